This is an optimization exercise on Yosys and OpenROAD, whose aim is small area, not a production implementation. At most, simulation tests tie the RTL to the original design; equivalence was not proved. Runs are listed by start time; runs that overlapped did not see each other's results, and the first one shown may already differ from the original design. Some runs may be left out. An edit can pass the tests and still lose a function that they never use. Function not checked in runs 1 to 4 and 6: the RTL went through the layout flow alone.

File: config.mk
export PLATFORM = sky130hd
export DESIGN_NAME = top
export DESIGN_NICKNAME = top
export VERILOG_FILES = /design/flow/design.v
export SDC_FILE = /design/flow/constraint.sdc
export NUM_CORES = 4
export LEC_CHECK = 0
export CAP_MARGIN = 20
export CORE_MARGIN = 2
export CORE_UTILIZATION = 50
export SLEW_MARGIN = 20
File: constraint.sdc
create_clock -name core_clock -period 12.0 [get_ports {clk}]
set_input_delay 2.4000 -clock core_clock [delete_from_list [all_inputs] [get_ports {clk}]]
set_output_delay 2.4000 -clock core_clock [all_outputs]
set_load 0.01 [all_outputs]
File: design.v
`timescale 1ns/10ps
module top(
			clk, rst, data_in, data1, data2,
			lut_q_R0, lut_q_R1, lut_q_R2, lut_q_R3,
			lut_q_L0, lut_q_L1, lut_q_L2, lut_q_L3,
			lut_q_U0, lut_q_U1, lut_q_U2, lut_q_U3,
			lut_q_D0, lut_q_D1, lut_q_D2, lut_q_D3,
			out_valid,  
			en, 
			addr,
			out1, out2, out3, out4,
			addr1, addr2,
			lut_wen, lut_da, lut_db,
			lut_a_R0, lut_a_R1, lut_a_R2, lut_a_R3,
			lut_a_L0, lut_a_L1, lut_a_L2, lut_a_L3,
			lut_a_U0, lut_a_U1, lut_a_U2, lut_a_U3,
			lut_a_D0, lut_a_D1, lut_a_D2, lut_a_D3
			);
parameter width = 114; 
parameter width_minus_1 = width - 1; 
parameter height = 172; 
input clk, rst;
input [7:0] data_in;
input [31:0] data1, data2;
output reg out_valid;
output reg en;
output reg [$clog2(width*height)-1:0] addr;
output reg signed [7:0] out1, out2, out3, out4;
output [11 :0] addr1, addr2;
input  [31:0] lut_q_R0, lut_q_R1, lut_q_R2, lut_q_R3;
input  [31:0] lut_q_L0, lut_q_L1, lut_q_L2, lut_q_L3;
input  [31:0] lut_q_U0, lut_q_U1, lut_q_U2, lut_q_U3;
input  [31:0] lut_q_D0, lut_q_D1, lut_q_D2, lut_q_D3;
output lut_wen;
output [31:0] lut_da, lut_db;
output [11:0] lut_a_R0, lut_a_R1, lut_a_R2, lut_a_R3;
output [11:0] lut_a_L0, lut_a_L1, lut_a_L2, lut_a_L3;
output [11:0] lut_a_U0, lut_a_U1, lut_a_U2, lut_a_U3;
output [11:0] lut_a_D0, lut_a_D1, lut_a_D2, lut_a_D3;
wire  [31:0] O0_R = lut_q_R0, O1_R = lut_q_R1, O2_R = lut_q_R2, O3_R = lut_q_R3;
wire  [31:0] O0_L = lut_q_L0, O1_L = lut_q_L1, O2_L = lut_q_L2, O3_L = lut_q_L3; 
wire  [31:0] O0_U = lut_q_U0, O1_U = lut_q_U1, O2_U = lut_q_U2, O3_U = lut_q_U3; 
wire  [31:0] O0_D = lut_q_D0, O1_D = lut_q_D1, O2_D = lut_q_D2, O3_D = lut_q_D3; 
reg SR_start, LUT_WE;
wire [11:0] O0_addr_R, O1_addr_R, O2_addr_R, O3_addr_R, O0_addr_L, O1_addr_L, O2_addr_L, O3_addr_L, O0_addr_U, O1_addr_U, O2_addr_U, O3_addr_U, O0_addr_D, O1_addr_D, O2_addr_D, O3_addr_D;
parameter IDLE = 0;
parameter STATE1 = 1;
parameter STATE2 = 2; 
reg [1:0] cur_state, next_state;
reg [7:0] wdata; 
reg [7:0] col_1 [0:4];
reg [7:0] col_2 [0:4];
reg [7:0] col_3 [0:4];
reg [7:0] col_4 [0:4];
wire [7:0] SRAM_0, SRAM_1, SRAM_2, SRAM_3;
wire signed [10:0] out1_R, out2_R, out3_R, out4_R;
wire signed [10:0] out1_L, out2_L, out3_L, out4_L;
wire signed [10:0] out1_U, out2_U, out3_U, out4_U;
wire signed [10:0] out1_D, out2_D, out3_D, out4_D;
wire signed [8:0] out1_buffer, out2_buffer, out3_buffer, out4_buffer; 
Rotational_Ensemble_calculator_Y_8_C my_REC_8(
			.out1_R(out1_R), .out2_R(out2_R), .out3_R(out3_R), .out4_R(out4_R), 
			.out1_L(out1_L), .out2_L(out2_L), .out3_L(out3_L), .out4_L(out4_L), 
			.out1_U(out1_U), .out2_U(out2_U), .out3_U(out3_U), .out4_U(out4_U), 
			.out1_D(out1_D), .out2_D(out2_D), .out3_D(out3_D), .out4_D(out4_D), 
			.out1_buffer(out1_buffer), .out2_buffer(out2_buffer), .out3_buffer(out3_buffer), .out4_buffer(out4_buffer)
			);
Direction_Calculator_Y_8 Right(
			.clk(clk), .rst(rst), .center(col_3[2]), .data1(col_4[2]), .data2(SRAM_2), .O0(O0_R), .O1(O1_R), .O2(O2_R), .O3(O3_R), 
			.O0_addr(O0_addr_R), .O1_addr(O1_addr_R), .O2_addr(O2_addr_R), .O3_addr(O3_addr_R),
			.out1(out1_R), .out2(out2_R), .out3(out3_R), .out4(out4_R)
			);
Direction_Calculator_Y_8 Left(
			.clk(clk), .rst(rst), .center(col_3[2]), .data1(col_2[2]), .data2(col_1[2]), .O0(O0_L), .O1(O1_L), .O2(O2_L), .O3(O3_L), 
			.O0_addr(O0_addr_L), .O1_addr(O1_addr_L), .O2_addr(O2_addr_L), .O3_addr(O3_addr_L),
			.out1(out1_L), .out2(out2_L), .out3(out3_L), .out4(out4_L)
			);
Direction_Calculator_Y_8 Up(
			.clk(clk), .rst(rst), .center(col_3[2]), .data1(col_3[1]), .data2(col_3[0]), .O0(O0_U), .O1(O1_U), .O2(O2_U), .O3(O3_U), 
			.O0_addr(O0_addr_U), .O1_addr(O1_addr_U), .O2_addr(O2_addr_U), .O3_addr(O3_addr_U),
			.out1(out1_U), .out2(out2_U), .out3(out3_U), .out4(out4_U)
			);
Direction_Calculator_Y_8 Down(
			.clk(clk), .rst(rst), .center(col_3[2]), .data1(col_3[3]), .data2(col_3[4]), .O0(O0_D), .O1(O1_D), .O2(O2_D), .O3(O3_D), 
			.O0_addr(O0_addr_D), .O1_addr(O1_addr_D), .O2_addr(O2_addr_D), .O3_addr(O3_addr_D),
			.out1(out1_D), .out2(out2_D), .out3(out3_D), .out4(out4_D)
			);
Line_Buf my_Line_Buf
(
	.clk(clk),
	.rst(rst),
	.en(en),
	.wdata(wdata),
	.out1(SRAM_0),
	.out2(SRAM_1),
	.out3(SRAM_2),
	.out4(SRAM_3)
);
assign lut_wen = LUT_WE;
LUT myLUT
(
    .clk(clk),
	.rst(rst),
    .data1(data1), .data2(data2),
    .O0_addr_R(O0_addr_R), .O1_addr_R(O1_addr_R), .O2_addr_R(O2_addr_R), .O3_addr_R(O3_addr_R), 
	.O0_addr_L(O0_addr_L), .O1_addr_L(O1_addr_L), .O2_addr_L(O2_addr_L), .O3_addr_L(O3_addr_L), 
	.O0_addr_U(O0_addr_U), .O1_addr_U(O1_addr_U), .O2_addr_U(O2_addr_U), .O3_addr_U(O3_addr_U), 
	.O0_addr_D(O0_addr_D), .O1_addr_D(O1_addr_D), .O2_addr_D(O2_addr_D), .O3_addr_D(O3_addr_D), 	
    .addr1(addr1), .addr2(addr2), .SR_start(SR_start),
    .data1_(lut_da), .data2_(lut_db),
    .addr1_R(lut_a_R0), .addr2_R(lut_a_R1), .addr3_R(lut_a_R2), .addr4_R(lut_a_R3),
    .addr1_L(lut_a_L0), .addr2_L(lut_a_L1), .addr3_L(lut_a_L2), .addr4_L(lut_a_L3),
    .addr1_U(lut_a_U0), .addr2_U(lut_a_U1), .addr3_U(lut_a_U2), .addr4_U(lut_a_U3),
    .addr1_D(lut_a_D0), .addr2_D(lut_a_D1), .addr3_D(lut_a_D2), .addr4_D(lut_a_D3)
);
integer i;
always@(posedge clk) begin
		if(rst) begin
			for(i=0 ; i<=4 ; i=i+1)	begin
				col_1[i] <= 0;
				col_2[i] <= 0;
				col_3[i] <= 0;
				col_4[i] <= 0;
			end
			wdata <= 0;
			out1 <= 0;
			out2 <= 0;
			out3 <= 0;
			out4 <= 0;
		end
		else begin
			wdata <= data_in;
			col_4[0] <= SRAM_0;
			col_4[1] <= SRAM_1;
			col_4[2] <= SRAM_2;
			col_4[3] <= SRAM_3;
			col_4[4] <= wdata;
			for(i=0 ; i<=4 ; i=i+1)	begin
				col_1[i] <= col_2[i];
				col_2[i] <= col_3[i];
				col_3[i] <= col_4[i];
			end
			out1 <= $signed(out1_buffer[7:0]);
			out2 <= $signed(out2_buffer[7:0]);
			out3 <= $signed(out3_buffer[7:0]);
			out4 <= $signed(out4_buffer[7:0]);
		end
	end
reg [10:0] addr_base;
assign addr1 = {addr_base, 1'b0};
assign addr2 = {addr_base, 1'b1};
always@(posedge clk) begin
	if(rst) begin
		LUT_WE <= 0;
		SR_start <= 0;
		addr_base <= 0;
	end
	else begin
		if(addr_base >= 1689) begin
			LUT_WE <= 1;
			SR_start <= 1;
		end	
		else begin
			addr_base <= addr_base + 1;
		end	
	end
end
if (((width & (width - 1)) == 0)) begin 
	always@(posedge clk) begin
		if(rst) addr <= {$clog2(width*height){1'b1}};
		else begin
			if(SR_start) addr <= addr + 1;
		end
	end
	wire [$clog2(width)-1:0] X = addr[$clog2(width)-1:0];
	wire [$clog2(height)-1:0] Y = addr[$clog2(width*height)-1:$clog2(width)];
	always@(*) begin
		case(cur_state)
		IDLE: next_state = STATE1;
		STATE1: begin
			if(X == 7 && Y == 4) next_state = STATE2;
			else next_state = STATE1;
		end
		STATE2: next_state = STATE2;
		default: next_state = IDLE;
		endcase
	end
	always@(posedge clk) begin
		if(rst) cur_state <= IDLE;
		else cur_state <= next_state;
	end
	always@(posedge clk) begin
		if(rst) begin	
			out_valid <= 0;
			en <= 0;
		end
		else begin		
			case(cur_state) 
			IDLE: out_valid <= 0;
			STATE1: begin
				out_valid <= 0;				
				if(X && !Y) en <= 1;
			end
			STATE2:	begin				
				if(X > 3 && X < 8) out_valid <= 0; 			
				else out_valid <= 1;
			end
			endcase
		end
	end
end 	
else begin
	reg [$clog2(width)-1:0] pixel_x;
	reg [$clog2(height)-1:0] pixel_y;
	wire [$clog2(width*height)-1:0] addr_buffer = (pixel_y*width) + pixel_x;
	always@(*) begin
		case(cur_state)
		IDLE: next_state = STATE1;
		STATE1: begin
			if(pixel_x == 8 && pixel_y == 4) next_state = STATE2;			
			else next_state = STATE1;
		end
		STATE2: next_state = STATE2;
		default: next_state = IDLE;
		endcase
	end
	always@(posedge clk) begin
		if(rst) cur_state <= IDLE;
		else cur_state <= next_state;
	end
	always@(posedge clk) begin
		if(rst) begin
			pixel_x <= 0;
			pixel_y <= 0;
			addr <= 0;
		end
		else begin
			if(SR_start) begin
				if(pixel_x >= width_minus_1) begin
					pixel_x <= 0;
					pixel_y <= pixel_y + 1;
				end
				else pixel_x <= pixel_x + 1;
			end			
			addr <= addr_buffer;
		end
	end
	always@(posedge clk) begin
		if(rst) begin	
			out_valid <= 0;
			en <= 0;
		end
		else begin		
			case(cur_state) 
			IDLE: out_valid <= 0;
			STATE1: begin
				out_valid <= 0;			
				if(pixel_x > 1) en <= 1;
			end
			STATE2:	begin		
				if(pixel_x > 4 && pixel_x < 9) out_valid <= 0;
			else out_valid <= 1;
			end
			endcase
		end
	end
end
endmodule
module LUT
(    
    clk,
    rst,
    data1, data2,
    O0_addr_R, O1_addr_R, O2_addr_R, O3_addr_R, 
    O0_addr_L, O1_addr_L, O2_addr_L, O3_addr_L, 
    O0_addr_U, O1_addr_U, O2_addr_U, O3_addr_U, 
    O0_addr_D, O1_addr_D, O2_addr_D, O3_addr_D,
    addr1, addr2, SR_start,
    data1_, data2_,
    addr1_R, addr2_R, addr3_R, addr4_R,
    addr1_L, addr2_L, addr3_L, addr4_L,
    addr1_U, addr2_U, addr3_U, addr4_U,
    addr1_D, addr2_D, addr3_D, addr4_D
);
input clk, rst;
input [31:0] data1, data2;
input [11:0] O0_addr_R, O1_addr_R, O2_addr_R, O3_addr_R, O0_addr_L, O1_addr_L, O2_addr_L, O3_addr_L, O0_addr_U, O1_addr_U, O2_addr_U, O3_addr_U, O0_addr_D, O1_addr_D, O2_addr_D, O3_addr_D;
input [11:0] addr1, addr2;
input SR_start;
output reg [31:0] data1_, data2_;
output [11:0] addr1_R, addr2_R, addr3_R, addr4_R;
output [11:0] addr1_L, addr2_L, addr3_L, addr4_L;
output [11:0] addr1_U, addr2_U, addr3_U, addr4_U;
output [11:0] addr1_D, addr2_D, addr3_D, addr4_D;
assign addr1_R = (SR_start)? O0_addr_R : (addr1-4);
assign addr2_R = (SR_start)? O1_addr_R : (addr2-4);
assign addr3_R = (SR_start)? O2_addr_R : (addr1-4);
assign addr4_R = (SR_start)? O3_addr_R : (addr2-4);
always@(posedge clk) begin
	if(rst) begin
        data1_ <= 0;
        data2_ <= 0;
	end
	else begin
        data1_ <= data1;
        data2_ <= data2;
	end
end
assign addr1_L = (SR_start)? O0_addr_L : addr1-4;
assign addr2_L = (SR_start)? O1_addr_L : addr2-4;
assign addr3_L = (SR_start)? O2_addr_L : addr1-4;
assign addr4_L = (SR_start)? O3_addr_L : addr2-4;
assign addr1_U = (SR_start)? O0_addr_U : addr1-4;
assign addr2_U = (SR_start)? O1_addr_U : addr2-4;
assign addr3_U = (SR_start)? O2_addr_U : addr1-4;
assign addr4_U = (SR_start)? O3_addr_U : addr2-4;
assign addr1_D = (SR_start)? O0_addr_D : addr1-4;
assign addr2_D = (SR_start)? O1_addr_D : addr2-4;
assign addr3_D = (SR_start)? O2_addr_D : addr1-4;
assign addr4_D = (SR_start)? O3_addr_D : addr2-4;
endmodule
module Line_Buf
(
    clk,
    rst,
    en,
    wdata,
    out1,
    out2,
    out3,
    out4
);
parameter input_size = 8;
parameter line_width = 114;
input clk;
input rst;
input en;
input [input_size-1:0] wdata;
output [input_size-1:0] out1;
output [input_size-1:0] out2;
output [input_size-1:0] out3;
output [input_size-1:0] out4;
reg [8:0] cur_waddr, cur_raddr;
wire [input_size*4-1:0] full_wdata;
wire [input_size*4-1:0] full_rdata;
assign out1 = full_rdata[input_size*4-1 : input_size*3];
assign out2 = full_rdata[input_size*3-1 : input_size*2];
assign out3 = full_rdata[input_size*2-1 : input_size*1];
assign out4 = full_rdata[input_size*1-1 : 0];
assign full_wdata = (en)?{out2, out3, out4, wdata}:32'b0;
reg [8:0] rst_addr;
wire [8:0] waddr = (en)?cur_waddr:rst_addr;
always@(posedge clk) begin
    if(rst) begin
        cur_waddr <= $unsigned(2'b00);
        cur_raddr <= $unsigned(2'b01);
        rst_addr <= 0;
    end        
    else begin
        if(en) begin
            cur_waddr <= (cur_waddr == line_width-$unsigned(2'b01))? 0 : cur_waddr+$unsigned(2'b01);
            cur_raddr <= (cur_raddr == line_width-$unsigned(2'b01))? 0 : cur_raddr+$unsigned(2'b01);            
        end
        else begin
            rst_addr <= rst_addr + 1;
        end
    end
end
reg [31:0] out_reg;
reg [31:0] line_mem [0:line_width-1];
assign full_rdata = out_reg;
always@(posedge clk) begin
    if(waddr < line_width) line_mem[waddr] <= full_wdata;     
    out_reg <= line_mem[cur_raddr];
end
endmodule
module Direction_Calculator_Y_8(
			clk, rst, center, data1, data2, O0, O1, O2, O3, 
			O0_addr, O1_addr, O2_addr, O3_addr,
			out1, out2, out3, out4
			);
input clk, rst;
input [7:0] center, data1, data2;  
input [31:0] O0, O1, O2, O3;  
output reg [11:0] O0_addr, O1_addr, O2_addr, O3_addr;
output reg signed [10:0] out1, out2, out3, out4; 
wire [7:0] center_Normal = center-16;
wire [7:0] data1_Normal = data1-16;
wire [7:0] data2_Normal = data2-16;
wire [3:0] img_a1 = center_Normal[7:4];  
wire [3:0] img_b1 = data1_Normal[7:4];
wire [3:0] img_c1 = data2_Normal[7:4];
wire [4:0] img_a2 = img_a1 + 1;  
wire [4:0] img_b2 = img_b1 + 1;
wire [4:0] img_c2 = img_c1 + 1;
wire [2:0] Lx = center[3:1];
wire [2:0] Ly = data1[3:1];
wire [2:0] Lz = data2[3:1];
wire [11:0] addr_P000 = img_a1*225 + img_b1*15 + img_c1;  
wire [11:0] addr_P001 = addr_P000 + 1;
wire [11:0] addr_P010 = addr_P000 + 15;
wire [11:0] addr_P011 = addr_P000 + 16;
wire [11:0] addr_P100 = addr_P000 + 225;
wire [11:0] addr_P101 = addr_P000 + 226;
wire [11:0] addr_P110 = addr_P000 + 240;
wire [11:0] addr_P111 = addr_P000 + 241;
reg signed [4:0] W0;  
reg signed [3:0] W1, W2, W3;  
reg [3:0] W0_;  
reg [2:0] W1_, W2_, W3_;  
always@(posedge clk) begin
	if(rst) begin
		W0 <= 0;
		W1 <= 0;
		W2 <= 0;
		W3 <= 0;
	end
	else begin
		W0 <= {1'b0, W0_};
		W1 <= {1'b0, W1_};
		W2 <= {1'b0, W2_};
		W3 <= {1'b0, W3_};
		out1  <= ($signed(O0[31:24])*W0 + $signed(O1[31:24])*W1) + ($signed(O2[31:24])*W2 + $signed(O3[31:24])*W3);
		out2  <= ($signed(O0[23:16])*W0 + $signed(O1[23:16])*W1) + ($signed(O2[23:16])*W2 + $signed(O3[23:16])*W3);
		out3  <= ($signed(O0[15:8])*W0 + $signed(O1[15:8])*W1) + ($signed(O2[15:8])*W2 + $signed(O3[15:8])*W3);
		out4  <= ($signed(O0[7:0])*W0 + $signed(O1[7:0])*W1) + ($signed(O2[7:0])*W2 + $signed(O3[7:0])*W3);		 
	end
end
always@(*) begin
	if(Lx > Ly) begin
		if(Ly > Lz) begin
			W0_ = 8 - Lx;
			W1_ = Lx - Ly;
			W2_ = Ly - Lz;
			W3_ = Lz;
			O0_addr = addr_P000;			
			O1_addr = addr_P100;
			O2_addr = addr_P110;
			O3_addr = addr_P111;			
		end
		else if(Lx > Lz) begin
			W0_ = 8 - Lx;
			W1_ = Lx - Lz;
			W2_ = Lz - Ly;
			W3_ = Ly;
			O0_addr = addr_P000;
			O1_addr = addr_P100;
			O2_addr = addr_P101;
			O3_addr = addr_P111;			                           
		end
		else begin
			W0_ = 8 - Lz;
			W1_ = Lz - Lx;
			W2_ = Lx - Ly;
			W3_ = Ly;
			O0_addr = addr_P000;
			O1_addr = addr_P001;
			O2_addr = addr_P101;
			O3_addr = addr_P111;			                          
		end
	end
	else begin
		if(Lz > Ly) begin
			W0_ = 8 - Lz;
			W1_ = Lz - Ly;
			W2_ = Ly - Lx;
			W3_ = Lx;
			O0_addr = addr_P000;
			O1_addr = addr_P001;
			O2_addr = addr_P011;
			O3_addr = addr_P111;			
		end
		else if(Lz > Lx) begin
			W0_ = 8 - Ly;
			W1_ = Ly - Lz;
			W2_ = Lz - Lx;
			W3_ = Lx;
			O0_addr = addr_P000;
			O1_addr = addr_P010;
			O2_addr = addr_P011;
			O3_addr = addr_P111;                         
		end
		else begin
			W0_ = 8 - Ly;
			W1_ = Ly - Lx;
			W2_ = Lx - Lz;
			W3_ = Lz;
			O0_addr = addr_P000;
			O1_addr = addr_P010;
			O2_addr = addr_P110;
			O3_addr = addr_P111;			
		end
	end
end
endmodule
module Rotational_Ensemble_calculator_Y_8_C(
			out1_R, out2_R, out3_R, out4_R,
            out1_L, out2_L, out3_L, out4_L,
            out1_U, out2_U, out3_U, out4_U,
            out1_D, out2_D, out3_D, out4_D,
			out1_buffer,out2_buffer, out3_buffer, out4_buffer
			);
input signed [10:0] out1_R, out2_R, out3_R, out4_R;
input signed [10:0] out1_L, out2_L, out3_L, out4_L;
input signed [10:0] out1_U, out2_U, out3_U, out4_U;
input signed [10:0] out1_D, out2_D, out3_D, out4_D;
output signed [8:0] out1_buffer,out2_buffer, out3_buffer, out4_buffer;
wire signed [12:0] out1_1 = (out1_R + out4_L) + (out2_U + out3_D);
wire signed [8:0] out1_1_ = $signed({1'b0,out1_1[10:3]}) + $signed({7'b0,out1_1[2]});  
wire signed [8:0] out1_buffer = (out1_1[12])? 16 : (out1_1 >= 1752)? 235 : (out1_1_+16) ;  
wire signed [12:0] out2_1 = (out2_R + out3_L) + (out4_U + out1_D);
wire signed [8:0] out2_1_ = $signed({1'b0,out2_1[10:3]}) + $signed({7'b0,out2_1[2]}); 
wire signed [8:0] out2_buffer = (out2_1[12])? 16 : (out2_1 >= 1752)? 235 : (out2_1_+16) ;
wire signed [12:0] out3_1 = (out3_R + out2_L) + (out1_U + out4_D);
wire signed [8:0] out3_1_ = $signed({1'b0,out3_1[10:3]}) + $signed({7'b0,out3_1[2]}); 
wire signed [8:0] out3_buffer = (out3_1[12])? 16 : (out3_1 >= 1752)? 235 : (out3_1_+16) ;
wire signed [12:0] out4_1 = (out4_R + out1_L) + (out3_U + out2_D);
wire signed [8:0] out4_1_ = $signed({1'b0,out4_1[10:3]}) + $signed({7'b0,out4_1[2]}); 
wire signed [8:0] out4_buffer = (out4_1[12])? 16 : (out4_1 >= 1752)? 235 : (out4_1_+16) ;
endmodule
File: run.sh
#!/bin/bash
# synth_recipe.tcl (not shown) runs the flow's synth.tcl, then flattens the netlist and writes it again
# the make line also repeats each setting of config.mk as NAME=value (left out here)
make -C /OpenROAD-flow-scripts/flow DESIGN_CONFIG=/design/flow/config.mk WORK_HOME=/design/flow/orfs CLKGATE_MAP_FILE= SYNTH_SCRIPT=/design/flow/synth_recipe.tcl finish
==> flow_metrics.py, run 1 <==
metrics = {
    "floorplanning": {
        "die-area_mm2": 0.441,
        "floorplan.rows": 242,
        "initial_core_util_pct": 50.2,
        "core_area_mm2": 0.434,
        "io_pins": 916,
        "die_h_um": 664,
        "die_w_um": 664,
    },
    "route": {
        "drc": 0,
        "wl_met3_um": 42400,
        "drt-initial-drc-count": 11800,
        "maxUsedRoutingLayer": "met5",
        "routed_wl_um": 639000,
        "drtPass1Iterations": 6,
        "drt-met1-wl_um": 254000,
        "wl_met2_um": 317000,
        "ant_nets": 0,
        "post_drt_wl_per_cell_um": 28.4,
        "via_per_inst": 5.69,
        "vias": 128000,
    },
    "final_layout": {
        "layout_commonest_cell": "edfxtp_1",
        "areaGrowthSynthToFinish_pct": 13.7,
        "top_regs": "my_Line_Buf.line_mem x3192, col_3 x35, col_4 x35",
        "nets": 19600,
        "final_cell_mix": "3368 x edfxtp_1, 2169 x inv_1, 1403 x fa_1",
        "top_register": "my_Line_Buf.line_mem",
        "largest_reg_flops": 3192,
        "drive_gt1_share_pct": 12.9,
    },
    "global_route": {
        "overflow": 0,
        "grt_pass1_wl_um": 923000,
        "grt_pass1_vias": 131000,
        "grt_max_degree": 148,
        "antenna_found_initial": 143,
        "grt_usage_pct": 28.9,
    },
    "synthesis": {
        "synth_top_area_share_pct": 46.4,
        "yosys.area.top_type": "edfxtp_1",
        "ys_types": 88,
        "ys_warn_count": 12,
        "synthTopCellsByArea": "edfxtp_1 46%, fa_1 13%, mux4_2 11%",
        "seq_area_frac_synth_pct": 49.5,
        "synth_ff_type": "edfxtp_1",
        "avgSynthCellArea_um2": 14.2,
        "syn-instance-count": 15300,
        "async_flop_share_pct": 0,
        "syn-cell-area_mm2": 0.218,
        "synth-seq-cells": 3708,
        "synth_edf_count": 3368,
    },
    "setup_path": {
        "endpoint_kind": "output port",
        "arrival_ps": 8420,
        "path_class": "reg2out",
        "cp_data_required_time_ps": 9600,
        "cp-start-kind": "register",
        "crit_fanout": 10,
    },
    "sta": {
        "skew_ps": 68.4,
        "slew_headroom_pct": 12.9,
        "hold_ws_ps": 430,
        "max_freq_mhz": 92.5,
        "fin_tns_setup_ps": 0,
        "grt_setup_unrepaired": "false",
        "period_minus_slack_ps": 10820,
        "finalSetupViolCount": 0,
        "setup_ws_ps": 1180,
        "finalHoldViolCount": 0,
        "worst_pin_slew_ps": 1310,
        "timing.final.max_slew_violations": 0,
        "fin_crit_sh_pct": 90.1,
    },
    "clock_network": {
        "clockBufferDepth": 4,
        "root_buffer": "clkbuf_16",
        "cts_tree": "built",
        "cts_buffers": 386,
        "clk_latency_ps": 970,
        "postCtsSetupRepairBufs": 0,
        "ctsResizeCount": 0,
        "htreeDepth": 5,
        "cts.clk_slew.worst_paths_ps": 70,
        "numClockSinks": 3708,
        "hold_buffers": 0,
    },
    "place": {
        "dp_slack_ps": 2210,
        "place_congestion": 0.969,
        "io_buffers": 912,
        "hpwl_um": 445000,
    },
    "run_status": {
        "status": "no timing/DRC/antenna violations",
    },
    "job": {
        "cap_violations": 0,
    },
    "worst_hold_path": {
        "hold_path.class": "reg2reg",
    },
}
==> layer usage <==
metal / GRT usage (%) / up-vias
met2: 48.7 / 4192
met4: 10.2 / 44
met5: 0 / -
li1: - / 56100
met1: 38.5 / 66700
met3: 4.34 / 962
==> path summary, 6_finish.rpt <==
| check | from | to | slack [ps] | depth (start not counted) |
|---|---|---|---|---|
| setup / recovery | col_3[3][4]$_SDFF_PP0_ | lut_a_D1[9] | 1180 | 21 |
| hold / removal | col_4[0][1]$_SDFF_PP0_ | col_3[0][1]$_SDFF_PP0_ | 430 | 1 |
| setup reg to reg | Right.W2[0]$_SDFF_PP0_ | Right.out4[9]$_DFFE_PN_ | 5770 | 19 |
| hold reg to reg | col_4[0][1]$_SDFF_PP0_ | col_3[0][1]$_SDFF_PP0_ | 430 | 1 |
==> stage by stage <==
| stage | area (um^2) | std cells | util [%] |
|---|---|---|---|
| 2_1_floorplan | 218000 | 15300 | - |
| 3_3_place_gp | 235000 | 21700 | 54.2 |
| 3_5_place_dp | 235000 | 21700 | 54.2 |
| 4_1_cts | 248000 | 22400 | 57.0 |
| 5_1_grt | 248000 | 22400 | 57.1 |
| 6_report | 248000 | 22500 | 57.1 |
==> cells in the mapped netlist (all sizes together), types with 16 or more instances <==
cell type / n
edfxtp: 3368
inv: 2171
fa: 1403
ha: 1275
and2: 1253
mux4: 1032
nand2: 738
xnor2: 683
nor2: 459
clkbuf: 428
a21oi: 370
dfxtp: 340
nor2b: 182
o21ai: 179
xor2: 151
a21o: 145
buf: 142
o21bai: 117
nor3: 88
nand3: 83
mux2: 58
o21a: 57
a31oi: 56
mux2i: 52
a211oi: 45
nor4: 37
o211ai: 36
and3: 28
nand4: 26
o221ai: 26
or2: 26
o22ai: 25
o31ai: 21
or3: 17
a21boi: 16
a31o: 16
==> layout make-up <==
| class | count | area (um^2) |
|---|---|---|
| Antenna cell | 74 | 185 |
| Inverter | 2181 | 8200 |
| Clock inverter | 186 | 1740 |
| Sequential cell | 3708 | 108000 |
| Fill cell | 35000 | 186000 |
| Timing Repair Buffer | 1198 | 11500 |
| Tap cell | 5734 | 7170 |
| Clock buffer | 516 | 10500 |
| Multi-Input combinational cell | 8887 | 101000 |
==> logic make-up after synthesis <==
| group | after synthesis | share of synthesized area, % |
|---|---|---|
| multiplexers | 1142 | 11.2 |
| AO/OA/AOI/OAI | 1251 | 3.76 |
| adder cells (fa/ha/maj) | 2678 | 20.2 |
| AND/OR/NAND/NOR | 2980 | 7.11 |
| other | 2 | 0.00345 |
| buffers and inverters | 2751 | 4.82 |
| XOR/XNOR | 834 | 3.36 |
| flip-flops | 3708 | 49.5 |
==> critical path, cell delays in order, from the launching register on <==
cell and delay, ps:
dfxtp_1 440, inv_1 70, ha_1 220, xnor2_1 250, inv_1 150, ha_1 300
ha_1 360, xnor2_1 230, inv_1 90, fa_1 540, inv_1 50, fa_1 450
ha_1 510, xor2_1 710, nand3_1 470, nor3_1 610, o211ai_1 280, nor2_1 200
xnor2_1 90, o211a_1 210, o21ai_0 220, clkdlybuf4s50_1 1030
Power of run 1 is not shown: the default activity estimate is doubtful for this run.
--- run 2: outline of the changes from run 1 ---
design.v: 520 -> 4972 lines; modules unchanged: 0
  top: edited, 267 -> 126 lines
  srl_addr: new, 193 lines
  fa: new, 4 lines
  ha: new, 4 lines
  srl_weights: new, 13 lines
  srl_sum: new, 4631 lines, shown in part
  removed: LUT, Line_Buf, Direction_Calculator_Y_8, Rotational_Ensemble_calculator_Y_8_C
==> module top as of run 2 <==
module top(
			clk, rst, data_in, data1, data2,
			lut_q_R0, lut_q_R1, lut_q_R2, lut_q_R3,
			lut_q_L0, lut_q_L1, lut_q_L2, lut_q_L3,
			lut_q_U0, lut_q_U1, lut_q_U2, lut_q_U3,
			lut_q_D0, lut_q_D1, lut_q_D2, lut_q_D3,
			out_valid,
			en,
			addr,
			out1, out2, out3, out4,
			addr1, addr2,
			lut_wen, lut_da, lut_db,
			lut_a_R0, lut_a_R1, lut_a_R2, lut_a_R3,
			lut_a_L0, lut_a_L1, lut_a_L2, lut_a_L3,
			lut_a_U0, lut_a_U1, lut_a_U2, lut_a_U3,
			lut_a_D0, lut_a_D1, lut_a_D2, lut_a_D3
			);
input clk, rst;
input [7:0] data_in;
input [31:0] data1, data2;
output out_valid;
output en;
output [14:0] addr;
output reg signed [7:0] out1, out2, out3, out4;
output [11 :0] addr1, addr2;
input  [31:0] lut_q_R0, lut_q_R1, lut_q_R2, lut_q_R3;
input  [31:0] lut_q_L0, lut_q_L1, lut_q_L2, lut_q_L3;
input  [31:0] lut_q_U0, lut_q_U1, lut_q_U2, lut_q_U3;
input  [31:0] lut_q_D0, lut_q_D1, lut_q_D2, lut_q_D3;
output lut_wen;
output reg [31:0] lut_da, lut_db;
output [11:0] lut_a_R0, lut_a_R1, lut_a_R2, lut_a_R3;
output [11:0] lut_a_L0, lut_a_L1, lut_a_L2, lut_a_L3;
output [11:0] lut_a_U0, lut_a_U1, lut_a_U2, lut_a_U3;
output [11:0] lut_a_D0, lut_a_D1, lut_a_D2, lut_a_D3;
reg sr, sr_d;
reg [14:0] cnt;
reg [6:0] cmod;
wire load_end = (cnt[10:0] == 11'd1689);
always @(posedge clk) begin
	if (rst) begin
		sr <= 1'b0;
		sr_d <= 1'b0;
		cnt <= 15'd0;
		cmod <= 7'd0;
	end
	else begin
		sr <= sr | load_end;
		sr_d <= sr;
		if (sr_d) cnt <= cnt + 15'd1;
		else if (!sr) cnt <= load_end ? 15'd0 : cnt + 15'd1;
		if (sr_d) cmod <= (cmod == 7'd113) ? 7'd0 : cmod + 7'd1;
	end
end
assign lut_wen = sr;
assign addr = sr ? cnt : 15'd0;
assign addr1 = {(sr ? 11'd1689 : cnt[10:0]), 1'b0};
assign addr2 = {(sr ? 11'd1689 : cnt[10:0]), 1'b1};
assign en = sr & (|cnt[14:1]);
assign out_valid = sr & (cnt >= 15'd465) & ~((cmod >= 7'd5) & (cmod <= 7'd8));
always @(posedge clk) begin
	if (rst) begin
		lut_da <= 32'd0;
		lut_db <= 32'd0;
	end
	else begin
		lut_da <= data1;
		lut_db <= data2;
	end
end
reg [6:0] wdata;
reg [6:0] x1, x2;
reg [2:0] x3;
always @(posedge clk) begin
	wdata <= {data_in[7:4] - 4'd1, data_in[3:1]};
	x1 <= wdata;
	x2 <= x1;
	x3 <= x2[2:0];
end
reg [7*458-1:0] chain;
reg [2:0] chain_last;
always @(posedge clk) begin
	chain <= {chain[7*457-1:0], (en ? wdata : 7'b1111000)};
	chain_last <= chain[7*457 +: 3];
end
wire [7*459-1:0] taps = {4'b0, chain_last, chain};
wire [6:0] ctr = taps[7*(230)-1 -: 7];
wire [2:0] pctr = taps[7*(231)-5 -: 3];
reg [11:0] a225;
always @(*) begin
	case (ctr[6:3])
	4'd0: a225 = 12'd0;     4'd1: a225 = 12'd225;   4'd2: a225 = 12'd450;   4'd3: a225 = 12'd675;
	4'd4: a225 = 12'd900;   4'd5: a225 = 12'd1125;  4'd6: a225 = 12'd1350;  4'd7: a225 = 12'd1575;
	4'd8: a225 = 12'd1800;  4'd9: a225 = 12'd2025;  4'd10: a225 = 12'd2250; 4'd11: a225 = 12'd2475;
	4'd12: a225 = 12'd2700; 4'd13: a225 = 12'd2925; 4'd14: a225 = 12'd3150; default: a225 = 12'd3375;
	endcase
end
wire [10:0] lbase = cnt[10:0] - 11'd2;
wire [11:0] A = sr ? a225 : {lbase, 1'b0};
srl_addr ad_R(.sr(sr), .A(A), .pb(taps[7*(229)-1 -: 7]), .pc(taps[7*(228)-1 -: 7]), .fx(ctr[2:0]),
	.o0(lut_a_R0), .o1(lut_a_R1), .o2(lut_a_R2), .o3(lut_a_R3));
srl_addr ad_L(.sr(sr), .A(A), .pb(taps[7*(231)-1 -: 7]), .pc(taps[7*(232)-1 -: 7]), .fx(ctr[2:0]),
	.o0(lut_a_L0), .o1(lut_a_L1), .o2(lut_a_L2), .o3(lut_a_L3));
srl_addr ad_U(.sr(sr), .A(A), .pb(taps[7*(344)-1 -: 7]), .pc(taps[7*(458)-1 -: 7]), .fx(ctr[2:0]),
	.o0(lut_a_U0), .o1(lut_a_U1), .o2(lut_a_U2), .o3(lut_a_U3));
srl_addr ad_D(.sr(sr), .A(A), .pb(taps[7*(116)-1 -: 7]), .pc(x2), .fx(ctr[2:0]),
	.o0(lut_a_D0), .o1(lut_a_D1), .o2(lut_a_D2), .o3(lut_a_D3));
wire [12:0] wR, wL, wU, wD;
srl_weights we_R(.fx(pctr), .fy(taps[7*(230)-5 -: 3]), .fz(taps[7*(229)-5 -: 3]), .w(wR));
srl_weights we_L(.fx(pctr), .fy(taps[7*(232)-5 -: 3]), .fz(taps[7*(233)-5 -: 3]), .w(wL));
srl_weights we_U(.fx(pctr), .fy(taps[7*(345)-5 -: 3]), .fz(taps[7*(459)-5 -: 3]), .w(wU));
srl_weights we_D(.fx(pctr), .fy(taps[7*(117)-5 -: 3]), .fz(x3), .w(wD));
wire [7:0] r1, r2, r3, r4;
srl_sum sum_i(
	.qR0(lut_q_R0), .qR1(lut_q_R1), .qR2(lut_q_R2), .qR3(lut_q_R3),
	.qL0(lut_q_L0), .qL1(lut_q_L1), .qL2(lut_q_L2), .qL3(lut_q_L3),
	.qU0(lut_q_U0), .qU1(lut_q_U1), .qU2(lut_q_U2), .qU3(lut_q_U3),
	.qD0(lut_q_D0), .qD1(lut_q_D1), .qD2(lut_q_D2), .qD3(lut_q_D3),
	.wR(wR), .wL(wL), .wU(wU), .wD(wD),
	.r1(r1), .r2(r2), .r3(r3), .r4(r4));
reg [7:0] p1, p2, p3, p4;
always @(posedge clk) begin
	p1 <= r1; p2 <= r2; p3 <= r3; p4 <= r4;
	out1 <= p1; out2 <= p2; out3 <= p3; out4 <= p4;
end
endmodule
==> module srl_addr as of run 2 <==
module srl_addr(
  input sr,
  input [11:0] A,
  input [6:0] pb, input [6:0] pc, input [2:0] fx,
  output [11:0] o0, output [11:0] o1, output [11:0] o2, output [11:0] o3
);
  wire [3:0] b = pb[6:3] & {4{sr}};
  wire [3:0] c = pc[6:3] & {4{sr}};
  wire [2:0] fy = pb[2:0], fz = pc[2:0];
  wire pa_1;
  wire pa_2;
  fa upa_1 (.a(A[0]), .b(1'b1), .c(c[0]), .s(pa_1), .co(pa_2));
  wire pa_3;
  wire pa_4;
  ha upa_3 (.a(~b[0]), .b(pa_1), .s(pa_3), .co(pa_4));
  wire pa_5;
  wire pa_6;
  fa upa_5 (.a(A[1]), .b(c[1]), .c(~b[1]), .s(pa_5), .co(pa_6));
  wire pa_7;
  wire pa_8;
  fa upa_7 (.a(pa_2), .b(pa_5), .c(pa_4), .s(pa_7), .co(pa_8));
  wire pa_9;
  wire pa_10;
  fa upa_9 (.a(A[2]), .b(c[2]), .c(~b[2]), .s(pa_9), .co(pa_10));
  wire pa_11;
  wire pa_12;
  fa upa_11 (.a(pa_6), .b(pa_9), .c(pa_8), .s(pa_11), .co(pa_12));
  wire pa_13;
  wire pa_14;
  fa upa_13 (.a(A[3]), .b(c[3]), .c(~b[3]), .s(pa_13), .co(pa_14));
  wire pa_15;
  wire pa_16;
  fa upa_15 (.a(pa_10), .b(pa_13), .c(pa_12), .s(pa_15), .co(pa_16));
  wire pa_17;
  wire pa_18;
  fa upa_17 (.a(A[4]), .b(1'b1), .c(b[0]), .s(pa_17), .co(pa_18));
  wire pa_19;
  wire pa_20;
  fa upa_19 (.a(pa_14), .b(pa_17), .c(pa_16), .s(pa_19), .co(pa_20));
  wire pa_21;
  wire pa_22;
  fa upa_21 (.a(A[5]), .b(1'b1), .c(b[1]), .s(pa_21), .co(pa_22));
  wire pa_23;
  wire pa_24;
  fa upa_23 (.a(pa_18), .b(pa_21), .c(pa_20), .s(pa_23), .co(pa_24));
  wire pa_25;
  wire pa_26;
  fa upa_25 (.a(A[6]), .b(1'b1), .c(b[2]), .s(pa_25), .co(pa_26));
  wire pa_27;
  wire pa_28;
  fa upa_27 (.a(pa_22), .b(pa_25), .c(pa_24), .s(pa_27), .co(pa_28));
  wire pa_29;
  wire pa_30;
  fa upa_29 (.a(A[7]), .b(1'b1), .c(b[3]), .s(pa_29), .co(pa_30));
  wire pa_31;
  wire pa_32;
  fa upa_31 (.a(pa_26), .b(pa_29), .c(pa_28), .s(pa_31), .co(pa_32));
  wire pa_33;
  wire pa_34;
  fa upa_33 (.a(A[8]), .b(1'b1), .c(pa_30), .s(pa_33), .co(pa_34));
  wire pa_35;
  wire pa_36;
  ha upa_35 (.a(pa_33), .b(pa_32), .s(pa_35), .co(pa_36));
  wire pa_37;
  wire pa_38;
  fa upa_37 (.a(A[9]), .b(1'b1), .c(pa_34), .s(pa_37), .co(pa_38));
  wire pa_39;
  wire pa_40;
  ha upa_39 (.a(pa_37), .b(pa_36), .s(pa_39), .co(pa_40));
  wire pa_41;
  wire pa_42;
  fa upa_41 (.a(A[10]), .b(1'b1), .c(pa_38), .s(pa_41), .co(pa_42));
  wire pa_43;
  wire pa_44;
  ha upa_43 (.a(pa_41), .b(pa_40), .s(pa_43), .co(pa_44));
  wire pa_45;
  assign pa_45 = A[11] ^ 1'b1 ^ pa_42;
  wire pa_46;
  assign pa_46 = pa_45 ^ pa_44;
  assign o0 = {pa_46, pa_43, pa_39, pa_35, pa_31, pa_27, pa_23, pa_19, pa_15, pa_11, pa_7, pa_3};
  wire c1 = fx > fy, c2 = fy > fz, c3 = fx > fz, c4 = fz > fy, c5 = fz > fx;
  wire sa = sr & c1 & (c2 | c3);
  wire sb = sr & ~c1 & ~c4;
  wire t240 = sr & ((c1 & c2) | (~c1 & ~c4 & ~c5));
  wire t226 = sr & c1 & ~c2;
  wire t16 = sr & ~c1 & (c4 | c5);
  wire o1_1;
  wire o1_2;
  ha uo1_1 (.a(o0[0]), .b(1'b1), .s(o1_1), .co(o1_2));
  wire o1_3;
  wire o1_4;
  fa uo1_3 (.a(o0[1]), .b(sb), .c(o1_2), .s(o1_3), .co(o1_4));
  wire o1_5;
  wire o1_6;
  fa uo1_5 (.a(o0[2]), .b(sb), .c(o1_4), .s(o1_5), .co(o1_6));
  wire o1_7;
  wire o1_8;
  fa uo1_7 (.a(o0[3]), .b(sb), .c(o1_6), .s(o1_7), .co(o1_8));
  wire o1_9;
  wire o1_10;
  ha uo1_9 (.a(o0[4]), .b(o1_8), .s(o1_9), .co(o1_10));
  wire o1_11;
  wire o1_12;
  fa uo1_11 (.a(o0[5]), .b(sa), .c(o1_10), .s(o1_11), .co(o1_12));
  wire o1_13;
  wire o1_14;
  fa uo1_13 (.a(o0[6]), .b(sa), .c(o1_12), .s(o1_13), .co(o1_14));
  wire o1_15;
  wire o1_16;
  fa uo1_15 (.a(o0[7]), .b(sa), .c(o1_14), .s(o1_15), .co(o1_16));
  wire o1_17;
  wire o1_18;
  ha uo1_17 (.a(o0[8]), .b(o1_16), .s(o1_17), .co(o1_18));
  wire o1_19;
  wire o1_20;
  ha uo1_19 (.a(o0[9]), .b(o1_18), .s(o1_19), .co(o1_20));
  wire o1_21;
  wire o1_22;
  ha uo1_21 (.a(o0[10]), .b(o1_20), .s(o1_21), .co(o1_22));
  wire o1_23;
  assign o1_23 = o0[11] ^ o1_22;
  assign o1 = {o1_23, o1_21, o1_19, o1_17, o1_15, o1_13, o1_11, o1_9, o1_7, o1_5, o1_3, o1_1};
  wire t4 = t16 | t240, t5 = t226 | t240;
  wire o2_1;
  wire o2_2;
  ha uo2_1 (.a(o0[1]), .b(t226), .s(o2_1), .co(o2_2));
  wire o2_3;
  wire o2_4;
  ha uo2_3 (.a(o0[2]), .b(o2_2), .s(o2_3), .co(o2_4));
  wire o2_5;
  wire o2_6;
  ha uo2_5 (.a(o0[3]), .b(o2_4), .s(o2_5), .co(o2_6));
  wire o2_7;
  wire o2_8;
  fa uo2_7 (.a(o0[4]), .b(t4), .c(o2_6), .s(o2_7), .co(o2_8));
  wire o2_9;
  wire o2_10;
  fa uo2_9 (.a(o0[5]), .b(t5), .c(o2_8), .s(o2_9), .co(o2_10));
  wire o2_11;
  wire o2_12;
  fa uo2_11 (.a(o0[6]), .b(t5), .c(o2_10), .s(o2_11), .co(o2_12));
  wire o2_13;
  wire o2_14;
  fa uo2_13 (.a(o0[7]), .b(t5), .c(o2_12), .s(o2_13), .co(o2_14));
  wire o2_15;
  wire o2_16;
  ha uo2_15 (.a(o0[8]), .b(o2_14), .s(o2_15), .co(o2_16));
  wire o2_17;
  wire o2_18;
  ha uo2_17 (.a(o0[9]), .b(o2_16), .s(o2_17), .co(o2_18));
  wire o2_19;
  wire o2_20;
  ha uo2_19 (.a(o0[10]), .b(o2_18), .s(o2_19), .co(o2_20));
  wire o2_21;
  assign o2_21 = o0[11] ^ o2_20;
  assign o2 = {o2_21, o2_19, o2_17, o2_15, o2_13, o2_11, o2_9, o2_7, o2_5, o2_3, o2_1, o0[0]};
  wire o3_1;
  wire o3_2;
  ha uo3_1 (.a(o0[0]), .b(1'b1), .s(o3_1), .co(o3_2));
  wire o3_3;
  wire o3_4;
  ha uo3_3 (.a(o0[1]), .b(o3_2), .s(o3_3), .co(o3_4));
  wire o3_5;
  wire o3_6;
  ha uo3_5 (.a(o0[2]), .b(o3_4), .s(o3_5), .co(o3_6));
  wire o3_7;
  wire o3_8;
  ha uo3_7 (.a(o0[3]), .b(o3_6), .s(o3_7), .co(o3_8));
  wire o3_9;
  wire o3_10;
  fa uo3_9 (.a(o0[4]), .b(sr), .c(o3_8), .s(o3_9), .co(o3_10));
  wire o3_11;
  wire o3_12;
  fa uo3_11 (.a(o0[5]), .b(sr), .c(o3_10), .s(o3_11), .co(o3_12));
  wire o3_13;
  wire o3_14;
  fa uo3_13 (.a(o0[6]), .b(sr), .c(o3_12), .s(o3_13), .co(o3_14));
  wire o3_15;
  wire o3_16;
  fa uo3_15 (.a(o0[7]), .b(sr), .c(o3_14), .s(o3_15), .co(o3_16));
  wire o3_17;
  wire o3_18;
  ha uo3_17 (.a(o0[8]), .b(o3_16), .s(o3_17), .co(o3_18));
  wire o3_19;
  wire o3_20;
  ha uo3_19 (.a(o0[9]), .b(o3_18), .s(o3_19), .co(o3_20));
  wire o3_21;
  wire o3_22;
  ha uo3_21 (.a(o0[10]), .b(o3_20), .s(o3_21), .co(o3_22));
  wire o3_23;
  assign o3_23 = o0[11] ^ o3_22;
  assign o3 = {o3_23, o3_21, o3_19, o3_17, o3_15, o3_13, o3_11, o3_9, o3_7, o3_5, o3_3, o3_1};
endmodule
==> module fa as of run 2 <==
module fa(input a, input b, input c, output s, output co);
  assign s = a ^ b ^ c;
  assign co = (a & b) | (c & (a ^ b));
endmodule
==> module ha as of run 2 <==
module ha(input a, input b, output s, output co);
  assign s = a ^ b;
  assign co = a & b;
endmodule
==> module srl_weights as of run 2 <==
module srl_weights(input [2:0] fx, input [2:0] fy, input [2:0] fz, output [12:0] w);
  wire [2:0] mx1 = (fx > fy) ? fx : fy;
  wire [2:0] mn1 = (fx > fy) ? fy : fx;
  wire [2:0] mx = (mx1 > fz) ? mx1 : fz;
  wire [2:0] r = (mx1 > fz) ? fz : mx1;
  wire [2:0] md = (mn1 > r) ? mn1 : r;
  wire [2:0] mn = (mn1 > r) ? r : mn1;
  wire [2:0] a0 = ~mx;
  wire [2:0] w1 = mx - md;
  wire [2:0] w2 = md - mn;
  wire [2:0] w3 = mn;
  assign w = {1'b0, w3[2], w2[2], w1[2], a0[2], w3[1], w2[1], w1[1], a0[1], w3[0], w2[0], w1[0], a0[0]};
endmodule
==> module srl_sum as of run 2, first 56 of 4631 lines <==
module srl_sum(
  input [31:0] qR0,
  input [31:0] qR1,
  input [31:0] qR2,
  input [31:0] qR3,
  input [31:0] qL0,
  input [31:0] qL1,
  input [31:0] qL2,
  input [31:0] qL3,
  input [31:0] qU0,
  input [31:0] qU1,
  input [31:0] qU2,
  input [31:0] qU3,
  input [31:0] qD0,
  input [31:0] qD1,
  input [31:0] qD2,
  input [31:0] qD3,
  input [12:0] wR,
  input [12:0] wL,
  input [12:0] wU,
  input [12:0] wD,
  output [7:0] r1,
  output [7:0] r2,
  output [7:0] r3,
  output [7:0] r4
);
  wire p1_R1_m0 = ~(wR[0] ? 1'b0 : qR0[24]);
  wire p1_R1_m1 = ~(wR[0] ? qR0[24] : qR0[25]);
  wire p1_R1_m2 = ~(wR[0] ? qR0[25] : qR0[26]);
  wire p1_R1_m3 = ~(wR[0] ? qR0[26] : qR0[27]);
  wire p1_R1_m4 = ~(wR[0] ? qR0[27] : qR0[28]);
  wire p1_R1_m5 = ~(wR[0] ? qR0[28] : qR0[29]);
  wire p1_R1_m6 = ~(wR[0] ? qR0[29] : qR0[30]);
  wire p1_R1_m7 = ~(wR[0] ? qR0[30] : ~qR0[31]);
  wire p1_R1_m8 = ~(wR[0] ? ~qR0[31] : 1'b0);
  wire p1_R1_a1_0 = ~(wR[1] & qR1[24]);
  wire p1_R1_a1_1 = ~(wR[1] & qR1[25]);
  wire p1_R1_a1_2 = ~(wR[1] & qR1[26]);
  wire p1_R1_a1_3 = ~(wR[1] & qR1[27]);
  wire p1_R1_a1_4 = ~(wR[1] & qR1[28]);
  wire p1_R1_a1_5 = ~(wR[1] & qR1[29]);
  wire p1_R1_a1_6 = ~(wR[1] & qR1[30]);
  wire p1_R1_a1_7 = ~(wR[1] & ~qR1[31]);
  wire p1_R1_a2_0 = ~(wR[2] & qR2[24]);
  wire p1_R1_a2_1 = ~(wR[2] & qR2[25]);
  wire p1_R1_a2_2 = ~(wR[2] & qR2[26]);
  wire p1_R1_a2_3 = ~(wR[2] & qR2[27]);
  wire p1_R1_a2_4 = ~(wR[2] & qR2[28]);
  wire p1_R1_a2_5 = ~(wR[2] & qR2[29]);
  wire p1_R1_a2_6 = ~(wR[2] & qR2[30]);
  wire p1_R1_a2_7 = ~(wR[2] & ~qR2[31]);
  wire p1_R1_a3_0 = ~(wR[3] & qR3[24]);
  wire p1_R1_a3_1 = ~(wR[3] & qR3[25]);
  wire p1_R1_a3_2 = ~(wR[3] & qR3[26]);
  wire p1_R1_a3_3 = ~(wR[3] & qR3[27]);
  wire p1_R1_a3_4 = ~(wR[3] & qR3[28]);
--- a/config.mk
+++ b/config.mk
@@ -9,3 +9,5 @@
 export CORE_MARGIN = 2
 export CORE_UTILIZATION = 50
 export SLEW_MARGIN = 20
+export SYNTH_HIERARCHICAL = 1
+export SYNTH_MINIMUM_KEEP_SIZE = 0
==> flow_metrics.py, run 2 <==
metrics = {
    "floorplanning": {
        "die-area_mm2": 0.225,
        "core_area_mm2": 0.220,
        "initial_core_util_pct": 50.3,
        "floorplan.rows": 172,
        "io_pins": 916,
        "die_w_um": 474,
        "die_h_um": 474,
    },
    "sta": {
        "max_freq_mhz": 85.7,
        "skew_ps": 118,
        "worst_pin_slew_ps": 1240,
        "timing.final.max_slew_violations": 0,
        "slew_headroom_pct": 15.8,
        "period_minus_slack_ps": 11660,
        "finalHoldViolCount": 0,
        "fin_crit_sh_pct": 97.2,
        "finalSetupViolCount": 0,
        "hold_ws_ps": 212,
    },
    "final_layout": {
        "top_regs": "chain x3206, lut_da x32, lut_db x32",
        "final_util_pct": 62.1,
        "nets": 10800,
        "areaGrowthSynthToFinish_pct": 23.4,
        "drive_gt1_share_pct": 12.5,
        "fill_cells": 16600,
        "final_cell_mix": "3386 x dfxtp_1, 1217 x fa_1, 968 x nand2_1",
        "stdcell_area_mm2": 0.136,
        "largest_reg_flops": 3206,
        "layout_commonest_cell": "dfxtp_1",
        "top_register": "chain",
    },
    "place": {
        "placed_cell_area_mm2": 0.125,
        "place_congestion": 0.989,
        "io_buffers": 912,
        "hpwl_um": 241000,
    },
    "route": {
        "drtPass1Iterations": 7,
        "ant_nets": 0,
        "drc": 0,
        "drt-initial-drc-count": 4066,
        "via_per_inst": 5.03,
        "post_drt_wl_per_cell_um": 26.1,
        "vias": 60300,
        "routed_wl_um": 314000,
    },
    "clock_network": {
        "cts.clk_slew.worst_paths_ps": 60,
        "cts_buffers": 311,
        "htreeDepth": 5,
        "root_buffer": "clkbuf_16",
        "hold_buffers": 0,
        "clockBufferDepth": 4,
        "clk_latency_ps": 930,
        "cts_tree": "built",
        "numClockSinks": 3391,
    },
    "global_route": {
        "overflow": 0,
        "antenna_found_initial": 100,
        "grt_max_degree": 86,
        "grt_pass1_vias": 64300,
        "grt_usage_pct": 28.1,
        "grt_pass1_wl_um": 448000,
    },
    "setup_path": {
        "arrival_ps": 12450,
        "crit_path_frequent_cell": "fa_1",
        "path_class": "reg2reg",
        "cp_slowest_cell": "fa_1",
        "cp_data_required_time_ps": 12790,
        "endpoint_kind": "register",
        "max_stage_delay_ps": 580,
        "cp-start-kind": "register",
        "crit_fanout": 7,
    },
    "synthesis": {
        "avgSynthCellArea_um2": 14.8,
        "syn-instance-count": 7480,
        "ys_warn_count": 7,
        "syn-cell-area_mm2": 0.111,
    },
    "job": {
        "cap_violations": 0,
    },
    "worst_hold_path": {
        "hold_path.class": "reg2reg",
    },
    "run_status": {
        "status": "no timing/DRC/antenna violations",
    },
}
==> run 2: layer usage <==
metal,global-route usage (%),vias up,wire length [um]
li1,-,26300,-
met1,36.5,30500,128000
met2,42.7,2734,141000
met3,7.73,804,26000
met4,15.0,60,18500
met5,0,-,332
==> run 2: critical path, delay by kind of cell, from the launching register on <==
| family | cells | cell delay (ps) |
|---|---|---|
| fa+ha+maj | 20 | 7890 |
| compound gates | 6 | 1040 |
| mux | 3 | 910 |
| buf+inv | 6 | 890 |
| flops | 1 | 470 |
| xor+xnor | 2 | 340 |
| simple gates | 1 | 70 |
==> run 2: final cells by class <==
class	instances	area, um^2	area share, %
antenna	52	130	0.0954
timing repair buffer	1290	12500	9.18
clock buffer	428	8880	6.51
tap	2958	3700	2.71
clock inverter	113	1520	1.11
multi-input combinational	3574	41000	30.1
sequential	3391	67900	49.8
inverter	190	718	0.527
==> run 2: what timing repair did <==
action,4_1_cts,5_1_grt
setup buffers,4,11
resized for setup,45,119
endpoints found under the setup margin,32,32
pin swaps,4,61
==> run 2: per-stage QoR <==
stage | worst slack [ps] | setup TNS (ps) | cells
floorplan | 4.52 | 0 | 7543
detailed placement | -323 | -7340 | 11400
global route | -26.0 | -108 | 12000
finish | 338 | 0 | 12000
global placement | -166 | -3540 | 11400
CTS | 5.54 | 0 | 11900
==> run 2: final timing paths <==
| path | start | to | slack [ps] | depth (start not counted) |
|---|---|---|---|---|
| max | chain[1612]$_DFF_P_ | p1[4]$_DFF_P_ | 340 | 38 |
| min | chain[2463]$_DFF_P_ | chain[2470]$_DFF_P_ | 210 | 0 |
| max reg2reg | chain[1612]$_DFF_P_ | p1[4]$_DFF_P_ | 340 | 38 |
| min reg2reg | chain[2463]$_DFF_P_ | chain[2470]$_DFF_P_ | 210 | 0 |
Power of run 2 is not shown: the default activity estimate is doubtful for this run.
==> run 3: changes to the inputs <==
--- a/design.v
+++ b/design.v
@@ -327,15 +327,19 @@
   assign co = a & b;
 endmodule
 module srl_weights(input [2:0] fx, input [2:0] fy, input [2:0] fz, output [12:0] w);
-  wire [2:0] mx1 = (fx > fy) ? fx : fy;
-  wire [2:0] mn1 = (fx > fy) ? fy : fx;
-  wire [2:0] mx = (mx1 > fz) ? mx1 : fz;
-  wire [2:0] r = (mx1 > fz) ? fz : mx1;
-  wire [2:0] md = (mn1 > r) ? mn1 : r;
-  wire [2:0] mn = (mn1 > r) ? r : mn1;
+  wire gxy = (fx[2] & ~fy[2]) | (~(fx[2] ^ fy[2]) & ((fx[1] & ~fy[1]) | (~(fx[1] ^ fy[1]) & fx[0] & ~fy[0])));
+  wire gyz = (fy[2] & ~fz[2]) | (~(fy[2] ^ fz[2]) & ((fy[1] & ~fz[1]) | (~(fy[1] ^ fz[1]) & fy[0] & ~fz[0])));
+  wire gxz = (fx[2] & ~fz[2]) | (~(fx[2] ^ fz[2]) & ((fx[1] & ~fz[1]) | (~(fx[1] ^ fz[1]) & fx[0] & ~fz[0])));
+  wire [2:0] mx = gxy ? (gxz ? fx : fz) : (gyz ? fy : fz);
+  wire [2:0] mn = gxy ? (gyz ? fz : fy) : (gxz ? fz : fx);
+  wire [2:0] md = gxy ? (gyz ? fy : (gxz ? fz : fx)) : (gxz ? fx : (gyz ? fz : fy));
+  wire b11 = ~mx[0] & md[0];
+  wire b12 = (~mx[1] & md[1]) | (~(mx[1] ^ md[1]) & b11);
+  wire [2:0] w1 = {mx[2] ^ md[2] ^ b12, mx[1] ^ md[1] ^ b11, mx[0] ^ md[0]};
+  wire b21 = ~md[0] & mn[0];
+  wire b22 = (~md[1] & mn[1]) | (~(md[1] ^ mn[1]) & b21);
+  wire [2:0] w2 = {md[2] ^ mn[2] ^ b22, md[1] ^ mn[1] ^ b21, md[0] ^ mn[0]};
   wire [2:0] a0 = ~mx;
-  wire [2:0] w1 = mx - md;
-  wire [2:0] w2 = md - mn;
   wire [2:0] w3 = mn;
   assign w = {1'b0, w3[2], w2[2], w1[2], a0[2], w3[1], w2[1], w1[1], a0[1], w3[0], w2[0], w1[0], a0[0]};
 endmodule
==> flow/run.sh (new file) <==
#!/bin/bash
# Standard layout, with the ports buffered by the smallest buffer and a
# clock tree built without dummy loads from mid-size clock buffers.
set -euo pipefail
export BUFFER_PORTS_ARGS="-buffer_cell sky130_fd_sc_hd__buf_1"
export CTS_ARGS="-sink_clustering_enable -repair_clock_nets -dont_use_dummy_load -buf_list {sky130_fd_sc_hd__clkbuf_8}"
bash standard.sh > flow.log 2>&1
==> standard.sh (new file) <==
#!/bin/bash
# synth_recipe.tcl (not shown) runs the flow's synth.tcl, then flattens the netlist and writes it again
# the make line also repeats each setting of config.mk as NAME=value (left out here)
make -C /OpenROAD-flow-scripts/flow DESIGN_CONFIG=/design/flow/config.mk WORK_HOME=/design/flow/orfs CLKGATE_MAP_FILE= SYNTH_SCRIPT=/design/flow/synth_recipe.tcl "${@:-finish}"
removed: run.sh
==> flow_metrics.py, run 3 <==
metrics = {
    "sta": {
        "slew_headroom_pct": 32.2,
        "finalHoldViolCount": 0,
        "period_minus_slack_ps": 11520,
        "timing.final.max_slew_violations": 0,
        "skew_ps": 125,
        "finalSetupViolCount": 0,
        "fin_tns_setup_ps": 0,
        "fin_crit_sh_pct": 96.0,
        "grt_setup_unrepaired": "false",
        "worst_pin_slew_ps": 1020,
        "max_freq_mhz": 86.8,
    },
    "route": {
        "via_per_inst": 5.16,
        "vias": 59400,
        "ant_nets": 0,
        "routed_wl_um": 304000,
        "drc": 0,
        "post_drt_wl_per_cell_um": 26.4,
        "drt-initial-drc-count": 4502,
        "drtPass1Iterations": 6,
    },
    "setup_path": {
        "cp-start-kind": "register",
        "endpoint_kind": "register",
        "cp_slowest_cell": "xnor3_2",
        "cp_data_required_time_ps": 12840,
        "crit_fanout": 22,
        "arrival_ps": 12360,
        "max_stage_delay_ps": 740,
        "crit_path_frequent_cell": "fa_1",
        "path_class": "reg2reg",
    },
    "final_layout": {
        "drive_gt1_share_pct": 8.43,
        "fill_cells": 18100,
        "nets": 10700,
        "areaGrowthSynthToFinish_pct": 11.9,
        "top_regs": "chain x3206, lut_da x32, lut_db x32",
        "top_register": "chain",
        "largest_reg_flops": 3206,
        "final_cell_mix": "3389 x dfxtp_1, 1260 x fa_1, 961 x nand2_1",
        "layout_commonest_cell": "dfxtp_1",
    },
    "run_status": {
        "status": "no timing/DRC/antenna violations",
    },
    "place": {
        "place_congestion": 0.971,
        "io_buffers": 912,
        "hpwl_um": 230000,
    },
    "clock_network": {
        "clk_latency_ps": 990,
        "clockBufferDepth": 4,
        "cts_buffers": 477,
        "cts.clk_slew.worst_paths_ps": 60,
        "hold_buffers": 0,
        "cts_tree": "built",
        "numClockSinks": 3391,
        "htreeDepth": 5,
        "root_buffer": "clkbuf_8",
    },
    "global_route": {
        "grt_pass1_wl_um": 438000,
        "grt_max_degree": 86,
        "grt_usage_pct": 27.3,
        "grt_pass1_vias": 63400,
        "overflow": 0,
        "antenna_found_initial": 91,
    },
    "floorplanning": {
        "io_pins": 916,
        "die-area_mm2": 0.224,
        "die_h_um": 474,
        "initial_core_util_pct": 50.3,
        "floorplan.rows": 172,
        "die_w_um": 474,
        "core_area_mm2": 0.220,
    },
    "synthesis": {
        "syn-cell-area_mm2": 0.110,
        "ys_warn_count": 7,
        "syn-instance-count": 7404,
        "avgSynthCellArea_um2": 14.9,
    },
    "worst_hold_path": {
        "hold_path.class": "reg2reg",
    },
    "job": {
        "cap_violations": 0,
    },
}
-- run 3: what timing repair did --
item | in CTS | in global routing
setup buffers | 0 | 0
resized for setup | 0 | 2
setup endpoints to repair | 0 | 17
-- run 3: worst max-delay path, delay by kind of cell, from the launching register on --
| kind | cells | cell delay (ps) |
|---|---|---|
| DFF | 1 | 300 |
| and+or+nand+nor | 4 | 1060 |
| buffers and inverters | 5 | 960 |
| adders and majority gates | 17 | 6830 |
| AOI/OAI and AO/OA | 4 | 1140 |
| xor gates and xnor gates | 3 | 1010 |
-- run 3: path summary, 6_finish.rpt --
path / from / to / slack [ps] / cells past startpoint
setup / recovery: chain[1612]$_DFF_P_ / p2[2]$_DFF_P_ / 480 / 33
setup reg to reg: chain[1612]$_DFF_P_ / p2[2]$_DFF_P_ / 480 / 33
hold / removal: chain[2411]$_DFF_P_ / chain[2418]$_DFF_P_ / 200 / 0
hold reg to reg: chain[2411]$_DFF_P_ / chain[2418]$_DFF_P_ / 200 / 0
-- run 3: stage by stage --
stage | util [%] | hold WS [ps] | cell area [um^2] | worst slack (ps) | cells
floorplan | - | 310 | 111000 | 1400 | 7467
finish | 56.3 | 197 | 123000 | 475 | 11500
global route | 56.2 | 182 | 123000 | 46.6 | 11500
global placement | 53.2 | 310 | 117000 | 434 | 11000
CTS | 56.2 | 177 | 123000 | 330 | 11500
detailed placement | 53.2 | 312 | 117000 | 289 | 11000
-- run 3: metal layers --
layer	track usage [%]	wire, um	vias to the layer above	share of wire (%)
li1	-	-	25500	-
met1	35.7	125000	30100	41
met2	41.7	137000	2865	45
met3	7.85	26500	858	8.7
met4	13.8	16300	54	5.4
met5	0	327	-	0.11
-- run 3: layout make-up --
| class | count | area (um^2) | area share [%] |
|---|---|---|---|
| Timing Repair Buffer | 1046 | 4710 | 3.81 |
| Inverter | 178 | 668 | 0.541 |
| Antenna cell | 41 | 103 | 0.0831 |
| Multi-Input combinational cell | 3510 | 40000 | 32.4 |
| Tap cell | 2871 | 3590 | 2.91 |
| Sequential cell | 3391 | 67900 | 55.0 |
| Clock buffer | 477 | 6570 | 5.32 |
Power of run 3 is not shown: the default activity estimate is doubtful for this run.
==> run 4: changes to the inputs <==
--- a/design.v
+++ b/design.v
@@ -90,10 +90,10 @@
 reg [11:0] a225;
 always @(*) begin
 	case (ctr[6:3])
-	4'd0: a225 = 12'd0;     4'd1: a225 = 12'd225;   4'd2: a225 = 12'd450;   4'd3: a225 = 12'd675;
-	4'd4: a225 = 12'd900;   4'd5: a225 = 12'd1125;  4'd6: a225 = 12'd1350;  4'd7: a225 = 12'd1575;
-	4'd8: a225 = 12'd1800;  4'd9: a225 = 12'd2025;  4'd10: a225 = 12'd2250; 4'd11: a225 = 12'd2475;
-	4'd12: a225 = 12'd2700; 4'd13: a225 = 12'd2925; 4'd14: a225 = 12'd3150; default: a225 = 12'd3375;
+	4'd0: a225 = 12'd4081;     4'd1: a225 = 12'd210;   4'd2: a225 = 12'd435;   4'd3: a225 = 12'd660;
+	4'd4: a225 = 12'd885;   4'd5: a225 = 12'd1110;  4'd6: a225 = 12'd1335;  4'd7: a225 = 12'd1560;
+	4'd8: a225 = 12'd1785;  4'd9: a225 = 12'd2010;  4'd10: a225 = 12'd2235; 4'd11: a225 = 12'd2460;
+	4'd12: a225 = 12'd2685; 4'd13: a225 = 12'd2910; 4'd14: a225 = 12'd3135; default: a225 = 12'd3360;
 	endcase
 end
 wire [10:0] lbase = cnt[10:0] - 11'd2;
@@ -132,79 +132,66 @@
   output [11:0] o0, output [11:0] o1, output [11:0] o2, output [11:0] o3
 );
   wire [3:0] b = pb[6:3] & {4{sr}};
+  wire [3:0] nb = ~pb[6:3] & {4{sr}};
   wire [3:0] c = pc[6:3] & {4{sr}};
   wire [2:0] fy = pb[2:0], fz = pc[2:0];
   wire pa_1;
   wire pa_2;
-  fa upa_1 (.a(A[0]), .b(1'b1), .c(c[0]), .s(pa_1), .co(pa_2));
+  fa upa_1 (.a(A[0]), .b(c[0]), .c(nb[0]), .s(pa_1), .co(pa_2));
   wire pa_3;
   wire pa_4;
-  ha upa_3 (.a(~b[0]), .b(pa_1), .s(pa_3), .co(pa_4));
+  fa upa_3 (.a(A[1]), .b(c[1]), .c(nb[1]), .s(pa_3), .co(pa_4));
   wire pa_5;
   wire pa_6;
-  fa upa_5 (.a(A[1]), .b(c[1]), .c(~b[1]), .s(pa_5), .co(pa_6));
+  ha upa_5 (.a(pa_2), .b(pa_3), .s(pa_5), .co(pa_6));
   wire pa_7;
   wire pa_8;
-  fa upa_7 (.a(pa_2), .b(pa_5), .c(pa_4), .s(pa_7), .co(pa_8));
+  fa upa_7 (.a(A[2]), .b(c[2]), .c(nb[2]), .s(pa_7), .co(pa_8));
   wire pa_9;
   wire pa_10;
-  fa upa_9 (.a(A[2]), .b(c[2]), .c(~b[2]), .s(pa_9), .co(pa_10));
+  fa upa_9 (.a(pa_4), .b(pa_7), .c(pa_6), .s(pa_9), .co(pa_10));
   wire pa_11;
   wire pa_12;
-  fa upa_11 (.a(pa_6), .b(pa_9), .c(pa_8), .s(pa_11), .co(pa_12));
+  fa upa_11 (.a(A[3]), .b(c[3]), .c(nb[3]), .s(pa_11), .co(pa_12));
   wire pa_13;
   wire pa_14;
-  fa upa_13 (.a(A[3]), .b(c[3]), .c(~b[3]), .s(pa_13), .co(pa_14));
+  fa upa_13 (.a(pa_8), .b(pa_11), .c(pa_10), .s(pa_13), .co(pa_14));
   wire pa_15;
   wire pa_16;
-  fa upa_15 (.a(pa_10), .b(pa_13), .c(pa_12), .s(pa_15), .co(pa_16));
+  fa upa_15 (.a(A[4]), .b(b[0]), .c(pa_12), .s(pa_15), .co(pa_16));
   wire pa_17;
   wire pa_18;
-  fa upa_17 (.a(A[4]), .b(1'b1), .c(b[0]), .s(pa_17), .co(pa_18));
+  ha upa_17 (.a(pa_15), .b(pa_14), .s(pa_17), .co(pa_18));
   wire pa_19;
   wire pa_20;
-  fa upa_19 (.a(pa_14), .b(pa_17), .c(pa_16), .s(pa_19), .co(pa_20));
+  fa upa_19 (.a(A[5]), .b(b[1]), .c(pa_16), .s(pa_19), .co(pa_20));
   wire pa_21;
   wire pa_22;
-  fa upa_21 (.a(A[5]), .b(1'b1), .c(b[1]), .s(pa_21), .co(pa_22));
+  ha upa_21 (.a(pa_19), .b(pa_18), .s(pa_21), .co(pa_22));
   wire pa_23;
   wire pa_24;
-  fa upa_23 (.a(pa_18), .b(pa_21), .c(pa_20), .s(pa_23), .co(pa_24));
+  fa upa_23 (.a(A[6]), .b(b[2]), .c(pa_20), .s(pa_23), .co(pa_24));
   wire pa_25;
   wire pa_26;
-  fa upa_25 (.a(A[6]), .b(1'b1), .c(b[2]), .s(pa_25), .co(pa_26));
+  ha upa_25 (.a(pa_23), .b(pa_22), .s(pa_25), .co(pa_26));
   wire pa_27;
   wire pa_28;
-  fa upa_27 (.a(pa_22), .b(pa_25), .c(pa_24), .s(pa_27), .co(pa_28));
+  fa upa_27 (.a(A[7]), .b(b[3]), .c(pa_24), .s(pa_27), .co(pa_28));
   wire pa_29;
   wire pa_30;
-  fa upa_29 (.a(A[7]), .b(1'b1), .c(b[3]), .s(pa_29), .co(pa_30));
+  ha upa_29 (.a(pa_27), .b(pa_26), .s(pa_29), .co(pa_30));
   wire pa_31;
   wire pa_32;
-  fa upa_31 (.a(pa_26), .b(pa_29), .c(pa_28), .s(pa_31), .co(pa_32));
+  fa upa_31 (.a(A[8]), .b(pa_28), .c(pa_30), .s(pa_31), .co(pa_32));
   wire pa_33;
   wire pa_34;
-  fa upa_33 (.a(A[8]), .b(1'b1), .c(pa_30), .s(pa_33), .co(pa_34));
+  ha upa_33 (.a(A[9]), .b(pa_32), .s(pa_33), .co(pa_34));
   wire pa_35;
   wire pa_36;
-  ha upa_35 (.a(pa_33), .b(pa_32), .s(pa_35), .co(pa_36));
+  ha upa_35 (.a(A[10]), .b(pa_34), .s(pa_35), .co(pa_36));
   wire pa_37;
-  wire pa_38;
-  fa upa_37 (.a(A[9]), .b(1'b1), .c(pa_34), .s(pa_37), .co(pa_38));
-  wire pa_39;
-  wire pa_40;
-  ha upa_39 (.a(pa_37), .b(pa_36), .s(pa_39), .co(pa_40));
-  wire pa_41;
-  wire pa_42;
-  fa upa_41 (.a(A[10]), .b(1'b1), .c(pa_38), .s(pa_41), .co(pa_42));
-  wire pa_43;
-  wire pa_44;
-  ha upa_43 (.a(pa_41), .b(pa_40), .s(pa_43), .co(pa_44));
-  wire pa_45;
-  assign pa_45 = A[11] ^ 1'b1 ^ pa_42;
-  wire pa_46;
-  assign pa_46 = pa_45 ^ pa_44;
-  assign o0 = {pa_46, pa_43, pa_39, pa_35, pa_31, pa_27, pa_23, pa_19, pa_15, pa_11, pa_7, pa_3};
+  assign pa_37 = A[11] ^ pa_36;
+  assign o0 = {pa_37, pa_35, pa_33, pa_31, pa_29, pa_25, pa_21, pa_17, pa_13, pa_9, pa_5, pa_1};
   wire c1 = fx > fy, c2 = fy > fz, c3 = fx > fz, c4 = fz > fy, c5 = fz > fx;
   wire sa = sr & c1 & (c2 | c3);
   wire sb = sr & ~c1 & ~c4;
@@ -212,41 +199,40 @@
   wire t226 = sr & c1 & ~c2;
   wire t16 = sr & ~c1 & (c4 | c5);
   wire o1_1;
+  assign o1_1 = ~o0[0];
   wire o1_2;
-  ha uo1_1 (.a(o0[0]), .b(1'b1), .s(o1_1), .co(o1_2));
   wire o1_3;
+  fa uo1_2 (.a(o0[1]), .b(sb), .c(o0[0]), .s(o1_2), .co(o1_3));
   wire o1_4;
-  fa uo1_3 (.a(o0[1]), .b(sb), .c(o1_2), .s(o1_3), .co(o1_4));
   wire o1_5;
+  fa uo1_4 (.a(o0[2]), .b(sb), .c(o1_3), .s(o1_4), .co(o1_5));
   wire o1_6;
-  fa uo1_5 (.a(o0[2]), .b(sb), .c(o1_4), .s(o1_5), .co(o1_6));
   wire o1_7;
+  fa uo1_6 (.a(o0[3]), .b(sb), .c(o1_5), .s(o1_6), .co(o1_7));
   wire o1_8;
-  fa uo1_7 (.a(o0[3]), .b(sb), .c(o1_6), .s(o1_7), .co(o1_8));
   wire o1_9;
+  ha uo1_8 (.a(o0[4]), .b(o1_7), .s(o1_8), .co(o1_9));
   wire o1_10;
-  ha uo1_9 (.a(o0[4]), .b(o1_8), .s(o1_9), .co(o1_10));
   wire o1_11;
+  fa uo1_10 (.a(o0[5]), .b(sa), .c(o1_9), .s(o1_10), .co(o1_11));
   wire o1_12;
-  fa uo1_11 (.a(o0[5]), .b(sa), .c(o1_10), .s(o1_11), .co(o1_12));
   wire o1_13;
+  fa uo1_12 (.a(o0[6]), .b(sa), .c(o1_11), .s(o1_12), .co(o1_13));
   wire o1_14;
-  fa uo1_13 (.a(o0[6]), .b(sa), .c(o1_12), .s(o1_13), .co(o1_14));
   wire o1_15;
+  fa uo1_14 (.a(o0[7]), .b(sa), .c(o1_13), .s(o1_14), .co(o1_15));
   wire o1_16;
-  fa uo1_15 (.a(o0[7]), .b(sa), .c(o1_14), .s(o1_15), .co(o1_16));
   wire o1_17;
+  ha uo1_16 (.a(o0[8]), .b(o1_15), .s(o1_16), .co(o1_17));
   wire o1_18;
-  ha uo1_17 (.a(o0[8]), .b(o1_16), .s(o1_17), .co(o1_18));
   wire o1_19;
+  ha uo1_18 (.a(o0[9]), .b(o1_17), .s(o1_18), .co(o1_19));
   wire o1_20;
-  ha uo1_19 (.a(o0[9]), .b(o1_18), .s(o1_19), .co(o1_20));
   wire o1_21;
+  ha uo1_20 (.a(o0[10]), .b(o1_19), .s(o1_20), .co(o1_21));
   wire o1_22;
-  ha uo1_21 (.a(o0[10]), .b(o1_20), .s(o1_21), .co(o1_22));
-  wire o1_23;
-  assign o1_23 = o0[11] ^ o1_22;
-  assign o1 = {o1_23, o1_21, o1_19, o1_17, o1_15, o1_13, o1_11, o1_9, o1_7, o1_5, o1_3, o1_1};
+  assign o1_22 = o0[11] ^ o1_21;
+  assign o1 = {o1_22, o1_20, o1_18, o1_16, o1_14, o1_12, o1_10, o1_8, o1_6, o1_4, o1_2, o1_1};
   wire t4 = t16 | t240, t5 = t226 | t240;
   wire o2_1;
   wire o2_2;
@@ -282,41 +268,40 @@
   assign o2_21 = o0[11] ^ o2_20;
   assign o2 = {o2_21, o2_19, o2_17, o2_15, o2_13, o2_11, o2_9, o2_7, o2_5, o2_3, o2_1, o0[0]};
   wire o3_1;
+  assign o3_1 = ~o0[0];
   wire o3_2;
-  ha uo3_1 (.a(o0[0]), .b(1'b1), .s(o3_1), .co(o3_2));
   wire o3_3;
+  ha uo3_2 (.a(o0[1]), .b(o0[0]), .s(o3_2), .co(o3_3));
   wire o3_4;
-  ha uo3_3 (.a(o0[1]), .b(o3_2), .s(o3_3), .co(o3_4));
   wire o3_5;
+  ha uo3_4 (.a(o0[2]), .b(o3_3), .s(o3_4), .co(o3_5));
   wire o3_6;
-  ha uo3_5 (.a(o0[2]), .b(o3_4), .s(o3_5), .co(o3_6));
   wire o3_7;
+  ha uo3_6 (.a(o0[3]), .b(o3_5), .s(o3_6), .co(o3_7));
   wire o3_8;
-  ha uo3_7 (.a(o0[3]), .b(o3_6), .s(o3_7), .co(o3_8));
   wire o3_9;
+  fa uo3_8 (.a(o0[4]), .b(sr), .c(o3_7), .s(o3_8), .co(o3_9));
   wire o3_10;
-  fa uo3_9 (.a(o0[4]), .b(sr), .c(o3_8), .s(o3_9), .co(o3_10));
   wire o3_11;
+  fa uo3_10 (.a(o0[5]), .b(sr), .c(o3_9), .s(o3_10), .co(o3_11));
   wire o3_12;
-  fa uo3_11 (.a(o0[5]), .b(sr), .c(o3_10), .s(o3_11), .co(o3_12));
   wire o3_13;
+  fa uo3_12 (.a(o0[6]), .b(sr), .c(o3_11), .s(o3_12), .co(o3_13));
   wire o3_14;
-  fa uo3_13 (.a(o0[6]), .b(sr), .c(o3_12), .s(o3_13), .co(o3_14));
   wire o3_15;
+  fa uo3_14 (.a(o0[7]), .b(sr), .c(o3_13), .s(o3_14), .co(o3_15));
   wire o3_16;
-  fa uo3_15 (.a(o0[7]), .b(sr), .c(o3_14), .s(o3_15), .co(o3_16));
   wire o3_17;
+  ha uo3_16 (.a(o0[8]), .b(o3_15), .s(o3_16), .co(o3_17));
   wire o3_18;
-  ha uo3_17 (.a(o0[8]), .b(o3_16), .s(o3_17), .co(o3_18));
   wire o3_19;
+  ha uo3_18 (.a(o0[9]), .b(o3_17), .s(o3_18), .co(o3_19));
   wire o3_20;
-  ha uo3_19 (.a(o0[9]), .b(o3_18), .s(o3_19), .co(o3_20));
   wire o3_21;
+  ha uo3_20 (.a(o0[10]), .b(o3_19), .s(o3_20), .co(o3_21));
   wire o3_22;
-  ha uo3_21 (.a(o0[10]), .b(o3_20), .s(o3_21), .co(o3_22));
-  wire o3_23;
-  assign o3_23 = o0[11] ^ o3_22;
-  assign o3 = {o3_23, o3_21, o3_19, o3_17, o3_15, o3_13, o3_11, o3_9, o3_7, o3_5, o3_3, o3_1};
+  assign o3_22 = o0[11] ^ o3_21;
+  assign o3 = {o3_22, o3_20, o3_18, o3_16, o3_14, o3_12, o3_10, o3_8, o3_6, o3_4, o3_2, o3_1};
 endmodule
 module fa(input a, input b, input c, output s, output co);
   assign s = a ^ b ^ c;
==> flow/run.sh (replaced) <==
#!/bin/bash
# Standard layout, with the ports buffered by the smallest buffer and a
# clock tree built without dummy loads from mid-size clock buffers.
set -euo pipefail
export BUFFER_PORTS_ARGS="-buffer_cell sky130_fd_sc_hd__buf_1"
export CTS_ARGS="-sink_clustering_enable -repair_clock_nets -dont_use_dummy_load -buf_list {sky130_fd_sc_hd__clkbuf_8} -sink_clustering_size 20 -sink_clustering_max_diameter 60"
bash standard.sh > flow.log 2>&1
==> flow_metrics.py, run 4 <==
metrics = {
    "clock_network": {
        "clockBufferDepth": 3,
        "clk_latency_ps": 970,
        "cts.clk_slew.worst_paths_ps": 110,
        "cts_buffers": 207,
        "hold_buffers": 0,
        "numClockSinks": 3397,
        "root_buffer": "clkbuf_8",
        "postCtsSetupRepairBufs": 0,
        "cts_tree": "built",
        "ctsResizeCount": 0,
        "htreeDepth": 4,
    },
    "final_layout": {
        "areaGrowthSynthToFinish_pct": 8.46,
        "top_regs": "chain x3206, lut_da x32, lut_db x32",
        "drive_gt1_share_pct": 5.55,
        "nets": 10300,
        "largest_reg_flops": 3206,
        "layout_commonest_cell": "dfxtp_1",
        "top_register": "chain",
        "fill_cells": 18400,
        "final_cell_mix": "3394 x dfxtp_1, 1232 x fa_1, 947 x nand2_1",
    },
    "sta": {
        "setup_ws_ps": 469,
        "grt_setup_unrepaired": "false",
        "period_minus_slack_ps": 11530,
        "max_freq_mhz": 86.7,
        "fin_tns_setup_ps": 0,
        "fin_crit_sh_pct": 96.1,
        "finalHoldViolCount": 0,
        "timing.final.max_slew_violations": 0,
        "skew_ps": 136,
        "slew_headroom_pct": 28.0,
        "worst_pin_slew_ps": 1080,
        "finalSetupViolCount": 0,
    },
    "synthesis": {
        "syn-instance-count": 7391,
        "syn-cell-area_mm2": 0.110,
        "avgSynthCellArea_um2": 14.9,
        "ys_warn_count": 7,
    },
    "setup_path": {
        "max_stage_delay_ps": 660,
        "cp-start-kind": "register",
        "path_class": "reg2reg",
        "cp_data_required_time_ps": 12720,
        "r2r_slack_ps": 470,
        "crit_family": "adder cells",
        "crit_path_frequent_cell": "fa_1",
        "arrival_ps": 12250,
        "crit_fanout": 18,
        "cp_slowest_cell": "dfxtp_2",
        "endpoint_kind": "register",
        "cp_num_buf_inv": 3,
    },
    "job": {
        "cap_violations": 0,
    },
    "place": {
        "place_congestion": 0.978,
        "dp_slack_ps": 156,
        "io_buffers": 912,
        "hpwl_um": 241000,
    },
    "route": {
        "post_drt_wl_per_cell_um": 28.1,
        "vias": 58300,
        "ant_nets": 0,
        "drt-initial-drc-count": 4508,
        "routed_wl_um": 315000,
        "drtPass1Iterations": 6,
        "via_per_inst": 5.20,
        "drc": 0,
    },
    "global_route": {
        "grt_pass1_vias": 60800,
        "overflow": 0,
        "grt_max_degree": 86,
        "antenna_found_initial": 90,
        "grt_usage_pct": 28.2,
        "grt_pass1_wl_um": 445000,
    },
    "floorplanning": {
        "initial_core_util_pct": 50.2,
        "io_pins": 916,
        "die_h_um": 473,
        "die-area_mm2": 0.224,
        "floorplan.rows": 172,
        "core_area_mm2": 0.219,
        "die_w_um": 473,
    },
    "worst_hold_path": {
        "hold_path.class": "reg2reg",
    },
    "run_status": {
        "status": "no timing/DRC/antenna violations",
    },
}
==> run 4: worst paths after layout <==
kind	start	end	cells past startpoint
max	chain[1612]$_DFF_P_	p4[5]$_DFF_P_	31
min	chain[667]$_DFF_P_	chain[674]$_DFF_P_	0
max reg2reg	chain[1612]$_DFF_P_	p4[5]$_DFF_P_	31
min reg2reg	chain[667]$_DFF_P_	chain[674]$_DFF_P_	0
==> run 4: stage by stage <==
step	hold WS (ps)	instance area (um^2)	util, %	cells
global placement	310	116000	53.1	11000
floorplan	310	110000	-	7418
global route	187	119000	54.4	11200
detailed placement	312	116000	53.1	11000
CTS	184	119000	54.4	11200
finish	205	119000	54.4	11200
==> run 4: final cells by class <==
cell class | count | area, um^2 | area share [%]
Sequential cell | 3397 | 68000 | 57.0
Multi-Input combinational cell | 3459 | 39300 | 33.0
Timing Repair Buffer | 1055 | 4710 | 3.95
Tap cell | 2871 | 3590 | 3.01
Clock buffer | 207 | 2850 | 2.39
Inverter | 174 | 653 | 0.548
Antenna cell | 41 | 103 | 0.0860
==> run 4: layer usage <==
layer  vias to the layer above  wire length, um  share of wire, %  GRT usage (%)
met5                         -              316              0.10              0
li1                      24900                -                 -              -
met2                      2687           142000                45           43.3
met1                     29900           133000                42           38.1
met3                       751            25000               7.9           7.00
met4                        54            14300               4.5           12.5
Power of run 4 is not shown: the default activity estimate is doubtful for this run.
==> run 5: too many edits to list; what changed since run 4 <==
design.v: 4961 -> 3992 lines; modules unchanged: 3
  top: edited, 126 -> 126 lines
  srl_weights: edited, 17 -> 20 lines
  srl_sum: edited, 4631 -> 3659 lines, shown in part
==> module top, changes in run 5 <==
@@ -105,7 +105,7 @@
 	.o0(lut_a_U0), .o1(lut_a_U1), .o2(lut_a_U2), .o3(lut_a_U3));
 srl_addr ad_D(.sr(sr), .A(A), .pb(taps[7*(116)-1 -: 7]), .pc(x2), .fx(ctr[2:0]),
 	.o0(lut_a_D0), .o1(lut_a_D1), .o2(lut_a_D2), .o3(lut_a_D3));
-wire [12:0] wR, wL, wU, wD;
+wire [13:0] wR, wL, wU, wD;
 srl_weights we_R(.fx(pctr), .fy(taps[7*(230)-5 -: 3]), .fz(taps[7*(229)-5 -: 3]), .w(wR));
 srl_weights we_L(.fx(pctr), .fy(taps[7*(232)-5 -: 3]), .fz(taps[7*(233)-5 -: 3]), .w(wL));
 srl_weights we_U(.fx(pctr), .fy(taps[7*(345)-5 -: 3]), .fz(taps[7*(459)-5 -: 3]), .w(wU));
==> module srl_weights as of run 5 <==
module srl_weights(input [2:0] fx, input [2:0] fy, input [2:0] fz, output [13:0] w);
  wire gxy = (fx[2] & ~fy[2]) | (~(fx[2] ^ fy[2]) & ((fx[1] & ~fy[1]) | (~(fx[1] ^ fy[1]) & fx[0] & ~fy[0])));
  wire gyz = (fy[2] & ~fz[2]) | (~(fy[2] ^ fz[2]) & ((fy[1] & ~fz[1]) | (~(fy[1] ^ fz[1]) & fy[0] & ~fz[0])));
  wire gxz = (fx[2] & ~fz[2]) | (~(fx[2] ^ fz[2]) & ((fx[1] & ~fz[1]) | (~(fx[1] ^ fz[1]) & fx[0] & ~fz[0])));
  wire [2:0] mx = gxy ? (gxz ? fx : fz) : (gyz ? fy : fz);
  wire [2:0] mn = gxy ? (gyz ? fz : fy) : (gxz ? fz : fx);
  wire [2:0] md = gxy ? (gyz ? fy : (gxz ? fz : fx)) : (gxz ? fx : (gyz ? fz : fy));
  wire b11 = ~mx[0] & md[0];
  wire b12 = (~mx[1] & md[1]) | (~(mx[1] ^ md[1]) & b11);
  wire [2:0] w1 = {mx[2] ^ md[2] ^ b12, mx[1] ^ md[1] ^ b11, mx[0] ^ md[0]};
  wire b21 = ~md[0] & mn[0];
  wire b22 = (~md[1] & mn[1]) | (~(md[1] ^ mn[1]) & b21);
  wire [2:0] w2 = {md[2] ^ mn[2] ^ b22, md[1] ^ mn[1] ^ b21, md[0] ^ mn[0]};
  wire [2:0] a0 = ~mx;
  wire [2:0] w3 = mn;
  wire r1a = a0[1], r1b = ~a0[1] & w1[1];
  wire r2b = w3[1], r2a = ~w3[1] & w2[1];
  wire x12 = a0[1] & w1[1], x22 = w2[1] & w3[1];
  assign w = {w3[2], w2[2], w1[2], a0[2], x22, x12, r2b, r2a, r1b, r1a, w3[0], w2[0], w1[0], a0[0]};
endmodule
==> module srl_sum, changes in run 5, first 51 of 5375 lines <==
@@ -15,10 +15,10 @@
   input [31:0] qD1,
   input [31:0] qD2,
   input [31:0] qD3,
-  input [12:0] wR,
-  input [12:0] wL,
-  input [12:0] wU,
-  input [12:0] wD,
+  input [13:0] wR,
+  input [13:0] wL,
+  input [13:0] wU,
+  input [13:0] wD,
   output [7:0] r1,
   output [7:0] r2,
   output [7:0] r3,
@@ -57,46 +57,31 @@
   wire p1_R1_a3_5 = ~(wR[3] & qR3[29]);
   wire p1_R1_a3_6 = ~(wR[3] & qR3[30]);
   wire p1_R1_a3_7 = ~(wR[3] & ~qR3[31]);
-  wire p1_R1_b0_0 = ~(wR[4] & qR0[24]);
-  wire p1_R1_b0_1 = ~(wR[4] & qR0[25]);
-  wire p1_R1_b0_2 = ~(wR[4] & qR0[26]);
-  wire p1_R1_b0_3 = ~(wR[4] & qR0[27]);
-  wire p1_R1_b0_4 = ~(wR[4] & qR0[28]);
-  wire p1_R1_b0_5 = ~(wR[4] & qR0[29]);
-  wire p1_R1_b0_6 = ~(wR[4] & qR0[30]);
-  wire p1_R1_b0_7 = ~(wR[4] & ~qR0[31]);
-  wire p1_R1_b1_0 = ~(wR[5] & qR1[24]);
-  wire p1_R1_b1_1 = ~(wR[5] & qR1[25]);
-  wire p1_R1_b1_2 = ~(wR[5] & qR1[26]);
-  wire p1_R1_b1_3 = ~(wR[5] & qR1[27]);
-  wire p1_R1_b1_4 = ~(wR[5] & qR1[28]);
-  wire p1_R1_b1_5 = ~(wR[5] & qR1[29]);
-  wire p1_R1_b1_6 = ~(wR[5] & qR1[30]);
-  wire p1_R1_b1_7 = ~(wR[5] & ~qR1[31]);
-  wire p1_R1_b2_0 = ~(wR[6] & qR2[24]);
-  wire p1_R1_b2_1 = ~(wR[6] & qR2[25]);
-  wire p1_R1_b2_2 = ~(wR[6] & qR2[26]);
-  wire p1_R1_b2_3 = ~(wR[6] & qR2[27]);
-  wire p1_R1_b2_4 = ~(wR[6] & qR2[28]);
-  wire p1_R1_b2_5 = ~(wR[6] & qR2[29]);
-  wire p1_R1_b2_6 = ~(wR[6] & qR2[30]);
-  wire p1_R1_b2_7 = ~(wR[6] & ~qR2[31]);
-  wire p1_R1_b3_0 = ~(wR[7] & qR3[24]);
-  wire p1_R1_b3_1 = ~(wR[7] & qR3[25]);
-  wire p1_R1_b3_2 = ~(wR[7] & qR3[26]);
-  wire p1_R1_b3_3 = ~(wR[7] & qR3[27]);
-  wire p1_R1_b3_4 = ~(wR[7] & qR3[28]);
-  wire p1_R1_b3_5 = ~(wR[7] & qR3[29]);
-  wire p1_R1_b3_6 = ~(wR[7] & qR3[30]);
-  wire p1_R1_b3_7 = ~(wR[7] & ~qR3[31]);
==> flow_metrics.py, run 5 <==
metrics = {
    "clock_network": {
        "hold_buffers": 0,
        "numClockSinks": 3397,
        "htreeDepth": 4,
        "ctsResizeCount": 0,
        "clk_latency_ps": 990,
        "clockBufferDepth": 3,
        "root_buffer": "clkbuf_8",
        "cts.clk_slew.worst_paths_ps": 110,
        "cts_tree": "built",
        "cts_buffers": 200,
        "postCtsSetupRepairBufs": 0,
    },
    "setup_path": {
        "endpoint_kind": "register",
        "r2r_slack_ps": 460,
        "r2r_start": "chain[1618]$_DFF_P_",
        "r2r_end": "p3[2]$_DFF_P_",
        "crit_path_frequent_cell": "fa_1",
        "cp_data_required_time_ps": 12710,
        "path_class": "reg2reg",
        "cp_slowest_cell": "xnor3_2",
        "arrival_ps": 12250,
        "max_stage_delay_ps": 650,
        "reg2reg_depth": 31,
        "crit_fanout": 10,
        "cp-start-kind": "register",
    },
    "final_layout": {
        "fill_cells": 17600,
        "final_util_pct": 54.6,
        "largest_reg_flops": 3206,
        "areaGrowthSynthToFinish_pct": 8.58,
        "drive_gt1_share_pct": 5.99,
        "instances_no_fill": 10900,
        "layout_commonest_cell": "dfxtp_1",
        "nets": 9839,
        "top_register": "chain",
        "final_cell_mix": "3393 x dfxtp_1, 996 x fa_1, 911 x buf_1",
        "top_regs": "chain x3206, lut_da x32, lut_db x32",
    },
    "route": {
        "routed_wl_um": 302000,
        "drt-initial-drc-count": 5488,
        "vias": 58300,
        "via_per_inst": 5.34,
        "ant_nets": 0,
        "post_drt_wl_per_cell_um": 27.6,
        "drtPass1Iterations": 9,
        "drc": 0,
    },
    "synthesis": {
        "ys_types": 72,
        "synthTopCellsByArea": "dfxtp_1 64%, fa_1 19%, a22oi_1 3.7%",
        "synthTopCellsByCount": "3397 x dfxtp_1, 996 x fa_1, 567 x nand2_1",
        "yosysMostFrequentCell": "dfxtp_1",
        "synth_ff_type": "dfxtp_1",
        "synth_top_area_share_pct": 63.7,
        "syn-instance-count": 7188,
        "ys_warn_count": 7,
        "async_flop_share_pct": 0,
        "synth_edf_count": 0,
        "syn-cell-area_mm2": 0.107,
        "yosys.area.top_type": "dfxtp_1",
        "synth-seq-cells": 3397,
        "seq_area_frac_synth_pct": 63.7,
        "avgSynthCellArea_um2": 14.8,
    },
    "worst_hold_path": {
        "hold_path.class": "reg2reg",
        "worstHoldEndpoint": "chain[1343]$_DFF_P_",
        "hold-path-cell-count": 0,
        "min_from": "chain[1336]$_DFF_P_",
    },
    "floorplanning": {
        "floorplan.rows": 169,
        "die_h_um": 466,
        "initial_core_util_pct": 50.3,
        "die_w_um": 466,
        "core_area_mm2": 0.212,
        "die-area_mm2": 0.217,
        "io_pins": 916,
    },
    "sta": {
        "slew_headroom_pct": 27.8,
        "finalHoldViolCount": 0,
        "skew_ps": 155,
        "hold_ws_ps": 218,
        "grt_setup_unrepaired": "false",
        "fin_tns_setup_ps": 0,
        "max_freq_mhz": 86.7,
        "finalSetupViolCount": 0,
        "worst_pin_slew_ps": 1080,
        "fin_crit_sh_pct": 96.1,
        "period_minus_slack_ps": 11540,
        "timing.final.max_slew_violations": 0,
    },
    "place": {
        "hpwl_um": 230000,
        "post-place-cells": 10700,
        "place_congestion": 1.00,
        "io_buffers": 912,
    },
    "global_route": {
        "overflow": 0,
        "grt_pass1_wl_um": 428000,
        "grt_pass1_vias": 59100,
        "grt_usage_pct": 27.7,
        "grt_max_degree": 80,
        "antenna_found_initial": 120,
    },
    "job": {
        "cap_violations": 0,
    },
    "run_status": {
        "status": "no timing/DRC/antenna violations",
    },
}
[run 5: cell families (layout without fill, tap and decap cells)]
kind of cell | Yosys count | after routing | share of synthesized area [%]
other | 3 | 79 | 0.0106
xor gates and xnor gates | 54 | 54 | 0.608
adders and majority gates | 1201 | 1201 | 21.1
muxes | 136 | 136 | 1.28
and+or+nand+nor | 956 | 956 | 4.32
DFF | 3397 | 3397 | 63.7
AOI/OAI and AO/OA | 824 | 824 | 5.91
buffers and inverters | 617 | 1460 | 3.02
[run 5: per-module statistics from Yosys, one instance, submodules excluded]
module	flops+latches	area [um^2]
srl_weights	0	679
top	3397	70200
srl_sum	0	9880
fa	0	20.0
ha	0	12.5
srl_addr	0	726
[run 5: per-layer routing]
layer / vias up / part of all wire (%) / GRT usage (%)
met2: 3105 / 42 / 39.8
met1: 29400 / 43 / 38.7
li1: 25000 / - / -
met3: 815 / 9.6 / 8.27
met5: - / 0.098 / 0
met4: 46 / 5.1 / 12.5
[run 5: how the worst max path moves through the flow]
stage	start	endpoint	slack [ps]
5_1_grt	chain[1618]$_DFF_P_	p2[1]$_DFF_P_	6
6_report	chain[1618]$_DFF_P_	p3[2]$_DFF_P_	460
2_1_floorplan	chain[1612]$_DFF_P_	p3[2]$_DFF_P_	1560
3_5_place_dp	chain[1611]$_DFF_P_	p3[2]$_DFF_P_	190
4_1_cts	chain[1611]$_DFF_P_	p3[2]$_DFF_P_	210
3_3_place_gp	chain[1611]$_DFF_P_	p3[2]$_DFF_P_	340
[run 5: worst max-delay path: cells and delay by family (launching register included)]
kind                     cells  cell delay [ps]
adder cells (fa/ha/maj)     17             7120
AO/OA/AOI/OAI                5             1690
XOR/XNOR                     3             1290
flip-flops                   1              600
AND/OR/NAND/NOR              4              490
buffers and inverters        2              230
[run 5: final cells by class]
cell class / count / area (um^2) / share of cell area, %
diodes: 57 / 143 / 0.123
clock buffers: 200 / 2750 / 2.38
inverters: 189 / 709 / 0.612
multi-input cells: 3193 / 35800 / 30.9
flip-flops and latches: 3397 / 68000 / 58.7
well taps: 2821 / 3530 / 3.05
repair buffers: 1071 / 4930 / 4.26
[run 5: per-stage QoR]
step	cell area [um^2]	setup slack, ps
after detailed placement	113000	187
after floorplan	107000	1560
after global placement	113000	335
after CTS	116000	208
final	116000	463
after global routing	116000	5.99
Power of run 5 is not shown: the default activity estimate is doubtful for this run.
==> run 6: changes to the inputs <==
--- a/design.v
+++ b/design.v
@@ -87,15 +87,19 @@
 wire [7*459-1:0] taps = {4'b0, chain_last, chain};
 wire [6:0] ctr = taps[7*(230)-1 -: 7];
 wire [2:0] pctr = taps[7*(231)-5 -: 3];
-reg [11:0] a225;
-always @(*) begin
-	case (ctr[6:3])
-	4'd0: a225 = 12'd4081;     4'd1: a225 = 12'd210;   4'd2: a225 = 12'd435;   4'd3: a225 = 12'd660;
-	4'd4: a225 = 12'd885;   4'd5: a225 = 12'd1110;  4'd6: a225 = 12'd1335;  4'd7: a225 = 12'd1560;
-	4'd8: a225 = 12'd1785;  4'd9: a225 = 12'd2010;  4'd10: a225 = 12'd2235; 4'd11: a225 = 12'd2460;
-	4'd12: a225 = 12'd2685; 4'd13: a225 = 12'd2910; 4'd14: a225 = 12'd3135; default: a225 = 12'd3360;
-	endcase
-end
+wire [11:0] a225;   
+assign a225[0] = (ctr[6:3] == 4'd0) | (ctr[6:3] == 4'd2) | (ctr[6:3] == 4'd4) | (ctr[6:3] == 4'd6) | (ctr[6:3] == 4'd8) | (ctr[6:3] == 4'd10) | (ctr[6:3] == 4'd12) | (ctr[6:3] == 4'd14);
+assign a225[1] = (ctr[6:3] == 4'd1) | (ctr[6:3] == 4'd2) | (ctr[6:3] == 4'd5) | (ctr[6:3] == 4'd6) | (ctr[6:3] == 4'd9) | (ctr[6:3] == 4'd10) | (ctr[6:3] == 4'd13) | (ctr[6:3] == 4'd14);
+assign a225[2] = (ctr[6:3] == 4'd3) | (ctr[6:3] == 4'd4) | (ctr[6:3] == 4'd5) | (ctr[6:3] == 4'd6) | (ctr[6:3] == 4'd11) | (ctr[6:3] == 4'd12) | (ctr[6:3] == 4'd13) | (ctr[6:3] == 4'd14);
+assign a225[3] = (ctr[6:3] == 4'd7) | (ctr[6:3] == 4'd8) | (ctr[6:3] == 4'd9) | (ctr[6:3] == 4'd10) | (ctr[6:3] == 4'd11) | (ctr[6:3] == 4'd12) | (ctr[6:3] == 4'd13) | (ctr[6:3] == 4'd14);
+assign a225[4] = (ctr[6:3] == 4'd0) | (ctr[6:3] == 4'd1) | (ctr[6:3] == 4'd2) | (ctr[6:3] == 4'd3) | (ctr[6:3] == 4'd4) | (ctr[6:3] == 4'd5) | (ctr[6:3] == 4'd6) | (ctr[6:3] == 4'd7) | (ctr[6:3] == 4'd8) | (ctr[6:3] == 4'd9) | (ctr[6:3] == 4'd10) | (ctr[6:3] == 4'd11) | (ctr[6:3] == 4'd12) | (ctr[6:3] == 4'd13) | (ctr[6:3] == 4'd14);
+assign a225[5] = (ctr[6:3] == 4'd0) | (ctr[6:3] == 4'd2) | (ctr[6:3] == 4'd4) | (ctr[6:3] == 4'd6) | (ctr[6:3] == 4'd8) | (ctr[6:3] == 4'd10) | (ctr[6:3] == 4'd12) | (ctr[6:3] == 4'd14) | (ctr[6:3] == 4'd15);
+assign a225[6] = (ctr[6:3] == 4'd0) | (ctr[6:3] == 4'd1) | (ctr[6:3] == 4'd4) | (ctr[6:3] == 4'd5) | (ctr[6:3] == 4'd8) | (ctr[6:3] == 4'd9) | (ctr[6:3] == 4'd12) | (ctr[6:3] == 4'd13);
+assign a225[7] = (ctr[6:3] == 4'd0) | (ctr[6:3] == 4'd1) | (ctr[6:3] == 4'd2) | (ctr[6:3] == 4'd3) | (ctr[6:3] == 4'd8) | (ctr[6:3] == 4'd9) | (ctr[6:3] == 4'd10) | (ctr[6:3] == 4'd11);
+assign a225[8] = (ctr[6:3] == 4'd0) | (ctr[6:3] == 4'd2) | (ctr[6:3] == 4'd4) | (ctr[6:3] == 4'd6) | (ctr[6:3] == 4'd9) | (ctr[6:3] == 4'd11) | (ctr[6:3] == 4'd13) | (ctr[6:3] == 4'd15);
+assign a225[9] = (ctr[6:3] == 4'd0) | (ctr[6:3] == 4'd3) | (ctr[6:3] == 4'd4) | (ctr[6:3] == 4'd7) | (ctr[6:3] == 4'd8) | (ctr[6:3] == 4'd9) | (ctr[6:3] == 4'd12) | (ctr[6:3] == 4'd13);
+assign a225[10] = (ctr[6:3] == 4'd0) | (ctr[6:3] == 4'd5) | (ctr[6:3] == 4'd6) | (ctr[6:3] == 4'd7) | (ctr[6:3] == 4'd8) | (ctr[6:3] == 4'd9) | (ctr[6:3] == 4'd14) | (ctr[6:3] == 4'd15);
+assign a225[11] = (ctr[6:3] == 4'd0) | (ctr[6:3] == 4'd10) | (ctr[6:3] == 4'd11) | (ctr[6:3] == 4'd12) | (ctr[6:3] == 4'd13) | (ctr[6:3] == 4'd14) | (ctr[6:3] == 4'd15);
 wire [10:0] lbase = cnt[10:0] - 11'd2;
 wire [11:0] A = sr ? a225 : {lbase, 1'b0};
 srl_addr ad_R(.sr(sr), .A(A), .pb(taps[7*(229)-1 -: 7]), .pc(taps[7*(228)-1 -: 7]), .fx(ctr[2:0]),
==> flow_metrics.py, run 6 <==
metrics = {
    "synthesis": {
        "synth_ff_type": "dfxtp_1",
        "syn-instance-count": 7174,
        "synthTopCellsByArea": "dfxtp_1 64%, fa_1 19%, a22oi_1 3.7%",
        "ys_warn_count": 7,
        "yosys.area.top_type": "dfxtp_1",
        "syn-cell-area_mm2": 0.106,
        "async_flop_share_pct": 0,
        "ys_types": 70,
        "avgSynthCellArea_um2": 14.8,
        "synth-seq-cells": 3385,
        "synth_edf_count": 0,
        "seq_area_frac_synth_pct": 63.7,
        "synth_top_area_share_pct": 63.7,
        "synthTopCellsByCount": "3385 x dfxtp_1, 996 x fa_1, 565 x nand2_1",
        "yosysMostFrequentCell": "dfxtp_1",
    },
    "final_layout": {
        "nets": 9832,
        "drive_gt1_share_pct": 6.12,
        "layout_commonest_cell": "dfxtp_1",
        "stdcell_area_mm2": 0.116,
        "final_cell_mix": "3383 x dfxtp_1, 996 x fa_1, 911 x buf_1",
        "top_regs": "chain x3206, lut_da x32, lut_db x32",
        "areaGrowthSynthToFinish_pct": 8.79,
        "top_register": "chain",
        "largest_reg_flops": 3206,
        "final_util_pct": 54.7,
    },
    "sta": {
        "max_freq_mhz": 87.2,
        "timing.final.max_slew_violations": 0,
        "finalSetupViolCount": 0,
        "grt_setup_unrepaired": "false",
        "finalHoldViolCount": 0,
        "slew_headroom_pct": 26.9,
        "period_minus_slack_ps": 11460,
        "fin_crit_sh_pct": 95.5,
        "skew_ps": 211,
        "fin_tns_setup_ps": 0,
        "worst_pin_slew_ps": 1090,
    },
    "setup_path": {
        "arrival_ps": 12270,
        "crit_fanout": 23,
        "cp_data_required_time_ps": 12800,
        "max_stage_delay_ps": 1060,
        "crit_path_end": "p4[2]$_DFF_P_",
        "r2r_slack_ps": 540,
        "cp_slowest_cell": "dfxtp_1",
        "path_class": "reg2reg",
        "crit_path_start": "chain[1610]$_DFF_P_",
        "reg2reg_depth": 30,
        "cp-start-kind": "register",
        "crit_cells": 30,
        "crit_family": "adder cells",
        "r2r_start": "chain[1610]$_DFF_P_",
        "r2r_end": "p4[2]$_DFF_P_",
        "crit_path_frequent_cell": "fa_1",
        "cp_num_buf_inv": 2,
        "endpoint_kind": "register",
    },
    "run_status": {
        "status": "no timing/DRC/antenna violations",
    },
    "route": {
        "drt-initial-drc-count": 5904,
        "routed_wl_um": 305000,
        "drc": 0,
        "ant_nets": 0,
        "via_per_inst": 5.33,
        "vias": 58200,
        "post_drt_wl_per_cell_um": 27.9,
        "drtPass1Iterations": 7,
    },
    "job": {
        "cap_violations": 0,
    },
    "clock_network": {
        "cts_buffers": 200,
        "cts_tree": "built",
        "hold_buffers": 0,
        "htreeDepth": 4,
        "clockBufferDepth": 3,
        "clk_latency_ps": 1000,
        "numClockSinks": 3385,
        "cts.clk_slew.worst_paths_ps": 110,
        "root_buffer": "clkbuf_8",
    },
    "place": {
        "hpwl_um": 233000,
        "placed_cell_area_mm2": 0.113,
        "place_congestion": 1.00,
        "io_buffers": 912,
    },
    "global_route": {
        "grt_pass1_wl_um": 434000,
        "grt_usage_pct": 28.2,
        "top_usage_layer": "met2",
        "grt_max_degree": 83,
        "met1_usage_pct": 40.0,
        "antenna_found_initial": 102,
        "use_met2_pct": 41.1,
        "grt_pass1_vias": 59600,
        "use_met3_pct": 7.35,
        "overflow": 0,
    },
    "floorplanning": {
        "core_area_mm2": 0.212,
        "die_w_um": 465,
        "floorplan.rows": 169,
        "die_h_um": 465,
        "initial_core_util_pct": 50.2,
        "io_pins": 916,
        "die-area_mm2": 0.216,
    },
    "worst_hold_path": {
        "hold_path.class": "reg2reg",
    },
}
==> run 6: cell count changes in the layout (fill, tap and decap cells not counted), moves of 5 or more <==
| cell | previous run | this run |
|---|---|---|
| mux2i_1 | 131 | 136 |
| ha_1 | 205 | 197 |
| or2b_1 | 9 | 4 |
| o21ai_1 | 11 | 4 |
| and2_1 | 61 | 56 |
| buf_4 | 134 | 145 |
| dfxtp_1 | 3393 | 3383 |
==> run 6: area by class of cell <==
cell class,count,area (um^2)
antenna,60,150
clock buffer,200,2750
fill,17700,96000
inverter,190,713
multi-input combinational,3188,35700
sequential,3385,67800
tap,2821,3530
timing repair buffer,1088,5110
==> run 6: worst min path at each step <==
stage / cells past startpoint / slack, ps / startpoint / to
final: 0 / 140 / chain[3131]$_DFF_P_ / chain[3138]$_DFF_P_
after floorplan: 0 / 310 / chain[993]$_DFF_P_ / chain[1000]$_DFF_P_
after global routing: 0 / 100 / chain[3131]$_DFF_P_ / chain[3138]$_DFF_P_
after detailed placement: 0 / 310 / chain[1079]$_DFF_P_ / chain[1086]$_DFF_P_
after global placement: 0 / 310 / chain[2235]$_DFF_P_ / chain[2242]$_DFF_P_
after CTS: 0 / 120 / chain[3131]$_DFF_P_ / chain[3138]$_DFF_P_
==> run 6: modules after synthesis, one instance, submodules excluded <==
module / times used / flip-flops and latches
fa: 988 / 0
ha: 96 / 0
srl_addr: 4 / 0
srl_sum: 1 / 0
srl_weights: 4 / 0
top: 1 / 3385
==> run 6: logic make-up after synthesis <==
family          count (synthesis)  synth area share, %
buf+inv                       620                 3.04
xor+xnor                       52                0.593
compound gates                827                 5.97
flops                        3385                 63.7
fa+ha+maj                    1193                 21.1
mux                           140                 1.32
simple gates                  954                 4.27
other cells                     3               0.0106
==> run 6: what timing repair did <==
action,CTS,global route
buffers inserted,0,0
gates resized for setup,0,1
setup endpoints to repair,0,4
endpoints found under the hold margin,0,0
==> run 6: metrics by stage <==
step                cells  hold WS [ps]  setup WS (ps)
finish              10900           140            538
global route        10900           101            181
CTS                 10900           117            381
detailed placement  10700           312            292
global placement    10700           310            492
floorplan            7193           310           1560
==> run 6: layer usage <==
layer	routed length, um	vias to the layer above
met5	223	-
met2	131000	3014
met1	134000	29400
met4	13500	38
li1	-	25000
met3	27000	786
Power of run 6 is not shown: the default activity estimate is doubtful for this run.
==> run 7: changes to the inputs <==
--- a/design.v
+++ b/design.v
@@ -70,18 +70,13 @@
 	end
 end
 reg [6:0] wdata;
-reg [6:0] x1, x2;
-reg [2:0] x3;
-always @(posedge clk) begin
+always @(posedge clk)
 	wdata <= {data_in[7:4] - 4'd1, data_in[3:1]};
-	x1 <= wdata;
-	x2 <= x1;
-	x3 <= x2[2:0];
-end
 reg [7*458-1:0] chain;
 reg [2:0] chain_last;
+wire en_2 = sr & (|cnt[14:2]);   
 always @(posedge clk) begin
-	chain <= {chain[7*457-1:0], (en ? wdata : 7'b1111000)};
+	chain <= {chain[7*457-1:14], (en_2 ? chain[13:7] : 7'b1111000), chain[6:0], wdata};
 	chain_last <= chain[7*457 +: 3];
 end
 wire [7*459-1:0] taps = {4'b0, chain_last, chain};
@@ -108,13 +103,13 @@
 	.o0(lut_a_L0), .o1(lut_a_L1), .o2(lut_a_L2), .o3(lut_a_L3));
 srl_addr ad_U(.sr(sr), .A(A), .pb(taps[7*(344)-1 -: 7]), .pc(taps[7*(458)-1 -: 7]), .fx(ctr[2:0]),
 	.o0(lut_a_U0), .o1(lut_a_U1), .o2(lut_a_U2), .o3(lut_a_U3));
-srl_addr ad_D(.sr(sr), .A(A), .pb(taps[7*(116)-1 -: 7]), .pc(x2), .fx(ctr[2:0]),
+srl_addr ad_D(.sr(sr), .A(A), .pb(taps[7*(116)-1 -: 7]), .pc(taps[7*(2)-1 -: 7]), .fx(ctr[2:0]),
 	.o0(lut_a_D0), .o1(lut_a_D1), .o2(lut_a_D2), .o3(lut_a_D3));
 wire [13:0] wR, wL, wU, wD;
 srl_weights we_R(.fx(pctr), .fy(taps[7*(230)-5 -: 3]), .fz(taps[7*(229)-5 -: 3]), .w(wR));
 srl_weights we_L(.fx(pctr), .fy(taps[7*(232)-5 -: 3]), .fz(taps[7*(233)-5 -: 3]), .w(wL));
 srl_weights we_U(.fx(pctr), .fy(taps[7*(345)-5 -: 3]), .fz(taps[7*(459)-5 -: 3]), .w(wU));
-srl_weights we_D(.fx(pctr), .fy(taps[7*(117)-5 -: 3]), .fz(x3), .w(wD));
+srl_weights we_D(.fx(pctr), .fy(taps[7*(117)-5 -: 3]), .fz(taps[7*(3)-5 -: 3]), .w(wD));
 wire [7:0] r1, r2, r3, r4;
 srl_sum sum_i(
 	.qR0(lut_q_R0), .qR1(lut_q_R1), .qR2(lut_q_R2), .qR3(lut_q_R3),
==> flow_metrics.py, run 7 <==
metrics = {
    "run_status": {
        "status": "no timing/DRC/antenna violations",
    },
    "synthesis": {
        "synthTopCellsByCount": "3368 x dfxtp_1, 996 x fa_1, 565 x nand2_1",
        "synthTopCellsByArea": "dfxtp_1 64%, fa_1 19%, a22oi_1 3.7%",
        "syn-cell-area_mm2": 0.106,
        "synth-seq-cells": 3368,
        "ys_warn_count": 7,
        "synth_edf_count": 0,
        "yosys.area.top_type": "dfxtp_1",
        "avgSynthCellArea_um2": 14.8,
        "ys_types": 67,
        "async_flop_share_pct": 0,
        "seq_area_frac_synth_pct": 63.6,
        "synth_ff_type": "dfxtp_1",
        "synth_top_area_share_pct": 63.6,
        "syn-instance-count": 7152,
        "yosysMostFrequentCell": "dfxtp_1",
    },
    "floorplanning": {
        "io_pins": 916,
        "floorplan.rows": 168,
        "die-area_mm2": 0.216,
        "die_w_um": 464,
        "die_h_um": 464,
        "core_area_mm2": 0.210,
        "initial_core_util_pct": 50.4,
    },
    "clock_network": {
        "postCtsSetupRepairBufs": 0,
        "clk_latency_ps": 1000,
        "clockBufferDepth": 3,
        "cts.clk_slew.worst_paths_ps": 110,
        "htreeDepth": 4,
        "cts_tree": "built",
        "numClockSinks": 3368,
        "cts_buffers": 201,
        "root_buffer": "clkbuf_8",
    },
    "final_layout": {
        "final_cell_mix": "3367 x dfxtp_1, 996 x fa_1, 911 x buf_1",
        "largest_reg_flops": 3206,
        "top_register": "chain",
        "drive_gt1_share_pct": 5.84,
        "nets": 9784,
        "areaGrowthSynthToFinish_pct": 8.54,
        "layout_commonest_cell": "dfxtp_1",
        "fill_cells": 17700,
        "top_regs": "chain x3206, lut_da x32, lut_db x32",
    },
    "setup_path": {
        "crit_fanout": 15,
        "r2r_end": "p2[2]$_DFF_P_",
        "cp_slowest_cell": "xnor3_2",
        "crit_path_frequent_cell": "fa_1",
        "reg2reg_depth": 32,
        "arrival_ps": 12460,
        "r2r_start": "chain[1625]$_DFF_P_",
        "r2r_slack_ps": 360,
        "path_class": "reg2reg",
        "cp-start-kind": "register",
        "endpoint_kind": "register",
        "max_stage_delay_ps": 700,
        "cp_data_required_time_ps": 12820,
    },
    "worst_hold_path": {
        "hold-path-cell-count": 0,
        "hold_path.class": "reg2reg",
        "min_from": "chain[2085]$_DFF_P_",
        "worstHoldEndpoint": "chain[2092]$_DFF_P_",
    },
    "route": {
        "ant_nets": 0,
        "via_per_inst": 5.28,
        "drc": 0,
        "post_drt_wl_per_cell_um": 27.8,
        "drt-initial-drc-count": 5640,
        "routed_wl_um": 304000,
        "vias": 57700,
        "drtPass1Iterations": 6,
    },
    "place": {
        "hpwl_um": 238000,
        "io_buffers": 912,
        "place_congestion": 0.976,
    },
    "sta": {
        "finalSetupViolCount": 0,
        "timing.final.max_slew_violations": 0,
        "slew_headroom_pct": 28.1,
        "worst_pin_slew_ps": 1080,
        "skew_ps": 105,
        "grt_setup_unrepaired": "false",
        "fin_tns_setup_ps": 0,
        "max_freq_mhz": 85.9,
        "fin_crit_sh_pct": 97.0,
        "finalHoldViolCount": 0,
        "period_minus_slack_ps": 11640,
    },
    "global_route": {
        "grt_usage_pct": 28.0,
        "grt_pass1_wl_um": 428000,
        "grt_pass1_vias": 58400,
        "antenna_found_initial": 193,
        "grt_max_degree": 82,
        "overflow": 0,
    },
    "job": {
        "cap_violations": 0,
    },
}
-- run 7: cell count changes in the layout (fill, tap and decap cells not counted), moves of 4 or more --
cell and delta:
nand2b_1 -6, dfxtp_1 -16, xnor2_1 +4, or4_1 +4, a31oi_1 -4, buf_4 -12, or2_2 +4, nor2_1 +8
and2_1 -6, buf_12 -15, or3_1 +4, a211oi_1 -4, diode_2 +48
-- run 7: modules after synthesis (local to each module, per instance) --
module       cells  cell area (um^2)  flip-flops and latches  times used
fa               1              20.0                       0         988
ha               1              12.5                       0          96
srl_addr       102               726                       0           4
srl_sum       1625              9880                       0           1
srl_weights     81               679                       0           4
top           3711             69500                    3368           1
-- run 7: worst max-delay path by stage --
| stage | start | end | cells past startpoint |
|---|---|---|---|
| after floorplan | chain[1612]$_DFF_P_ | p3[2]$_DFF_P_ | 33 |
| after global placement | chain[1625]$_DFF_P_ | p2[2]$_DFF_P_ | 32 |
| after detailed placement | chain[1625]$_DFF_P_ | p2[2]$_DFF_P_ | 32 |
| after CTS | chain[1625]$_DFF_P_ | p2[2]$_DFF_P_ | 32 |
| after global routing | chain[1625]$_DFF_P_ | p2[2]$_DFF_P_ | 32 |
| final | chain[1625]$_DFF_P_ | p2[2]$_DFF_P_ | 32 |
-- run 7: final cells by class --
type	instances	area, um^2	area share [%]
tap	2805	3510	3.05
timing repair buffer	1059	4700	4.09
inverter	193	724	0.630
sequential	3368	67400	58.6
multi-input combinational	3182	35600	31.0
clock buffer	201	2770	2.41
antenna	108	270	0.235
-- run 7: stage by stage --
| step | std cells | utilization, % | worst slack (ps) | area [um^2] | hold slack (ps) |
|---|---|---|---|---|---|
| 2_1_floorplan | 7171 | - | 1560 | 106000 | 310 |
| 3_3_place_gp | 10600 | 53.3 | 210 | 112000 | 310 |
| 3_5_place_dp | 10600 | 53.3 | 327 | 112000 | 312 |
| 4_1_cts | 10800 | 54.6 | 333 | 115000 | 231 |
| 5_1_grt | 10900 | 54.7 | 107 | 115000 | 236 |
| 6_report | 10900 | 54.7 | 361 | 115000 | 246 |
-- run 7: critical path: cells and delay by family (launching register included) --
kind | cells | cell delay [ps]
simple gates | 5 | 1200
buf+inv | 3 | 510
xor+xnor | 3 | 1080
flops | 1 | 430
fa+ha+maj | 17 | 7100
compound gates | 4 | 1220
-- run 7: timing repair --
action                                  4_1_cts  5_1_grt
gates resized for setup                       0        2
endpoints found under the setup margin        0       17
hold buffers                                  0        0
-- run 7: per-layer routing --
layer	share of wire, %	global-route usage, %	vias to the layer above
li1	-	-	24900
met1	43	38.8	29100
met2	43	40.5	2848
met3	9.9	9.44	720
met4	4.0	11.1	74
met5	0.20	0.290	-
-- run 7: logic make-up after synthesis --
family,count (synthesis),share of synthesized area (%)
compound gates,816,5.92
xor+xnor,55,0.620
fa+ha+maj,1193,21.1
buf+inv,621,3.05
flops,3368,63.6
mux,141,1.34
other cells,3,0.0106
simple gates,955,4.28
Power of run 7 is not shown: the default activity estimate is doubtful for this run.
==> run 8: changes to the inputs <==
--- a/config.mk
+++ b/config.mk
@@ -5,6 +5,7 @@
 export SDC_FILE = /design/flow/constraint.sdc
 export NUM_CORES = 4
 export LEC_CHECK = 0
+export ABC_AREA = 1
 export CAP_MARGIN = 20
 export CORE_MARGIN = 2
 export CORE_UTILIZATION = 50
==> flow_metrics.py, run 8 <==
metrics = {
    "job": {
        "cap_violations": 0,
    },
    "synthesis": {
        "async_flop_share_pct": 0,
        "syn-instance-count": 8903,
        "syn-cell-area_mm2": 0.110,
        "seq_area_frac_synth_pct": 61.1,
        "synth_edf_count": 0,
        "yosys.area.top_type": "dfxtp_1",
        "synth-seq-cells": 3368,
        "ys_types": 47,
        "yosysMostFrequentCell": "dfxtp_1",
        "synth_ff_type": "dfxtp_1",
        "avgSynthCellArea_um2": 12.4,
        "synth_top_area_share_pct": 61.1,
        "ys_warn_count": 7,
        "synthTopCellsByArea": "dfxtp_1 61%, fa_1 18%, nand2_1 4.5%",
        "synthTopCellsByCount": "3368 x dfxtp_1, 1316 x nand2_1, 1015 x inv_1",
    },
    "sta": {
        "fin_tns_setup_ps": 0,
        "worst_pin_slew_ps": 1130,
        "timing.final.max_slew_violations": 0,
        "skew_ps": 147,
        "grt_setup_unrepaired": "false",
        "hold_ws_ps": 224,
        "max_freq_mhz": 87.5,
        "slew_headroom_pct": 24.5,
        "finalHoldViolCount": 0,
        "finalSetupViolCount": 0,
        "fin_crit_sh_pct": 95.3,
        "period_minus_slack_ps": 11430,
    },
    "clock_network": {
        "numClockSinks": 3368,
        "postCtsSetupRepairBufs": 0,
        "clk_latency_ps": 990,
        "cts.clk_slew.worst_paths_ps": 110,
        "cts_tree": "built",
        "ctsResizeCount": 0,
        "htreeDepth": 4,
        "hold_buffers": 0,
        "root_buffer": "clkbuf_8",
        "clockBufferDepth": 3,
        "cts_buffers": 195,
    },
    "global_route": {
        "grt_pass1_wl_um": 469000,
        "grt_max_degree": 83,
        "grt_pass1_vias": 64500,
        "overflow": 0,
        "grt_usage_pct": 29.8,
        "antenna_found_initial": 160,
    },
    "setup_path": {
        "cp_data_required_time_ps": 12720,
        "path_class": "reg2reg",
        "r2r_end": "p1[4]$_DFF_P_",
        "r2r_start": "chain[1611]$_DFF_P_",
        "endpoint_kind": "register",
        "crit_path_frequent_cell": "fa_1",
        "max_stage_delay_ps": 630,
        "crit_family": "adder cells",
        "arrival_ps": 12150,
        "crit_fanout": 20,
        "r2r_slack_ps": 570,
        "cp-start-kind": "register",
        "reg2reg_depth": 35,
        "cp_num_buf_inv": 3,
        "cp_slowest_cell": "nand2_2",
    },
    "worst_hold_path": {
        "min_from": "chain[1244]$_DFF_P_",
        "hold_path.class": "reg2reg",
        "hold-path-cell-count": 0,
        "worstHoldEndpoint": "chain[1251]$_DFF_P_",
    },
    "floorplanning": {
        "die_h_um": 474,
        "initial_core_util_pct": 50.3,
        "die_w_um": 474,
        "io_pins": 916,
        "die-area_mm2": 0.224,
        "core_area_mm2": 0.220,
        "floorplan.rows": 172,
    },
    "final_layout": {
        "areaGrowthSynthToFinish_pct": 7.81,
        "layout_commonest_cell": "dfxtp_1",
        "stdcell_area_mm2": 0.119,
        "drive_gt1_share_pct": 6.15,
        "fill_cells": 19000,
        "multiInputGateArea_mm2": 0.0363,
        "top_register": "chain",
        "instances_no_fill": 12700,
        "ff_latch_area_mm2": 0.0674,
        "nets": 11500,
        "final_cell_mix": "3367 x dfxtp_1, 1305 x nand2_1, 1004 x inv_1",
        "top_regs": "chain x3206, lut_da x32, lut_db x32",
        "largest_reg_flops": 3206,
    },
    "route": {
        "drt-met1-wl_um": 145000,
        "wl_met2_um": 136000,
        "maxUsedRoutingLayer": "met5",
        "drtPass1Iterations": 8,
        "routed_wl_um": 335000,
        "drc": 0,
        "vias": 64700,
        "via_per_inst": 5.10,
        "wl_met3_um": 37800,
        "ant_nets": 0,
        "drt-initial-drc-count": 6279,
        "post_drt_wl_per_cell_um": 26.4,
    },
    "place": {
        "hpwl_um": 261000,
        "placed_cell_area_mm2": 0.116,
        "post-place-cells": 12400,
        "io_buffers": 912,
        "place_congestion": 1.02,
    },
    "run_status": {
        "status": "no timing/DRC/antenna violations",
    },
}
run 8: per-stage QoR:
stage,utilization (%),worst slack (ps)
floorplan,-,2100
global route,54.2,256
finish,54.2,568
detailed placement,52.9,667
CTS,54.1,682
global placement,52.9,763
run 8: area by class of cell:
| type | count | area share (%) |
|---|---|---|
| tap | 2871 | 3.02 |
| sequential | 3368 | 56.7 |
| multi-input combinational | 4052 | 30.5 |
| antenna | 73 | 0.154 |
| timing repair buffer | 1059 | 3.93 |
| inverter | 1077 | 3.43 |
| clock buffer | 195 | 2.26 |
run 8: worst max-delay path by stage:
| stage | startpoint | endpoint | slack [ps] | cells after the start |
|---|---|---|---|---|
| 2_1_floorplan | chain[1612]$_DFF_P_ | p3[4]$_DFF_P_ | 2100 | 37 |
| 3_3_place_gp | chain[1612]$_DFF_P_ | p2[4]$_DFF_P_ | 760 | 36 |
| 3_5_place_dp | chain[1612]$_DFF_P_ | p2[4]$_DFF_P_ | 670 | 36 |
| 4_1_cts | chain[1611]$_DFF_P_ | p1[4]$_DFF_P_ | 680 | 35 |
| 5_1_grt | chain[1611]$_DFF_P_ | p1[4]$_DFF_P_ | 260 | 35 |
| 6_report | chain[1611]$_DFF_P_ | p1[4]$_DFF_P_ | 570 | 35 |
run 8: kinds of logic (layout without fill, tap and decap cells):
logic type | after synthesis | count (layout) | share of synthesized area (%)
simple gates | 1990 | 1990 | 7.91
other cells | 3 | 95 | 0.0102
fa+ha+maj | 1193 | 1193 | 20.3
buf+inv | 1502 | 2331 | 6.10
xor+xnor | 36 | 36 | 0.367
compound gates | 811 | 811 | 4.18
flops | 3368 | 3368 | 61.1
run 8: per-layer routing:
layer  vias to the layer above  GRT usage, %
li1                      28700             -
met2                      3233          41.5
met4                        78          12.7
met3                       797          11.3
met1                     31900          41.4
met5                         -             0
run 8: per-module statistics from Yosys (local to each module, per instance):
module       area, um^2  cells  flip-flops and latches
srl_sum           12700   2871                       0
srl_addr            756    120                       0
ha                 12.5      1                       0
srl_weights         961    152                       0
fa                 20.0      1                       0
top               69800   3860                    3368
Power of run 8 is not shown: the default activity estimate is doubtful for this run.
==> run 9: changes to the inputs <==
--- a/design.v
+++ b/design.v
@@ -191,7 +191,11 @@
   wire pa_37;
   assign pa_37 = A[11] ^ pa_36;
   assign o0 = {pa_37, pa_35, pa_33, pa_31, pa_29, pa_25, pa_21, pa_17, pa_13, pa_9, pa_5, pa_1};
-  wire c1 = fx > fy, c2 = fy > fz, c3 = fx > fz, c4 = fz > fy, c5 = fz > fx;
+  wire c1 = (fx[2] & ~fy[2]) | ((fx[2] | ~fy[2]) & ((fx[1] & ~fy[1]) | ((fx[1] | ~fy[1]) & fx[0] & ~fy[0])));
+  wire c2 = (fy[2] & ~fz[2]) | ((fy[2] | ~fz[2]) & ((fy[1] & ~fz[1]) | ((fy[1] | ~fz[1]) & fy[0] & ~fz[0])));
+  wire c3 = (fx[2] & ~fz[2]) | ((fx[2] | ~fz[2]) & ((fx[1] & ~fz[1]) | ((fx[1] | ~fz[1]) & fx[0] & ~fz[0])));
+  wire c4 = (fz[2] & ~fy[2]) | ((fz[2] | ~fy[2]) & ((fz[1] & ~fy[1]) | ((fz[1] | ~fy[1]) & fz[0] & ~fy[0])));
+  wire c5 = (fz[2] & ~fx[2]) | ((fz[2] | ~fx[2]) & ((fz[1] & ~fx[1]) | ((fz[1] | ~fx[1]) & fz[0] & ~fx[0])));
   wire sa = sr & c1 & (c2 | c3);
   wire sb = sr & ~c1 & ~c4;
   wire t240 = sr & ((c1 & c2) | (~c1 & ~c4 & ~c5));
@@ -311,9 +315,9 @@
   assign co = a & b;
 endmodule
 module srl_weights(input [2:0] fx, input [2:0] fy, input [2:0] fz, output [13:0] w);
-  wire gxy = (fx[2] & ~fy[2]) | (~(fx[2] ^ fy[2]) & ((fx[1] & ~fy[1]) | (~(fx[1] ^ fy[1]) & fx[0] & ~fy[0])));
-  wire gyz = (fy[2] & ~fz[2]) | (~(fy[2] ^ fz[2]) & ((fy[1] & ~fz[1]) | (~(fy[1] ^ fz[1]) & fy[0] & ~fz[0])));
-  wire gxz = (fx[2] & ~fz[2]) | (~(fx[2] ^ fz[2]) & ((fx[1] & ~fz[1]) | (~(fx[1] ^ fz[1]) & fx[0] & ~fz[0])));
+  wire gxy = (fx[2] & ~fy[2]) | ((fx[2] | ~fy[2]) & ((fx[1] & ~fy[1]) | ((fx[1] | ~fy[1]) & fx[0] & ~fy[0])));
+  wire gyz = (fy[2] & ~fz[2]) | ((fy[2] | ~fz[2]) & ((fy[1] & ~fz[1]) | ((fy[1] | ~fz[1]) & fy[0] & ~fz[0])));
+  wire gxz = (fx[2] & ~fz[2]) | ((fx[2] | ~fz[2]) & ((fx[1] & ~fz[1]) | ((fx[1] | ~fz[1]) & fx[0] & ~fz[0])));
   wire [2:0] mx = gxy ? (gxz ? fx : fz) : (gyz ? fy : fz);
   wire [2:0] mn = gxy ? (gyz ? fz : fy) : (gxz ? fz : fx);
   wire [2:0] md = gxy ? (gyz ? fy : (gxz ? fz : fx)) : (gxz ? fx : (gyz ? fz : fy));
@@ -1263,7 +1267,10 @@
   assign s1_448 = s1_447 ^ s1_446;
   wire [12:0] t1 = {s1_448, s1_445, s1_439, s1_427, s1_403, s1_361, s1_307, s1_253, s1_199, s1_147, s1_97, s1_51, s1_15};
   wire [12:0] R1 = ~t1;
-  assign r1 = R1[12] ? 8'd16 : ((R1[11] || R1[10:3] >= 8'd219) ? 8'd235 : R1[10:3] + 8'd16);
+  wire [7:0] v1 = R1[10:3];
+  wire ge1 = v1[7] & v1[6] & (v1[5] | (v1[4] & v1[3] & (v1[2] | (v1[1] & v1[0]))));
+  wire [3:0] hi1 = {v1[7] ^ (v1[6] & v1[5] & v1[4]), v1[6] ^ (v1[5] & v1[4]), v1[5] ^ v1[4], ~v1[4]};
+  assign r1 = R1[12] ? 8'd16 : ((R1[11] | ge1) ? 8'd235 : {hi1, v1[3:0]});
   wire p2_R2_m0 = ~(wR[0] ? 1'b0 : qR0[16]);
   wire p2_R2_m1 = ~(wR[0] ? qR0[16] : qR0[17]);
   wire p2_R2_m2 = ~(wR[0] ? qR0[17] : qR0[18]);
@@ -2171,7 +2178,10 @@
   assign s2_448 = s2_447 ^ s2_446;
   wire [12:0] t2 = {s2_448, s2_445, s2_439, s2_427, s2_403, s2_361, s2_307, s2_253, s2_199, s2_147, s2_97, s2_51, s2_15};
   wire [12:0] R2 = ~t2;
-  assign r2 = R2[12] ? 8'd16 : ((R2[11] || R2[10:3] >= 8'd219) ? 8'd235 : R2[10:3] + 8'd16);
+  wire [7:0] v2 = R2[10:3];
+  wire ge2 = v2[7] & v2[6] & (v2[5] | (v2[4] & v2[3] & (v2[2] | (v2[1] & v2[0]))));
+  wire [3:0] hi2 = {v2[7] ^ (v2[6] & v2[5] & v2[4]), v2[6] ^ (v2[5] & v2[4]), v2[5] ^ v2[4], ~v2[4]};
+  assign r2 = R2[12] ? 8'd16 : ((R2[11] | ge2) ? 8'd235 : {hi2, v2[3:0]});
   wire p3_R3_m0 = ~(wR[0] ? 1'b0 : qR0[8]);
   wire p3_R3_m1 = ~(wR[0] ? qR0[8] : qR0[9]);
   wire p3_R3_m2 = ~(wR[0] ? qR0[9] : qR0[10]);
@@ -3079,7 +3089,10 @@
   assign s3_448 = s3_447 ^ s3_446;
   wire [12:0] t3 = {s3_448, s3_445, s3_439, s3_427, s3_403, s3_361, s3_307, s3_253, s3_199, s3_147, s3_97, s3_51, s3_15};
   wire [12:0] R3 = ~t3;
-  assign r3 = R3[12] ? 8'd16 : ((R3[11] || R3[10:3] >= 8'd219) ? 8'd235 : R3[10:3] + 8'd16);
+  wire [7:0] v3 = R3[10:3];
+  wire ge3 = v3[7] & v3[6] & (v3[5] | (v3[4] & v3[3] & (v3[2] | (v3[1] & v3[0]))));
+  wire [3:0] hi3 = {v3[7] ^ (v3[6] & v3[5] & v3[4]), v3[6] ^ (v3[5] & v3[4]), v3[5] ^ v3[4], ~v3[4]};
+  assign r3 = R3[12] ? 8'd16 : ((R3[11] | ge3) ? 8'd235 : {hi3, v3[3:0]});
   wire p4_R4_m0 = ~(wR[0] ? 1'b0 : qR0[0]);
   wire p4_R4_m1 = ~(wR[0] ? qR0[0] : qR0[1]);
   wire p4_R4_m2 = ~(wR[0] ? qR0[1] : qR0[2]);
@@ -3987,5 +4000,8 @@
   assign s4_448 = s4_447 ^ s4_446;
   wire [12:0] t4 = {s4_448, s4_445, s4_439, s4_427, s4_403, s4_361, s4_307, s4_253, s4_199, s4_147, s4_97, s4_51, s4_15};
   wire [12:0] R4 = ~t4;
-  assign r4 = R4[12] ? 8'd16 : ((R4[11] || R4[10:3] >= 8'd219) ? 8'd235 : R4[10:3] + 8'd16);
+  wire [7:0] v4 = R4[10:3];
+  wire ge4 = v4[7] & v4[6] & (v4[5] | (v4[4] & v4[3] & (v4[2] | (v4[1] & v4[0]))));
+  wire [3:0] hi4 = {v4[7] ^ (v4[6] & v4[5] & v4[4]), v4[6] ^ (v4[5] & v4[4]), v4[5] ^ v4[4], ~v4[4]};
+  assign r4 = R4[12] ? 8'd16 : ((R4[11] | ge4) ? 8'd235 : {hi4, v4[3:0]});
 endmodule
--- a/config.mk
+++ b/config.mk
@@ -5,7 +5,6 @@
 export SDC_FILE = /design/flow/constraint.sdc
 export NUM_CORES = 4
 export LEC_CHECK = 0
-export ABC_AREA = 1
 export CAP_MARGIN = 20
 export CORE_MARGIN = 2
 export CORE_UTILIZATION = 50
==> flow_metrics.py, run 9 <==
metrics = {
    "clock_network": {
        "cts_tree": "built",
        "cts.clk_slew.worst_paths_ps": 110,
        "htreeDepth": 4,
        "cts_buffers": 199,
        "numClockSinks": 3368,
        "clockBufferDepth": 3,
        "clk_latency_ps": 970,
        "root_buffer": "clkbuf_8",
    },
    "setup_path": {
        "path_class": "reg2reg",
        "cp_slowest_cell": "a221oi_1",
        "cp-start-kind": "register",
        "cp_data_required_time_ps": 12700,
        "r2r_start": "chain[1611]$_DFF_P_",
        "crit_path_frequent_cell": "fa_1",
        "crit_fanout": 11,
        "endpoint_kind": "register",
        "reg2reg_depth": 31,
        "r2r_end": "p1[2]$_DFF_P_",
        "max_stage_delay_ps": 640,
        "arrival_ps": 12250,
        "r2r_slack_ps": 450,
    },
    "global_route": {
        "grt_pass1_wl_um": 431000,
        "antenna_found_initial": 211,
        "grt_usage_pct": 28.3,
        "grt_max_degree": 64,
        "overflow": 0,
        "grt_pass1_vias": 58800,
    },
    "sta": {
        "slew_headroom_pct": 21.4,
        "period_minus_slack_ps": 11550,
        "worst_pin_slew_ps": 1180,
        "max_freq_mhz": 86.6,
        "fin_tns_setup_ps": 0,
        "grt_setup_unrepaired": "false",
        "finalSetupViolCount": 0,
        "fin_crit_sh_pct": 96.3,
        "timing.final.max_slew_violations": 0,
        "hold_ws_ps": 228,
        "skew_ps": 115,
        "finalHoldViolCount": 0,
    },
    "synthesis": {
        "synth_top_area_share_pct": 63.9,
        "yosysMostFrequentCell": "dfxtp_1",
        "synthTopCellsByArea": "dfxtp_1 64%, fa_1 19%, a22oi_1 3.6%",
        "async_flop_share_pct": 0,
        "synth-seq-cells": 3368,
        "synth_edf_count": 0,
        "ys_warn_count": 7,
        "yosys.area.top_type": "dfxtp_1",
        "syn-cell-area_mm2": 0.106,
        "synthTopCellsByCount": "3368 x dfxtp_1, 996 x fa_1, 569 x nand2_1",
        "avgSynthCellArea_um2": 14.7,
        "ys_types": 75,
        "synth_ff_type": "dfxtp_1",
        "seq_area_frac_synth_pct": 63.9,
        "syn-instance-count": 7160,
    },
    "route": {
        "drc": 0,
        "post_drt_wl_per_cell_um": 28.0,
        "drt-initial-drc-count": 5548,
        "ant_nets": 0,
        "drtPass1Iterations": 7,
        "routed_wl_um": 306000,
        "vias": 58000,
        "via_per_inst": 5.32,
    },
    "floorplanning": {
        "io_pins": 916,
        "floorplan.rows": 168,
        "die_h_um": 463,
        "initial_core_util_pct": 50.3,
        "die-area_mm2": 0.215,
        "core_area_mm2": 0.210,
        "die_w_um": 463,
    },
    "worst_hold_path": {
        "hold_path.class": "reg2reg",
        "min_from": "chain[1819]$_DFF_P_",
        "worstHoldEndpoint": "chain[1826]$_DFF_P_",
        "hold-path-cell-count": 0,
    },
    "final_layout": {
        "areaGrowthSynthToFinish_pct": 8.70,
        "final_cell_mix": "3366 x dfxtp_1, 996 x fa_1, 911 x buf_1",
        "layout_commonest_cell": "dfxtp_1",
        "top_regs": "chain x3206, lut_da x32, lut_db x32",
        "nets": 9696,
        "final_util_pct": 54.7,
        "largest_reg_flops": 3206,
        "drive_gt1_share_pct": 6.00,
        "top_register": "chain",
    },
    "place": {
        "place_congestion": 1.01,
        "hpwl_um": 234000,
        "io_buffers": 912,
    },
    "run_status": {
        "status": "no timing/DRC/antenna violations",
    },
    "job": {
        "cap_violations": 0,
    },
}
run 9: changes by cell type in the layout (fill, tap and decap cells not counted), moves of 152 or more:
cell	delta
inv_1	-837
a22oi_1	+512
o21ai_0	-300
o22ai_1	-202
nand3_1	-193
nor2_1	-152
nand2_1	-736
run 9: how the worst max path moves through the flow:
stage,from,endpoint,slack [ps],depth (start not counted)
final,chain[1611]$_DFF_P_,p1[2]$_DFF_P_,450,31
after global routing,chain[1612]$_DFF_P_,p1[3]$_DFF_P_,30,30
after CTS,chain[1610]$_DFF_P_,p1[2]$_DFF_P_,370,31
after detailed placement,chain[1610]$_DFF_P_,p1[2]$_DFF_P_,480,31
after global placement,chain[1610]$_DFF_P_,p1[2]$_DFF_P_,550,31
after floorplan,chain[1610]$_DFF_P_,p1[2]$_DFF_P_,1800,32
run 9: logic make-up (layout without fill, tap and decap cells):
family | after synthesis | after routing | synth area share, %
multiplexers | 125 | 125 | 1.19
XOR/XNOR | 63 | 63 | 0.608
flip-flops | 3368 | 3368 | 63.9
buffers and inverters | 605 | 1421 | 3.05
AND/OR/NAND/NOR | 999 | 999 | 4.55
other | 3 | 135 | 0.0107
adder cells (fa/ha/maj) | 1129 | 1129 | 20.4
AO/OA/AOI/OAI | 868 | 868 | 6.27
run 9: Yosys stat by module, one instance, submodules excluded:
module,area [um^2],flip-flops and latches,cells inside,times used
top,69500,3368,3711,1
srl_sum,9820,0,1609,1
srl_addr,728,0,100,4
srl_weights,592,0,89,4
fa,20.0,0,1,988
ha,12.5,0,1,96
run 9: layout make-up:
cell class,instances,area (um^2)
flip-flops and latches,3368,67400
repair buffers,1053,4770
well taps,2805,3510
diodes,113,283
clock buffers,199,2740
multi-input cells,3206,35400
inverters,169,634
fillers,17500,95000
run 9: worst max-delay path: cells and delay by family, from the launching register on:
family	cells	cell delay [ps]
AO/OA/AOI/OAI	5	1520
XOR/XNOR	3	950
adder cells (fa/ha/maj)	17	7290
buffers and inverters	3	460
flip-flops	1	580
AND/OR/NAND/NOR	3	540
run 9: metrics by stage:
step,worst slack (ps),area [um^2],cells
after floorplan,1800,106000,7179
after global placement,550,112000,10600
after detailed placement,482,112000,10600
after CTS,370,114000,10800
after global routing,34.5,115000,10900
final,449,115000,10900
run 9: repair_timing:
action	4_1_cts	5_1_grt
gates resized for setup	0	1
endpoints found under the hold margin	0	0
hold buffers	0	0
buffers inserted	0	5
setup endpoints to repair	0	8
run 9: per-layer routing:
metal	global-route usage (%)	share of wire (%)	wire length, um
met4	14.4	5.1	15600
met2	39.2	41	126000
met5	0	0.16	500
met1	38.6	42	129000
met3	10.9	11	34400
Power of run 9 is not shown: the default activity estimate is doubtful for this run.
==> run 10: changes to the inputs <==
==> flow/run.sh (replaced) <==
#!/bin/bash
# Standard layout, with the ports buffered by the smallest buffer and a
# clock tree built without dummy loads from mid-size clock buffers.
set -euo pipefail
export BUFFER_PORTS_ARGS="-buffer_cell sky130_fd_sc_hd__buf_1"
export CTS_ARGS="-sink_clustering_enable -repair_clock_nets -dont_use_dummy_load -buf_list {sky130_fd_sc_hd__clkbuf_8} -sink_clustering_size 23 -sink_clustering_max_diameter 50"
bash standard.sh > flow.log 2>&1
==> flow_metrics.py, run 10 <==
metrics = {
    "clock_network": {
        "cts_buffers": 199,
        "root_buffer": "clkbuf_8",
        "cts_tree": "built",
        "htreeDepth": 4,
        "clk_latency_ps": 1000,
        "cts.clk_slew.worst_paths_ps": 120,
        "numClockSinks": 3368,
        "clockBufferDepth": 3,
    },
    "sta": {
        "finalHoldViolCount": 0,
        "worst_pin_slew_ps": 1190,
        "skew_ps": 168,
        "max_freq_mhz": 86.4,
        "finalSetupViolCount": 0,
        "period_minus_slack_ps": 11570,
        "slew_headroom_pct": 20.7,
        "fin_tns_setup_ps": 0,
        "timing.final.max_slew_violations": 0,
        "grt_setup_unrepaired": "false",
        "fin_crit_sh_pct": 96.4,
    },
    "global_route": {
        "top_usage_layer": "met2",
        "grt_usage_pct": 28.3,
        "antenna_found_initial": 215,
        "use_met3_pct": 10.8,
        "grt_max_degree": 64,
        "met1_usage_pct": 38.6,
        "grt_pass1_vias": 58800,
        "use_met2_pct": 39.4,
        "grt_pass1_wl_um": 431000,
        "overflow": 0,
    },
    "synthesis": {
        "async_flop_share_pct": 0,
        "synth_top_area_share_pct": 63.9,
        "synthTopCellsByCount": "3368 x dfxtp_1, 996 x fa_1, 569 x nand2_1",
        "synth_edf_count": 0,
        "syn-cell-area_mm2": 0.106,
        "yosys.area.top_type": "dfxtp_1",
        "yosysMostFrequentCell": "dfxtp_1",
        "synth_ff_type": "dfxtp_1",
        "avgSynthCellArea_um2": 14.7,
        "ys_types": 75,
        "synthTopCellsByArea": "dfxtp_1 64%, fa_1 19%, a22oi_1 3.6%",
        "synth-seq-cells": 3368,
        "ys_warn_count": 7,
        "syn-instance-count": 7160,
        "seq_area_frac_synth_pct": 63.9,
    },
    "final_layout": {
        "instances_no_fill": 10900,
        "final_util_pct": 54.7,
        "nets": 9695,
        "areaGrowthSynthToFinish_pct": 8.66,
        "top_register": "chain",
        "top_regs": "chain x3206, lut_da x32, lut_db x32",
        "layout_commonest_cell": "dfxtp_1",
        "final_cell_mix": "3366 x dfxtp_1, 996 x fa_1, 911 x buf_1",
        "drive_gt1_share_pct": 5.99,
        "largest_reg_flops": 3206,
    },
    "route": {
        "via_per_inst": 5.31,
        "vias": 57900,
        "ant_nets": 0,
        "post_drt_wl_per_cell_um": 28.1,
        "drt-initial-drc-count": 5578,
        "drtPass1Iterations": 7,
        "drc": 0,
        "routed_wl_um": 306000,
    },
    "setup_path": {
        "r2r_start": "chain[1611]$_DFF_P_",
        "max_stage_delay_ps": 640,
        "crit_path_start": "chain[1611]$_DFF_P_",
        "crit_path_end": "p1[1]$_DFF_P_",
        "crit_path_frequent_cell": "fa_1",
        "r2r_end": "p1[1]$_DFF_P_",
        "cp_data_required_time_ps": 12720,
        "endpoint_kind": "register",
        "arrival_ps": 12290,
        "cp_slowest_cell": "a221oi_1",
        "reg2reg_depth": 31,
        "r2r_slack_ps": 430,
        "path_class": "reg2reg",
        "cp-start-kind": "register",
        "crit_fanout": 11,
    },
    "worst_hold_path": {
        "hold_path.class": "reg2reg",
    },
    "place": {
        "post-place-cells": 10600,
        "io_buffers": 912,
        "hpwl_um": 234000,
        "place_congestion": 1.01,
    },
    "floorplanning": {
        "initial_core_util_pct": 50.3,
        "die-area_mm2": 0.215,
        "core_area_mm2": 0.210,
        "floorplan.rows": 168,
        "die_w_um": 463,
        "die_h_um": 463,
        "io_pins": 916,
    },
    "run_status": {
        "status": "no timing/DRC/antenna violations",
    },
    "job": {
        "cap_violations": 0,
    },
}
## run 10: cell count changes in the layout (fill, tap and decap cells not counted), sizes merged
cell	delta
diode	-14
buf	-1
## run 10: worst max-delay path, delay by kind of cell, from the launching register on
| kind | cells | cell delay, ps |
|---|---|---|
| compound gates | 6 | 1620 |
| xor+xnor | 3 | 950 |
| fa+ha+maj | 17 | 7270 |
| buf+inv | 3 | 460 |
| flops | 1 | 570 |
| simple gates | 2 | 430 |
## run 10: final cells by class
cell class	count	area, um^2
diodes	99	248
clock buffers	199	2740
repair buffers	1052	4760
multi-input cells	3206	35400
inverters	169	634
fillers	17500	95100
well taps	2805	3510
flip-flops and latches	3368	67400
## run 10: cells by family (layout without fill, tap and decap cells)
| group | after synthesis | count (layout) | share of synthesized area [%] |
|---|---|---|---|
| DFF | 3368 | 3368 | 63.9 |
| xor gates and xnor gates | 63 | 63 | 0.608 |
| and+or+nand+nor | 999 | 999 | 4.55 |
| buffers and inverters | 605 | 1420 | 3.05 |
| other | 3 | 121 | 0.0107 |
| AOI/OAI and AO/OA | 868 | 868 | 6.27 |
| muxes | 125 | 125 | 1.19 |
| adders and majority gates | 1129 | 1129 | 20.4 |
## run 10: per-module statistics from Yosys (local to each module, per instance)
module	cells inside	flip-flops and latches
srl_addr	100	0
fa	1	0
srl_weights	89	0
srl_sum	1609	0
ha	1	0
top	3711	3368
## run 10: per-stage QoR
stage                     setup WS [ps]  instance area (um^2)  hold slack [ps]
after global routing               57.8                115000              210
after global placement              550                112000              310
after floorplan                    1800                106000              310
after CTS                           332                114000              202
after detailed placement            482                112000              312
final                               430                115000              219
## run 10: worst min-delay path by stage
| stage | startpoint | to | slack [ps] | cells past startpoint |
|---|---|---|---|---|
| 2_1_floorplan | wdata[0]$_DFF_P_ | chain[0]$_DFF_P_ | 310 | 0 |
| 3_3_place_gp | chain[1556]$_DFF_P_ | chain[1563]$_DFF_P_ | 310 | 0 |
| 3_5_place_dp | chain[1134]$_DFF_P_ | chain[1141]$_DFF_P_ | 310 | 0 |
| 4_1_cts | chain[2024]$_DFF_P_ | chain[2031]$_DFF_P_ | 200 | 0 |
| 5_1_grt | chain[2024]$_DFF_P_ | chain[2031]$_DFF_P_ | 210 | 0 |
| 6_report | chain[2010]$_DFF_P_ | chain[2017]$_DFF_P_ | 220 | 0 |
## run 10: per-layer routing
layer  part of all wire (%)  wire [um]
met3                     11      34300
met1                     42     129000
met2                     41     126000
met4                    5.1      15500
met5                   0.22        662
## run 10: timing repair
| item | in CTS | in global routing |
|---|---|---|
| gates resized for setup | 0 | 1 |
| endpoints found under the setup margin | 0 | 10 |
| hold buffers | 0 | 0 |
| buffers inserted | 0 | 4 |
Power of run 10 is not shown: the default activity estimate is doubtful for this run.
==> run 11: changes to the inputs <==
==> flow/run.sh (replaced) <==
#!/bin/bash
# Standard layout, with the ports buffered by the smallest buffer and a
# clock tree built without dummy loads from mid-size clock buffers.
set -euo pipefail
export BUFFER_PORTS_ARGS="-buffer_cell sky130_fd_sc_hd__buf_1"
export CTS_ARGS="-sink_clustering_enable -repair_clock_nets -dont_use_dummy_load -buf_list {sky130_fd_sc_hd__clkbuf_8} -sink_clustering_size 20 -sink_clustering_max_diameter 60"
bash standard.sh > flow.log 2>&1
--- a/config.mk
+++ b/config.mk
@@ -5,9 +5,9 @@
 export SDC_FILE = /design/flow/constraint.sdc
 export NUM_CORES = 4
 export LEC_CHECK = 0
-export CAP_MARGIN = 20
+export CAP_MARGIN = 5
 export CORE_MARGIN = 2
 export CORE_UTILIZATION = 50
-export SLEW_MARGIN = 20
+export SLEW_MARGIN = 5
 export SYNTH_HIERARCHICAL = 1
 export SYNTH_MINIMUM_KEEP_SIZE = 0
==> flow_metrics.py, run 11 <==
metrics = {
    "synthesis": {
        "synth_edf_count": 0,
        "synth_ff_type": "dfxtp_1",
        "yosysMostFrequentCell": "dfxtp_1",
        "synth-seq-cells": 3368,
        "syn-cell-area_mm2": 0.106,
        "ys_warn_count": 7,
        "seq_area_frac_synth_pct": 63.9,
        "async_flop_share_pct": 0,
        "synth_top_area_share_pct": 63.9,
        "yosys.area.top_type": "dfxtp_1",
        "synthTopCellsByArea": "dfxtp_1 64%, fa_1 19%, a22oi_1 3.6%",
        "syn-instance-count": 7160,
        "ys_types": 75,
        "synthTopCellsByCount": "3368 x dfxtp_1, 996 x fa_1, 569 x nand2_1",
        "avgSynthCellArea_um2": 14.7,
    },
    "setup_path": {
        "crit_fanout": 21,
        "max_stage_delay_ps": 800,
        "r2r_end": "p4[1]$_DFF_P_",
        "crit_path_frequent_cell": "fa_1",
        "crit_path_end": "p4[1]$_DFF_P_",
        "cp_data_required_time_ps": 12690,
        "crit_path_start": "chain[1610]$_DFF_P_",
        "cp-start-kind": "register",
        "endpoint_kind": "register",
        "r2r_start": "chain[1610]$_DFF_P_",
        "path_class": "reg2reg",
        "reg2reg_depth": 31,
        "r2r_slack_ps": 300,
        "cp_slowest_cell": "dfxtp_1",
        "arrival_ps": 12380,
    },
    "sta": {
        "fin_crit_sh_pct": 97.5,
        "finalSetupViolCount": 0,
        "timing.final.max_slew_violations": 0,
        "grt_setup_unrepaired": "false",
        "max_freq_mhz": 85.5,
        "skew_ps": 167,
        "fin_tns_setup_ps": 0,
        "finalHoldViolCount": 0,
        "worst_pin_slew_ps": 1240,
        "period_minus_slack_ps": 11700,
        "slew_headroom_pct": 17.4,
        "hold_ws_ps": 198,
    },
    "floorplanning": {
        "floorplan.rows": 168,
        "io_pins": 916,
        "die_w_um": 463,
        "die-area_mm2": 0.215,
        "die_h_um": 463,
        "initial_core_util_pct": 50.3,
        "core_area_mm2": 0.210,
    },
    "route": {
        "drt-initial-drc-count": 5534,
        "vias": 57800,
        "via_per_inst": 5.30,
        "routed_wl_um": 306000,
        "post_drt_wl_per_cell_um": 28.1,
        "ant_nets": 0,
        "drc": 0,
        "drtPass1Iterations": 7,
    },
    "place": {
        "place_congestion": 1.01,
        "io_buffers": 912,
        "hpwl_um": 234000,
        "post-place-cells": 10600,
    },
    "final_layout": {
        "nets": 9691,
        "drive_gt1_share_pct": 5.92,
        "largest_reg_flops": 3206,
        "final_util_pct": 54.6,
        "final_cell_mix": "3367 x dfxtp_1, 996 x fa_1, 911 x buf_1",
        "fill_cells": 17500,
        "areaGrowthSynthToFinish_pct": 8.60,
        "top_register": "chain",
        "top_regs": "chain x3206, lut_da x32, lut_db x32",
        "layout_commonest_cell": "dfxtp_1",
        "instances_no_fill": 10900,
    },
    "worst_hold_path": {
        "hold_path.class": "reg2reg",
        "hold-path-cell-count": 0,
    },
    "clock_network": {
        "numClockSinks": 3368,
        "cts_tree": "built",
        "cts_buffers": 197,
        "ctsResizeCount": 0,
        "cts.clk_slew.worst_paths_ps": 110,
        "htreeDepth": 4,
        "clockBufferDepth": 3,
        "root_buffer": "clkbuf_8",
        "clk_latency_ps": 1010,
    },
    "job": {
        "cap_violations": 0,
    },
    "global_route": {
        "overflow": 0,
        "grt_max_degree": 64,
        "grt_pass1_wl_um": 431000,
        "grt_usage_pct": 28.4,
        "grt_pass1_vias": 58900,
        "antenna_found_initial": 217,
    },
    "run_status": {
        "status": "no timing/DRC/antenna violations",
    },
}
[run 11: cell counts after synthesis]
No cell type changed its count.
[run 11: final cells by class]
cell class	instances	area, um^2	area share, %
flip-flops and latches	3368	67400	58.8
multi-input cells	3206	35400	30.8
repair buffers	1050	4740	4.13
well taps	2805	3510	3.06
clock buffers	197	2710	2.37
inverters	169	634	0.553
diodes	102	255	0.223
[run 11: worst min path at each step]
stage          slack [ps]                   to           startpoint
5_1_grt               190   chain[799]$_DFF_P_   chain[792]$_DFF_P_
4_1_cts               170   chain[799]$_DFF_P_   chain[792]$_DFF_P_
3_5_place_dp          310  chain[1141]$_DFF_P_  chain[1134]$_DFF_P_
3_3_place_gp          310  chain[1563]$_DFF_P_  chain[1556]$_DFF_P_
6_report              200   chain[799]$_DFF_P_   chain[792]$_DFF_P_
2_1_floorplan         310     chain[0]$_DFF_P_     wdata[0]$_DFF_P_
[run 11: metrics by stage]
step / worst slack (ps) / instance area, um^2
finish: 304 / 115000
detailed placement: 475 / 112000
floorplan: 1800 / 106000
CTS: 384 / 114000
global placement: 550 / 112000
global route: 25.9 / 115000
[run 11: per-layer routing]
layer	vias up	global-route usage, %	part of all wire [%]
met5	-	0	0.19
met4	96	14.3	4.8
met3	796	11.1	11
met2	3071	39.3	41
met1	28900	38.5	42
li1	24900	-	-
[run 11: timing repair]
action / 4_1_cts / 5_1_grt
endpoints found under the hold margin: 0 / 0
endpoints found under the setup margin: 0 / 9
buffers inserted: 0 / 3
hold buffers: 0 / 0
[run 11: kinds of logic (layout without fill, tap and decap cells)]
logic type / count (synthesis) / count (layout) / synth area share (%)
fa+ha+maj: 1129 / 1129 / 20.4
simple gates: 999 / 999 / 4.55
flops: 3368 / 3368 / 63.9
mux: 125 / 125 / 1.19
buf+inv: 605 / 1416 / 3.05
xor+xnor: 63 / 63 / 0.608
other cells: 3 / 124 / 0.0107
compound gates: 868 / 868 / 6.27
[run 11: worst max-delay path: cells and delay by family, from the launching register on]
family,cells,cell delay [ps]
AO/OA/AOI/OAI,6,1520
XOR/XNOR,3,820
adder cells (fa/ha/maj),17,7260
buffers and inverters,2,350
flip-flops,1,800
AND/OR/NAND/NOR,3,670
[run 11: modules after synthesis (local to each module, per instance)]
module	cells inside	flip-flops and latches
ha	1	0
fa	1	0
top	3711	3368
srl_weights	89	0
srl_addr	100	0
srl_sum	1609	0
Power of run 11 is not shown: the default activity estimate is doubtful for this run.

==> afterwards: timing with drivers on the ports <==
Ports are ideal in the flow. The routed layouts listed here were re-timed in OpenROAD.
Step 1, drivers: a clkbuf_16 drives clk and a buf_2 each remaining input, both assumed.
Step 2, shift: input delay + t, output delay - t, t = (earliest + latest rising clock arrival at the registers) / 2. This alone moves slack from input paths to output paths.
Slacks: ideal / step 1 / step 2; pairs: ideal / step 1.
run | t, ns | setup slack, ns | worst setup path after step 2 | pins driven straight from the clock port
run 1 | 1.052 | 1.184 / 1.070 / 2.122 | register to output | 1
run 2 | 0.968 | 0.338 / 0.338 / 0.338 | register to register | 1
run 3 | 1.050 | 0.475 / 0.475 / 0.475 | register to register | 1
run 4 | 0.993 | 0.469 / 0.469 / 0.469 | register to register | 1
run 5 | 0.985 | 0.463 / 0.463 / 0.463 | register to register | 1
run 6 | 0.982 | 0.538 / 0.538 / 0.538 | register to register | 1
run 7 | 1.021 | 0.361 / 0.361 / 0.361 | register to register | 1
run 8 | 0.998 | 0.568 / 0.568 / 0.568 | register to register | 1
run 9 | 0.990 | 0.449 / 0.449 / 0.449 | register to register | 1
run 10 | 1.008 | 0.430 / 0.430 / 0.430 | register to register | 1
run 11 | 1.015 | 0.304 / 0.304 / 0.304 | register to register | 1
After both steps setup and hold are still met in every run listed.
